What follows belongs to an exercise in optimizing a design on an open flow for small area; a production flow would make more cautious choices. Where RTL was checked, it was by simulation tests only, not by an equivalence proof against the original. Order is by start time. A run may have started before the one above it ended, and the first run may already hold edits. Some runs may be left out. An edit can pass the tests and still lose a function that they never use. For runs 2 and 5 to 7, only the layout was checked, not whether the RTL still works. No driver is modelled on the clock port, so clocking that relies on it looks cheaper here than on a real chip. No activity file was given, so power comes from the tool's default toggle rates.

==> flow/design.v <==
module seg_decoder(
    input [3:0] digit,
    output reg [6:0] seg
    );
    always @(*) begin
        case(digit)
            4'd0: seg = 7'b1000000;  
            4'd1: seg = 7'b1111001;  
            4'd2: seg = 7'b0100100;  
            4'd3: seg = 7'b0110000;  
            4'd4: seg = 7'b0011001;  
            4'd5: seg = 7'b0010010;  
            4'd6: seg = 7'b0000010;  
            4'd7: seg = 7'b1111000;  
            4'd8: seg = 7'b0000000;  
            4'd9: seg = 7'b0010000;  
            4'ha: seg = 7'b0001000;  
            4'hb: seg = 7'b1000111;  
            4'hc: seg = 7'b1111001;  
            4'hd: seg = 7'b0001110;  
            4'he: seg = 7'b0111111;  
            default: seg = 7'b1111111;  
        endcase
    end
endmodule
module seven_seg_display #(
    parameter SCAN_MSB = 19  
    )(
    input clk,
    input rst,         
    input fail,
    input [15:0] current_time,
    input [15:0] best_time,
    output reg [7:0] an,
    output reg [6:0] seg,
    output dp
    );
    reg dp_reg;
    assign dp = dp_reg;
    reg [SCAN_MSB:0] clkdiv;
    always @(posedge clk) begin
        if (rst) clkdiv <= 0;
        else clkdiv <= clkdiv + 1;
    end
    wire no_record = (best_time == 16'hFFFF);
    wire [3:0] cur_thousands = current_time / 1000;
    wire [3:0] cur_hundreds  = (current_time % 1000) / 100;
    wire [3:0] cur_tens      = (current_time % 100) / 10;
    wire [3:0] cur_ones      = current_time % 10;
    wire [3:0] bst_thousands = no_record ? 4'he : best_time / 1000; 
    wire [3:0] bst_hundreds  = no_record ? 4'he : (best_time % 1000) / 100;
    wire [3:0] bst_tens      = no_record ? 4'he : (best_time % 100) / 10;
    wire [3:0] bst_ones      = no_record ? 4'he : best_time % 10;
    reg [3:0] cur_digit[3:0];
    always @(*) begin
        if(fail) begin
            cur_digit[3] = 4'hd;  
            cur_digit[2] = 4'ha;  
            cur_digit[1] = 4'hc;  
            cur_digit[0] = 4'hb;  
        end else begin
            cur_digit[3] = cur_thousands;
            cur_digit[2] = cur_hundreds;
            cur_digit[1] = cur_tens;
            cur_digit[0] = cur_ones;
        end
    end
    reg [3:0] bst_digit[3:0];
    always @(*) begin
        bst_digit[3] = bst_thousands;
        bst_digit[2] = bst_hundreds;
        bst_digit[1] = bst_tens;
        bst_digit[0] = bst_ones;
    end
    reg [3:0] digit;
    wire [6:0] seg_out;
    seg_decoder decoder(.digit(digit), .seg(seg_out));
    always @(*) begin
        case(clkdiv[SCAN_MSB:SCAN_MSB-2])
            3'b000: begin an = 8'b11111110; digit = cur_digit[0]; end
            3'b001: begin an = 8'b11111101; digit = cur_digit[1]; end
            3'b010: begin an = 8'b11111011; digit = cur_digit[2]; end
            3'b011: begin an = 8'b11110111; digit = cur_digit[3]; end  
            3'b100: begin an = 8'b11101111; digit = bst_digit[0]; end
            3'b101: begin an = 8'b11011111; digit = bst_digit[1]; end
            3'b110: begin an = 8'b10111111; digit = bst_digit[2]; end
            3'b111: begin an = 8'b01111111; digit = bst_digit[3]; end  
        endcase
    end
    always @(*) seg = seg_out;
    always @(*) begin
        case(clkdiv[SCAN_MSB:SCAN_MSB-2])
            3'b011: begin
                if(fail)
                    dp_reg = 1;  
                else
                    dp_reg = 0;  
            end
            3'b111: begin
                if(no_record)
                    dp_reg = 1;  
                else
                    dp_reg = 0;  
            end
            default:
                dp_reg = 1;  
        endcase
    end
endmodule
module clock_divider #(
    parameter TICK_CYCLES = 100000  
    )(
    input clk,          
    input rst,          
    output reg tick_1ms  
    );
    reg [$clog2(TICK_CYCLES)-1:0] count;  
    always @(posedge clk) begin
        if (rst) begin
            count <= 0;
            tick_1ms <= 0;
        end else if (count == TICK_CYCLES - 1) begin
            count <= 0;        
            tick_1ms <= 1;     
        end else begin
            count <= count + 1;  
            tick_1ms <= 0;       
        end
    end
endmodule
module debouncer #(
    parameter STABLE_CYCLES = 1000000  
    )(
    input clk,      
    input rst,      
    input I,        
    output reg O    
    );
    reg [$clog2(STABLE_CYCLES)-1:0] cnt;  
    reg Iv;          
    always @(posedge clk) begin
        if (rst) begin
            cnt <= 0;
            Iv <= 0;
            O <= 0;
        end else if (I == Iv) begin
            if (cnt < STABLE_CYCLES - 1) begin 
                cnt <= cnt + 1;
            end else begin
                O <= I;
            end
        end else begin
            cnt <= 0;
            Iv <= I;
        end
    end
endmodule
module lfsr_random(
    input clk,           
    input rst,           
    input reset,         
    output reg [11:0] random_value  
    );
    reg [11:0] lfsr_reg;  
    wire feedback = lfsr_reg[11] ^ lfsr_reg[3] ^ lfsr_reg[2] ^ lfsr_reg[0]; 
    always @(posedge clk or posedge reset) begin
        if(reset) begin
            lfsr_reg <= 12'hACE;
        end else if(rst) begin
            lfsr_reg <= 12'hACE;
        end else begin
            lfsr_reg <= {lfsr_reg[10:0], feedback};
        end
    end
    always @(*) begin
        random_value = (lfsr_reg % 3001) + 500; 
    end
endmodule
module reaction_timer(
    input clk,          
    input tick_1ms,     
    input start,        
    input stop,         
    input reset,        
    input rst,          
    output reg [15:0] time_ms
    );
    reg running;  
    always @(posedge clk or posedge reset) begin
        if(reset) begin
            time_ms <= 0;        
            running <= 0;        
        end else if(rst) begin
            time_ms <= 0;
            running <= 0;
        end else begin
            if(start) begin
                running <= 1;    
                time_ms <= 0;    
            end else if(stop) begin
                running <= 0;    
            end else if(running && tick_1ms) begin
                time_ms <= time_ms + 1;  
            end
        end
    end
endmodule
module max_record_tracker(
    input clk,
    input rst,
    input sync_rst,    
    input update,
    input [15:0] current_time,
    output reg [15:0] best_time
    );
    always @(posedge clk or posedge rst) begin
        if(rst) begin
            best_time <= 16'hFFFF;  
        end else if(sync_rst) begin
            best_time <= 16'hFFFF;
        end else if(update) begin
            if(current_time < best_time)
                best_time <= current_time;  
        end
    end
endmodule
module reaction_game_top(
    input CLK100MHZ,    
    input RST,          
    input BTNC,         
    input BTNL,         
    input BTNR,         
    output [6:0] SEG,   
    output [7:0] AN,    
    output DP,          
    output LED15        
    );
    localparam TICK_CYCLES   = 100;
    localparam STABLE_CYCLES = 1000;
    localparam SCAN_MSB      = 9;
    wire btnc_deb, btnl_deb, btnr_deb;
    debouncer #(.STABLE_CYCLES(STABLE_CYCLES)) db_start(.clk(CLK100MHZ), .rst(RST), .I(BTNC), .O(btnc_deb));
    debouncer #(.STABLE_CYCLES(STABLE_CYCLES)) db_react(.clk(CLK100MHZ), .rst(RST), .I(BTNL), .O(btnl_deb));
    debouncer #(.STABLE_CYCLES(STABLE_CYCLES)) db_reset(.clk(CLK100MHZ), .rst(RST), .I(BTNR), .O(btnr_deb));
    wire tick_1ms;
    clock_divider #(.TICK_CYCLES(TICK_CYCLES)) clkdiv(.clk(CLK100MHZ), .rst(RST), .tick_1ms(tick_1ms));
    wire [11:0] random_delay;
    lfsr_random lfsr(
        .clk(CLK100MHZ),
        .rst(RST),
        .reset(btnr_deb),           
        .random_value(random_delay)
    );
    wire [15:0] reaction_time;
    reg timer_start;
    reg timer_stop;
    reg timer_reset;
    reaction_timer rt(
        .clk(CLK100MHZ),
        .tick_1ms(tick_1ms),
        .start(timer_start),
        .stop(timer_stop),
        .reset(timer_reset),
        .rst(RST),
        .time_ms(reaction_time)
    );
    wire [15:0] best_time;
    reg record_reset;
    reg fail;
    reg timer_stop_d;
    always @(posedge CLK100MHZ) begin
        if(RST) timer_stop_d <= 0;
        else timer_stop_d <= timer_stop;
    end
    wire update_record = (!fail && timer_stop && !timer_stop_d);
    max_record_tracker mr(
        .clk(CLK100MHZ),
        .rst(record_reset),
        .sync_rst(RST),
        .update(update_record),
        .current_time(reaction_time),
        .best_time(best_time)
    );
    reg [2:0] state;
    localparam S_IDLE=0, S_WAIT_RANDOM=1, S_LED_ON=2, S_WAIT_REACT=3, S_SHOW=4;
    reg [15:0] delay_counter;
    reg LED_reg;
    assign LED15 = LED_reg;
    always @(posedge CLK100MHZ) begin
        if(RST) begin
            state <= S_IDLE;
            record_reset <= 0;
            timer_reset <= 0;
            LED_reg <= 0;
            timer_start <= 0;
            timer_stop <= 0;
            fail <= 0;
            delay_counter <= 0;
        end else if(btnr_deb) begin
            state <= S_IDLE;
            record_reset <= 1;
            timer_reset <= 1;
            LED_reg <= 0;
            timer_start <= 0;
            timer_stop <= 0;
            fail <= 0;
        end else begin
            record_reset <= 0;
            timer_reset <= 0;
            case(state)
                S_IDLE: begin
                    LED_reg <= 0;
                    timer_start <= 0;
                    timer_stop <= 0;
                    fail <= 0;
                    if(btnc_deb) begin
                        state <= S_WAIT_RANDOM;
                    end
                end
                S_WAIT_RANDOM: begin
                    delay_counter <= random_delay; 
                    if(btnl_deb) begin
                        fail <= 1;
                        state <= S_SHOW;
                    end else begin
                        state <= S_LED_ON;
                    end
                end
                S_LED_ON: begin
                    if(btnl_deb) begin
                        fail <= 1;
                        state <= S_SHOW;
                    end else if(tick_1ms) begin
                        if(delay_counter > 0) begin
                            delay_counter <= delay_counter - 1;
                        end else begin
                            LED_reg <= 1;
                            timer_start <= 1; 
                            state <= S_WAIT_REACT;
                        end
                    end
                end
                S_WAIT_REACT: begin
                    timer_start <= 0;  
                    if(btnl_deb) begin
                        timer_stop <= 1;  
                        LED_reg <= 0;
                        state <= S_SHOW;
                    end else begin
                        timer_stop <= 0;
                        if(reaction_time >= 16'd10000) begin
                            fail <= 1;
                            LED_reg <= 0;
                            state <= S_SHOW;
                        end
                    end
                end
                S_SHOW: begin
                    timer_start <= 0;
                    timer_stop <= 0;
                    if(btnc_deb) begin
                        timer_reset <= 1;
                        fail <= 0;
                        state <= S_WAIT_RANDOM;
                    end
                end
                default: state <= S_IDLE;
            endcase
        end
    end
    seven_seg_display #(.SCAN_MSB(SCAN_MSB)) ssd(
        .clk(CLK100MHZ),
        .rst(RST),
        .fail(fail),
        .current_time(reaction_time),
        .best_time(best_time),
        .an(AN),
        .seg(SEG),
        .dp(DP)
    );
endmodule
==> flow/run.sh <==
#!/bin/bash
# synth_recipe.tcl (not shown) runs the flow's synth.tcl, then flattens the netlist and writes it again
# the make line also repeats each setting of config.mk as NAME=value (left out here)
make -C /OpenROAD-flow-scripts/flow DESIGN_CONFIG=/design/flow/config.mk WORK_HOME=/design/flow/orfs CLKGATE_MAP_FILE= SYNTH_SCRIPT=/design/flow/synth_recipe.tcl finish
==> flow/config.mk <==
export PLATFORM = sky130hd
export DESIGN_NAME = reaction_game_top
export DESIGN_NICKNAME = reaction_game_top
export VERILOG_FILES = /design/flow/design.v
export SDC_FILE = /design/flow/constraint.sdc
export NUM_CORES = 4
export LEC_CHECK = 0
export CAP_MARGIN = 20
export CORE_MARGIN = 2
export CORE_UTILIZATION = 40
export SLEW_MARGIN = 20
==> flow/constraint.sdc <==
create_clock -name core_clock -period 100.0 [get_ports {CLK100MHZ}]
set_input_delay 20.0000 -clock core_clock [delete_from_list [all_inputs] [get_ports {CLK100MHZ}]]
set_output_delay 20.0000 -clock core_clock [all_outputs]
set_load 0.01 [all_outputs]
==> results.yml, run 1 <==
status:
  status: "timing/DRC/antenna clean"
clock_tree:
  cts_setup_buffers: 0
  numCtsBuffers: 17
  hold_buffers: 0
  cts_root_buf: "clkbuf_16"
  cts_resized: 0
  clk_pin_slew_worst_paths_ns: 0.06
  cts_tree: "done"
  clock_sinks: 125
  worstSkewPairLatency_ns: 0.44
  htreeDepth: 4
  cts_max_path_buffers: 2
timing:
  max_freq_mhz: 28.5
  grt_setup_unrepaired: "false"
  final.setup.tns_ns: 0
  fin_crit_sh_pct: 35.0
  worst_pin_slew_ns: 1.03
  fin_skew_ns: 0.0159
  finalSetupViolCount: 0
  hold_viol: 0
  drv_slew: 0
  fin_crit_ns: 35.04
  relSlewSlack_pct: 31.2
place:
  dp_cells: 4888
  port_buffers: 21
  gp_congestion: 0.932
  dp_hpwl_um: 63000
grt:
  grt_usage_pct: 21.8
  grt_pass1_wl_um: 140000
  grt_pass1_vias: 28192
  antenna_found_initial: 0
  grt_max_degree: 50
  grt_overflow: 0
power_and_ir_drop:
  ir_drop_mv: 0.00903
  p_leak_uw: 0.0105
  sw_frac_of_total_pct: 34.1
  cellPowerDensity_nw_per_um2: 5.46
  power_switching_uw: 54.6
  pwr-share-clk_pct: 38.7
  power_uw: 160
  p_int_uw: 106
  seqPwrFrac_pct: 36.4
  pwr-share-comb_pct: 24.8
synthesis:
  yosysSeqAreaShare_pct: 9.77
  synth-edff-count: 0
  yosys_warnings: 10
  synth_cells: 4129
  synth_nets: 4175
  yosysUniqueCellTypes: 162
  ys.flop_type: "dfxtp_1"
  ys_ff_latch: 125
  netlist_area_um2: 28200
  async_reset_ff_share_pct: 36.0
  synth.avg_cell_area_um2: 6.83
worst_setup_path:
  critPathCaptureType: "primary output"
  crit_type: "register to primary output"
  slowest_stage: "a2111oi_2"
  critPathLaunchType: "register"
  cpPeakStageDelay_ns: 0.71
  worstPathArrival_ns: 15.04
  crit_path_max_fanout: 40
  crit_required_ns: 80.00
hold_path:
  min_path_type: "register to async pin"
cells_and_area:
  diodes: 0
  drive_above_1_share_pct: 9.10
  finalNetCount: 4013
  syn_to_final_growth_pct: 4.19
  final_util_pct: 42.0
  fin_cells: 4920
  final_common_cell: "nor2_1"
  mostFrequentLayoutCells: "nor2_1, nand2_1, a21oi_1"
  reg_top3: "delay_counter x16, mr.best_time x16, rt.time_ms x16"
job:
  max-cap-violations: 0
die:
  core-area_um2: 69900
  die_x_um: 270
  die_y_um: 270
  rows: 97
  die-area_um2: 72600
  io_pins: 22
  start_util_pct: 40.3
detailed_routing:
  vias_per_cell: 6.39
  firstDrtPassIters: 6
  drtIter0Drc: 2723
  wl_um: 83600
  final_antenna_net_count: 0
  wl_per_cell_um: 17.0
  vias: 31428
  drc: 0
-- Yosys cell counts, types with 43 or more instances --
library cell	n	share of area, %
a211oi_1	89	2.4
a21oi_1	269	4.8
a31oi_1	60	1.3
and2_1	54	1.2
and3_1	71	1.6
buf_2	55	0.98
clkbuf_1	140	1.9
dfxtp_1	80	5.7
inv_1	88	1.2
mux2i_1	75	2.7
nand2_1	406	5.4
nand2b_1	46	1.0
nand3_1	172	3.1
nand4_1	70	1.6
nor2_1	442	5.9
nor2b_1	43	0.95
nor3_1	158	2.8
o211ai_1	90	2.4
o21a_1	48	1.3
o21ai_0	233	4.1
o31ai_1	43	1.1
or2_2	43	0.95
or3_1	53	1.2
xnor2_1	178	5.5
xor2_1	62	1.9
-- metrics by stage --
| step | setup WS [ns] | hold WS [ns] | cell area [µm²] |
|---|---|---|---|
| after global placement | 65.54 | 0.304 | 28800 |
| after CTS | 65.18 | 0.305 | 29400 |
| after floorplan | 68.59 | 0.201 | 28200 |
| after detailed placement | 65.69 | 0.299 | 28800 |
| final | 64.96 | 0.290 | 29400 |
| after global routing | 64.03 | 0.352 | 29400 |
-- per-layer routing --
layer  global-route usage (%)  vias up  routed length (µm)
met4                     6.39        0                1840
met2                     37.3      882               39300
li1                         -    15582                   -
met5                        0        -                   0
met1                     29.3    14846               38900
met3                     1.52      118                3610
-- logic make-up (layout without fill, tap and decap cells) --
family	Yosys count	in the layout	share of synthesized area (%)
AOI/OAI and AO/OA	1495	1495	39.1
xor gates and xnor gates	247	247	7.96
adders and majority gates	67	67	2.75
buffers and inverters	338	189	5.16
DFF	125	125	9.77
muxes	106	106	4.03
and+or+nand+nor	1751	1751	31.3
-- critical path: cells and delay by family, from the launching register on --
kind | cells | cell delay [ns]
AOI/OAI and AO/OA | 15 | 4.96
adders and majority gates | 1 | 0.41
buffers and inverters | 2 | 0.78
DFF | 1 | 0.45
muxes | 5 | 2.16
and+or+nand+nor | 17 | 5.79
-- final cells by class --
type | count | area, µm²
clock buffer | 17 | 425
clock inverter | 15 | 174
fill | 7381 | 40500
inverter | 99 | 372
multi-input combinational | 3666 | 24000
sequential | 125 | 2760
tap | 940 | 1180
timing repair buffer | 58 | 483
-- power groups by stage --
stage / logic (µW) / registers (µW) / clock network [µW]
floorplan: 31.4 / 57.0 / 0
global placement: 39.4 / 59.4 / 0
detailed placement: 39.4 / 59.3 / 0
CTS: 39.7 / 58.4 / 63.5
global route: 44.6 / 59.0 / 65.8
finish: 39.8 / 58.4 / 62.1
-- final timing paths --
kind                                 startpoint         endpoint  slack (ns)  cells past startpoint
worst max-delay path             rt.time_ms[13]           SEG[0]       64.96                     40
worst min-delay path                timer_reset       rt.running        0.29                      1
worst max register to register  mr.best_time[1]  mr.best_time[0]       95.16                     24
worst min register to register      timer_reset       rt.running        0.29                      1
max in group asynchronous           timer_reset    rt.time_ms[1]       99.28                      1
min in group core_clock           ssd.clkdiv[0]    ssd.clkdiv[0]        0.45                      1
==> inputs of run 2 (changes only) <==
==> flow/design.v (replaced) <==
module seg_decoder (
    input      [3:0] digit,
    output reg [6:0] seg
    );
    always @(*) begin
        case (digit)
            4'd0: seg = 7'b1000000;
            4'd1: seg = 7'b1111001;
            4'd2: seg = 7'b0100100;
            4'd3: seg = 7'b0110000;
            4'd4: seg = 7'b0011001;
            4'd5: seg = 7'b0010010;
            4'd6: seg = 7'b0000010;
            4'd7: seg = 7'b1111000;
            4'd8: seg = 7'b0000000;
            4'd9: seg = 7'b0010000;
            4'ha: seg = 7'b0001000;
            4'hb: seg = 7'b1000111;
            4'hc: seg = 7'b1111001;
            4'hd: seg = 7'b0001110;
            4'he: seg = 7'b0111111;
            default: seg = 7'b1111111;
        endcase
    end
endmodule
module seven_seg_display (
    input  [2:0]  sel,
    input         blank,
    input  [15:0] cur,
    input  [15:0] best,
    output [7:0]  an,
    output [6:0]  seg,
    output        dp
    );
    wire [15:0] w = sel[2] ? best : cur;
    reg  [3:0]  d;
    always @(*) begin
        case (sel[1:0])
            2'd0: d = w[3:0];
            2'd1: d = w[7:4];
            2'd2: d = w[11:8];
            default: d = w[15:12];
        endcase
    end
    wire [3:0] digit = (blank & ~sel[2]) ? 4'd0 : d;
    seg_decoder dec (.digit(digit), .seg(seg));
    assign an = ~(8'd1 << sel);
    assign dp = ~(sel[1] & sel[0]) | (digit[3] & digit[2]);
endmodule
module clock_divider (
    input            clk,
    input            rst,
    output reg [9:0] scan,
    output           tick
    );
    reg [4:0] c25;
    wire wrap = c25[4] & c25[3];           
    always @(posedge clk) begin
        scan <= rst ? 10'd0 : scan + 10'd1;
        c25  <= rst ? 5'd31 : (wrap ? 5'd0 : c25 + 5'd1);
    end
    assign tick = wrap & ~c25[0] & ~scan[1] & ~scan[0];
endmodule
module debouncer (
    input      clk,
    input      rst,    
    input      I,      
    output reg O       
    );
    localparam [9:0] HIT = 10'd127;
    reg       Iv;      
    reg [9:0] q;       
    wire clr = rst | (I ^ Iv);
    always @(posedge clk) begin
        Iv <= I & ~rst;
        q  <= clr ? 10'd0 : {~q[8:0], q[2] ^ q[9]};
        if (rst)
            O <= 1'b0;
        else if (!clr && q == HIT)
            O <= Iv;
    end
endmodule
module lfsr_random (
    input         clk,
    input         load,    
    output [11:0] lfsr
    );
    localparam [11:0] SEED = 12'hACE;
    localparam [11:0] POL  = 12'hAAA;
    reg  [11:0] s;
    assign lfsr = s ^ POL;
    wire fb = lfsr[11] ^ lfsr[3] ^ lfsr[2] ^ lfsr[0];
    always @(posedge clk)
        s <= load ? (SEED ^ POL) : ({lfsr[10:0], fb} ^ POL);
endmodule
module reaction_timer (
    input             clk,
    input             clear,
    input             fail,
    input             load,
    input      [15:0] load_val,
    input             inc,
    input             bcd,
    output reg [15:0] t
    );
    wire c0 = 1'b1;
    wire w0 = bcd & t[3]  & t[0];
    wire w1 = bcd & t[7]  & t[4];
    wire w2 = bcd & t[11] & t[8];
    wire c1 = w0 | (&t[3:0]);
    wire c2 = c1 & (w1 | (&t[7:4]));
    wire c3 = c2 & (w2 | (&t[11:8]));
    wire [15:0] nx;
    assign nx[3:0]   = w0 ? 4'd0 : t[3:0] + 4'd1;
    assign nx[7:4]   = c1 ? (w1 ? 4'd0 : t[7:4] + 4'd1) : t[7:4];
    assign nx[11:8]  = c2 ? (w2 ? 4'd0 : t[11:8] + 4'd1) : t[11:8];
    assign nx[15:12] = c3 ? t[15:12] + 4'd1 : t[15:12];
    always @(posedge clk) begin
        if (clear)     t <= 16'h0000;
        else if (fail) t <= 16'hDACB;
        else if (load) t <= load_val;
        else if (inc)  t <= nx;
    end
endmodule
module max_record_tracker (
    input             clk,
    input             clear,
    input             update,
    input      [15:0] cur,
    output reg [15:0] best
    );
    always @(posedge clk) begin
        if (clear)                      best <= 16'hEEEE;
        else if (update && cur < best)  best <= cur;
    end
endmodule
module reaction_game_top(
    input        CLK100MHZ,
    input        RST,
    input        BTNC,
    input        BTNL,
    input        BTNR,
    output [6:0] SEG,
    output [7:0] AN,
    output       DP,
    output       LED15
    );
    wire btnc, btnl, btnr;
    debouncer db_start(.clk(CLK100MHZ), .rst(RST), .I(BTNC), .O(btnc));
    debouncer db_react(.clk(CLK100MHZ), .rst(RST), .I(BTNL), .O(btnl));
    debouncer db_reset(.clk(CLK100MHZ), .rst(RST), .I(BTNR), .O(btnr));
    wire [9:0] scan;
    wire tick;
    clock_divider tbase(.clk(CLK100MHZ), .rst(RST), .scan(scan), .tick(tick));
    wire [11:0] lfsr;
    lfsr_random rnd(.clk(CLK100MHZ), .load(RST | btnr), .lfsr(lfsr));
    localparam [2:0] S_SHOW  = 3'b000,
                     S_SHOW1 = 3'b001,
                     S_WAIT  = 3'b011,
                     S_DELAY = 3'b010,
                     S_REACT = 3'b100;
    reg [2:0] state;
    wire [15:0] t;
    wire [15:0] best;
    wire big = (lfsr >= 12'd3001);
    wire end_big    = ~t[12] & t[10] & t[9] & t[5] & t[4] & t[3] & t[1];
    wire end_nonbig = t[13] & t[8] & t[7] & t[6] & t[5] & t[4] & t[1] & t[0];
    wire delay_end  = end_big | end_nonbig;
    wire timeout = t[15] & t[13];                     
    wire go   = ~RST & ~btnr;
    wire in_show = (state == S_SHOW) | (state == S_SHOW1);
    reg [2:0] nstate;
    always @(*) begin
        nstate = state;
        case (state)
            S_SHOW, S_SHOW1: nstate = btnc ? S_WAIT : S_SHOW;
            S_WAIT:  nstate = btnl ? S_SHOW : S_DELAY;
            S_DELAY: if (btnl) nstate = S_SHOW;
                     else if (tick & delay_end) nstate = S_REACT;
            S_REACT: if (btnl) nstate = S_SHOW1;
                     else if (timeout) nstate = S_SHOW;
            default: nstate = S_SHOW;
        endcase
    end
    always @(posedge CLK100MHZ)
        state <= go ? nstate : S_SHOW;
    wire t_clear = ~go | (in_show & btnc) | ((state == S_DELAY) & tick & delay_end & ~btnl);
    wire t_fail  = ((state == S_WAIT) | (state == S_DELAY)) & btnl
                 | (state == S_REACT) & ~btnl & timeout;
    wire t_load  = (state == S_WAIT);
    wire t_inc   = tick & ((state == S_DELAY) | (state == S_REACT));
    reaction_timer tm(.clk(CLK100MHZ), .clear(t_clear), .fail(t_fail),
        .load(t_load), .load_val({3'b000, ~big, ~lfsr}),
        .inc(t_inc), .bcd(state == S_REACT), .t(t));
    max_record_tracker mr(.clk(CLK100MHZ), .clear(~go), .update(state == S_SHOW1),
        .cur(t), .best(best));
    seven_seg_display disp(.sel(scan[9:7]), .blank(state == S_DELAY),
        .cur(t), .best(best), .an(AN), .seg(SEG), .dp(DP));
    assign LED15 = (state == S_REACT);
endmodule
==> results.yml, run 2 <==
synthesis:
  synth_top_cell_area_share_pct: 39.5
  yosys_warnings: 8
  ys_top_cells_by_count: "dfxtp_1, nor2_1, nand3_1, o21ai_0, a21oi_1"
  async_reset_ff_share_pct: 0
  synth-edff-count: 0
  ys_ff_latch: 98
  yosysUniqueCellTypes: 75
  ys.flop_type: "dfxtp_1"
  synthMostInstantiatedCell: "dfxtp_1"
  netlist_area_um2: 4970
  yosys.area.top_type: "dfxtp_1"
  synth_cells: 574
  ys_top_cells_by_area: "dfxtp_1, ha_1, nor2_1, nand3_1, o21ai_0"
  yosysSeqAreaShare_pct: 39.5
  synth.avg_cell_area_um2: 8.66
  synth_nets: 606
power_and_ir_drop:
  p_leak_uw: 0.00213
  ir_drop_mv: 0.0150
  cellPowerDensity_nw_per_um2: 14.4
timing:
  max_freq_mhz: 42.5
  drv_slew: 0
  fin_crit_ns: 23.55
  grt_setup_unrepaired: "false"
  fin_crit_sh_pct: 23.5
  final.setup.tns_ns: 0
  finalSetupViolCount: 0
  fin_skew_ns: 0.0116
  relSlewSlack_pct: 27.6
  worst_pin_slew_ns: 1.08
  holdWs_ns: 0.404
  hold_viol: 0
place:
  port_buffers: 21
  gp_congestion: 0.883
  dp_hpwl_um: 8350
die:
  die_y_um: 115
  io_pins: 22
  die_x_um: 115
  core-area_um2: 12100
  die-area_um2: 13300
  rows: 40
  start_util_pct: 41.2
clock_tree:
  clk_pin_slew_worst_paths_ns: 0.07
  htreeDepth: 3
  cts_max_path_buffers: 2
  cts_tree: "done"
  cts_root_buf: "clkbuf_16"
  numCtsBuffers: 9
  hold_buffers: 0
  clock_sinks: 98
  worstSkewPairLatency_ns: 0.34
  cts_setup_buffers: 0
  cts_resized: 0
detailed_routing:
  firstDrtPassIters: 5
  final_antenna_net_count: 0
  drtIter0Drc: 296
  wl_per_cell_um: 15.5
  wl_um: 11600
  vias_per_cell: 5.54
  drc: 0
  vias: 4143
worst_setup_path:
  cpPeakStageDelay_ns: 0.79
  crit_path_max_fanout: 18
  critPathCaptureType: "primary output"
  critPathLaunchType: "register"
  crit_type: "register to primary output"
  r2r_setup_slack_ns: 97.34
  worstPathArrival_ns: 3.55
  cp_top_family: "multiplexers"
  worst-path-buf-inv: 1
  slowest_stage: "mux2i_1"
  worstReg2RegStart: "tm.t[13]"
  r2r_end: "mr.best[0]"
  rr_worst_depth: 6
  crit_chain: "mux4_2, mux2i_1, nor2b_1, a32o_1, clkdlybuf4s50_1"
  crit_required_ns: 80.00
cells_and_area:
  regArea_um2: 1960
  diodes: 0
  finalNetCount: 607
  final_common_cell: "dfxtp_1"
  syn_to_final_growth_pct: 11.0
  reg_top3: "mr.best x16, tm.t x16, rnd.s x12"
  mostFrequentLayoutCells: "dfxtp_1, nor2_1, nand3_1"
  drive_above_1_share_pct: 7.24
  multi_input_area_um2: 2730
  nFillCells: 1190
grt:
  grt_max_degree: 27
  grt_pass1_wl_um: 19600
  antenna_found_initial: 0
  grt_pass1_vias: 3944
  grt_overflow: 0
  grt_usage_pct: 18.5
hold_path:
  hold_depth: 1
  hold_start: "rnd.s[5]"
  min_path_type: "register to register"
  min_to: "rnd.s[6]"
job:
  max-cap-violations: 0
status:
  status: "timing/DRC/antenna clean"
[run 2: cell count changes after synthesis, moves of 89 or more]
cell	delta
a21oi_1	-238
clkbuf_1	-125
nand2_1	-378
nand3_1	-126
nor2_1	-370
nor3_1	-142
o211ai_1	-89
o21ai_0	-200
xnor2_1	-163
[run 2: worst max path at each step]
stage	slack (ns)	cells past startpoint	from	endpoint
finish	76.45	5	tbase.scan[9]	SEG[1]
CTS	76.47	10	tbase.scan[8]	SEG[0]
detailed placement	76.84	10	tbase.scan[8]	SEG[0]
global placement	76.94	7	tbase.scan[9]	SEG[6]
floorplan	77.61	10	tbase.scan[9]	SEG[3]
global route	76.11	11	tbase.scan[9]	SEG[6]
[run 2: power by group]
group	internal, µW	leakage (µW)	switching (µW)
combinational	1.73	0.00118	2.04
clock	17.5	0.000140	16.0
sequential	41.0	0.000803	1.45
total	60.2	0.00213	19.5
[run 2: final cells by class]
type	count	share of cell area [%]
sequential	98	35.5
inverter	26	1.86
clock inverter	7	1.22
tap	168	3.81
multi-input combinational	417	49.4
timing repair buffer	23	4.08
clock buffer	9	4.08
[run 2: cells by family (layout without fill, tap and decap cells)]
family | after synthesis | in the layout | synth area share (%)
compound gates | 125 | 125 | 16.8
xor+xnor | 19 | 19 | 3.35
simple gates | 228 | 228 | 23.6
fa+ha+maj | 27 | 27 | 6.80
buf+inv | 59 | 65 | 5.81
flops | 98 | 98 | 39.5
mux | 18 | 18 | 4.18
[run 2: through the flow]
stage	area (µm²)	total power, µW	utilization (%)	std cells	worst slack (ns)
final	5520	79.7	45.8	748	76.45
after global routing	5520	83.2	45.8	748	76.11
after CTS	5510	80.5	45.7	748	76.47
after detailed placement	5220	47.2	43.3	732	76.84
after global placement	5220	47.0	43.3	732	76.94
after floorplan	4970	46.0	-	574	77.61
[run 2: routing by layer]
| metal | global-route usage [%] | wire length (µm) |
|---|---|---|
| met5 | 0 | 0 |
| met4 | 4.26 | 93 |
| met3 | 3.56 | 470 |
| met2 | 28.9 | 5270 |
| met1 | 26.5 | 5770 |
==> inputs of run 3 (changes only) <==
--- a/flow/design.v
+++ b/flow/design.v
@@ -32,17 +32,19 @@
     output [6:0]  seg,
     output        dp
     );
-    wire [15:0] w = sel[2] ? best : cur;
-    reg  [3:0]  d;
-    always @(*) begin
-        case (sel[1:0])
-            2'd0: d = w[3:0];
-            2'd1: d = w[7:4];
-            2'd2: d = w[11:8];
-            default: d = w[15:12];
+    function [3:0] pick;
+        input [15:0] v;
+        input [1:0] s;
+        case (s)
+            2'd0: pick = v[3:0];
+            2'd1: pick = v[7:4];
+            2'd2: pick = v[11:8];
+            default: pick = v[15:12];
         endcase
-    end
-    wire [3:0] digit = (blank & ~sel[2]) ? 4'd0 : d;
+    endfunction
+    wire [3:0] dc = pick(cur, sel[1:0]) & {4{~blank}};
+    wire [3:0] db = pick(best, sel[1:0]);
+    wire [3:0] digit = sel[2] ? db : dc;
     seg_decoder dec (.digit(digit), .seg(seg));
     assign an = ~(8'd1 << sel);
     assign dp = ~(sel[1] & sel[0]) | (digit[3] & digit[2]);
@@ -53,11 +55,19 @@
     output reg [9:0] scan,
     output           tick
     );
-    reg [4:0] c25;
+    reg  [4:0] c25;
+    wire [10:0] cy;                        
+    assign cy[0] = 1'b1;
+    genvar i;
+    generate for (i = 0; i < 10; i = i + 1) begin : g_scan
+        assign cy[i+1] = cy[i] & scan[i];
+    end endgenerate
     wire wrap = c25[4] & c25[3];           
+    wire [4:0] c25_inc = {c25[4] ^ (&c25[3:0]), c25[3] ^ (&c25[2:0]),
+                          c25[2] ^ (&c25[1:0]), c25[1] ^ c25[0], ~c25[0]};
     always @(posedge clk) begin
-        scan <= rst ? 10'd0 : scan + 10'd1;
-        c25  <= rst ? 5'd31 : (wrap ? 5'd0 : c25 + 5'd1);
+        scan <= rst ? 10'd0 : (scan ^ cy[9:0]);
+        c25  <= rst ? 5'd31 : (wrap ? 5'd0 : c25_inc);
     end
     assign tick = wrap & ~c25[0] & ~scan[1] & ~scan[0];
 endmodule
@@ -68,16 +78,14 @@
     output reg O       
     );
     localparam [9:0] HIT = 10'd127;
-    reg       Iv;      
-    reg [9:0] q;       
-    wire clr = rst | (I ^ Iv);
+    reg       Iv;
+    reg [9:0] q;
+    wire same = ~(I ^ Iv);
+    wire clr  = rst | ~same;
     always @(posedge clk) begin
         Iv <= I & ~rst;
         q  <= clr ? 10'd0 : {~q[8:0], q[2] ^ q[9]};
-        if (rst)
-            O <= 1'b0;
-        else if (!clr && q == HIT)
-            O <= Iv;
+        O  <= ~rst & ((same & (q == HIT)) ? Iv : O);
     end
 endmodule
 module lfsr_random (
@@ -97,30 +105,33 @@
     input             clk,
     input             clear,
     input             fail,
-    input             load,
+    input             load,        
     input      [15:0] load_val,
     input             inc,
     input             bcd,
     output reg [15:0] t
     );
-    wire c0 = 1'b1;
-    wire w0 = bcd & t[3]  & t[0];
-    wire w1 = bcd & t[7]  & t[4];
-    wire w2 = bcd & t[11] & t[8];
-    wire c1 = w0 | (&t[3:0]);
-    wire c2 = c1 & (w1 | (&t[7:4]));
-    wire c3 = c2 & (w2 | (&t[11:8]));
-    wire [15:0] nx;
-    assign nx[3:0]   = w0 ? 4'd0 : t[3:0] + 4'd1;
-    assign nx[7:4]   = c1 ? (w1 ? 4'd0 : t[7:4] + 4'd1) : t[7:4];
-    assign nx[11:8]  = c2 ? (w2 ? 4'd0 : t[11:8] + 4'd1) : t[11:8];
-    assign nx[15:12] = c3 ? t[15:12] + 4'd1 : t[15:12];
-    always @(posedge clk) begin
-        if (clear)     t <= 16'h0000;
-        else if (fail) t <= 16'hDACB;
-        else if (load) t <= load_val;
-        else if (inc)  t <= nx;
-    end
+    function [4:0] dig;            
+        input [3:0] d;
+        input c, dec;
+        reg w, c1, c2, c3;
+        begin
+            c1 = c & d[0];
+            c2 = c1 & d[1];
+            c3 = c2 & d[2];
+            w  = c & dec & d[3] & d[0];             
+            dig = {c & d[3] & d[0] & (dec | (d[1] & d[2])),
+                   (d[3] ^ c3) & ~w, d[2] ^ c2, (d[1] ^ c1) & ~w, d[0] ^ c};
+        end
+    endfunction
+    wire [4:0] n0 = dig(t[3:0],   inc,   bcd);
+    wire [4:0] n1 = dig(t[7:4],   n0[4], bcd);
+    wire [4:0] n2 = dig(t[11:8],  n1[4], bcd);
+    wire [4:0] n3 = dig(t[15:12], n2[4], 1'b0);
+    wire [15:0] nx = {n3[3:0], n2[3:0], n1[3:0], n0[3:0]};
+    localparam [15:0] FAILV = 16'hDACB;
+    always @(posedge clk)
+        t <= clear ? 16'h0000 : fail ? FAILV : (nx | (load_val & {16{load}}));
 endmodule
 module max_record_tracker (
     input             clk,
@@ -129,10 +140,15 @@
     input      [15:0] cur,
     output reg [15:0] best
     );
-    always @(posedge clk) begin
-        if (clear)                      best <= 16'hEEEE;
-        else if (update && cur < best)  best <= cur;
-    end
+    wire [16:0] br;
+    assign br[0] = 1'b0;
+    genvar i;
+    generate for (i = 0; i < 16; i = i + 1) begin : g_cmp
+        assign br[i+1] = (~cur[i] & best[i]) | (~cur[i] & br[i]) | (best[i] & br[i]);
+    end endgenerate
+    wire take = update & br[16];
+    always @(posedge clk)
+        best <= clear ? 16'hEEEE : (take ? cur : best);
 endmodule
 module reaction_game_top(
     input        CLK100MHZ,
@@ -191,7 +207,7 @@
     wire t_inc   = tick & ((state == S_DELAY) | (state == S_REACT));
     reaction_timer tm(.clk(CLK100MHZ), .clear(t_clear), .fail(t_fail),
         .load(t_load), .load_val({3'b000, ~big, ~lfsr}),
-        .inc(t_inc), .bcd(state == S_REACT), .t(t));
+        .inc(t_inc), .bcd(state[2]), .t(t));
     max_record_tracker mr(.clk(CLK100MHZ), .clear(~go), .update(state == S_SHOW1),
         .cur(t), .best(best));
     seven_seg_display disp(.sel(scan[9:7]), .blank(state == S_DELAY),
==> results.yml, run 3 <==
synthesis:
  synth_top_family_by_area: "simple AND/OR/NAND/NOR gates"
  ys.flop_type: "dfxtp_1"
  synth_nets: 528
  yosys.area_share.simple_pct: 22.7
  yosys.area.top_type: "dfxtp_1"
  yosysUniqueCellTypes: 51
  synthMostInstantiatedCell: "dfxtp_1"
  synth.avg_cell_area_um2: 9.09
  yosys_warnings: 8
  synth_cells: 495
  synthMuxAreaShare_pct: 5.37
  yosysSeqAreaShare_pct: 43.6
  ys_top_cells_by_area: "dfxtp_1, ha_1, nor2_1, nand3_1, mux4_1"
  ys_ff_latch: 98
  synth_compound_area_share_pct: 13.4
  synthAdderAreaFrac_pct: 7.78
  synth-edff-count: 0
  netlist_area_um2: 4500
  async_reset_ff_share_pct: 0
  synth_top_cell_area_share_pct: 43.6
  synth_xor_area_share_pct: 2.72
  ys_top_cells_by_count: "dfxtp_1, nor2_1, nand3_1, ha_1, o21ai_0"
cells_and_area:
  final_common_cell: "dfxtp_1"
  diodes: 0
  reg_top3: "mr.best x16, tm.t x16, rnd.s x12"
  syn_to_final_growth_pct: 10.8
  mostFrequentLayoutCells: "dfxtp_1, nor2_1, nand3_1"
  finalNetCount: 536
  final_util_pct: 45.8
  final_area_um2: 4980
  drive_above_1_share_pct: 6.30
detailed_routing:
  drtIter0Drc: 184
  drc: 0
  vias: 3517
  wl_um: 9840
  wl_met1_um: 4600
  highest_layer: "met4"
  wl_per_cell_um: 15.2
  wl_met3_um: 477
  firstDrtPassIters: 4
  vias_per_cell: 5.43
  final_antenna_net_count: 0
  wl_met2_um: 4650
die:
  die-area_um2: 12100
  core-area_um2: 10900
  start_util_pct: 41.3
  rows: 38
  die_y_um: 110
  io_pins: 22
  die_x_um: 110
clock_tree:
  cts_resized: 0
  clk_pin_slew_worst_paths_ns: 0.10
  clock_sinks: 98
  worstSkewPairLatency_ns: 0.37
  cts_max_path_buffers: 2
  hold_buffers: 0
  htreeDepth: 3
  cts_root_buf: "clkbuf_8"
  cts_setup_buffers: 0
  numCtsBuffers: 9
  cts_tree: "done"
place:
  gp_congestion: 0.865
  port_buffers: 21
  placed_area_um2: 4760
  dp_hpwl_um: 6890
timing:
  fin_crit_sh_pct: 23.5
  drv_slew: 0
  worst_pin_slew_ns: 0.898
  relSlewSlack_pct: 40.0
  final.setup.tns_ns: 0
  max_freq_mhz: 42.6
  hold_viol: 0
  finalSetupViolCount: 0
  fin_skew_ns: 0.0151
  fin_crit_ns: 23.50
  grt_setup_unrepaired: "false"
worst_setup_path:
  critPathLaunchType: "register"
  crit_path_max_fanout: 18
  crit_required_ns: 80.00
  crit_type: "register to primary output"
  critPathCaptureType: "primary output"
  rr_worst_depth: 12
  worstPathArrival_ns: 3.50
grt:
  grt_pass1_vias: 3395
  grt_pass1_wl_um: 16200
  antenna_found_initial: 0
  grt_usage_pct: 17.3
  grt_overflow: 0
  grt_max_degree: 27
power_and_ir_drop:
  ir_drop_mv: 0.00822
  p_leak_uw: 0.00201
  cellPowerDensity_nw_per_um2: 14.7
status:
  status: "timing/DRC/antenna clean"
hold_path:
  hold_depth: 1
  min_path_type: "register to register"
job:
  max-cap-violations: 0
[run 3: cell types whose count changed after synthesis, moves of 5 or more]
cell | before | now
a211oi_1 | 7 | 2
a21oi_1 | 31 | 23
a31oi_1 | 10 | 4
mux2i_1 | 14 | 2
mux4_1 | 0 | 5
nand2_1 | 28 | 23
nand3_1 | 46 | 31
nor2_1 | 72 | 82
nor2b_1 | 14 | 21
nor3_1 | 16 | 7
o21ai_0 | 33 | 25
or3_1 | 11 | 1
[run 3: logic make-up (layout without fill, tap and decap cells)]
group           after synthesis  in the layout
simple gates                207            207
flops                        98             98
compound gates               92             92
buf+inv                      44             57
fa+ha+maj                    28             28
xor+xnor                     14             14
mux                          12             12
[run 3: cell type report]
type	instances	area [µm²]
clock buffers	10	138
clock inverters	6	83.8
fillers	1098	5900
inverters	20	75.1
multi-input cells	353	2340
flip-flops and latches	98	1960
well taps	140	175
repair buffers	21	210
[run 3: worst paths after layout]
kind / from / endpoint / slack [ns]
worst max-delay path: tbase.scan[7] / SEG[0] / 76.50
worst min-delay path: db_reset.q[8] / db_reset.q[9] / 0.40
worst max register to register: tbase.c25[4] / tm.t[15] / 97.26
worst min register to register: db_reset.q[8] / db_reset.q[9] / 0.40
[run 3: layer usage]
layer	track usage, %	vias to the layer above
li1	-	1759
met1	21.4	1675
met2	29.5	71
met3	3.64	12
met4	6.33	0
met5	0	-
[run 3: where the power goes]
part	switching [µW]	internal (µW)
clock network	14.8	12.8
registers	1.37	41.0
logic	1.85	1.58
total	18.0	55.4
[run 3: metrics by stage]
step                instances  total power (µW)  setup WS (ns)  hold WS [ns]
global placement          632              46.6          76.98         0.384
detailed placement        632              46.8          76.89         0.384
floorplan                 495              45.8          77.80         0.371
CTS                       648              74.6          76.48         0.408
finish                    648              73.5          76.50         0.400
global route              648              76.6          76.25         0.419
[run 3: critical path: stages (launching register included)]
cell and delay [ns]:
dfxtp_1 0.77, mux4_1 0.64, a22oi_1 0.41, inv_1 0.15
ha_1 0.25, mux2_2 0.27, nor2_1 0.09, a21oi_1 0.05
clkdlybuf4s50_1 0.50
==> inputs of run 4 (changes only) <==
--- a/flow/config.mk
+++ b/flow/config.mk
@@ -8,4 +8,5 @@
 export CAP_MARGIN = 20
 export CORE_MARGIN = 2
 export CORE_UTILIZATION = 40
+export CTS_BUF_LIST = sky130_fd_sc_hd__clkbuf_4 sky130_fd_sc_hd__clkbuf_8
 export SLEW_MARGIN = 20
==> results.yml, run 4 <==
die:
  die-area_um2: 12100
  io_pins: 22
  rows: 38
  core-area_um2: 10900
  die_y_um: 110
  start_util_pct: 41.3
  die_x_um: 110
synthesis:
  synth.avg_cell_area_um2: 9.09
  ys_top_cells_by_area: "dfxtp_1, ha_1, nor2_1, nand3_1, mux4_1"
  synth_cells: 495
  ys_ff_latch: 98
  synth_nets: 528
  yosys_warnings: 8
  yosysUniqueCellTypes: 51
  async_reset_ff_share_pct: 0
  synth_top_cell_area_share_pct: 43.6
  synth-edff-count: 0
  ys.flop_type: "dfxtp_1"
  netlist_area_um2: 4500
  synthMostInstantiatedCell: "dfxtp_1"
  yosysSeqAreaShare_pct: 43.6
  yosys.area.top_type: "dfxtp_1"
  ys_top_cells_by_count: "dfxtp_1, nor2_1, nand3_1, ha_1, o21ai_0"
timing:
  holdWs_ns: 0.400
  fin_crit_sh_pct: 23.5
  finalSetupViolCount: 0
  setup_slack_ns: 76.50
  worst_pin_slew_ns: 0.898
  grt_setup_unrepaired: "false"
  fin_crit_ns: 23.50
  max_freq_mhz: 42.6
  fin_skew_ns: 0.0151
  final.setup.tns_ns: 0
  drv_slew: 0
  relSlewSlack_pct: 40.0
  hold_viol: 0
worst_setup_path:
  critPathCaptureType: "primary output"
  cpPeakStageDelay_ns: 0.77
  crit_required_ns: 80.00
  rr_worst_depth: 12
  worstReg2RegStart: "tbase.c25[4]"
  r2r_end: "tm.t[15]"
  crit_type: "register to primary output"
  worstPathArrival_ns: 3.50
  critPathLaunchType: "register"
  r2r_setup_slack_ns: 97.26
  crit_chain: "mux4_1, a22oi_1, inv_1, ha_1, mux2_2, nor2_1, a21oi_1, clkdlybuf4s50_1"
  slowest_stage: "dfxtp_1"
  crit_path_max_fanout: 18
detailed_routing:
  wl_per_cell_um: 15.2
  final_antenna_net_count: 0
  vias: 3517
  wl_um: 9840
  firstDrtPassIters: 4
  vias_per_cell: 5.43
  drtIter0Drc: 184
  drc: 0
place:
  port_buffers: 21
  placed_area_um2: 4760
  pre_cts_ws_ns: 76.89
  gp_congestion: 0.865
  dp_hpwl_um: 6890
power_and_ir_drop:
  ir_drop_mv: 0.00822
  cellPowerDensity_nw_per_um2: 14.7
  power_uw: 73.5
  p_leak_uw: 0.00201
hold_path:
  hold_start: "db_reset.q[8]"
  min_to: "db_reset.q[9]"
  hold_depth: 1
  min_path_type: "register to register"
clock_tree:
  hold_buffers: 0
  clk_pin_slew_worst_paths_ns: 0.10
  cts_setup_buffers: 0
  cts_max_path_buffers: 2
  cts_resized: 0
  cts_tree: "done"
  worstSkewPairLatency_ns: 0.37
  htreeDepth: 3
  numCtsBuffers: 9
  cts_root_buf: "clkbuf_8"
  clock_sinks: 98
cells_and_area:
  mostFrequentLayoutCells: "dfxtp_1, nor2_1, nand3_1"
  diodes: 0
  drive_above_1_share_pct: 6.30
  syn_to_final_growth_pct: 10.8
  final_area_um2: 4980
  finalNetCount: 536
  reg_top3: "mr.best x16, tm.t x16, rnd.s x12"
  final_common_cell: "dfxtp_1"
grt:
  grt_pass1_wl_um: 16200
  grt_max_degree: 27
  grt_overflow: 0
  grt_usage_pct: 17.3
  grt_pass1_vias: 3395
  antenna_found_initial: 0
job:
  max-cap-violations: 0
status:
  status: "timing/DRC/antenna clean"
[run 4: cell counts after synthesis]
Identical to the previous run, type by type.
[run 4: kinds of logic (layout without fill, tap and decap cells)]
group | Yosys count | count (layout) | share of synthesized area [%]
adder cells (fa/ha/maj) | 28 | 28 | 7.78
AO/OA/AOI/OAI | 92 | 92 | 13.4
XOR/XNOR | 14 | 14 | 2.72
buffers and inverters | 44 | 57 | 4.45
flip-flops | 98 | 98 | 43.6
AND/OR/NAND/NOR | 207 | 207 | 22.7
multiplexers | 12 | 12 | 5.37
[run 4: layout make-up]
class	count	area [µm²]
Clock buffer	10	138
Clock inverter	6	83.8
Fill cell	1098	5900
Inverter	20	75.1
Multi-Input combinational cell	353	2340
Sequential cell	98	1960
Tap cell	140	175
Timing Repair Buffer	21	210
[run 4: power breakdown]
group	internal, µW	leakage (µW)	switching (µW)
clock network	12.8	0.000112	14.8
logic	1.58	0.00109	1.85
registers	41.0	0.000803	1.37
[run 4: worst max-delay path by stage]
| stage | to | from | cells past startpoint | slack [ns] |
|---|---|---|---|---|
| final | SEG[0] | tbase.scan[7] | 8 | 76.50 |
| after global routing | SEG[0] | tbase.scan[7] | 8 | 76.25 |
| after CTS | SEG[0] | tbase.scan[7] | 8 | 76.48 |
| after detailed placement | SEG[0] | tbase.scan[7] | 8 | 76.89 |
| after global placement | SEG[0] | tbase.scan[7] | 8 | 76.98 |
| after floorplan | SEG[3] | tbase.scan[7] | 8 | 77.80 |
[run 4: per-stage QoR]
stage	utilization, %	cells
2_1_floorplan	-	495
6_report	45.8	648
5_1_grt	45.8	648
3_5_place_dp	43.7	632
4_1_cts	45.8	648
3_3_place_gp	43.7	632
[run 4: per-layer routing]
layer	wire length, µm	track usage, %	vias to the layer above
met5	0	0	-
met4	108	6.33	0
met3	477	3.64	12
met2	4650	29.5	71
met1	4600	21.4	1675
li1	-	-	1759
[run 4: critical path, delay by kind of cell, from the launching register on]
family	cells	cell delay, ns
multiplexers	2	0.91
AND/OR/NAND/NOR	1	0.09
flip-flops	1	0.77
AO/OA/AOI/OAI	2	0.46
adder cells (fa/ha/maj)	1	0.25
buffers and inverters	2	0.65
==> inputs of run 5 (changes only) <==
--- a/flow/design.v
+++ b/flow/design.v
@@ -1,27 +1,15 @@
 module seg_decoder (
-    input      [3:0] digit,
-    output reg [6:0] seg
-    );
-    always @(*) begin
-        case (digit)
-            4'd0: seg = 7'b1000000;
-            4'd1: seg = 7'b1111001;
-            4'd2: seg = 7'b0100100;
-            4'd3: seg = 7'b0110000;
-            4'd4: seg = 7'b0011001;
-            4'd5: seg = 7'b0010010;
-            4'd6: seg = 7'b0000010;
-            4'd7: seg = 7'b1111000;
-            4'd8: seg = 7'b0000000;
-            4'd9: seg = 7'b0010000;
-            4'ha: seg = 7'b0001000;
-            4'hb: seg = 7'b1000111;
-            4'hc: seg = 7'b1111001;
-            4'hd: seg = 7'b0001110;
-            4'he: seg = 7'b0111111;
-            default: seg = 7'b1111111;
-        endcase
-    end
+    input  [3:0] digit,
+    output [6:0] seg
+    );
+    wire [3:0] d = digit;
+    assign seg[0] = (d[2]&~d[1]&~d[0]) | (d[3]&d[1]&d[0]) | (~d[3]&~d[2]&~d[1]&d[0]);
+    assign seg[1] = ~((~d[2]) | (~d[3]&~d[1]&~d[0]) | (~d[3]&d[1]&d[0]));
+    assign seg[2] = (d[3]&d[2]) | (~d[3]&~d[2]&d[1]&~d[0]);
+    assign seg[3] = (d[2]&d[1]&d[0]) | (d[3]&d[1]) | (~d[3]&~d[2]&~d[1]&d[0]) | (~d[3]&d[2]&~d[1]&~d[0]);
+    assign seg[4] = d[0] | (~d[3]&d[2]&~d[1]);
+    assign seg[5] = (d[1]&d[0]) | (~d[3]&~d[2]&d[0]) | (~d[3]&~d[2]&d[1]);
+    assign seg[6] = (~d[3]&~d[2]&~d[1]) | (d[3]&d[2]&~d[1]) | (~d[3]&d[2]&d[1]&d[0]);
 endmodule
 module seven_seg_display (
     input  [2:0]  sel,
@@ -77,15 +65,18 @@
     input      I,      
     output reg O       
     );
-    localparam [9:0] HIT = 10'd127;
+    localparam [9:0] CLR   = 10'd97;
+    localparam [9:0] HMASK = 10'b1101111110;
+    localparam [9:0] HIT   = 10'b0101010100;
     reg       Iv;
     reg [9:0] q;
     wire same = ~(I ^ Iv);
     wire clr  = rst | ~same;
+    wire hit  = ((q & HMASK) == HIT);
     always @(posedge clk) begin
         Iv <= I & ~rst;
-        q  <= clr ? 10'd0 : {~q[8:0], q[2] ^ q[9]};
-        O  <= ~rst & ((same & (q == HIT)) ? Iv : O);
+        q  <= clr ? CLR : {~q[8:0], q[2] ^ q[9]};
+        O  <= ~rst & ((same & hit) ? Iv : O);
     end
 endmodule
 module lfsr_random (
@@ -129,7 +120,7 @@
     wire [4:0] n2 = dig(t[11:8],  n1[4], bcd);
     wire [4:0] n3 = dig(t[15:12], n2[4], 1'b0);
     wire [15:0] nx = {n3[3:0], n2[3:0], n1[3:0], n0[3:0]};
-    localparam [15:0] FAILV = 16'hDACB;
+    localparam [15:0] FAILV = 16'hEA1C;
     always @(posedge clk)
         t <= clear ? 16'h0000 : fail ? FAILV : (nx | (load_val & {16{load}}));
 endmodule
@@ -148,7 +139,7 @@
     end endgenerate
     wire take = update & br[16];
     always @(posedge clk)
-        best <= clear ? 16'hEEEE : (take ? cur : best);
+        best <= clear ? 16'hFFFF : (take ? cur : best);
 endmodule
 module reaction_game_top(
     input        CLK100MHZ,
--- a/flow/config.mk
+++ b/flow/config.mk
@@ -8,5 +8,7 @@
 export CAP_MARGIN = 20
 export CORE_MARGIN = 2
 export CORE_UTILIZATION = 40
-export CTS_BUF_LIST = sky130_fd_sc_hd__clkbuf_4 sky130_fd_sc_hd__clkbuf_8
+export CTS_BUF_LIST = sky130_fd_sc_hd__clkbuf_8
+export CTS_CLUSTER_DIAMETER = 100
+export CTS_CLUSTER_SIZE = 30
 export SLEW_MARGIN = 20
==> results.yml, run 5 <==
grt:
  grt_pass1_vias: 3182
  antenna_found_initial: 0
  grt_overflow: 0
  grt_usage_pct: 16.8
  grt_max_degree: 30
  grt_pass1_wl_um: 15300
clock_tree:
  clock_sinks: 98
  cts_tree: "done"
  hold_buffers: 0
  cts_setup_buffers: 0
  cts_root_buf: "clkbuf_8"
  worstSkewPairLatency_ns: 0.37
  cts_resized: 0
  clk_pin_slew_worst_paths_ns: 0.10
  htreeDepth: 3
  numCtsBuffers: 9
  cts_max_path_buffers: 2
die:
  core-area_um2: 10700
  die_x_um: 108
  die_y_um: 108
  die-area_um2: 11700
  start_util_pct: 40.5
  io_pins: 22
  rows: 38
power_and_ir_drop:
  power_uw: 72.8
  ir_drop_mv: 0.00698
  cellPowerDensity_nw_per_um2: 14.9
  p_leak_uw: 0.00182
synthesis:
  yosys_warnings: 7
  yosysUniqueCellTypes: 58
  ys_top_cells_by_count: "dfxtp_1, nor2_1, nand2_1, nor2b_1, ha_1"
  synth-edff-count: 0
  async_reset_ff_share_pct: 0
  yosysSeqAreaShare_pct: 45.0
  ys.flop_type: "dfxtp_1"
  ys_top_cells_by_area: "dfxtp_1, ha_1, nor2_1, mux4_2, nor2b_1"
  synth.avg_cell_area_um2: 9.45
  synthMostInstantiatedCell: "dfxtp_1"
  netlist_area_um2: 4360
  yosys.area.top_type: "dfxtp_1"
  synth_nets: 488
  ys_ff_latch: 98
  synth_top_cell_area_share_pct: 45.0
  synth_cells: 461
place:
  gp_congestion: 0.938
  port_buffers: 21
  dp_hpwl_um: 6630
timing:
  drv_slew: 0
  final.setup.tns_ns: 0
  fin_crit_ns: 23.10
  hold_viol: 0
  max_freq_mhz: 43.3
  worst_pin_slew_ns: 0.851
  fin_crit_sh_pct: 23.1
  fin_skew_ns: 0.00914
  grt_setup_unrepaired: "false"
  relSlewSlack_pct: 43.3
  finalSetupViolCount: 0
worst_setup_path:
  critPathLaunchType: "register"
  crit_path_max_fanout: 18
  crit_required_ns: 80.00
  critPathCaptureType: "primary output"
  worstPathArrival_ns: 3.10
  r2r_setup_slack_ns: 97.40
  crit_type: "register to primary output"
  crit_start: "tbase.scan[7]"
  worstReg2RegStart: "tbase.c25[4]"
status:
  status: "timing/DRC/antenna clean"
detailed_routing:
  highest_layer: "met4"
  wl_per_cell_um: 14.7
  wl_met2_um: 4310
  drc: 0
  wl_met1_um: 4240
  drtIter0Drc: 195
  final_antenna_net_count: 0
  wl_met3_um: 439
  firstDrtPassIters: 4
  wl_um: 9130
  vias: 3322
  vias_per_cell: 5.34
cells_and_area:
  mostFrequentLayoutCells: "dfxtp_1, nor2_1, nand2_1"
  final_common_cell: "dfxtp_1"
  reg_top3: "mr.best x16, tm.t x16, rnd.s x12"
  finalNetCount: 504
  syn_to_final_growth_pct: 11.8
  diodes: 0
  drive_above_1_share_pct: 11.2
job:
  max-cap-violations: 0
hold_path:
  min_path_type: "register to register"
  hold_start: "db_start.q[4]"
## run 5: changes by cell type after synthesis, sizes merged, moves of 5 or more
cell / before / now
nand3: 31 / 5
a31oi: 4 / 21
nor2: 82 / 67
nand2: 23 / 33
clkbuf: 18 / 9
o21ai: 27 / 20
ha: 28 / 22
nand4b: 5 / 0
nor2b: 21 / 26
## run 5: cell families after synthesis
| group | Yosys count | synth area share, % |
|---|---|---|
| flip-flops | 98 | 45.0 |
| buffers and inverters | 38 | 4.08 |
| multiplexers | 12 | 5.08 |
| AO/OA/AOI/OAI | 101 | 16.7 |
| adder cells (fa/ha/maj) | 23 | 6.55 |
| XOR/XNOR | 14 | 2.81 |
| AND/OR/NAND/NOR | 175 | 19.8 |
## run 5: final timing paths
| path | cells after the start | endpoint |
|---|---|---|
| hold / removal | 1 | db_start.q[5] |
| setup / recovery | 6 | SEG[6] |
| setup reg to reg | 11 | tm.t[15] |
| hold reg to reg | 1 | db_start.q[5] |
## run 5: stage by stage
| stage | hold slack [ns] | std cells | setup slack [ns] | instance area, µm² | utilization, % |
|---|---|---|---|---|---|
| 2_1_floorplan | 0.354 | 461 | 78.22 | 4360 | - |
| 3_3_place_gp | 0.365 | 606 | 77.38 | 4650 | 43.3 |
| 3_5_place_dp | 0.366 | 606 | 77.28 | 4650 | 43.3 |
| 4_1_cts | 0.391 | 622 | 76.86 | 4870 | 45.3 |
| 5_1_grt | 0.400 | 622 | 76.60 | 4870 | 45.3 |
| 6_report | 0.387 | 622 | 76.90 | 4870 | 45.3 |
## run 5: layout make-up
type,instances,area (µm²)
Clock buffer,9,124
Clock inverter,7,96.3
Fill cell,1101,5870
Inverter,21,78.8
Multi-Input combinational cell,325,2220
Sequential cell,98,1960
Tap cell,140,175
Timing Repair Buffer,22,218
## run 5: per-layer routing
| layer | GRT usage [%] | vias up |
|---|---|---|
| met5 | 0 | - |
| met4 | 5.49 | 0 |
| met3 | 4.58 | 11 |
| met2 | 27.9 | 70 |
| met1 | 21.1 | 1584 |
| li1 | - | 1657 |
## run 5: critical path, stage by stage (launching register included)
cell and delay, ns:
dfxtp_1 0.83, mux4_2 0.59, a22o_1 0.35, nor2_1 0.22, nor2_1 0.08, a21oi_1 0.12, clkdlybuf4s50_1 0.54
## run 5: where the power goes
group | switching [µW] | internal [µW] | leakage (µW)
registers | 1.22 | 40.8 | 0.000803
clock network | 14.9 | 12.3 | 0.000108
logic | 1.84 | 1.62 | 0.000906
==> inputs of run 6 (changes only) <==
--- a/flow/design.v
+++ b/flow/design.v
@@ -20,22 +20,18 @@
     output [6:0]  seg,
     output        dp
     );
-    function [3:0] pick;
-        input [15:0] v;
-        input [1:0] s;
-        case (s)
-            2'd0: pick = v[3:0];
-            2'd1: pick = v[7:4];
-            2'd2: pick = v[11:8];
-            default: pick = v[15:12];
-        endcase
-    endfunction
-    wire [3:0] dc = pick(cur, sel[1:0]) & {4{~blank}};
-    wire [3:0] db = pick(best, sel[1:0]);
-    wire [3:0] digit = sel[2] ? db : dc;
+    wire [7:0] on = 8'd1 << sel;                     
+    wire [31:0] v = {best, cur & {16{~blank}}};
+    reg  [3:0] digit;
+    integer j;
+    always @(*) begin
+        digit = 4'd0;
+        for (j = 0; j < 8; j = j + 1)
+            digit = digit | (v[4*j +: 4] & {4{on[j]}});
+    end
     seg_decoder dec (.digit(digit), .seg(seg));
-    assign an = ~(8'd1 << sel);
-    assign dp = ~(sel[1] & sel[0]) | (digit[3] & digit[2]);
+    assign an = ~on;
+    assign dp = ~(on[3] | on[7]) | (digit[3] & digit[2]);
 endmodule
 module clock_divider (
     input            clk,
==> flow/flow/run.sh (new file) <==
#!/bin/bash
# Own layout flow: the standard synthesis, then an area-oriented re-mapping
# of the combinational logic (registers kept as the standard synthesis made
# them, same instances and names), then the standard layout steps.
set -euo pipefail
W=$PWD
F=$W/flow
R=$W/orfs/results/$FLOW_PLATFORM/reaction_game_top/base
LIB=$FLOW_HOME/platforms/$FLOW_PLATFORM/lib/sky130_fd_sc_hd__tt_025C_1v80.lib

# 1. standard synthesis
bash standard.sh synth > $W/log_1_synth.txt 2>&1

# 2. re-map the combinational logic for area
cp $R/1_2_yosys.v $W/std_1_2_yosys.v
sed -e "s#@LIB@#$LIB#g" -e "s#@IN@#$W/std_1_2_yosys.v#g" -e "s#@OUT@#$W/remap_1_2_yosys.v#g" \
    -e "s#@ABC@#$F/area.abc#g" $F/remap.ys > $W/remap.ys
yosys -s $W/remap.ys > $W/log_2_remap.txt 2>&1
cp $W/remap_1_2_yosys.v $R/1_2_yosys.v
rm -f $R/1_synth.odb $R/1_synth.sdc

# 3. standard layout from the re-mapped netlist
export BUFFER_PORTS_ARGS="-buffer_cell sky130_fd_sc_hd__buf_1"
bash standard.sh finish > $W/log_3_layout.txt 2>&1
==> flow/flow/area.abc (new file) <==
strash
dch
map -a
&get -n
&st
&dch
&nf -R 1000
&put
==> flow/flow/remap.ys (new file) <==
# Re-map the combinational logic of the standard synthesis netlist for area.
# Register cells are kept as they are (same instances, names and types).
read_liberty -ignore_miss_func @LIB@
read_verilog -sv @IN@
hierarchy -top reaction_game_top
setattr -mod -set keep_hierarchy 1 sky130_fd_sc_hd__df* sky130_fd_sc_hd__edf* sky130_fd_sc_hd__sdf* sky130_fd_sc_hd__sedf* sky130_fd_sc_hd__dl*
flatten
opt_clean -purge
techmap
opt -fast
abc -liberty @LIB@ -dont_use sky130_fd_sc_hd__probe_p_8 -dont_use sky130_fd_sc_hd__probec_p_8 -dont_use sky130_fd_sc_hd__lpflow_bleeder_1 -dont_use sky130_fd_sc_hd__lpflow_clkbufkapwr_1 -dont_use sky130_fd_sc_hd__lpflow_clkbufkapwr_16 -dont_use sky130_fd_sc_hd__lpflow_clkbufkapwr_2 -dont_use sky130_fd_sc_hd__lpflow_clkbufkapwr_4 -dont_use sky130_fd_sc_hd__lpflow_clkbufkapwr_8 -dont_use sky130_fd_sc_hd__lpflow_clkinvkapwr_1 -dont_use sky130_fd_sc_hd__lpflow_clkinvkapwr_16 -dont_use sky130_fd_sc_hd__lpflow_clkinvkapwr_2 -dont_use sky130_fd_sc_hd__lpflow_clkinvkapwr_4 -dont_use sky130_fd_sc_hd__lpflow_clkinvkapwr_8 -dont_use sky130_fd_sc_hd__lpflow_decapkapwr_12 -dont_use sky130_fd_sc_hd__lpflow_decapkapwr_3 -dont_use sky130_fd_sc_hd__lpflow_decapkapwr_4 -dont_use sky130_fd_sc_hd__lpflow_decapkapwr_6 -dont_use sky130_fd_sc_hd__lpflow_decapkapwr_8 -dont_use sky130_fd_sc_hd__lpflow_inputiso0n_1 -dont_use sky130_fd_sc_hd__lpflow_inputiso0p_1 -dont_use sky130_fd_sc_hd__lpflow_inputiso1n_1 -dont_use sky130_fd_sc_hd__lpflow_inputiso1p_1 -dont_use sky130_fd_sc_hd__lpflow_inputisolatch_1 -dont_use sky130_fd_sc_hd__lpflow_isobufsrc_1 -dont_use sky130_fd_sc_hd__lpflow_isobufsrc_16 -dont_use sky130_fd_sc_hd__lpflow_isobufsrc_2 -dont_use sky130_fd_sc_hd__lpflow_isobufsrc_4 -dont_use sky130_fd_sc_hd__lpflow_isobufsrc_8 -dont_use sky130_fd_sc_hd__lpflow_isobufsrckapwr_16 -dont_use sky130_fd_sc_hd__lpflow_lsbuf_lh_hl_isowell_tap_1 -dont_use sky130_fd_sc_hd__lpflow_lsbuf_lh_hl_isowell_tap_2 -dont_use sky130_fd_sc_hd__lpflow_lsbuf_lh_hl_isowell_tap_4 -dont_use sky130_fd_sc_hd__lpflow_lsbuf_lh_isowell_4 -dont_use sky130_fd_sc_hd__lpflow_lsbuf_lh_isowell_tap_1 -dont_use sky130_fd_sc_hd__lpflow_lsbuf_lh_isowell_tap_2 -dont_use sky130_fd_sc_hd__lpflow_lsbuf_lh_isowell_tap_4 -script @ABC@
opt_clean -purge
splitnets
opt_clean -purge
hilomap -singleton -hicell sky130_fd_sc_hd__conb_1 HI -locell sky130_fd_sc_hd__conb_1 LO
insbuf -buf sky130_fd_sc_hd__buf_1 A X
check
tee -o @OUT@.stat stat -liberty @LIB@
select reaction_game_top
write_verilog -noattr -nohex -nodec -selected @OUT@
==> flow/standard.sh (new file) <==
#!/bin/bash
# synth_recipe.tcl (not shown) runs the flow's synth.tcl, then flattens the netlist and writes it again
# the make line also repeats each setting of config.mk as NAME=value (left out here)
make -C /OpenROAD-flow-scripts/flow DESIGN_CONFIG=/design/flow/config.mk WORK_HOME=/design/flow/orfs CLKGATE_MAP_FILE= SYNTH_SCRIPT=/design/flow/synth_recipe.tcl "${@:-finish}"
--- a/flow/config.mk
+++ b/flow/config.mk
@@ -9,6 +9,4 @@
 export CORE_MARGIN = 2
 export CORE_UTILIZATION = 40
 export CTS_BUF_LIST = sky130_fd_sc_hd__clkbuf_8
-export CTS_CLUSTER_DIAMETER = 100
-export CTS_CLUSTER_SIZE = 30
 export SLEW_MARGIN = 20
removed: flow/run.sh
==> results.yml, run 6 <==
power_and_ir_drop:
  ir_drop_mv: 0.00733
  p_leak_uw: 0.00164
  power_uw: 71.4
  cellPowerDensity_nw_per_um2: 16.0
cells_and_area:
  final_area_um2: 4470
  drive_above_1_share_pct: 4.05
  reg_top3: "mr.best x16, tm.t x16, rnd.s x12"
  finalNetCount: 519
  diodes: 0
  multi_input_area_um2: 1910
  nFillCells: 1008
  regArea_um2: 1960
  mostFrequentLayoutCells: "dfxtp_1, nor2_1, nand2_1"
  syn_to_final_growth_pct: 12.4
  final_common_cell: "dfxtp_1"
timing:
  fin_skew_ns: 0.0149
  holdWs_ns: 0.377
  finalSetupViolCount: 0
  final.setup.tns_ns: 0
  worst_pin_slew_ns: 0.778
  grt_setup_unrepaired: "false"
  relSlewSlack_pct: 48.2
  fin_crit_ns: 22.66
  max_freq_mhz: 44.1
  setup_slack_ns: 77.34
  fin_crit_sh_pct: 22.7
  drv_slew: 0
  hold_viol: 0
clock_tree:
  cts_max_path_buffers: 2
  clk_pin_slew_worst_paths_ns: 0.10
  cts_tree: "done"
  cts_setup_buffers: 0
  cts_resized: 0
  cts_root_buf: "clkbuf_8"
  worstSkewPairLatency_ns: 0.37
  hold_buffers: 0
  clock_sinks: 98
  numCtsBuffers: 9
  htreeDepth: 3
detailed_routing:
  drc: 0
  firstDrtPassIters: 5
  drtIter0Drc: 174
  wl_per_cell_um: 13.9
  vias: 3458
  vias_per_cell: 5.30
  final_antenna_net_count: 0
  wl_um: 9070
die:
  core-area_um2: 9730
  die_y_um: 104
  die_x_um: 104
  io_pins: 22
  rows: 36
  start_util_pct: 40.9
  die-area_um2: 10800
worst_setup_path:
  crit_required_ns: 80.00
  crit_path_max_fanout: 13
  crit_type: "register to primary output"
  critPathCaptureType: "primary output"
  critPathLaunchType: "register"
  worstPathArrival_ns: 2.66
  crit_start: "tbase.scan[7]"
  worstReg2RegStart: "tbase.c25[3]"
grt:
  grt_max_degree: 30
  grt_pass1_vias: 3165
  grt_overflow: 0
  grt_pass1_wl_um: 15100
  grt_usage_pct: 17.3
  antenna_found_initial: 0
synthesis:
  netlist_area_um2: 3980
  synth.avg_cell_area_um2: 8.33
  synth_cells: 478
  synth_nets: 483
  yosys_warnings: 7
job:
  max-cap-violations: 0
hold_path:
  min_path_type: "register to register"
  hold_start: "db_start.q[0]"
status:
  status: "timing/DRC/antenna clean"
place:
  port_buffers: 21
  pre_cts_ws_ns: 77.74
  placed_area_um2: 4260
  dp_hpwl_um: 6560
  gp_congestion: 0.843
==> run 6: critical path, cell delays in order (launching register included) <==
cell and delay, ns:
dfxtp_1 0.55, nor3b_1 0.55, a22oi_1 0.20, a21oi_1 0.17
a2111oi_0 0.08, buf_4 0.20, nor2_1 0.14, nor3_1 0.08
a21oi_1 0.16, buf_1 0.17
==> run 6: layout make-up <==
class                           instances  share of cell area, %
Clock buffer                           10                   3.08
Clock inverter                          6                   1.62
Inverter                               31                   2.60
Multi-Input combinational cell        349                   42.7
Sequential cell                        98                   43.8
Tap cell                              133                   3.72
Timing Repair Buffer                   25                   2.43
==> run 6: routing by layer <==
metal  vias up  GRT usage, %  wire length (µm)
li1       1781             -                 -
met1      1601          22.4              4340
met2        65          27.7              4160
met3        11          3.27               447
met4         0          8.30               125
met5         -             0                 0
==> run 6: final timing paths <==
path,to,depth (start not counted),slack (ns)
worst max-delay path,SEG[1],9,77.34
worst min-delay path,db_start.q[1],1,0.38
worst max register to register,tm.t[15],11,96.80
worst min register to register,db_start.q[1],1,0.38
==> run 6: metrics by stage <==
stage                     utilization (%)  std cells
after floorplan                         -        478
after global placement               43.8        636
after detailed placement             43.8        636
after CTS                            46.0        652
after global routing                 46.0        652
final                                46.0        652
==> run 6: report_power, final <==
part	internal (µW)	switching [µW]	leakage, µW
Combinational	1.19	1.75	0.000742
Sequential	40.6	1.18	0.000803
Clock	12.5	14.2	0.0000971
==> inputs of run 7 (changes only) <==
--- a/flow/design.v
+++ b/flow/design.v
@@ -121,21 +121,23 @@
         t <= clear ? 16'h0000 : fail ? FAILV : (nx | (load_val & {16{load}}));
 endmodule
 module max_record_tracker (
-    input             clk,
-    input             clear,
-    input             update,
-    input      [15:0] cur,
-    output reg [15:0] best
-    );
-    wire [16:0] br;
-    assign br[0] = 1'b0;
+    input         clk,
+    input         clear,
+    input         update,
+    input  [15:0] cur,
+    output [15:0] best
+    );
+    reg  [15:0] bn;
+    assign best = ~bn;
+    wire [16:0] y;
+    assign y[0] = 1'b1;
     genvar i;
     generate for (i = 0; i < 16; i = i + 1) begin : g_cmp
-        assign br[i+1] = (~cur[i] & best[i]) | (~cur[i] & br[i]) | (best[i] & br[i]);
+        assign y[i+1] = (cur[i] & bn[i]) | (cur[i] & y[i]) | (bn[i] & y[i]);
     end endgenerate
-    wire take = update & br[16];
+    wire take = update & ~y[16];
     always @(posedge clk)
-        best <= clear ? 16'hFFFF : (take ? cur : best);
+        bn <= clear ? 16'h0000 : (take ? ~cur : bn);
 endmodule
 module reaction_game_top(
     input        CLK100MHZ,
--- a/flow/flow/run.sh
+++ b/flow/flow/run.sh
@@ -21,4 +21,5 @@
 
 # 3. standard layout from the re-mapped netlist
 export BUFFER_PORTS_ARGS="-buffer_cell sky130_fd_sc_hd__buf_1"
+export CTS_ARGS="-sink_clustering_enable -repair_clock_nets -dont_use_dummy_load -buf_list sky130_fd_sc_hd__clkbuf_8 -root_buf sky130_fd_sc_hd__clkbuf_8 -sink_clustering_size 25 -sink_clustering_max_diameter 100"
 bash standard.sh finish > $W/log_3_layout.txt 2>&1
--- a/flow/config.mk
+++ b/flow/config.mk
@@ -8,5 +8,4 @@
 export CAP_MARGIN = 20
 export CORE_MARGIN = 2
 export CORE_UTILIZATION = 40
-export CTS_BUF_LIST = sky130_fd_sc_hd__clkbuf_8
 export SLEW_MARGIN = 20
==> results.yml, run 7 <==
status:
  status: "timing/DRC/antenna clean"
worst_setup_path:
  crit_path_max_fanout: 13
  r2r_setup_slack_ns: 97.09
  worstReg2RegStart: "tbase.c25[4]"
  crit_type: "register to primary output"
  crit_required_ns: 80.00
  r2r_end: "tm.t[15]"
  critPathCaptureType: "primary output"
  rr_worst_depth: 9
  worstPathArrival_ns: 2.70
  critPathLaunchType: "register"
power_and_ir_drop:
  p_leak_uw: 0.00160
  ir_drop_mv: 0.00620
  p_int_uw: 49.9
  cellPowerDensity_nw_per_um2: 15.0
  power_switching_uw: 14.4
  sw_frac_of_total_pct: 22.3
  power_uw: 64.2
  pwr-share-comb_pct: 4.4
  seqPwrFrac_pct: 65.1
  pwr-share-clk_pct: 30.5
die:
  rows: 35
  start_util_pct: 41.6
  core-area_um2: 9330
  die_y_um: 103
  die_x_um: 103
  die-area_um2: 10500
  io_pins: 22
detailed_routing:
  wl_met1_um: 4170
  wl_per_cell_um: 14.1
  wl_um: 8790
  firstDrtPassIters: 5
  final_antenna_net_count: 0
  drc: 0
  vias: 3425
  vias_per_cell: 5.49
  highest_layer: "met4"
  wl_met3_um: 413
  wl_met2_um: 4020
  drtIter0Drc: 158
grt:
  antenna_found_initial: 0
  grt_max_degree: 31
  grt_pass1_wl_um: 15200
  grt_overflow: 0
  grt_usage_pct: 18.3
  grt_pass1_vias: 3234
clock_tree:
  cts_setup_buffers: 0
  cts_tree: "done"
  worstSkewPairLatency_ns: 0.37
  cts_max_path_buffers: 2
  cts_resized: 0
  hold_buffers: 0
  clk_pin_slew_worst_paths_ns: 0.11
  numCtsBuffers: 9
  cts_root_buf: "clkbuf_8"
  htreeDepth: 3
  clock_sinks: 98
place:
  port_buffers: 21
  gp_congestion: 0.827
  dp_hpwl_um: 6350
cells_and_area:
  final_util_pct: 45.8
  final_common_cell: "dfxtp_1"
  finalNetCount: 502
  drive_above_1_share_pct: 2.63
  mostFrequentLayoutCells: "dfxtp_1, nor2_1, a21oi_1"
  syn_to_final_growth_pct: 10.1
  reg_top3: "mr.bn x16, tm.t x16, rnd.s x12"
  diodes: 0
hold_path:
  min_to: "db_start.q[5]"
  hold_start: "db_start.q[4]"
  min_path_type: "register to register"
  hold_depth: 1
timing:
  holdWs_ns: 0.375
  fin_skew_ns: 0.0370
  fin_crit_ns: 22.70
  drv_slew: 0
  fin_crit_sh_pct: 22.7
  grt_setup_unrepaired: "false"
  final.setup.tns_ns: 0
  relSlewSlack_pct: 43.8
  worst_pin_slew_ns: 0.843
  hold_viol: 0
  max_freq_mhz: 44.1
  finalSetupViolCount: 0
synthesis:
  synth_nets: 467
  synth_cells: 462
  yosys_warnings: 7
  synth.avg_cell_area_um2: 8.41
  netlist_area_um2: 3880
job:
  max-cap-violations: 0
==> run 7: worst max-delay path by stage <==
stage,to,startpoint,slack [ns],cells past startpoint
floorplan,SEG[6],tbase.scan[7],78.12,8
global placement,SEG[6],tbase.scan[7],77.89,9
detailed placement,SEG[6],tbase.scan[7],77.75,9
CTS,SEG[6],tbase.scan[7],77.33,9
global route,SEG[6],tbase.scan[7],77.00,9
finish,SEG[6],tbase.scan[7],77.30,9
==> run 7: layout make-up <==
class	count	area, µm²
Clock buffer	9	124
Inverter	11	41.3
Sequential cell	98	1960
Timing Repair Buffer	24	101
Fill cell	944	5050
Tap cell	129	161
Multi-Input combinational cell	353	1890
==> run 7: power by group through the flow <==
stage                     logic (µW)  clock network [µW]  registers (µW)
after global placement          2.76                   0            42.7
after global routing            3.32                22.1            42.1
final                           2.85                19.6            41.8
after floorplan                 2.06                   0            42.4
after detailed placement        2.89                   0            42.7
after CTS                       2.89                20.4            41.8
==> run 7: worst max-delay path, stage by stage (launching register included) <==
cell      delay [ns]
dfxtp_1         0.55
nor3b_1         0.56
a22oi_1         0.14
a21oi_1         0.19
or3_1           0.22
clkinv_1        0.10
nor2_1          0.19
nand2_1         0.10
o22ai_1         0.13
buf_1           0.17
==> run 7: metal layers <==
metal  up-vias  track usage [%]
met5         -                0
met4         0             6.26
met3        14             3.93
met2        73             30.5
met1      1613             23.6
li1       1725                -
==> run 7: metrics by stage <==
stage / cells / setup slack, ns / area, µm²
final: 624 / 77.30 / 4280
after CTS: 624 / 77.33 / 4280
after floorplan: 462 / 78.12 / 3880
after global placement: 615 / 77.89 / 4150
after global routing: 624 / 77.00 / 4280
after detailed placement: 615 / 77.75 / 4150
==> inputs of run 8 (changes only) <==
--- a/flow/design.v
+++ b/flow/design.v
@@ -62,17 +62,15 @@
     output reg O       
     );
     localparam [9:0] CLR   = 10'd97;
-    localparam [9:0] HMASK = 10'b1101111110;
-    localparam [9:0] HIT   = 10'b0101010100;
-    reg       Iv;
-    reg [9:0] q;
-    wire same = ~(I ^ Iv);
-    wire clr  = rst | ~same;
+    localparam [9:0] HMASK = 10'b1011111101;
+    localparam [9:0] HIT   = 10'b0001010101;
+    reg  [9:0] q;
+    wire diff = I ^ O;
     wire hit  = ((q & HMASK) == HIT);
+    wire clr  = rst | ~diff | hit;            
     always @(posedge clk) begin
-        Iv <= I & ~rst;
-        q  <= clr ? CLR : {~q[8:0], q[2] ^ q[9]};
-        O  <= ~rst & ((same & hit) ? Iv : O);
+        q <= clr ? CLR : {~q[8:0], q[2] ^ q[9]};
+        O <= ~rst & (O ^ (diff & hit));
     end
 endmodule
 module lfsr_random (
==> results.yml, run 8 <==
clock_tree:
  cts_root_buf: "clkbuf_8"
  cts_setup_buffers: 0
  worstSkewPairLatency_ns: 0.35
  cts_resized: 0
  htreeDepth: 3
  hold_buffers: 0
  cts_max_path_buffers: 2
  clk_pin_slew_worst_paths_ns: 0.08
  cts_tree: "done"
  clock_sinks: 95
  numCtsBuffers: 9
timing:
  fin_crit_ns: 22.71
  final.setup.tns_ns: 0
  max_freq_mhz: 44.0
  drv_slew: 0
  fin_skew_ns: 0.0211
  fin_crit_sh_pct: 22.7
  relSlewSlack_pct: 40.0
  worst_pin_slew_ns: 0.900
  grt_setup_unrepaired: "false"
  finalSetupViolCount: 0
  setup_slack_ns: 77.29
  hold_viol: 0
grt:
  grt_overflow: 0
  grt_pass1_wl_um: 14100
  grt_pass1_vias: 3037
  antenna_found_initial: 0
  grt_usage_pct: 17.3
  grt_max_degree: 25
worst_setup_path:
  worstReg2RegStart: "state[2]"
  slowest_stage: "nor3b_1"
  r2r_end: "tm.t[15]"
  critPathLaunchType: "register"
  cpPeakStageDelay_ns: 0.57
  rr_worst_depth: 9
  critPathCaptureType: "primary output"
  r2r_setup_slack_ns: 97.06
  crit_path_max_fanout: 13
  crit_chain: "nor3b_1, a22oi_1, a21oi_1, nor3_1, nor2_1, clkinv_1, a21oi_1, buf_1"
  cp_common_cell: "a21oi_1"
  worstPathArrival_ns: 2.71
  crit_required_ns: 80.00
  crit_type: "register to primary output"
cells_and_area:
  finalNetCount: 490
  diodes: 0
  reg_top3: "mr.bn x16, tm.t x16, rnd.s x12"
  drive_above_1_share_pct: 2.48
  final_area_um2: 4120
  regArea_um2: 1900
  syn_to_final_growth_pct: 9.61
  multi_input_area_um2: 1810
  mostFrequentLayoutCells: "dfxtp_1, nor2_1, a21oi_1"
  fin_cells: 594
  nFillCells: 934
  final_common_cell: "dfxtp_1"
  final_util_pct: 44.8
hold_path:
  hold_start: "db_start.q[8]"
  min_path_type: "register to register"
  min_to: "db_start.q[9]"
  hold_depth: 1
place:
  dp_hpwl_um: 5900
  pre_cts_ws_ns: 77.75
  gp_congestion: 0.905
  placed_area_um2: 4000
  port_buffers: 21
  dp_cells: 585
detailed_routing:
  drtIter0Drc: 208
  vias_per_cell: 5.63
  wl_um: 8470
  wl_per_cell_um: 14.3
  final_antenna_net_count: 0
  vias: 3345
  drc: 0
  firstDrtPassIters: 5
status:
  status: "timing/DRC/antenna clean"
power_and_ir_drop:
  seqPwrFrac_pct: 64.9
  ir_drop_mv: 0.00640
  pwr-share-comb_pct: 3.9
  p_int_uw: 48.2
  cellPowerDensity_nw_per_um2: 15.0
  sw_frac_of_total_pct: 22.2
  power_switching_uw: 13.8
  pwr-share-clk_pct: 31.2
  p_leak_uw: 0.00152
die:
  die_x_um: 101
  io_pins: 22
  start_util_pct: 40.9
  die_y_um: 101
  die-area_um2: 10200
  core-area_um2: 9200
  rows: 35
synthesis:
  synth.avg_cell_area_um2: 8.34
  synth_nets: 456
  synth_cells: 451
  netlist_area_um2: 3760
  yosys_warnings: 7
job:
  max-cap-violations: 0
==> run 8: cell count changes in the layout (fill, tap and decap cells not counted), moves of 4 or more <==
cell,change
xnor2_1,-4
o21bai_1,+4
nor2_1,-4
clkinv_1,+5
nor2b_1,-8
==> run 8: power by group through the flow <==
| stage | Combinational (µW) | Clock (µW) | Sequential, µW |
|---|---|---|---|
| floorplan | 1.79 | 0 | 40.8 |
| global placement | 2.38 | 0 | 41.1 |
| detailed placement | 2.47 | 0 | 41.1 |
| CTS | 2.47 | 20.2 | 40.2 |
| global route | 2.89 | 21.6 | 40.5 |
| finish | 2.43 | 19.3 | 40.2 |
==> run 8: cell type report <==
cell class | instances | area share, %
inverter | 16 | 1.46
sequential | 95 | 46.1
tap | 111 | 3.37
multi-input combinational | 340 | 43.8
clock buffer | 9 | 3.00
timing repair buffer | 23 | 2.28
==> run 8: layer usage <==
metal	global-route usage (%)	wire [µm]	up-vias
met1	23.3	4250	1558
met3	3.74	341	14
met2	26.5	3730	81
li1	-	-	1692
met5	0	0	-
met4	7.80	157	0
==> run 8: worst max-delay path by stage <==
stage | from | endpoint | slack (ns) | depth (start not counted)
2_1_floorplan | tbase.scan[7] | SEG[3] | 78.15 | 7
3_3_place_gp | tbase.scan[7] | SEG[3] | 77.90 | 8
3_5_place_dp | tbase.scan[7] | SEG[3] | 77.75 | 8
4_1_cts | tbase.scan[7] | SEG[3] | 77.35 | 8
5_1_grt | tbase.scan[8] | SEG[5] | 77.02 | 8
6_report | tbase.scan[7] | SEG[5] | 77.29 | 8
==> run 8: worst max-delay path, delay by kind of cell, from the launching register on <==
| family | cells | cell delay (ns) |
|---|---|---|
| flops | 1 | 0.55 |
| simple gates | 3 | 1.00 |
| buf+inv | 2 | 0.30 |
| compound gates | 3 | 0.51 |
==> run 8: stage by stage <==
step,total power (µW),hold slack [ns]
CTS,62.9,0.374
global route,64.9,0.392
floorplan,42.6,0.354
finish,62.0,0.382
global placement,43.5,0.366
detailed placement,43.6,0.368
==> inputs of run 9 (changes only) <==
--- a/flow/config.mk
+++ b/flow/config.mk
@@ -5,7 +5,8 @@
 export SDC_FILE = /design/flow/constraint.sdc
 export NUM_CORES = 4
 export LEC_CHECK = 0
-export CAP_MARGIN = 20
+export CAP_MARGIN = 0
 export CORE_MARGIN = 2
-export CORE_UTILIZATION = 40
-export SLEW_MARGIN = 20
+export CORE_UTILIZATION = 65
+export PLACE_DENSITY = 0.8
+export SLEW_MARGIN = 0
==> results.yml, run 9 <==
status:
  status: "timing/DRC/antenna clean"
timing:
  fin_crit_sh_pct: 22.7
  grt_setup_unrepaired: "false"
  relSlewSlack_pct: 19.2
  fin_crit_ns: 22.71
  max_freq_mhz: 44.0
  hold_viol: 0
  fin_skew_ns: 0.0291
  final.setup.tns_ns: 0
  drv_slew: 0
  worst_pin_slew_ns: 1.21
  finalSetupViolCount: 0
job:
  max-cap-violations: 0
clock_tree:
  htreeDepth: 3
  cts_max_path_buffers: 2
  clock_sinks: 95
  numCtsBuffers: 9
  hold_buffers: 0
  cts_resized: 0
  clk_pin_slew_worst_paths_ns: 0.08
  cts_setup_buffers: 0
  cts_root_buf: "clkbuf_8"
  cts_tree: "done"
  worstSkewPairLatency_ns: 0.36
grt:
  grt_pass1_vias: 3106
  grt_overflow: 0
  antenna_found_initial: 0
  grt_pass1_wl_um: 14300
  grt_usage_pct: 28.5
  grt_max_degree: 24
worst_setup_path:
  crit_required_ns: 80.00
  crit_start: "tbase.scan[7]"
  critPathLaunchType: "register"
  cpPeakStageDelay_ns: 0.56
  rr_worst_depth: 12
  crit_path_max_fanout: 13
  r2r_setup_slack_ns: 97.01
  crit_type: "register to primary output"
  worstReg2RegStart: "tm.t[1]"
  timing.critical_path.to: "SEG[5]"
  worstPathArrival_ns: 2.71
  slowest_stage: "nor3b_1"
  critPathCaptureType: "primary output"
  crit_chain: "nor3b_1, a22oi_1, a21oi_1, nor3_1, nor2_1, clkinv_1, a21oi_1, buf_1"
  r2r_end: "mr.bn[5]"
  cp_common_cell: "a21oi_1"
cells_and_area:
  reg_top3: "mr.bn x16, tm.t x16, rnd.s x12"
  final_util_pct: 73.7
  syn_to_final_growth_pct: 8.51
  mostFrequentLayoutCells: "dfxtp_1, nor2_1, a21oi_1"
  finalNetCount: 491
  drive_above_1_share_pct: 2.69
  diodes: 0
  final_common_cell: "dfxtp_1"
detailed_routing:
  vias: 3397
  drtIter0Drc: 307
  firstDrtPassIters: 5
  wl_per_cell_um: 15.3
  drc: 0
  wl_um: 8520
  vias_per_cell: 6.11
  final_antenna_net_count: 0
die:
  core-area_um2: 5540
  die_x_um: 80.1
  start_util_pct: 67.9
  rows: 27
  io_pins: 22
  die_y_um: 80.1
  die-area_um2: 6410
place:
  dp_hpwl_um: 5990
  gp_congestion: 0.903
  port_buffers: 21
power_and_ir_drop:
  ir_drop_mv: 0.0132
  p_leak_uw: 0.00153
  cellPowerDensity_nw_per_um2: 15.2
synthesis:
  synth.avg_cell_area_um2: 8.34
  synth_cells: 451
  yosys_warnings: 7
  synth_nets: 456
  netlist_area_um2: 3760
hold_path:
  min_path_type: "register to register"
run 9: cell count changes in the layout (fill, tap and decap cells not counted):
| cell | change |
|---|---|
| buf_4 | +1 |
run 9: per-layer routing:
| metal | up-vias | routed length (µm) | global-route usage, % |
|---|---|---|---|
| met3 | 28 | 466 | 7.08 |
| met4 | 0 | 184 | 10.0 |
| met2 | 103 | 3840 | 44.7 |
| li1 | 1693 | - | - |
| met5 | - | 0 | 0 |
| met1 | 1573 | 4040 | 38.5 |
run 9: metrics by stage:
stage | cell area (µm²) | total power (µW) | worst slack [ns] | cells | hold WS (ns)
final | 4080 | 62.3 | 77.29 | 556 | 0.391
after global routing | 4080 | 64.3 | 77.08 | 556 | 0.399
after CTS | 4080 | 62.4 | 77.41 | 556 | 0.392
after detailed placement | 3960 | 43.6 | 77.77 | 547 | 0.373
after global placement | 3960 | 43.4 | 77.91 | 547 | 0.368
after floorplan | 3760 | 42.6 | 78.15 | 451 | 0.354
run 9: power by group:
group	internal, µW	switching (µW)
Combinational	0.958	1.52
Sequential	39.2	1.04
Clock	8.09	11.4
run 9: area by class of cell:
type                    instances  area (µm²)
clock buffers                   9         124
fillers                       450        1460
inverters                      16        60.1
multi-input cells             340        1810
flip-flops and latches         95        1900
well taps                      72        90.1
repair buffers                 24         101
run 9: worst min path at each step:
stage | from | to | slack, ns | cells past startpoint
2_1_floorplan | db_start.q[4] | db_start.q[5] | 0.35 | 1
3_5_place_dp | db_reset.q[8] | db_reset.q[9] | 0.37 | 1
6_report | db_reset.q[1] | db_reset.q[2] | 0.39 | 1
4_1_cts | db_reset.q[1] | db_reset.q[2] | 0.39 | 1
5_1_grt | db_reset.q[1] | db_reset.q[2] | 0.40 | 1
3_3_place_gp | db_reset.q[4] | db_reset.q[5] | 0.37 | 1
run 9: worst max-delay path, delay by kind of cell (launching register included):
kind / cells / cell delay (ns)
flip-flops: 1 / 0.53
AO/OA/AOI/OAI: 3 / 0.56
AND/OR/NAND/NOR: 3 / 0.99
buffers and inverters: 2 / 0.29
==> inputs of run 10 (changes only) <==
==> flow/flow/area.abc (replaced) <==
&get -n
&st
&deepsyn -T 30
&put
dch
map -a
mfs
&get -n
&st
&dch
&nf -R 1000
&put
==> flow/config.mk (replaced) <==
export PLATFORM = sky130hd
export DESIGN_NAME = reaction_game_top
export DESIGN_NICKNAME = reaction_game_top
export VERILOG_FILES = /design/flow/design.v
export SDC_FILE = /design/flow/constraint.sdc
export NUM_CORES = 4
export LEC_CHECK = 0
export CAP_MARGIN = 20
export CORE_MARGIN = 2
export CORE_UTILIZATION = 40
export SLEW_MARGIN = 20
==> results.yml, run 10 <==
worst_setup_path:
  slowest_stage: "dfxtp_1"
  worst-path-buf-inv: 1
  crit_type: "register to primary output"
  rr_worst_depth: 12
  worstPathArrival_ns: 2.76
  crit_chain: "nor3b_1, a222oi_1, a21oi_1, or3_1, o21ai_0, nor2_1, a21oi_1, o21ai_0, buf_1"
  r2r_setup_slack_ns: 96.73
  cp_top_family: "compound AO/OA/AOI/OAI gates"
  critPathCaptureType: "primary output"
  critPathLaunchType: "register"
  cpPeakStageDelay_ns: 0.54
  worstReg2RegStart: "tbase.c25[0]"
  crit_required_ns: 80.00
  r2r_end: "tm.t[15]"
  crit_path_max_fanout: 13
clock_tree:
  cts_setup_buffers: 0
  cts_max_path_buffers: 2
  numCtsBuffers: 9
  clock_sinks: 95
  cts_resized: 0
  htreeDepth: 3
  cts_tree: "done"
  hold_buffers: 0
  cts_root_buf: "clkbuf_8"
  clk_pin_slew_worst_paths_ns: 0.10
  worstSkewPairLatency_ns: 0.36
timing:
  drv_slew: 0
  grt_setup_unrepaired: "false"
  fin_skew_ns: 0.0412
  fin_crit_ns: 22.76
  max_freq_mhz: 43.9
  final.setup.tns_ns: 0
  hold_viol: 0
  worst_pin_slew_ns: 0.972
  finalSetupViolCount: 0
  fin_crit_sh_pct: 22.8
  relSlewSlack_pct: 35.0
synthesis:
  synth_nets: 449
  netlist_area_um2: 3740
  synth_cells: 444
  synth.avg_cell_area_um2: 8.41
  yosys_warnings: 7
die:
  start_util_pct: 40.8
  io_pins: 22
  die-area_um2: 10100
  die_y_um: 101
  die_x_um: 101
  rows: 35
  core-area_um2: 9150
detailed_routing:
  drc: 0
  firstDrtPassIters: 5
  final_antenna_net_count: 0
  vias_per_cell: 5.56
  vias: 3252
  drtIter0Drc: 170
  wl_um: 8170
  wl_per_cell_um: 14.0
power_and_ir_drop:
  power_switching_uw: 13.4
  pwr-share-clk_pct: 30.4
  cellPowerDensity_nw_per_um2: 15.2
  ir_drop_mv: 0.00750
  p_leak_uw: 0.00151
  power_uw: 61.9
  p_int_uw: 48.5
  seqPwrFrac_pct: 65.2
  pwr-share-comb_pct: 4.4
  sw_frac_of_total_pct: 21.7
hold_path:
  hold_depth: 1
  min_path_type: "register to register"
  min_to: "db_reset.q[5]"
  hold_start: "db_reset.q[4]"
cells_and_area:
  diodes: 0
  nFillCells: 935
  final_common_cell: "dfxtp_1"
  syn_to_final_growth_pct: 9.14
  reg_top3: "mr.bn x16, tm.t x16, rnd.s x12"
  drive_above_1_share_pct: 1.90
  finalNetCount: 481
  mostFrequentLayoutCells: "dfxtp_1, nor2_1, nand2_1"
place:
  port_buffers: 21
  dp_hpwl_um: 6070
  gp_congestion: 0.858
grt:
  antenna_found_initial: 0
  grt_pass1_wl_um: 13500
  grt_usage_pct: 16.5
  grt_pass1_vias: 2948
  grt_max_degree: 25
  grt_overflow: 0
job:
  max-cap-violations: 0
status:
  status: "timing/DRC/antenna clean"
run 10: cell count changes in the layout (fill, tap and decap cells not counted), sizes merged, moves of 4 or more:
cell | before | now
a21oi | 51 | 32
nand2 | 46 | 59
nand2b | 2 | 6
nor2 | 76 | 63
o21ai | 29 | 38
o21bai | 9 | 3
o32ai | 0 | 4
run 10: layout make-up:
| class | instances | area, µm² | area share, % |
|---|---|---|---|
| Clock buffer | 9 | 124 | 3.04 |
| Timing Repair Buffer | 21 | 78.8 | 1.93 |
| Multi-Input combinational cell | 332 | 1770 | 43.4 |
| Tap cell | 111 | 139 | 3.41 |
| Inverter | 17 | 63.8 | 1.56 |
| Sequential cell | 95 | 1900 | 46.6 |
run 10: power by group through the flow:
stage                     clock network, µW  registers, µW  logic [µW]
after global placement                    0           41.2        2.71
after detailed placement                  0           41.2        2.77
after CTS                              19.8           40.4        2.78
after global routing                   21.1           40.6        3.18
after floorplan                           0           40.9        2.10
final                                  18.8           40.4        2.73
run 10: how the worst max path moves through the flow:
stage	slack, ns	cells past startpoint	endpoint	from
floorplan	78.01	8	SEG[0]	tbase.scan[7]
global placement	77.72	9	SEG[0]	tbase.scan[7]
detailed placement	77.59	9	SEG[0]	tbase.scan[7]
CTS	77.22	9	SEG[0]	tbase.scan[7]
global route	76.96	9	SEG[0]	tbase.scan[7]
finish	77.24	9	SEG[0]	tbase.scan[7]
run 10: worst register-to-register path, delay by kind of cell (launching register included):
family / cells / cell delay, ns
simple gates: 9 / 2.47
flops: 1 / 0.36
compound gates: 2 / 0.30
buf+inv: 1 / 0.07
run 10: per-layer routing:
layer	share of wire, %	vias to the layer above	GRT usage [%]
li1	-	1646	-
met1	47	1485	21.1
met2	46	113	27.4
met3	5.9	8	4.44
met4	0.93	0	4.64
met5	0	-	0
run 10: metrics by stage:
stage               utilization (%)  std cells  hold slack (ns)  setup slack [ns]  instance area [µm²]
floorplan                         -        444            0.354             78.01                 3740
global placement               43.2        576            0.363             77.72                 3950
detailed placement             43.2        576            0.363             77.59                 3950
CTS                            44.6        585            0.388             77.22                 4080
global route                   44.6        585            0.395             76.96                 4080
finish                         44.6        585            0.382             77.24                 4080
==> inputs of run 11 (changes only) <==
--- a/flow/design.v
+++ b/flow/design.v
@@ -37,7 +37,8 @@
     input            clk,
     input            rst,
     output reg [9:0] scan,
-    output           tick
+    output           tick,
+    output           tick_early
     );
     reg  [4:0] c25;
     wire [10:0] cy;                        
@@ -54,6 +55,7 @@
         c25  <= rst ? 5'd31 : (wrap ? 5'd0 : c25_inc);
     end
     assign tick = wrap & ~c25[0] & ~scan[1] & ~scan[0];
+    assign tick_early = c25[4] & ~c25[3] & c25[2] & c25[1] & c25[0] & scan[1] & scan[0];
 endmodule
 module debouncer (
     input      clk,
@@ -76,13 +78,15 @@
 module lfsr_random (
     input         clk,
     input         load,    
-    output [11:0] lfsr
+    output [11:0] lfsr,
+    output [11:0] lfsr_next    
     );
     localparam [11:0] SEED = 12'hACE;
     localparam [11:0] POL  = 12'hAAA;
     reg  [11:0] s;
     assign lfsr = s ^ POL;
     wire fb = lfsr[11] ^ lfsr[3] ^ lfsr[2] ^ lfsr[0];
+    assign lfsr_next = {lfsr[10:0], fb};
     always @(posedge clk)
         s <= load ? (SEED ^ POL) : ({lfsr[10:0], fb} ^ POL);
 endmodule
@@ -116,7 +120,7 @@
     wire [15:0] nx = {n3[3:0], n2[3:0], n1[3:0], n0[3:0]};
     localparam [15:0] FAILV = 16'hEA1C;
     always @(posedge clk)
-        t <= clear ? 16'h0000 : fail ? FAILV : (nx | (load_val & {16{load}}));
+        t <= (clear ? 16'h0000 : fail ? FAILV : nx) | (load_val & {16{load}});
 endmodule
 module max_record_tracker (
     input         clk,
@@ -153,51 +157,49 @@
     debouncer db_react(.clk(CLK100MHZ), .rst(RST), .I(BTNL), .O(btnl));
     debouncer db_reset(.clk(CLK100MHZ), .rst(RST), .I(BTNR), .O(btnr));
     wire [9:0] scan;
-    wire tick;
-    clock_divider tbase(.clk(CLK100MHZ), .rst(RST), .scan(scan), .tick(tick));
-    wire [11:0] lfsr;
-    lfsr_random rnd(.clk(CLK100MHZ), .load(RST | btnr), .lfsr(lfsr));
-    localparam [2:0] S_SHOW  = 3'b000,
-                     S_SHOW1 = 3'b001,
-                     S_WAIT  = 3'b011,
-                     S_DELAY = 3'b010,
-                     S_REACT = 3'b100;
-    reg [2:0] state;
+    wire tick, tick_early;
+    clock_divider tbase(.clk(CLK100MHZ), .rst(RST), .scan(scan), .tick(tick),
+        .tick_early(tick_early));
+    wire [11:0] lfsr, lfsr_next;
+    lfsr_random rnd(.clk(CLK100MHZ), .load(RST | btnr), .lfsr(lfsr),
+        .lfsr_next(lfsr_next));
+    localparam [1:0] S_SHOW  = 2'b00,
+                     S_SHOW1 = 2'b01,
+                     S_DELAY = 2'b10,
+                     S_REACT = 2'b11;
+    reg [1:0] state;
+    wire st_show  = ~state[1];                        
+    wire st_show1 = (state == S_SHOW1);
+    wire st_delay = (state == S_DELAY);
+    wire st_react = (state == S_REACT);
     wire [15:0] t;
     wire [15:0] best;
-    wire big = (lfsr >= 12'd3001);
-    wire end_big    = ~t[12] & t[10] & t[9] & t[5] & t[4] & t[3] & t[1];
-    wire end_nonbig = t[13] & t[8] & t[7] & t[6] & t[5] & t[4] & t[1] & t[0];
-    wire delay_end  = end_big | end_nonbig;
+    wire big = (lfsr_next >= 12'd3001);
+    wire end_big    = ~t[12] & t[10] & t[9] & t[5] & t[4] & t[3] & t[1] & t[0];
+    wire end_nonbig = t[13] & t[8] & t[7] & t[6] & t[5] & t[4] & t[2];
+    wire delay_end  = tick & (end_big | end_nonbig);
     wire timeout = t[15] & t[13];                     
-    wire go   = ~RST & ~btnr;
-    wire in_show = (state == S_SHOW) | (state == S_SHOW1);
-    reg [2:0] nstate;
+    wire go    = ~RST & ~btnr;
+    wire start = st_show & btnc;
+    reg [1:0] nstate;
     always @(*) begin
-        nstate = state;
         case (state)
-            S_SHOW, S_SHOW1: nstate = btnc ? S_WAIT : S_SHOW;
-            S_WAIT:  nstate = btnl ? S_SHOW : S_DELAY;
-            S_DELAY: if (btnl) nstate = S_SHOW;
-                     else if (tick & delay_end) nstate = S_REACT;
-            S_REACT: if (btnl) nstate = S_SHOW1;
-                     else if (timeout) nstate = S_SHOW;
-            default: nstate = S_SHOW;
+            S_SHOW, S_SHOW1: nstate = btnc ? S_DELAY : S_SHOW;
+            S_DELAY: nstate = btnl ? S_SHOW : (delay_end ? S_REACT : S_DELAY);
+            default: nstate = btnl ? S_SHOW1 : (timeout ? S_SHOW : S_REACT);
         endcase
     end
     always @(posedge CLK100MHZ)
         state <= go ? nstate : S_SHOW;
-    wire t_clear = ~go | (in_show & btnc) | ((state == S_DELAY) & tick & delay_end & ~btnl);
-    wire t_fail  = ((state == S_WAIT) | (state == S_DELAY)) & btnl
-                 | (state == S_REACT) & ~btnl & timeout;
-    wire t_load  = (state == S_WAIT);
-    wire t_inc   = tick & ((state == S_DELAY) | (state == S_REACT));
+    wire t_clear = ~go | start | (st_delay & delay_end & ~btnl);
+    wire t_fail  = st_delay & btnl | st_react & ~btnl & timeout;
+    wire t_inc   = st_delay & tick_early | st_react & tick;
     reaction_timer tm(.clk(CLK100MHZ), .clear(t_clear), .fail(t_fail),
-        .load(t_load), .load_val({3'b000, ~big, ~lfsr}),
-        .inc(t_inc), .bcd(state[2]), .t(t));
-    max_record_tracker mr(.clk(CLK100MHZ), .clear(~go), .update(state == S_SHOW1),
+        .load(go & start), .load_val({3'b000, ~big, ~lfsr_next}),
+        .inc(t_inc), .bcd(state[0]), .t(t));
+    max_record_tracker mr(.clk(CLK100MHZ), .clear(~go), .update(st_show1),
         .cur(t), .best(best));
-    seven_seg_display disp(.sel(scan[9:7]), .blank(state == S_DELAY),
+    seven_seg_display disp(.sel(scan[9:7]), .blank(st_delay),
         .cur(t), .best(best), .an(AN), .seg(SEG), .dp(DP));
-    assign LED15 = (state == S_REACT);
-endmodule
+    assign LED15 = st_react;
+endmodule
==> results.yml, run 11 <==
place:
  dp_cells: 573
  port_buffers: 21
  gp_congestion: 0.835
  dp_hpwl_um: 6190
  pre_cts_ws_ns: 77.21
grt:
  grt_overflow: 0
  antenna_found_initial: 0
  grt_usage_pct: 18.0
  grt_pass1_wl_um: 14500
  grt_pass1_vias: 3083
  grt_max_degree: 27
worst_setup_path:
  worst-path-buf-inv: 1
  crit_required_ns: 80.00
  worstPathArrival_ns: 3.24
  crit_type: "register to primary output"
  critPathLaunchType: "register"
  crit_path_max_fanout: 17
  slowest_stage: "dfxtp_1"
  rr_worst_depth: 13
  critPathCaptureType: "primary output"
  cp.depth: 13
  cp_top_family: "simple AND/OR/NAND/NOR gates"
  crit_chain: "nand2_1, nor2_1, a22oi_1, a21oi_1, a31oi_1, nand2_1, a21oi_1, or2_0, nand3b_1, o21ai_0, a21oi_1, nor2b_1, buf_1"
  cp_common_cell: "a21oi_1"
  cpPeakStageDelay_ns: 0.63
timing:
  hold_viol: 0
  setup_slack_ns: 76.76
  finalSetupViolCount: 0
  max_freq_mhz: 43.0
  holdWs_ns: 0.380
  worst_pin_slew_ns: 0.719
  final.setup.tns_ns: 0
  relSlewSlack_pct: 52.1
  fin_skew_ns: 0.0230
  fin_crit_sh_pct: 23.2
  fin_crit_ns: 23.24
  grt_setup_unrepaired: "false"
  drv_slew: 0
clock_tree:
  cts_root_buf: "clkbuf_8"
  htreeDepth: 3
  worstSkewPairLatency_ns: 0.35
  cts_resized: 0
  clock_sinks: 94
  hold_buffers: 0
  cts_setup_buffers: 0
  cts_tree: "done"
  clk_pin_slew_worst_paths_ns: 0.09
  numCtsBuffers: 9
  cts_max_path_buffers: 2
cells_and_area:
  fin_cells: 582
  final_common_cell: "dfxtp_1"
  reg_top3: "mr.bn x16, tm.t x16, rnd.s x12"
  finalNetCount: 478
  syn_to_final_growth_pct: 9.65
  diodes: 0
  nFillCells: 943
  drive_above_1_share_pct: 2.55
  mostFrequentLayoutCells: "dfxtp_1, nor2_1, nand2_1"
synthesis:
  synth_cells: 439
  synth.avg_cell_area_um2: 8.45
  netlist_area_um2: 3710
  synth_nets: 444
  yosys_warnings: 7
detailed_routing:
  drtIter0Drc: 166
  vias_per_cell: 5.60
  firstDrtPassIters: 4
  wl_per_cell_um: 14.8
  final_antenna_net_count: 0
  drc: 0
  wl_um: 8640
  vias: 3261
status:
  status: "timing/DRC/antenna clean"
power_and_ir_drop:
  ir_drop_mv: 0.00713
  power_switching_uw: 14.3
  power_uw: 62.7
  cellPowerDensity_nw_per_um2: 15.4
  pwr-share-comb_pct: 5.3
  p_leak_uw: 0.00146
  seqPwrFrac_pct: 63.9
  sw_frac_of_total_pct: 22.8
  p_int_uw: 48.4
  pwr-share-clk_pct: 30.8
die:
  die-area_um2: 10100
  start_util_pct: 40.7
  die_x_um: 100
  core-area_um2: 9110
  io_pins: 22
  rows: 35
  die_y_um: 100
job:
  max-cap-violations: 0
hold_path:
  min_path_type: "register to register"
  hold_depth: 1
run 11: final timing paths:
check                      from  slack (ns)             to
setup / recovery  tbase.scan[7]       76.76         SEG[1]
hold reg to reg   db_react.q[5]        0.38  db_react.q[6]
hold / removal    db_react.q[5]        0.38  db_react.q[6]
setup reg to reg       state[1]       96.30       tm.t[15]
run 11: layer usage:
| metal | wire length (µm) | vias to the layer above | global-route usage, % |
|---|---|---|---|
| met5 | 0 | - | 0 |
| met1 | 4100 | 1540 | 23.0 |
| met3 | 340 | 19 | 3.55 |
| met4 | 176 | 0 | 6.95 |
| li1 | - | 1637 | - |
| met2 | 4020 | 65 | 30.0 |
run 11: layout make-up:
| type | instances | area [µm²] | share of cell area (%) |
|---|---|---|---|
| multi-input cells | 336 | 1790 | 44.1 |
| well taps | 111 | 139 | 3.42 |
| clock buffers | 9 | 124 | 3.05 |
| flip-flops and latches | 94 | 1880 | 46.3 |
| repair buffers | 23 | 95.1 | 2.34 |
| inverters | 9 | 33.8 | 0.831 |
run 11: stage by stage:
step / util (%) / area [µm²]
floorplan: - / 3710
global placement: 43.3 / 3940
detailed placement: 43.3 / 3940
CTS: 44.6 / 4070
global route: 44.6 / 4070
finish: 44.6 / 4070
run 11: worst reg2reg max path, delay by kind of cell, from the launching register on:
| family | cells | cell delay [ns] |
|---|---|---|
| AOI/OAI and AO/OA | 3 | 0.77 |
| xor gates and xnor gates | 1 | 0.15 |
| DFF | 1 | 0.47 |
| and+or+nand+nor | 9 | 2.19 |
run 11: power groups by stage:
stage	clock [µW]	combinational (µW)	sequential, µW
after floorplan	0	2.43	40.6
after global placement	0	3.22	40.9
after detailed placement	0	3.32	40.9
after CTS	20.0	3.35	40.1
after global routing	21.7	3.75	40.3
final	19.3	3.30	40.1
==> inputs of run 12 (changes only) <==
--- a/flow/flow/run.sh
+++ b/flow/flow/run.sh
@@ -21,5 +21,9 @@
 
 # 3. standard layout from the re-mapped netlist
 export BUFFER_PORTS_ARGS="-buffer_cell sky130_fd_sc_hd__buf_1"
-export CTS_ARGS="-sink_clustering_enable -repair_clock_nets -dont_use_dummy_load -buf_list sky130_fd_sc_hd__clkbuf_8 -root_buf sky130_fd_sc_hd__clkbuf_8 -sink_clustering_size 25 -sink_clustering_max_diameter 100"
+# clock tree: the leaf buffers are placed by flow/pre_cts.tcl; CTS then only
+# sees the clock net (one sink) and leaves it as it is
+export PRE_CTS_TCL=$F/pre_cts.tcl
+export CLK_GROUPS=5
+export CTS_ARGS="-clk_nets CLK100MHZ -repair_clock_nets -dont_use_dummy_load -buf_list sky130_fd_sc_hd__clkbuf_8"
 bash standard.sh finish > $W/log_3_layout.txt 2>&1
==> flow/flow/pre_cts.tcl (new file) <==
# Manual leaf level of the clock tree: split the registers into NG groups by
# location and drive each group from its own clock buffer, fed by the clock
# net; clock_tree_synthesis then builds the tree above these buffers.
set ng [expr {[info exists ::env(CLK_GROUPS)] ? $::env(CLK_GROUPS) : 5}]
set bufm [expr {[info exists ::env(CLK_LEAF_BUF)] ? $::env(CLK_LEAF_BUF) : "sky130_fd_sc_hd__clkbuf_8"}]
set block [ord::get_db_block]
set clknet [$block findNet CLK100MHZ]
set sinks {}
foreach it [$clknet getITerms] {
  set inst [$it getInst]
  lappend sinks [list $it [lindex [$inst getLocation] 0] [lindex [$inst getLocation] 1]]
}
set n [llength $sinks]
puts "manual clock leaves: $n sinks into $ng groups"
# groups: columns by x, then rows by y within each column
set ncol [expr {$ng >= 4 ? 2 : 1}]
set byx [lsort -integer -index 1 $sinks]
set groups {}
set done 0; set gdone 0
for {set c 0} {$c < $ncol} {incr c} {
  set gc [expr {(($c + 1) * $ng) / $ncol - ($c * $ng) / $ncol}]
  set cnt [expr {(($gdone + $gc) * $n) / $ng - $done}]
  set col [lsort -integer -index 2 [lrange $byx $done [expr {$done + $cnt - 1}]]]
  for {set r 0} {$r < $gc} {incr r} {
    set lo [expr {($r * $cnt) / $gc}]
    set hi [expr {(($r + 1) * $cnt) / $gc - 1}]
    lappend groups [lrange $col $lo $hi]
  }
  incr done $cnt; incr gdone $gc
}
set master [[ord::get_db] findMaster $bufm]
# root buffer between the clock port and the leaf buffers
set rootm [[ord::get_db] findMaster [expr {[info exists ::env(CLK_ROOT_BUF)] ? $::env(CLK_ROOT_BUF) : "sky130_fd_sc_hd__clkbuf_4"}]]
set root [odb::dbInst_create $block $rootm "clkroot"]
set rootnet [odb::dbNet_create $block "clkroot_net"]
$rootnet setSigType CLOCK
[$root findITerm A] connect $clknet
[$root findITerm X] connect $rootnet
set rx 0; set ry 0
foreach s $sinks { set rx [expr {$rx + [lindex $s 1]}]; set ry [expr {$ry + [lindex $s 2]}] }
$root setLocation [expr {$rx / $n}] [expr {$ry / $n}]
$root setPlacementStatus PLACED
for {set g 0} {$g < $ng} {incr g} {
  set grp [lindex $groups $g]
  set sx 0; set sy 0
  foreach s $grp { set sx [expr {$sx + [lindex $s 1]}]; set sy [expr {$sy + [lindex $s 2]}] }
  set cx [expr {$sx / [llength $grp]}]; set cy [expr {$sy / [llength $grp]}]
  set inst [odb::dbInst_create $block $master "clkleaf_$g"]
  set net [odb::dbNet_create $block "clkleaf_net_$g"]
  $net setSigType CLOCK
  foreach s $grp {
    set it [lindex $s 0]
    $it disconnect
    $it connect $net
  }
  [$inst findITerm A] connect $rootnet
  [$inst findITerm X] connect $net
  $inst setLocation $cx $cy
  $inst setPlacementStatus PLACED
}
==> results.yml, run 12 <==
status:
  status: "timing/DRC/antenna clean"
detailed_routing:
  vias_per_cell: 5.63
  vias: 3257
  drc: 0
  final_antenna_net_count: 0
  firstDrtPassIters: 4
  wl_um: 8620
  drtIter0Drc: 170
  wl_per_cell_um: 14.9
clock_tree:
  clk_pin_slew_worst_paths_ns: 0.11
  cts_resized: 0
  cts_setup_buffers: 0
  worstSkewPairLatency_ns: 0.42
  hold_buffers: 0
hold_path:
  min_path_type: "register to register"
place:
  gp_congestion: 0.835
  placed_area_um2: 3940
  port_buffers: 21
  dp_hpwl_um: 6190
grt:
  grt_pass1_vias: 3022
  grt_pass1_wl_um: 14300
  grt_max_degree: 27
  grt_usage_pct: 17.0
  grt_overflow: 0
  antenna_found_initial: 0
synthesis:
  netlist_area_um2: 3710
  synth_nets: 444
  synth_cells: 439
  yosys_warnings: 7
  synth.avg_cell_area_um2: 8.45
worst_setup_path:
  worstPathArrival_ns: 3.30
  cpPeakStageDelay_ns: 0.64
  critPathCaptureType: "primary output"
  critPathLaunchType: "register"
  crit_chain: "nand2_1, nor2_1, a22oi_1, a21oi_1, a31oi_1, nand2_1, a21oi_1, or2_0, nand3b_1, o21ai_0, a21oi_1, nor2b_1, buf_1"
  slowest_stage: "dfxtp_1"
  crit_type: "register to primary output"
  cp_common_cell: "a21oi_1"
  crit_path_max_fanout: 17
  crit_required_ns: 80.00
cells_and_area:
  nFillCells: 945
  syn_to_final_growth_pct: 8.37
  diodes: 0
  final_common_cell: "dfxtp_1"
  mostFrequentLayoutCells: "dfxtp_1, nor2_1, nand2_1"
  regArea_um2: 1880
  finalNetCount: 475
  reg_top3: "mr.bn x16, tm.t x16, rnd.s x12"
  final_util_pct: 44.1
  multi_input_area_um2: 1790
  final_area_um2: 4020
  drive_above_1_share_pct: 1.92
die:
  die-area_um2: 10100
  die_x_um: 100
  core-area_um2: 9110
  rows: 35
  die_y_um: 100
  io_pins: 22
  start_util_pct: 40.7
timing:
  final.setup.tns_ns: 0
  fin_crit_sh_pct: 23.3
  fin_skew_ns: 0.0177
  grt_setup_unrepaired: "false"
  max_freq_mhz: 42.9
  drv_slew: 0
  fin_crit_ns: 23.30
  worst_pin_slew_ns: 0.705
  hold_viol: 0
  relSlewSlack_pct: 53.0
  finalSetupViolCount: 0
power_and_ir_drop:
  p_leak_uw: 0.00144
  ir_drop_mv: 0.0111
  cellPowerDensity_nw_per_um2: 14.7
job:
  max-cap-violations: 0
run 12: changes by cell type in the layout (fill, tap and decap cells not counted):
| cell | before | now |
|---|---|---|
| clkbuf_8 | 9 | 5 |
| clkbuf_4 | 0 | 1 |
run 12: cell type report:
type / instances / area share (%)
multi-input cells: 336 / 44.6
repair buffers: 23 / 2.37
flip-flops and latches: 94 / 46.8
well taps: 111 / 3.46
plain buffers: 6 / 1.90
inverters: 9 / 0.841
run 12: where the power goes:
| group | switching [µW] | internal, µW |
|---|---|---|
| Combinational | 1.88 | 1.41 |
| Clock | 10.8 | 5.02 |
| Sequential | 1.14 | 38.9 |
run 12: final timing paths:
path                 start       endpoint  slack [ns]  cells after the start
max          tbase.scan[7]         SEG[1]       76.70                     13
min          db_react.q[4]  db_react.q[5]        0.39                      1
max reg2reg       state[1]       tm.t[15]       96.28                     13
min reg2reg  db_react.q[4]  db_react.q[5]        0.39                      1
run 12: routing by layer:
metal	up-vias	wire length [µm]	part of all wire, %	GRT usage, %
li1	1635	-	-	-
met1	1522	4000	46	23.1
met2	84	3920	46	29.6
met3	16	459	5.3	1.18
met4	0	234	2.7	3.90
met5	-	0	0	0
run 12: stage by stage:
stage | worst slack, ns | total power [µW] | hold slack [ns] | std cells
finish | 76.70 | 59.2 | 0.388 | 579
CTS | 77.20 | 55.7 | 0.369 | 579
detailed placement | 77.21 | 44.2 | 0.369 | 573
floorplan | 77.48 | 43.1 | 0.358 | 439
global route | 76.32 | 61.9 | 0.404 | 579
global placement | 77.40 | 44.1 | 0.368 | 573
run 12: worst max-delay path, delay by kind of cell (launching register included):
kind	cells	cell delay, ns
flip-flops	1	0.64
AND/OR/NAND/NOR	6	1.24
AO/OA/AOI/OAI	6	0.84
buffers and inverters	1	0.16
==> inputs of run 13 (changes only) <==
--- a/flow/config.mk
+++ b/flow/config.mk
@@ -7,5 +7,6 @@
 export LEC_CHECK = 0
 export CAP_MARGIN = 20
 export CORE_MARGIN = 2
-export CORE_UTILIZATION = 40
+export CORE_UTILIZATION = 60
+export PLACE_DENSITY = 0.75
 export SLEW_MARGIN = 20
==> results.yml, run 13 <==
status:
  status: "timing/DRC/antenna clean"
detailed_routing:
  drtIter0Drc: 229
  drc: 0
  vias_per_cell: 5.99
  final_antenna_net_count: 0
  vias: 3259
  wl_per_cell_um: 15.0
  firstDrtPassIters: 5
  wl_um: 8190
worst_setup_path:
  worst-path-buf-inv: 1
  crit_chain: "nand2b_1, nor2_1, a22oi_1, a21oi_1, a31oi_1, a21oi_1, or2_0, nand3b_1, o21ai_0, a21oi_1, nor2b_1, buf_1"
  cp_top_family: "compound AO/OA/AOI/OAI gates"
  cpPeakStageDelay_ns: 0.64
  cp.depth: 12
  crit_type: "register to primary output"
  rr_worst_depth: 13
  crit_path_max_fanout: 17
  critPathCaptureType: "primary output"
  crit_required_ns: 80.00
  slowest_stage: "dfxtp_1"
  worstPathArrival_ns: 3.27
  cp_common_cell: "a21oi_1"
  critPathLaunchType: "register"
cells_and_area:
  drive_above_1_share_pct: 1.92
  reg_top3: "mr.bn x16, tm.t x16, rnd.s x12"
  finalNetCount: 476
  mostFrequentLayoutCells: "dfxtp_1, nor2_1, nand2_1"
  syn_to_final_growth_pct: 7.32
  final_common_cell: "dfxtp_1"
  diodes: 0
grt:
  grt_overflow: 0
  grt_max_degree: 27
  grt_usage_pct: 24.6
  grt_pass1_vias: 2985
  antenna_found_initial: 0
  grt_pass1_wl_um: 13400
clock_tree:
  clk_pin_slew_worst_paths_ns: 0.12
  cts_resized: 0
  cts_setup_buffers: 0
  worstSkewPairLatency_ns: 0.41
  hold_buffers: 0
power_and_ir_drop:
  p_leak_uw: 0.00144
  seqPwrFrac_pct: 67.9
  pwr-share-clk_pct: 26.6
  ir_drop_mv: 0.0154
  power_uw: 59.1
  cellPowerDensity_nw_per_um2: 14.8
  p_int_uw: 45.4
  sw_frac_of_total_pct: 23.2
  pwr-share-comb_pct: 5.5
  power_switching_uw: 13.7
timing:
  fin_crit_ns: 23.27
  grt_setup_unrepaired: "false"
  final.setup.tns_ns: 0
  finalSetupViolCount: 0
  hold_viol: 0
  relSlewSlack_pct: 52.3
  worst_pin_slew_ns: 0.713
  fin_crit_sh_pct: 23.3
  fin_skew_ns: 0.0130
  setup_slack_ns: 76.73
  drv_slew: 0
  max_freq_mhz: 43.0
hold_path:
  hold_depth: 1
  min_path_type: "register to register"
job:
  max-cap-violations: 0
place:
  port_buffers: 21
  pre_cts_ws_ns: 77.24
  gp_congestion: 0.892
  dp_hpwl_um: 5850
die:
  rows: 28
  core-area_um2: 5960
  die-area_um2: 6830
  die_y_um: 82.6
  io_pins: 22
  start_util_pct: 62.3
  die_x_um: 82.6
synthesis:
  netlist_area_um2: 3710
  synth.avg_cell_area_um2: 8.45
  yosys_warnings: 7
  synth_cells: 439
  synth_nets: 444
-- run 13: changes by cell type in the layout (fill, tap and decap cells not counted) --
cell      change
buf_1         +1
clkbuf_2      -1
buf_4         +1
-- run 13: cell type report --
cell class                      count  area [µm²]
Multi-Input combinational cell    336        1790
Inverter                            9        33.8
Fill cell                         536        1980
Sequential cell                    94        1880
Timing Repair Buffer               24         101
Tap cell                           75        93.8
Buffer                              6        76.3
-- run 13: worst paths after layout --
path,from,to,slack [ns]
hold reg to reg,db_start.q[1],db_start.q[2],0.39
setup / recovery,tbase.scan[7],SEG[1],76.73
hold / removal,db_start.q[1],db_start.q[2],0.39
setup reg to reg,state[1],tm.t[15],96.26
-- run 13: per-stage QoR --
step	util [%]	area [µm²]	std cells	hold WS, ns
6_report	66.8	3980	544	0.387
5_1_grt	66.8	3980	544	0.402
4_1_cts	66.8	3980	544	0.367
3_5_place_dp	65.5	3900	538	0.367
3_3_place_gp	65.5	3900	538	0.364
2_1_floorplan	-	3710	439	0.358
-- run 13: power groups by stage --
stage               Sequential [µW]  Combinational, µW  Clock (µW)
detailed placement             40.9               3.28           0
floorplan                      40.6               2.43           0
CTS                            41.0               3.31        11.4
global route                   40.3               3.77        17.1
finish                         40.1               3.26        15.7
global placement               40.9               3.14           0
-- run 13: metal layers --
layer  vias to the layer above  share of wire [%]  GRT usage, %
li1                       1636                  -             -
met4                         0                2.4          5.90
met2                        93                 45          41.9
met3                        16                5.4          1.41
met1                      1514                 47          34.5
met5                         -                  0             0
==> inputs of run 14 (changes only) <==
--- a/flow/flow/run.sh
+++ b/flow/flow/run.sh
@@ -24,6 +24,6 @@
 # clock tree: the leaf buffers are placed by flow/pre_cts.tcl; CTS then only
 # sees the clock net (one sink) and leaves it as it is
 export PRE_CTS_TCL=$F/pre_cts.tcl
-export CLK_GROUPS=5
+export CLK_GROUPS=6
 export CTS_ARGS="-clk_nets CLK100MHZ -repair_clock_nets -dont_use_dummy_load -buf_list sky130_fd_sc_hd__clkbuf_8"
 bash standard.sh finish > $W/log_3_layout.txt 2>&1
--- a/flow/config.mk
+++ b/flow/config.mk
@@ -7,6 +7,5 @@
 export LEC_CHECK = 0
 export CAP_MARGIN = 20
 export CORE_MARGIN = 2
-export CORE_UTILIZATION = 60
-export PLACE_DENSITY = 0.75
+export CORE_UTILIZATION = 40
 export SLEW_MARGIN = 20
==> results.yml, run 14 <==
detailed_routing:
  vias_per_cell: 5.62
  drtIter0Drc: 167
  firstDrtPassIters: 4
  wl_per_cell_um: 15.0
  drc: 0
  final_antenna_net_count: 0
  wl_um: 8710
  vias: 3261
grt:
  grt_usage_pct: 17.0
  antenna_found_initial: 0
  grt_pass1_wl_um: 14400
  grt_pass1_vias: 3043
  grt_max_degree: 27
  grt_overflow: 0
worst_setup_path:
  worst-path-buf-inv: 1
  crit_path_max_fanout: 17
  critPathLaunchType: "register"
  worstPathArrival_ns: 3.32
  cp_top_family: "simple AND/OR/NAND/NOR gates"
  cpPeakStageDelay_ns: 0.64
  crit_chain: "nand2_1, nor2_1, a22oi_1, a21oi_1, a31oi_1, nand2_1, a21oi_1, or2_0, nand3b_1, o21ai_0, a21oi_1, nor2b_1, buf_1"
  crit_required_ns: 80.00
  slowest_stage: "dfxtp_1"
  critPathCaptureType: "primary output"
  crit_type: "register to primary output"
  cp_common_cell: "a21oi_1"
cells_and_area:
  finalNetCount: 476
  drive_above_1_share_pct: 2.13
  final_common_cell: "dfxtp_1"
  nFillCells: 941
  regArea_um2: 1880
  mostFrequentLayoutCells: "dfxtp_1, nor2_1, nand2_1"
  diodes: 0
  multi_input_area_um2: 1790
  syn_to_final_growth_pct: 8.74
  final_util_pct: 44.3
  reg_top3: "mr.bn x16, tm.t x16, rnd.s x12"
  fin_cells: 580
die:
  rows: 35
  die_y_um: 100
  start_util_pct: 40.7
  io_pins: 22
  die-area_um2: 10100
  core-area_um2: 9110
  die_x_um: 100
synthesis:
  netlist_area_um2: 3710
  synth.avg_cell_area_um2: 8.45
  yosys_warnings: 7
  synth_nets: 444
  synth_cells: 439
power_and_ir_drop:
  ir_drop_mv: 0.00885
  p_leak_uw: 0.00145
  cellPowerDensity_nw_per_um2: 15.0
timing:
  setup_slack_ns: 76.68
  fin_skew_ns: 0.0164
  final.setup.tns_ns: 0
  hold_viol: 0
  worst_pin_slew_ns: 0.707
  relSlewSlack_pct: 52.9
  finalSetupViolCount: 0
  fin_crit_sh_pct: 23.3
  grt_setup_unrepaired: "false"
  fin_crit_ns: 23.32
  max_freq_mhz: 42.9
  drv_slew: 0
  holdWs_ns: 0.384
place:
  port_buffers: 21
  pre_cts_ws_ns: 77.21
  gp_congestion: 0.835
  dp_hpwl_um: 6190
  dp_cells: 573
job:
  max-cap-violations: 0
status:
  status: "timing/DRC/antenna clean"
clock_tree:
  worstSkewPairLatency_ns: 0.44
  cts_resized: 0
  hold_buffers: 0
  cts_setup_buffers: 0
  clk_pin_slew_worst_paths_ns: 0.11
hold_path:
  min_path_type: "register to register"
run 14: cell count changes in the layout (fill, tap and decap cells not counted), sizes merged:
cell,change
buf,-2
clkbuf,+2
run 14: final cells by class:
type                            count  area share (%)
Sequential cell                    94            46.7
Multi-Input combinational cell    336            44.5
Tap cell                          111            3.44
Timing Repair Buffer               23            2.36
Buffer                              7            2.23
Inverter                            9           0.838
run 14: worst register-to-register path: stages (launching register included):
cell	delay, ns
dfxtp_1	0.48
nor2b_1	0.52
nand4_1	0.21
nand2_1	0.13
and3_1	0.20
a31o_1	0.26
nand4_1	0.17
a21boi_0	0.43
nand2_1	0.21
nor3b_1	0.44
and3_1	0.26
nand2_1	0.07
xor2_1	0.15
o21ai_0	0.08
run 14: routing by layer:
layer	global-route usage, %	vias up	wire length (µm)
li1	-	1637	-
met3	1.25	20	355
met1	22.9	1527	4100
met4	4.11	0	199
met2	29.8	77	4050
met5	0	-	0
run 14: path summary, 6_finish.rpt:
kind | from | endpoint | slack (ns) | depth (start not counted)
hold / removal | db_react.q[4] | db_react.q[5] | 0.38 | 1
hold reg to reg | db_react.q[4] | db_react.q[5] | 0.38 | 1
setup reg to reg | state[1] | tm.t[15] | 96.29 | 13
setup / recovery | tbase.scan[7] | SEG[1] | 76.68 | 13
run 14: per-stage QoR:
step	area [µm²]	power, µW
6_report	4030	60.5
5_1_grt	4030	63.0
4_1_cts	4030	56.8
3_5_place_dp	3940	44.2
3_3_place_gp	3940	44.1
2_1_floorplan	3710	43.1
run 14: where the power goes:
part / switching, µW / leakage, µW / internal (µW)
Clock: 11.3 / 0.0000477 / 5.86
Sequential: 1.14 / 0.000769 / 38.9
Combinational: 1.91 / 0.000630 / 1.41
Total: 14.3 / 0.00145 / 46.2
==> inputs of run 15 (changes only) <==
==> flow/flow/run.sh (replaced) <==
#!/bin/bash
# Own layout flow:
#  1. the standard synthesis (registers exactly as it makes them);
#  2. an area-oriented re-mapping of the combinational logic only (register
#     cells keep their instances, names and types): ABC deepsyn with a few
#     fixed random seeds, run side by side, keeping the smallest netlist;
#  3. the standard layout steps on that netlist, with the smallest buffer
#     on the ports and a two-level clock tree built by flow/pre_cts.tcl.
set -euo pipefail
W=$PWD
F=$W/flow
R=$W/orfs/results/$FLOW_PLATFORM/reaction_game_top/base
LIB=$FLOW_HOME/platforms/$FLOW_PLATFORM/lib/sky130_fd_sc_hd__tt_025C_1v80.lib

# 1. standard synthesis
bash standard.sh synth > $W/log_1_synth.txt 2>&1

# 2. re-map the combinational logic for area
cp $R/1_2_yosys.v $W/std_1_2_yosys.v
best=""
for S in 1 2 3 4 5 6; do
    sed -e "s#@SEED@#$S#g" $F/area.abc > $W/area_$S.abc
    sed -e "s#@LIB@#$LIB#g" -e "s#@IN@#$W/std_1_2_yosys.v#g" -e "s#@OUT@#$W/remap_$S.v#g" \
        -e "s#@ABC@#$W/area_$S.abc#g" $F/remap.ys > $W/remap_$S.ys
    yosys -s $W/remap_$S.ys > $W/log_2_remap_$S.txt 2>&1 &
done
wait
best_area=""
for S in 1 2 3 4 5 6; do
    a=$(awk '/Chip area for module/ {print $NF}' $W/remap_$S.v.stat 2>/dev/null || true)
    [[ -n "$a" ]] || continue
    if [[ -z "$best_area" ]] || awk -v a="$a" -v b="$best_area" 'BEGIN {exit !(a < b)}'; then
        best_area=$a; best=$S
    fi
done
echo "re-mapped netlists: best seed $best, area $best_area" > $W/log_2_remap.txt
cp $W/remap_$best.v $R/1_2_yosys.v
rm -f $R/1_synth.odb $R/1_synth.sdc

# 3. standard layout from the re-mapped netlist
export BUFFER_PORTS_ARGS="-buffer_cell sky130_fd_sc_hd__buf_1"
# clock tree: flow/pre_cts.tcl places a root buffer and CLK_GROUPS leaf
# buffers; CTS then only sees the clock net (one sink) and leaves it as it is
export PRE_CTS_TCL=$F/pre_cts.tcl
export CLK_GROUPS=6
export CTS_ARGS="-clk_nets CLK100MHZ -repair_clock_nets -dont_use_dummy_load -buf_list sky130_fd_sc_hd__clkbuf_8"
bash standard.sh finish > $W/log_3_layout.txt 2>&1
==> flow/flow/area.abc (replaced) <==
&get -n
&st
&deepsyn -S @SEED@ -J 150 -T 300
&put
dch
map -a
mfs
&get -n
&st
&dch
&nf -R 1000
&put
--- a/flow/flow/pre_cts.tcl
+++ b/flow/flow/pre_cts.tcl
@@ -1,6 +1,9 @@
-# Manual leaf level of the clock tree: split the registers into NG groups by
-# location and drive each group from its own clock buffer, fed by the clock
-# net; clock_tree_synthesis then builds the tree above these buffers.
+# Clock tree, run before CTS (PRE_CTS_TCL): split the registers into
+# CLK_GROUPS groups by location (columns by x, then rows by y), drive each
+# group from its own leaf clock buffer placed at the group's centre, and feed
+# all leaf buffers from one root buffer on the clock net. Every register
+# sees the same two buffer levels. CTS, given only the clock net, then finds
+# a single sink on it and leaves the tree as it is.
 set ng [expr {[info exists ::env(CLK_GROUPS)] ? $::env(CLK_GROUPS) : 5}]
 set bufm [expr {[info exists ::env(CLK_LEAF_BUF)] ? $::env(CLK_LEAF_BUF) : "sky130_fd_sc_hd__clkbuf_8"}]
 set block [ord::get_db_block]
==> results.yml, run 15 <==
worst_setup_path:
  cp_top_family: "simple AND/OR/NAND/NOR gates"
  worstReg2RegStart: "state[1]"
  slowest_stage: "nor3b_1"
  worst-path-buf-inv: 1
  cpPeakStageDelay_ns: 0.59
  crit_start: "tbase.scan[7]"
  crit_required_ns: 80.00
  critPathLaunchType: "register"
  worstPathArrival_ns: 2.91
  critPathCaptureType: "primary output"
  r2r_setup_slack_ns: 96.16
  crit_path_max_fanout: 13
  cp_common_cell: "or3_1"
  crit_chain: "nor3b_1, a22oi_1, a21oi_1, or3_1, and2_0, nor2_1, or3_1, nand2_1, buf_1"
  crit_type: "register to primary output"
power_and_ir_drop:
  ir_drop_mv: 0.00606
  p_leak_uw: 0.00144
  cellPowerDensity_nw_per_um2: 15.2
synthesis:
  netlist_area_um2: 3650
  yosys_warnings: 7
  synth_nets: 430
  synth_cells: 425
  synth.avg_cell_area_um2: 8.60
clock_tree:
  hold_buffers: 0
  worstSkewPairLatency_ns: 0.44
  cts_resized: 0
  clk_pin_slew_worst_paths_ns: 0.10
  cts_setup_buffers: 0
timing:
  fin_crit_sh_pct: 22.9
  hold_viol: 0
  finalSetupViolCount: 0
  final.setup.tns_ns: 0
  fin_crit_ns: 22.91
  max_freq_mhz: 43.7
  fin_skew_ns: 0.0135
  relSlewSlack_pct: 47.4
  setup_slack_ns: 77.09
  drv_slew: 0
  grt_setup_unrepaired: "false"
  worst_pin_slew_ns: 0.790
  holdWs_ns: 0.381
grt:
  grt_usage_pct: 16.6
  grt_pass1_vias: 2919
  grt_max_degree: 27
  grt_overflow: 0
  grt_pass1_wl_um: 14000
  antenna_found_initial: 1
die:
  die_x_um: 99.6
  die-area_um2: 9920
  start_util_pct: 41.5
  core-area_um2: 8810
  io_pins: 22
  die_y_um: 99.6
  rows: 34
hold_path:
  hold_start: "db_react.q[4]"
  min_path_type: "register to register"
cells_and_area:
  mostFrequentLayoutCells: "dfxtp_1, nor2_1, nand2_1"
  drive_above_1_share_pct: 1.76
  syn_to_final_growth_pct: 8.59
  final_common_cell: "dfxtp_1"
  reg_top3: "mr.bn x16, tm.t x16, rnd.s x12"
  final_area_um2: 3970
  finalNetCount: 461
  fin_cells: 563
detailed_routing:
  drc: 0
  wl_um: 8080
  drtIter0Drc: 112
  wl_per_cell_um: 14.4
  firstDrtPassIters: 4
  vias: 3069
  final_antenna_net_count: 0
  vias_per_cell: 5.45
place:
  gp_congestion: 0.832
  dp_cells: 555
  port_buffers: 21
  placed_area_um2: 3880
  dp_hpwl_um: 5910
  pre_cts_ws_ns: 77.60
job:
  max-cap-violations: 0
status:
  status: "timing/DRC/antenna clean"
-- run 15: report_power, final --
group / internal (µW) / switching, µW
Clock: 5.85 / 11.2
Combinational: 1.37 / 1.75
Sequential: 38.9 / 1.11
Total: 46.1 / 14.1
-- run 15: final timing paths --
| check | end | cells past startpoint |
|---|---|---|
| setup / recovery | SEG[3] | 9 |
| hold / removal | db_react.q[5] | 1 |
| setup reg to reg | tm.t[15] | 14 |
| hold reg to reg | db_react.q[5] | 1 |
-- run 15: final cells by class --
| class | count | area [µm²] |
|---|---|---|
| Multi-Input combinational cell | 320 | 1730 |
| Inverter | 11 | 41.3 |
| Antenna cell | 1 | 2.50 |
| Tap cell | 108 | 135 |
| Timing Repair Buffer | 22 | 86.3 |
| Buffer | 7 | 90.1 |
| Sequential cell | 94 | 1880 |
| Fill cell | 867 | 4840 |
-- run 15: metrics by stage --
step | total power [µW] | utilization (%)
2_1_floorplan | 43.0 | -
3_3_place_gp | 43.9 | 44.0
3_5_place_dp | 44.0 | 44.0
4_1_cts | 56.5 | 45.0
5_1_grt | 62.7 | 45.1
6_report | 60.2 | 45.1
-- run 15: routing by layer --
metal	part of all wire (%)	up-vias	GRT usage, %
li1	-	1581	-
met5	0	-	0
met4	2.3	0	4.00
met3	3.6	10	1.05
met1	50	1412	24.1
met2	44	66	26.9
==> inputs of run 16 (changes only) <==
--- a/flow/config.mk
+++ b/flow/config.mk
@@ -8,4 +8,5 @@
 export CAP_MARGIN = 20
 export CORE_MARGIN = 2
 export CORE_UTILIZATION = 40
+export GPL_TIMING_DRIVEN = 0
 export SLEW_MARGIN = 20
==> results.yml, run 16 <==
timing:
  max_freq_mhz: 43.6
  final.setup.tns_ns: 0
  grt_setup_unrepaired: "false"
  finalSetupViolCount: 0
  fin_skew_ns: 0.0129
  holdWs_ns: 0.387
  relSlewSlack_pct: 48.1
  worst_pin_slew_ns: 0.778
  hold_viol: 0
  fin_crit_ns: 22.91
  drv_slew: 0
  fin_crit_sh_pct: 22.9
cells_and_area:
  reg_top3: "mr.bn x16, tm.t x16, rnd.s x12"
  final_common_cell: "dfxtp_1"
  final_util_pct: 45.0
  fin_cells: 561
  finalNetCount: 460
  drive_above_1_share_pct: 1.77
  nFillCells: 892
  diodes: 0
  mostFrequentLayoutCells: "dfxtp_1, nor2_1, nand2_1"
  syn_to_final_growth_pct: 8.35
worst_setup_path:
  crit_chain: "nor3b_1, a22oi_1, a21oi_1, or3_1, and2_0, nor2_1, or3_1, nand2_1, buf_1"
  crit_type: "register to primary output"
  cp_common_cell: "or3_1"
  cp_top_family: "simple AND/OR/NAND/NOR gates"
  cpPeakStageDelay_ns: 0.56
  slowest_stage: "nor3b_1"
  worstPathArrival_ns: 2.91
  critPathLaunchType: "register"
  crit_path_max_fanout: 11
  worst-path-buf-inv: 1
  critPathCaptureType: "primary output"
  crit_required_ns: 80.00
detailed_routing:
  drc: 0
  wl_met1_um: 3780
  wl_met2_um: 3590
  highest_layer: "met4"
  firstDrtPassIters: 4
  final_antenna_net_count: 0
  wl_met3_um: 305
  vias: 3048
  wl_um: 7880
  vias_per_cell: 5.43
  drtIter0Drc: 117
  wl_per_cell_um: 14.0
grt:
  grt_usage_pct: 16.0
  antenna_found_initial: 0
  grt_pass1_wl_um: 13600
  grt_overflow: 0
  grt_max_degree: 27
  grt_pass1_vias: 2844
synthesis:
  synth_cells: 425
  synth.avg_cell_area_um2: 8.60
  yosys_warnings: 7
  synth_nets: 430
  netlist_area_um2: 3650
clock_tree:
  clk_pin_slew_worst_paths_ns: 0.10
  worstSkewPairLatency_ns: 0.44
  cts_setup_buffers: 0
  hold_buffers: 0
  cts_resized: 0
place:
  dp_hpwl_um: 5760
  dp_cells: 554
  gp_congestion: 0.892
  port_buffers: 21
die:
  io_pins: 22
  core-area_um2: 8810
  die_x_um: 99.6
  start_util_pct: 41.5
  die-area_um2: 9920
  die_y_um: 99.6
  rows: 34
power_and_ir_drop:
  p_leak_uw: 0.00143
  ir_drop_mv: 0.00609
  power_uw: 60.1
  cellPowerDensity_nw_per_um2: 15.2
hold_path:
  min_path_type: "register to register"
status:
  status: "timing/DRC/antenna clean"
job:
  max-cap-violations: 0
## run 16: metal layers
layer  vias up  track usage, %
li1       1585               -
met1      1389            22.7
met2        59            26.2
met3        15            1.19
met4         0            4.32
met5         -               0
## run 16: final timing paths
check	start	endpoint	slack (ns)	cells after the start
setup / recovery	tbase.scan[8]	SEG[0]	77.09	9
hold / removal	db_react.q[4]	db_react.q[5]	0.39	1
setup reg to reg	state[1]	tm.t[15]	96.19	14
hold reg to reg	db_react.q[4]	db_react.q[5]	0.39	1
## run 16: layout make-up
cell class	instances	area (µm²)	share of cell area (%)
multi-input combinational	320	1730	43.7
inverter	11	41.3	1.04
tap	108	135	3.41
timing repair buffer	21	80.1	2.02
buffer	7	90.1	2.27
sequential	94	1880	47.5
## run 16: where the power goes
| group | switching, µW | internal (µW) | total, µW |
|---|---|---|---|
| sequential | 1.13 | 38.9 | 40.0 |
| clock | 11.1 | 5.85 | 16.9 |
| combinational | 1.78 | 1.35 | 3.13 |
## run 16: per-stage QoR
| stage | worst slack (ns) | area (µm²) |
|---|---|---|
| 4_1_cts | 77.49 | 3960 |
| 3_5_place_dp | 77.50 | 3870 |
| 6_report | 77.09 | 3960 |
| 5_1_grt | 76.74 | 3960 |
| 3_3_place_gp | 77.51 | 3870 |
| 2_1_floorplan | 78.01 | 3650 |
==> inputs of run 17 (changes only) <==
==> flow/flow/area.abc (replaced) <==
&get -n
&st
&deepsyn -S @SEED@ -J 150 -T 300
&put
dch
map -a
mfs
&get -n
&st
&dch -f
&nf -R 1000 -C 32 -F 10 -A 10
&put
==> results.yml, run 17 <==
place:
  gp_congestion: 0.887
  dp_hpwl_um: 5620
  pre_cts_ws_ns: 77.25
  port_buffers: 21
worst_setup_path:
  cpPeakStageDelay_ns: 0.61
  crit_chain: "nor3b_1, a22o_1, a221oi_1, o21ai_0, and2_0, nor2_1, or3_1, nand3_1, buf_1"
  crit_path_max_fanout: 13
  worstReg2RegStart: "state[1]"
  slowest_stage: "nor3b_1"
  critPathCaptureType: "primary output"
  crit_required_ns: 80.00
  r2r_setup_slack_ns: 96.16
  crit_type: "register to primary output"
  critPathLaunchType: "register"
  rr_worst_depth: 13
  worstPathArrival_ns: 3.24
  r2r_end: "tm.t[15]"
power_and_ir_drop:
  seqPwrFrac_pct: 67.0
  power_switching_uw: 13.7
  p_int_uw: 45.9
  p_leak_uw: 0.00143
  sw_frac_of_total_pct: 22.9
  cellPowerDensity_nw_per_um2: 15.2
  pwr-share-clk_pct: 28.2
  pwr-share-comb_pct: 4.8
  ir_drop_mv: 0.0115
job:
  max-cap-violations: 0
detailed_routing:
  vias_per_cell: 5.56
  drtIter0Drc: 144
  drc: 0
  vias: 3062
  wl_um: 7850
  wl_per_cell_um: 14.2
  firstDrtPassIters: 6
  final_antenna_net_count: 0
clock_tree:
  cts_setup_buffers: 0
  clk_pin_slew_worst_paths_ns: 0.10
  worstSkewPairLatency_ns: 0.42
  cts_resized: 0
  hold_buffers: 0
synthesis:
  synth_nets: 419
  yosys_warnings: 7
  synth.avg_cell_area_um2: 8.74
  synth_cells: 414
  netlist_area_um2: 3620
timing:
  setup_slack_ns: 76.76
  holdWs_ns: 0.386
  fin_skew_ns: 0.0111
  worst_pin_slew_ns: 0.900
  relSlewSlack_pct: 40.0
  grt_setup_unrepaired: "false"
  final.setup.tns_ns: 0
  max_freq_mhz: 43.0
  finalSetupViolCount: 0
  fin_crit_sh_pct: 23.2
  drv_slew: 0
  fin_crit_ns: 23.24
  hold_viol: 0
status:
  status: "timing/DRC/antenna clean"
grt:
  grt_pass1_vias: 2753
  grt_pass1_wl_um: 13000
  grt_overflow: 0
  grt_usage_pct: 15.4
  grt_max_degree: 24
  antenna_found_initial: 1
die:
  rows: 34
  io_pins: 22
  start_util_pct: 41.3
  core-area_um2: 8760
  die_y_um: 99.1
  die_x_um: 99.1
  die-area_um2: 9830
cells_and_area:
  reg_top3: "mr.bn x16, tm.t x16, rnd.s x12"
  multi_input_area_um2: 1700
  nFillCells: 905
  finalNetCount: 449
  syn_to_final_growth_pct: 8.57
  drive_above_1_share_pct: 1.81
  regArea_um2: 1880
  mostFrequentLayoutCells: "dfxtp_1, nand2_1, nor2_1"
  final_common_cell: "dfxtp_1"
hold_path:
  hold_start: "db_start.q[8]"
  min_to: "db_start.q[9]"
  hold_depth: 1
  min_path_type: "register to register"
-- run 17: layout make-up --
cell class | count | area share (%)
Sequential cell | 94 | 47.9
Multi-Input combinational cell | 310 | 43.4
Tap cell | 108 | 3.44
Buffer | 7 | 2.29
Timing Repair Buffer | 21 | 2.01
Inverter | 10 | 0.955
Antenna cell | 1 | 0.0637
-- run 17: worst max-delay path, delay by kind of cell, from the launching register on --
family                 cells  cell delay (ns)
AO/OA/AOI/OAI              3             0.72
buffers and inverters      1             0.16
flip-flops                 1             0.55
AND/OR/NAND/NOR            5             1.38
-- run 17: worst max-delay path by stage --
stage,from,endpoint,slack [ns],cells past startpoint
detailed placement,tbase.scan[7],SEG[3],77.25,9
global placement,tbase.scan[7],SEG[3],77.35,9
global route,tbase.scan[7],SEG[3],76.57,9
CTS,tbase.scan[7],SEG[3],77.25,9
floorplan,tbase.scan[7],SEG[3],77.80,8
finish,tbase.scan[7],SEG[3],76.76,9
-- run 17: stage by stage --
step | area (µm²) | utilization [%] | std cells | power [µW]
after floorplan | 3620 | - | 414 | 42.7
after global placement | 3830 | 43.7 | 543 | 43.6
after detailed placement | 3830 | 43.7 | 543 | 43.7
after CTS | 3920 | 44.8 | 550 | 56.2
after global routing | 3930 | 44.8 | 551 | 62.1
final | 3930 | 44.8 | 551 | 59.6
-- run 17: per-layer routing --
metal / wire, µm / global-route usage [%] / vias up
met3: 341 / 1.12 / 18
met2: 3590 / 26.2 / 69
met1: 3710 / 20.8 / 1416
met4: 208 / 4.74 / 0
li1: - / - / 1559
met5: 0 / 0 / -
-- run 17: power by group through the flow --
stage,Combinational (µW),Sequential [µW],Clock [µW]
after floorplan,2.21,40.5,0
after global placement,2.81,40.8,0
after detailed placement,2.92,40.8,0
after CTS,2.92,40.8,12.5
after global routing,3.30,40.2,18.6
final,2.88,39.9,16.8

==> port drivers added, routing unchanged <==
The results above use ideal ports. As a check the final layouts listed here were re-extracted and re-timed, cells and wires unchanged. Step 1 assumes that a clkbuf_16 drives the clock port and a buf_2 every other input. Step 2 times the ports against the registers' clock, not the clock port: input delays grow and output delays shrink by t, the midpoint of the rising clock arrivals with the driver on. Slacks: no drivers / after step 1 / after step 2; pairs: no drivers / after step 1.
| run | t, ns | setup slack, ns | latest minus earliest clock arrival (ns) | worst slew at a driven data input, ns | pins driven straight from the clock port |
|---|---|---|---|---|---|
| run 1 | 0.480 | 64.959 / 64.912 / 65.393 | 0.020 / 0.021 | 0.03 | 1 |
| run 2 | 0.377 | 76.454 / 76.416 / 76.793 | 0.012 / 0.012 | 0.03 | 1 |
| run 3 | 0.395 | 76.504 / 76.472 / 76.867 | 0.016 / 0.016 | 0.03 | 1 |
| run 4 | 0.395 | 76.504 / 76.472 / 76.867 | 0.016 / 0.016 | 0.03 | 1 |
| run 5 | 0.394 | 76.897 / 76.864 / 77.258 | 0.010 / 0.010 | 0.03 | 1 |
| run 6 | 0.396 | 77.344 / 77.313 / 77.708 | 0.016 / 0.015 | 0.03 | 1 |
| run 7 | 0.378 | 77.301 / 77.270 / 77.647 | 0.037 / 0.037 | 0.04 | 1 |
| run 8 | 0.365 | 77.290 / 77.262 / 77.627 | 0.021 / 0.022 | 0.04 | 1 |
| run 9 | 0.379 | 77.293 / 77.263 / 77.641 | 0.029 / 0.029 | 0.03 | 1 |
| run 10 | 0.367 | 77.245 / 77.215 / 77.582 | 0.042 / 0.042 | 0.03 | 1 |
| run 11 | 0.371 | 76.758 / 76.728 / 77.099 | 0.024 / 0.024 | 0.03 | 1 |
| run 12 | 0.441 | 76.698 / 76.669 / 77.110 | 0.018 / 0.018 | 0.03 | 1 |
| run 13 | 0.432 | 76.730 / 76.703 / 77.135 | 0.013 / 0.014 | 0.03 | 1 |
| run 14 | 0.458 | 76.681 / 76.653 / 77.110 | 0.017 / 0.017 | 0.03 | 1 |
| run 15 | 0.465 | 77.091 / 77.060 / 77.525 | 0.016 / 0.016 | 0.03 | 1 |
| run 16 | 0.459 | 77.086 / 77.058 / 77.517 | 0.014 / 0.014 | 0.04 | 1 |
| run 17 | 0.446 | 76.762 / 76.732 / 77.178 | 0.012 / 0.012 | 0.03 | 1 |
After both steps every run listed still meets setup and hold.
